Context: an optimization exercise on an open-source flow, tuned for small area. The choices shown serve that exercise and are no tape-out recipe. At most, simulation tests tie the RTL to the original design; equivalence was not proved. The runs stand in the order in which they began. Some may have run side by side, so a run need not build on the results above it, and the first need not be the original design. Some runs may be left out. An edit can pass the tests and still lose a function that they never use. Only the layout flow was run in runs 13, 20, 25 and 26; the RTL was not checked for function there. The clock port is modelled as an ideal driver; clocking choices that lean on that would not hold on a real chip. Power figures rest on the tool's default switching activity, not on a simulated workload.

### design/flow/design.v
`timescale 1ns / 1ps
module meanfilter #(
    parameter           DATA_WITH    =  24,
    parameter    [7:0]  MEAN_Level   =  7
) 
(
    input       wire                        clk,
    input       wire                        rst,
    input       wire                        en,
    input       wire                        iValid,
    input       wire [DATA_WITH-1:0]     iData,
    output      wire  [DATA_WITH + MEAN_Level -1:0]     oData,
    output      wire                        oReady
);
reg     [DATA_WITH-1:0]  iDataReg;
reg     [DATA_WITH + MEAN_Level -1:0] data_mult;
reg     [DATA_WITH + MEAN_Level -1:0] data_sum;
reg     [DATA_WITH + MEAN_Level -1:0] data_div;
reg     [4:0]iValidReg;
reg     [1:0] StateReg;
wire  crossline =   ((iDataReg[DATA_WITH-1:DATA_WITH-2] ==2'b11) && (iData[DATA_WITH-1:DATA_WITH-2] == 2'b00))||
                    ((iDataReg[DATA_WITH-1:DATA_WITH-2] ==2'b00) && (iData[DATA_WITH-1:DATA_WITH-2] == 2'b11)) ;
always @(posedge clk) begin
    if (rst) begin
        StateReg    <=  2'd0;
        data_div    <=  0;
        data_mult   <=  0;
        data_sum    <=  0;
    end
    else if (en) begin
        case (StateReg)
            2'd0:begin
                if (crossline) begin
                    StateReg    <=  StateReg    +   1'b1;
                    data_div    <=  iData;
                end
                else if (~iValidReg[1] && iValidReg[0]) begin
                    StateReg    <=  StateReg    +   1'b1;
                    data_div    <=  iDataReg;
                end
            end 
            2'd1:begin
                if (crossline) begin
                    data_mult   <=  (iData   <<     MEAN_Level) -  iData;
                    StateReg    <=  StateReg    +   1'b1;
                end
                else if(~iValidReg[2] && iValidReg[1])    begin
                    data_mult   <=  (data_div    <<   MEAN_Level) - data_div;
                    StateReg    <=  StateReg    +   1'b1;
                end
            end
            2'd2:begin
                if (crossline) begin
                    data_sum    <=  iData << MEAN_Level;
                    StateReg    <=  StateReg    +   1'b1;
                end
                else if(~iValidReg[3] && iValidReg[2])    begin
                    data_sum    <=  data_mult   +   iData;
                    StateReg    <=  StateReg    +   1'b1;
                end
            end
            2'd3:begin
                if (crossline) begin
                    data_div    <=  iData ;
                    StateReg    <=  1;
                end
                else if (~iValidReg[4] && iValidReg[3]) begin
                    data_div        <=  data_sum    >>  MEAN_Level;
                    StateReg    <=  1;
                end
            end
            default: ;
        endcase 
    end
end
always @(posedge clk) begin
    if (rst) begin
        iDataReg    <=  iData;
    end
    else if (~iValidReg[0] && iValid) begin
        iDataReg    <=  iData;
    end
end
always @(posedge clk) begin
    if (rst) begin
        iValidReg   <=  5'd0;
    end
    else begin
        iValidReg   <=  {iValidReg[3:0],iValid};
    end
end
assign  oData   =   en  ?   data_sum    :   {iData,{(MEAN_Level){1'b0}}};
assign  oReady  =   iValidReg[4];
endmodule
### design/flow/run.sh
#!/bin/bash
# synth_recipe.tcl (not shown) runs the flow's synth.tcl, then flattens the netlist and writes it again
# the make line also repeats each setting of config.mk as NAME=value (left out here)
make -C /OpenROAD-flow-scripts/flow DESIGN_CONFIG=/design/flow/config.mk WORK_HOME=/design/flow/orfs CLKGATE_MAP_FILE= SYNTH_SCRIPT=/design/flow/synth_recipe.tcl finish
### design/flow/config.mk
export PLATFORM = sky130hd
export DESIGN_NAME = meanfilter
export DESIGN_NICKNAME = meanfilter
export VERILOG_FILES = /design/flow/design.v
export SDC_FILE = /design/flow/constraint.sdc
export NUM_CORES = 4
export LEC_CHECK = 0
export CAP_MARGIN = 20
export CORE_MARGIN = 2
export CORE_UTILIZATION = 40
export SLEW_MARGIN = 20
### design/flow/constraint.sdc
create_clock -name core_clock -period 5.0 [get_ports {clk}]
set_input_delay 1.0000 -clock core_clock [delete_from_list [all_inputs] [get_ports {clk}]]
set_output_delay 1.0000 -clock core_clock [all_outputs]
set_load 0.01 [all_outputs]
==> flow_summary.yaml, run 1 <==
run_status:
  status: "finished clean"
placement:
  io_buffers: 59
  hpwlAfterDp_um: 21600
  gp_congestion: 0.891
setup_path:
  critPathSlowestCell: "clkdlybuf4s50_1"
  cp_num_buf_inv: 1
  worstPathArrival_ps: 4460
  crit_required_ps: 5330
  crit_path_frequent_cell: "o21ai_0"
  slowest_delay_ps: 530
  startpoint_type: "primary input"
  cpLargestDelayFamily: "compound AO/OA/AOI/OAI gates"
  crit_path_max_fanout: 6
  end_kind: "flip-flop"
  worstSetupPathType: "primary input to flip-flop"
  crit_chain: "clkdlybuf4s50_1 -> ha_1 -> nand3_1 -> nor2_1 -> o211ai_1 -> a21bo_2 -> a211oi_1 -> o21ai_0 -> o21ai_0 -> mux2_2 -> a311oi_1"
global_route:
  overflow: 0
  grt.total_usage: 0.245
  grt_max_degree: 61
  first_global_vias: 8049
  antenna_found_initial: 0
  grt_pass1_wl_um: 45600
cells_and_area:
  fillers: 2267
  syn2layout_area_growth_pct: 14.6
  postLayoutCoreUtil: 0.464
  nets: 1284
  drive_above_1_share: 0.0881
  antenna_cells: 0
timing:
  slew_headroom: 0.440
  post-route-period-util: 0.825
  hold_viol_final: 0
  tns_ps: 0
  fin_worst_skew_ps: 8.91
  tightest_slew_ps: 838
  fmax_ghz: 0.243
  slew_viol_final: 0
  fin_crit_ps: 4120
  setup_viol: 0
  hold-worst-slack_ps: 452
  rsz0062_at_grt: "false"
power_and_ir_drop:
  power-per-cell-area_mw_per_mm2: 317
  vdd_ir_drop_max_uv: 208
  cellLeakagePower_nw: 4.07
drt:
  wl_um: 29100
  drc: 0
  wl_per_cell_um: 19.6
  vias_per_cell: 5.75
  drt_pre_antenna_iters: 5
  vias: 8552
  drt_iter0_drc: 799
  ant_nets: 0
synth:
  avgSynthCellArea_um2: 7.85
  postSynthCellCount: 1157
  synth.distinct_cells: 83
  yosysSeqAreaShare: 0.284
  synthArstFlopShare: 0
  netlist_area_mm2: 0.00909
  ys.warnings.count: 1
  synth_edf_count: 24
  synth-seq-cells: 117
  synth_ff_type: "dfxtp_1"
  syn_nets: 1251
flow_run:
  drv_cap: 0
cts:
  post_cts_buffers: 0
  path_clk_slew_ps: 60
  cts_resized: 0
  cts_tree: "done"
  cts_num_sinks: 117
  root_buffer: "clkbuf_16"
  htreeDepth: 4
  clock_path_buffers: 2
  cts_hold_repair.buffers: 0
  cts_buffers: 17
  worst_skew_pair.late_latency_ps: 430
floorplanning:
  fp.dieH_um: 155
  num_io_pins: 60
  die_width_um: 155
  dieArea_mm2: 0.0239
  core_mm2: 0.0224
  rows: 55
  initial_core_util: 0.405
worst_hold_path:
  hp-class: "flip-flop to flip-flop"
## metrics by stage
stage | cell area, µm² | instances | setup WS, ps | total power, mW
after floorplan | 9090 | 1157 | 1600 | 1.83
after global placement | 9850 | 1456 | 563 | 2.13
after detailed placement | 9850 | 1456 | 497 | 2.13
after CTS | 10400 | 1488 | 936 | 3.31
after global routing | 10400 | 1488 | 671 | 3.48
final | 10400 | 1488 | 877 | 3.30
## cell type report
class                   count  area, µm²  share of cell area
multi-input cells         913       5950               0.572
flip-flops and latches    117       2580               0.248
repair buffers             77        718              0.0690
clock buffers              19        464              0.0446
well taps                 285        357              0.0342
inverters                  64        240              0.0231
clock inverters            13       96.3             0.00925
## where the power goes
group          total [mW]  switching (mW)  internal [mW]
sequential           1.05          0.0410           1.01
clock                1.18           0.500          0.680
combinational        1.07           0.641          0.429
## path summary, 6_finish.rpt
kind | from | endpoint | slack, ps | cells past startpoint
worst max-delay path | iData[9] | data_sum[29]$_SDFFE_PP0P_ | 880 | 11
worst min register to register | iValidReg[0]$_SDFF_PP0_ | iValidReg[1]$_SDFF_PP0_ | 450 | 2
worst max register to register | data_mult[7]$_SDFFE_PP0P_ | data_sum[29]$_SDFFE_PP0P_ | 1700 | 10
worst min-delay path | iValidReg[0]$_SDFF_PP0_ | iValidReg[1]$_SDFF_PP0_ | 450 | 2
## flip-flops by register name (all words and copies together), names as in the netlist
register   cells
iDataReg      24
iValidReg      5
data_mult     31
data_div      24
data_sum      31
StateReg       2
## logic make-up (layout without fill, tap and decap cells)
| group | Yosys count | in the layout | synth area share |
|---|---|---|---|
| XOR/XNOR | 66 | 66 | 0.0636 |
| adder cells (fa/ha/maj) | 66 | 66 | 0.0917 |
| flip-flops | 117 | 117 | 0.284 |
| multiplexers | 32 | 32 | 0.0377 |
| buffers and inverters | 127 | 173 | 0.0622 |
| AND/OR/NAND/NOR | 398 | 398 | 0.201 |
| AO/OA/AOI/OAI | 351 | 351 | 0.260 |
## cell usage after synthesis (all sizes together) (5+ instances only)
| cell type | instances | share of area |
|---|---|---|
| nor2 | 135 | 0.056 |
| nand2 | 129 | 0.053 |
| a21oi | 108 | 0.060 |
| dfxtp | 93 | 0.20 |
| o21ai | 67 | 0.038 |
| ha | 65 | 0.090 |
| inv | 64 | 0.026 |
| clkbuf | 52 | 0.030 |
| xnor2 | 47 | 0.045 |
| nor3 | 35 | 0.019 |
| a211oi | 34 | 0.029 |
| a21o | 26 | 0.022 |
| nand3 | 26 | 0.014 |
| edfxtp | 24 | 0.079 |
| a311oi | 22 | 0.021 |
| xor2 | 19 | 0.018 |
| mux2 | 18 | 0.022 |
| a31oi | 14 | 0.010 |
| mux2i | 14 | 0.015 |
| buf | 11 | 0.0055 |
| o211ai | 11 | 0.0091 |
| and2 | 10 | 0.0070 |
| o21a | 10 | 0.0083 |
| and3 | 9 | 0.0070 |
| a211o | 8 | 0.0080 |
| nand2b | 8 | 0.0055 |
| nand4 | 8 | 0.0055 |
| or3 | 8 | 0.0055 |
| o21bai | 7 | 0.0058 |
| nor2b | 6 | 0.0041 |
| a2111oi | 5 | 0.0050 |
| nand3b | 5 | 0.0041 |
| nor4 | 5 | 0.0058 |
| o41ai | 5 | 0.0048 |
| or2 | 5 | 0.0034 |
## routing by layer
layer	part of all wire	vias up	GRT usage
met2	0.42	298	0.365
met5	0	-	0
li1	-	4251	-
met4	0.014	0	0.0604
met1	0.49	3966	0.362
met3	0.077	37	0.0465
## cells in the final DEF (no fill, tap or decap), types with 6 or more instances in the layout
master / count
a31oi_1: 13
nor3_1: 35
a21o_1: 25
clkinv_4: 6
nand3_1: 26
o21ai_0: 61
xor2_1: 19
nor2b_1: 6
mux2_2: 18
clkdlybuf4s50_1: 57
nand2b_1: 8
dfxtp_1: 93
inv_1: 64
xnor2_1: 47
mux2i_1: 14
o211ai_1: 11
buf_4: 19
ha_1: 65
edfxtp_1: 24
o21bai_1: 6
o21a_1: 10
clkbuf_16: 18
nand4_1: 8
nand2_1: 128
nor2_1: 135
or3_1: 8
a21oi_1: 106
a311oi_1: 22
a211oi_1: 33
and2_1: 8
a211o_1: 6
## worst reg2reg max path, cell delays in order (launching register included)
cell      delay, ps
dfxtp_1         340
ha_1            390
nand3_1         130
nor2_1          210
o211ai_1        170
a21bo_2         250
a211oi_1        520
o21ai_0         250
o21ai_0         350
mux2_2          380
a311oi_1        230
==> inputs of run 2 (changes only) <==
==> design/flow/design.v (replaced) <==
`timescale 1ns / 1ps
module meanfilter #(
    parameter           DATA_WITH    =  24,
    parameter    [7:0]  MEAN_Level   =  7
)
(
    input       wire                        clk,
    input       wire                        rst,
    input       wire                        en,
    input       wire                        iValid,
    input       wire [DATA_WITH-1:0]        iData,
    output      wire [DATA_WITH + MEAN_Level -1:0] oData,
    output      wire                        oReady
);
reg  [4:0]  v;       
reg  [1:0]  prev;    
reg         z;       
reg  [1:0]  cn;      
reg  [30:0] rn;      
reg  [3:0]  tn;      
wire st0 = iValid & ~v[0];
wire st1 = v[0] & ~v[1];
wire st2 = v[1] & ~v[2];
wire st3 = v[2] & ~v[3];
wire st4 = v[3] & ~v[4];
wire shift = en & (st0 | st1 | st2 | st3 | st4);
wire wrap = (prev == 2'b11 && iData[23:22] == 2'b00) ||
            (prev == 2'b00 && iData[23:22] == 2'b11);
wire m = z | (st0 & wrap);
wire g0 = m ? st1 : st0;
wire g1 = m ? st2 : st1;
wire g2 = m ? st3 : st2;
wire g3 = m ? st4 : st3;
wire [6:0] xdn = ~(({7{g0}} & iData[6:0]) | ({7{g1}} & iData[13:7]) |
                   ({7{g2}} & iData[20:14]) | ({7{g3}} & {4'b0, iData[23:21]}));
wire ga = m | st0;
wire gb = m | st4;
wire [6:0] an = {rn[6:3] | {4{ga | st4}}, rn[2:0] | {3{ga}}};
wire [6:0] bn = ~(rn[13:7] | {{4{gb | st3}}, {3{gb}}}) ;
wire [1:0] cin = st0 ? 2'b10 : cn;
wire [6:0] psn = an ^ bn ^ xdn;
wire [6:0] pcn = (an & bn) | (an & xdn) | (bn & xdn);
wire [7:0] rcn;
wire [6:0] dn;
assign dn[0]  = psn[0] ^ cin[0] ^ cin[1];
assign rcn[0] = (psn[0] & cin[0]) | (psn[0] & cin[1]) | (cin[0] & cin[1]);
genvar j;
generate for (j = 1; j < 7; j = j + 1) begin : g_rip
    assign dn[j]  = psn[j] ^ pcn[j-1] ^ rcn[j-1];
    assign rcn[j] = (psn[j] & pcn[j-1]) | (psn[j] & rcn[j-1]) | (pcn[j-1] & rcn[j-1]);
end endgenerate
always @(posedge clk) begin
    if (rst)
        v <= 5'd0;
    else
        v <= {v[3:0], iValid};
    prev <= iData[23:22];
    if (rst)
        z <= 1'b1;
    else if (en & st0 & wrap)
        z <= 1'b1;
    else if (en & st4)
        z <= 1'b0;
    cn <= {pcn[6], rcn[6]};
    tn <= dn[6:3];
    if (shift)
        rn <= {dn[2:0], tn, rn[30:7]};
end
assign oData  = en ? (z ? 31'd0 : ~rn) : {iData, 7'b0};
assign oReady = v[4];
endmodule
==> flow_summary.yaml, run 2 <==
synth:
  synth_edf_count: 31
  synth_commonest_cells: "inv_1 (34), edfxtp_1 (31), o22ai_1 (27)"
  synth-seq-cells: 45
  netlist_area_mm2: 0.00234
  ys.warnings.count: 1
  synth_top_area_cell: "edfxtp_1"
  syn_nets: 248
  synth_ff_type: "edfxtp_1"
  postSynthCellCount: 206
  netlist.area_leader.share: 0.397
  yosysSeqAreaShare: 0.517
  yosys.cell_count.top_type: "inv_1"
  avgSynthCellArea_um2: 11.4
  synth.distinct_cells: 35
  synthArstFlopShare: 0
  ys_top_cells_by_area: "edfxtp_1 (40%), dfxtp_1 (12%), fa_1 (12%)"
timing:
  post-route-period-util: 0.959
  setup_viol: 0
  slew_headroom: 0.596
  tns_ps: 0
  fmax_ghz: 0.209
  hold_viol_final: 0
  fin_worst_skew_ps: 9.39
  fin_ws_ps: 206
  fin_crit_ps: 4790
  rsz0062_at_grt: "false"
  slew_viol_final: 0
  tightest_slew_ps: 604
global_route:
  overflow: 0
  use_met1: 0.295
  grt_pass1_wl_um: 9660
  grt_busiest_layer: "met2"
  grt_max_degree: 32
  grt.total_usage: 0.198
  first_global_vias: 1881
  antenna_found_initial: 0
  grt.met2_usage: 0.300
  use_met3: 0.0360
placement:
  dp_slack_ps: -714
  gp_congestion: 0.828
  io_buffers: 59
  hpwlAfterDp_um: 4350
cells_and_area:
  antenna_cells: 0
  largest_reg_flops: 31
  ff_latch_area_mm2: 0.00121
  final_common_cell: "clkdlybuf4s50_1"
  nets: 334
  multi_input_area_mm2: 0.00103
  drive_above_1_share: 0.205
  top_regs: "rn (31), v (5), tn (4)"
  final_cell_mix: "clkdlybuf4s50_1 (56), inv_1 (32), edfxtp_1 (31), buf_4 (28), o22ai_1 (27)"
  syn2layout_area_growth_pct: 45.3
  fillers: 472
  top_register: "rn"
power_and_ir_drop:
  vdd_ir_drop_max_uv: 185
  cellLeakagePower_nw: 1.34
  power-per-cell-area_mw_per_mm2: 295
setup_path:
  worstPathArrival_ps: 4970
  crit_path_frequent_cell: "fa_2"
  end_kind: "flip-flop"
  r2r_cells: 15
  worstSetupPathType: "primary input to flip-flop"
  critPathSlowestCell: "fa_1"
  startpoint_type: "primary input"
  crit_chain: "clkdlybuf4s15_2 -> nor4bb_4 -> a31oi_4 -> buf_4 -> mux2i_1 -> a221o_1 -> a221o_1 -> fa_1 -> fa_2 -> fa_2 -> fa_2 -> inv_2 -> fa_2 -> fa_2 -> fa_1"
  crit_path_max_fanout: 6
  crit_required_ps: 5180
  slowest_delay_ps: 500
floorplanning:
  rows: 27
  dieArea_mm2: 0.00649
  num_io_pins: 60
  die_width_um: 80.5
  fp.dieH_um: 80.5
  initial_core_util: 0.420
  core_mm2: 0.00557
drt:
  drt_iter0_drc: 165
  vias_per_cell: 5.31
  wl_per_cell_um: 16.4
  vias: 1939
  drc: 0
  ant_nets: 0
  drt_pre_antenna_iters: 5
  wl_um: 5980
worst_hold_path:
  hp-class: "flip-flop to flip-flop"
  hold_depth: 0
cts:
  worst_skew_pair.late_latency_ps: 300
  path_clk_slew_ps: 80
  cts_tree: "done"
  cts_num_sinks: 45
  htreeDepth: 2
  cts_buffers: 5
  root_buffer: "clkbuf_8"
  clock_path_buffers: 2
flow_run:
  drv_cap: 0
run_status:
  status: "finished clean"
==> run 2: cells by family (layout without fill, tap and decap cells) <==
kind of cell	count (synthesis)	after routing	synth area share
AO/OA/AOI/OAI	54	54	0.178
multiplexers	3	3	0.0149
buffers and inverters	43	130	0.0689
adder cells (fa/ha/maj)	14	14	0.120
flip-flops	45	45	0.517
AND/OR/NAND/NOR	47	47	0.102
==> run 2: worst max-delay path, delay by kind of cell <==
kind / cells / cell delay [ps]
AO/OA/AOI/OAI: 3 / 700
adder cells (fa/ha/maj): 7 / 2380
buffers and inverters: 3 / 460
multiplexers: 1 / 120
AND/OR/NAND/NOR: 1 / 320
==> run 2: final timing paths <==
kind | startpoint | endpoint | slack, ps
worst max-delay path | iData[23] | tn[3]$_DFF_P_ | 210
worst min register to register | tn[0]$_DFF_P_ | rn[24]$_DFFE_PP_ | 420
worst max register to register | v[2]$_SDFF_PP0_ | tn[3]$_DFF_P_ | 530
worst min-delay path | tn[0]$_DFF_P_ | rn[24]$_DFFE_PP_ | 420
==> run 2: per-layer routing <==
metal	part of all wire	up-vias
li1	-	923
met1	0.49	945
met2	0.44	67
met3	0.063	4
met4	0.0067	0
met5	0	-
==> run 2: cell type report <==
class                      instances  share of cell area
clock inverter                     3              0.0202
inverter                          35              0.0386
clock buffer                       5              0.0202
tap                               72              0.0265
timing repair buffer              87               0.235
sequential                        45               0.356
multi-input combinational        118               0.304
==> run 2: timing repair <==
item | in CTS | in global routing
hold buffers | 0 | 0
setup buffers | 3 | 1
setup endpoints to repair | 3 | 3
resized for setup | 13 | 5
pin swaps | 6 | 11
==> run 2: metrics by stage <==
stage,hold slack [ps],power [mW],util,std cells,cell area (µm²)
3_3_place_gp,387,0.679,0.575,353,3200
2_1_floorplan,386,0.576,-,206,2370
6_report,424,1.00,0.611,365,3400
3_5_place_dp,407,0.681,0.575,353,3200
5_1_grt,433,1.05,0.611,365,3400
4_1_cts,428,1.01,0.606,364,3380
==> run 2: power by group <==
group | switching, mW | internal, mW | total (mW) | leakage [nW]
combinational | 0.0887 | 0.0998 | 0.189 | 0.857
clock | 0.125 | 0.201 | 0.326 | 0.0687
sequential | 0.0269 | 0.462 | 0.489 | 0.412
==> inputs of run 3 (changes only) <==
--- a/design/flow/config.mk
+++ b/design/flow/config.mk
@@ -5,6 +5,7 @@
 export SDC_FILE = /design/flow/constraint.sdc
 export NUM_CORES = 4
 export LEC_CHECK = 0
+export ABC_AREA = 1
 export CAP_MARGIN = 20
 export CORE_MARGIN = 2
 export CORE_UTILIZATION = 40
==> flow_summary.yaml, run 3 <==
floorplanning:
  core_mm2: 0.00557
  dieArea_mm2: 0.00646
  fp.dieH_um: 80.4
  die_width_um: 80.4
  rows: 27
  num_io_pins: 60
  initial_core_util: 0.419
power_and_ir_drop:
  p_int_mw: 0.665
  cellLeakagePower_nw: 1.37
  vdd_ir_drop_max_uv: 157
  seqPwrFrac: 0.539
  power-per-cell-area_mw_per_mm2: 271
  pwr-share-comb: 0.203
  swShare: 0.258
  power_switching_mw: 0.231
  clock_power_share: 0.257
drt:
  drc: 0
  wl_per_cell_um: 14.4
  wl_um: 5790
  ant_nets: 0
  drt_iter0_drc: 103
  vias_per_cell: 4.80
  drt_pre_antenna_iters: 4
  vias: 1925
setup_path:
  end_kind: "flip-flop"
  worstPathArrival_ps: 4980
  worstSetupPathType: "primary input to flip-flop"
  startpoint_type: "primary input"
  crit_path_max_fanout: 5
  crit_required_ps: 5180
placement:
  gp_congestion: 0.853
  hpwlAfterDp_um: 4350
  placed_cell_area_mm2: 0.00318
  io_buffers: 59
  placed_cells: 393
synth:
  synth_ff_type: "edfxtp_1"
  synth_commonest_cells: "nand2_1 (47), inv_1 (35), nor2_1 (33)"
  yosys.cell_count.top_type: "nand2_1"
  netlist.area_leader.share: 0.399
  avgSynthCellArea_um2: 9.53
  synth.distinct_cells: 22
  yosysSeqAreaShare: 0.519
  ys.warnings.count: 1
  synthArstFlopShare: 0
  synth_edf_count: 31
  netlist_area_mm2: 0.00233
  synth_top_area_cell: "edfxtp_1"
  postSynthCellCount: 245
  ys_top_cells_by_area: "edfxtp_1 (40%), dfxtp_1 (12%), fa_1 (12%)"
  syn_nets: 287
  synth-seq-cells: 45
cts:
  cts_buffers: 5
  root_buffer: "clkbuf_8"
  path_clk_slew_ps: 80
  cts_hold_repair.buffers: 0
  cts_tree: "done"
  cts_num_sinks: 45
  clock_path_buffers: 2
  worst_skew_pair.late_latency_ps: 300
  htreeDepth: 2
cells_and_area:
  final_cell_mix: "clkdlybuf4s50_1 (57), nand2_1 (46), inv_1 (34), nor2_1 (33), edfxtp_1 (31)"
  drive_above_1_share: 0.152
  final_cell_area_mm2: 0.00330
  largest_reg_flops: 31
  antenna_cells: 0
  postLayoutCoreUtil: 0.593
  nets: 370
  fillers: 501
  top_register: "rn"
  final_common_cell: "clkdlybuf4s50_1"
  stdcell_count: 401
  top_regs: "rn (31), v (5), tn (4)"
  syn2layout_area_growth_pct: 41.5
timing:
  rsz0062_at_grt: "false"
  fin_worst_skew_ps: 8.02
  fin_crit_ps: 4810
  fmax_ghz: 0.208
  slew_viol_final: 0
  post-route-period-util: 0.961
  hold_viol_final: 0
  tns_ps: 0
  slew_headroom: 0.467
  setup_viol: 0
  hold-worst-slack_ps: 410
  tightest_slew_ps: 798
global_route:
  grt_max_degree: 23
  grt.total_usage: 0.200
  first_global_vias: 1986
  grt_pass1_wl_um: 9690
  overflow: 0
  antenna_found_initial: 0
run_status:
  status: "finished clean"
flow_run:
  drv_cap: 0
worst_hold_path:
  hp-class: "flip-flop to flip-flop"
## run 3: cell count changes after synthesis, moves of 6 or more
cell,before,now
o22ai_1,27,5
a221o_1,6,0
or3_1,7,0
nand2_1,7,47
nand3_1,1,24
o21ai_0,1,20
nor2_1,18,33
nor2b_1,7,0
## run 3: worst max-delay path, stage by stage
cell	delay, ps
clkdlybuf4s50_1	450
inv_1	70
nor2_4	130
nand3_4	140
nand3_1	140
nand3_1	90
nand2_1	60
nor2_1	50
fa_1	520
inv_1	50
fa_2	330
fa_2	340
fa_2	350
fa_2	390
inv_2	70
fa_2	210
fa_2	210
fa_1	380
## run 3: repair_timing
action / CTS / global route
gates resized for setup: 8 / 4
gates cloned: 0 / 0
pin swaps: 1 / 4
endpoints found under the setup margin: 2 / 2
setup buffers: 0 / 0
## run 3: routing by layer
layer | global-route usage | wire, µm | up-vias
met4 | 0.0644 | 83 | 0
met2 | 0.309 | 2560 | 59
met5 | 0 | 0 | -
li1 | - | - | 953
met3 | 0.0449 | 345 | 7
met1 | 0.280 | 2810 | 906
## run 3: final timing paths
path	from	to	slack, ps	cells past startpoint
max reg2reg	v[0]$_SDFF_PP0_	tn[3]$_DFF_P_	1000	17
max	iValid	tn[3]$_DFF_P_	190	18
min	tn[2]$_DFF_P_	rn[26]$_DFFE_PP_	410	0
min reg2reg	tn[2]$_DFF_P_	rn[26]$_DFFE_PP_	410	0
## run 3: cell type report
cell class | count | area [µm²] | share of cell area
Inverter | 36 | 135 | 0.0409
Timing Repair Buffer | 82 | 768 | 0.232
Sequential cell | 45 | 1210 | 0.367
Tap cell | 72 | 90.1 | 0.0273
Clock buffer | 8 | 90.1 | 0.0273
Multi-Input combinational cell | 158 | 1010 | 0.306
## run 3: cell families after synthesis
| family | after synthesis | share of synthesized area |
|---|---|---|
| AOI/OAI and AO/OA | 26 | 0.0590 |
| DFF | 45 | 0.519 |
| buffers and inverters | 42 | 0.0686 |
| and+or+nand+nor | 118 | 0.234 |
| adders and majority gates | 14 | 0.120 |
## run 3: power by group through the flow
stage	registers, mW	clock network, mW	logic (mW)
final	0.483	0.231	0.182
after global placement	0.490	0	0.179
after global routing	0.490	0.248	0.205
after detailed placement	0.491	0	0.177
after floorplan	0.483	0	0.0873
after CTS	0.483	0.236	0.188
## run 3: stage by stage
stage / worst slack, ps / total power [mW]
after floorplan: 89.4 / 0.571
after global placement: -467 / 0.669
after detailed placement: -573 / 0.668
after CTS: 8.90 / 0.907
after global routing: 1.70 / 0.943
final: 195 / 0.896
==> inputs of run 4 (changes only) <==
==> design/flow/flow/run.sh (new file) <==
#!/bin/bash
set -e
cp standard.sh standard_sh_copy.log
export BUFFER_PORTS_ARGS="-buffer_cell sky130_fd_sc_hd__buf_1"
export RECOVER_POWER=100
bash standard.sh > standard.log 2>&1
==> design/flow/standard.sh (new file) <==
#!/bin/bash
# synth_recipe.tcl (not shown) runs the flow's synth.tcl, then flattens the netlist and writes it again
# the make line also repeats each setting of config.mk as NAME=value (left out here)
make -C /OpenROAD-flow-scripts/flow DESIGN_CONFIG=/design/flow/config.mk WORK_HOME=/design/flow/orfs CLKGATE_MAP_FILE= SYNTH_SCRIPT=/design/flow/synth_recipe.tcl "${@:-finish}"
removed: design/flow/run.sh
==> flow_summary.yaml, run 4 <==
cells_and_area:
  largest_reg_flops: 31
  nets: 364
  final_cell_mix: "buf_1 (58), nand2_1 (48), inv_1 (35), nor2_1 (33), edfxtp_1 (31)"
  drive_above_1_share: 0.102
  top_register: "rn"
  final_common_cell: "buf_1"
  antenna_cells: 0
  syn2layout_area_growth_pct: 20.9
  fillers: 576
  final_cell_area_mm2: 0.00282
  top_regs: "rn (31), v (5), tn (4)"
floorplanning:
  dieArea_mm2: 0.00646
  die_width_um: 80.4
  core_mm2: 0.00557
  initial_core_util: 0.419
  rows: 27
  num_io_pins: 60
  fp.dieH_um: 80.4
timing:
  fin_worst_skew_ps: 4.16
  post-route-period-util: 0.943
  rsz0062_at_grt: "false"
  setup_viol: 0
  fin_crit_ps: 4720
  tns_ps: 0
  fin_ws_ps: 283
  slew_viol_final: 16
  tightest_slew_ps: 1600
  hold_viol_final: 0
  fmax_ghz: 0.212
  hold-worst-slack_ps: 409
  slew_headroom: -0.0706
synth:
  synth_commonest_cells: "nand2_1 (47), inv_1 (35), nor2_1 (33)"
  synth.distinct_cells: 22
  syn_nets: 287
  synthArstFlopShare: 0
  avgSynthCellArea_um2: 9.53
  synth_top_area_cell: "edfxtp_1"
  yosys.cell_count.top_type: "nand2_1"
  synth-seq-cells: 45
  ys_top_cells_by_area: "edfxtp_1 (40%), dfxtp_1 (12%), fa_1 (12%)"
  postSynthCellCount: 245
  yosysSeqAreaShare: 0.519
  synth_edf_count: 31
  synth_ff_type: "edfxtp_1"
  netlist.area_leader.share: 0.399
  netlist_area_mm2: 0.00233
  ys.warnings.count: 1
setup_path:
  startpoint_type: "primary input"
  timing.rr.end: "tn[3]$_DFF_P_"
  crit_required_ps: 5170
  worstSetupPathType: "primary input to flip-flop"
  crit_path_max_fanout: 7
  r2r_cells: 17
  crit-reg2reg-launch: "v[0]$_SDFF_PP0_"
  worstPathArrival_ps: 4890
  end_kind: "flip-flop"
  rrSetupSlack_ps: 790
drt:
  drc: 0
  vias_per_cell: 4.90
  drt_iter0_drc: 89
  drt_pre_antenna_iters: 4
  vias: 1936
  wl_per_cell_um: 14.8
  wl_um: 5830
  ant_nets: 0
cts:
  path_clk_slew_ps: 80
  worst_skew_pair.late_latency_ps: 290
  htreeDepth: 2
  cts_tree: "done"
  cts_buffers: 5
  clock_path_buffers: 2
  root_buffer: "clkbuf_8"
  cts_num_sinks: 45
power_and_ir_drop:
  power_mw: 0.848
  power-per-cell-area_mw_per_mm2: 300
  vdd_ir_drop_max_uv: 165
  cellLeakagePower_nw: 1.16
global_route:
  grt.total_usage: 0.194
  overflow: 0
  antenna_found_initial: 0
  first_global_vias: 1937
  grt_pass1_wl_um: 9270
  grt_max_degree: 32
placement:
  hpwlAfterDp_um: 4320
  dp_slack_ps: -199
  io_buffers: 59
  gp_congestion: 0.846
  placed_cell_area_mm2: 0.00276
run_status:
  status: "complete, but fails checks"
  check-failures: "capacitance limit, slew limit"
worst_hold_path:
  hold_depth: 0
  hold_path_startpoint: "tn[0]$_DFF_P_"
  hold_end: "rn[24]$_DFFE_PP_"
  hp-class: "flip-flop to flip-flop"
flow_run:
  drv_cap: 1
[run 4: cell type report]
cell class | count | area, µm² | area share
multi-input cells | 158 | 968 | 0.343
repair buffers | 76 | 338 | 0.120
clock buffers | 7 | 76.3 | 0.0270
flip-flops and latches | 45 | 1210 | 0.429
clock inverters | 1 | 3.75 | 0.00133
well taps | 72 | 90.1 | 0.0319
inverters | 36 | 135 | 0.0479
[run 4: where the power goes]
group          internal [mW]  leakage, nW  switching (mW)  total (mW)
clock network         0.0975       0.0399           0.118       0.216
logic                 0.0583        0.710          0.0902       0.148
registers              0.463        0.410          0.0212       0.484
total                  0.619         1.16           0.230       0.848
[run 4: how the worst max path moves through the flow]
stage / cells after the start / slack (ps) / start / endpoint
floorplan: 16 / 90 / iValid / tn[3]$_DFF_P_
global placement: 20 / -80 / iData[22] / tn[3]$_DFF_P_
detailed placement: 20 / -200 / iData[23] / tn[3]$_DFF_P_
CTS: 20 / 100 / iData[23] / tn[3]$_DFF_P_
global route: 20 / 30 / iData[22] / tn[3]$_DFF_P_
finish: 20 / 280 / iData[23] / tn[3]$_DFF_P_
[run 4: cell families (layout without fill, tap and decap cells)]
group                      count (synthesis)  after routing  share of synthesized area
and+or+nand+nor                          118            118                      0.234
DFF                                       45             45                      0.519
buffers and inverters                     42            120                     0.0686
AOI/OAI and AO/OA                         26             26                     0.0590
adders and majority gates                 14             14                      0.120
[run 4: timing repair]
item,4_1_cts,5_1_grt
gates resized for setup,0,3
setup endpoints to repair,0,1
hold buffers,0,0
setup buffers,0,0
[run 4: layer usage]
layer / global-route usage / up-vias / wire [µm]
met5: 0 / - / 0
met4: 0.0542 / 0 / 69
met3: 0.0371 / 6 / 255
met2: 0.313 / 49 / 2700
met1: 0.267 / 939 / 2810
li1: - / 942 / -
[run 4: worst max-delay path: stages]
cell,delay [ps]
buf_1,130
inv_1,70
nand2_1,60
nand2_1,80
nand3_4,100
nand2_4,110
nand2_1,110
nand3_1,70
nand2_1,70
nor2_1,50
fa_1,530
inv_1,50
fa_2,340
fa_2,400
fa_2,400
fa_1,420
inv_1,90
fa_1,200
fa_1,210
fa_1,390
[run 4: stage by stage]
| step | utilization | std cells |
|---|---|---|
| 2_1_floorplan | - | 245 |
| 3_3_place_gp | 0.495 | 386 |
| 3_5_place_dp | 0.495 | 386 |
| 4_1_cts | 0.509 | 394 |
| 5_1_grt | 0.506 | 395 |
| 6_report | 0.506 | 395 |
==> inputs of run 5 (changes only) <==
==> design/flow/flow/run.sh (replaced) <==
#!/bin/bash
set -e
export BUFFER_PORTS_ARGS="-buffer_cell sky130_fd_sc_hd__buf_1"
bash standard.sh > standard.log 2>&1
--- a/design/flow/config.mk
+++ b/design/flow/config.mk
@@ -6,7 +6,9 @@
 export NUM_CORES = 4
 export LEC_CHECK = 0
 export ABC_AREA = 1
-export CAP_MARGIN = 20
+export CAP_MARGIN = 0
 export CORE_MARGIN = 2
 export CORE_UTILIZATION = 40
-export SLEW_MARGIN = 20
+export CTS_BUF_LIST = sky130_fd_sc_hd__clkbuf_8
+export GPL_TIMING_DRIVEN = 0
+export SLEW_MARGIN = 0
==> flow_summary.yaml, run 5 <==
timing:
  fin_crit_ps: 4800
  hold-worst-slack_ps: 412
  tns_ps: 0
  fmax_ghz: 0.209
  post-route-period-util: 0.959
  slew_viol_final: 0
  tightest_slew_ps: 671
  fin_worst_skew_ps: 5.01
  rsz0062_at_grt: "false"
  setup_viol: 0
  slew_headroom: 0.553
  hold_viol_final: 0
drt:
  wl_um: 6000
  vias_per_cell: 4.87
  drt_iter0_drc: 107
  wl_per_cell_um: 15.4
  drt_pre_antenna_iters: 4
  ant_nets: 0
  drc: 0
  vias: 1900
floorplanning:
  core_mm2: 0.00557
  initial_core_util: 0.419
  fp.dieH_um: 80.4
  die_width_um: 80.4
  num_io_pins: 60
  dieArea_mm2: 0.00646
  rows: 27
cells_and_area:
  largest_reg_flops: 31
  stdcell_count: 390
  final_cell_area_mm2: 0.00289
  fillers: 553
  antenna_cells: 0
  top_regs: "rn (31), v (5), tn (4)"
  final_common_cell: "buf_1"
  drive_above_1_share: 0.116
  top_register: "rn"
  final_cell_mix: "buf_1 (57), nand2_1 (46), inv_1 (36), nor2_1 (33), edfxtp_1 (31)"
  nets: 359
  syn2layout_area_growth_pct: 23.8
synth:
  synth_top_area_cell: "edfxtp_1"
  synthArstFlopShare: 0
  yosys.cell_count.top_type: "nand2_1"
  yosysSeqAreaShare: 0.519
  postSynthCellCount: 245
  avgSynthCellArea_um2: 9.53
  synth_top_family_by_area: "simple AND/OR/NAND/NOR gates"
  synth_edf_count: 31
  synthSimpleGateAreaFrac: 0.234
  synth_compound_area_frac: 0.0589
  netlist.area_leader.share: 0.399
  synth_mux_area_frac: 0
  synth_ff_type: "edfxtp_1"
  synthAdderAreaFrac: 0.120
  ys_top_cells_by_area: "edfxtp_1 (40%), dfxtp_1 (12%), fa_1 (12%)"
  netlist_area_mm2: 0.00233
  synth-seq-cells: 45
  ys.warnings.count: 1
  synth-xor-area-share: 0
  synth_commonest_cells: "nand2_1 (47), inv_1 (35), nor2_1 (33)"
  synth.distinct_cells: 22
  syn_nets: 287
setup_path:
  crit_path_max_fanout: 7
  worstPathArrival_ps: 4980
  startpoint_type: "primary input"
  crit_required_ps: 5180
  worstSetupPathType: "primary input to flip-flop"
  end_kind: "flip-flop"
worst_hold_path:
  hp-class: "flip-flop to flip-flop"
global_route:
  overflow: 0
  grt_max_degree: 20
  grt_pass1_wl_um: 9450
  first_global_vias: 1924
  grt.total_usage: 0.201
  antenna_found_initial: 0
cts:
  worst_skew_pair.late_latency_ps: 300
  cts_hold_repair.buffers: 0
  cts_buffers: 5
  htreeDepth: 2
  clock_path_buffers: 2
  cts_tree: "done"
  path_clk_slew_ps: 90
  cts_num_sinks: 45
  root_buffer: "clkbuf_8"
placement:
  hpwlAfterDp_um: 4400
  gp_congestion: 0.841
  io_buffers: 59
  placed_cells: 377
  placed_cell_area_mm2: 0.00269
power_and_ir_drop:
  power-per-cell-area_mw_per_mm2: 298
  clock_power_share: 0.260
  vdd_ir_drop_max_uv: 162
  pwr-share-comb: 0.180
  swShare: 0.279
  power_switching_mw: 0.241
  p_int_mw: 0.621
  cellLeakagePower_nw: 1.15
  seqPwrFrac: 0.560
run_status:
  status: "finished clean"
flow_run:
  drv_cap: 0
run 5: changes by cell type in the layout (fill, tap and decap cells not counted), moves of 2 or more:
cell / previous run / this run
buf_4: 13 / 5
nand2_8: 0 / 4
nand2_4: 4 / 1
clkbuf_1: 6 / 4
clkbuf_2: 0 / 2
clkinvlp_4: 0 / 2
fa_1: 11 / 9
fa_2: 3 / 5
nand2_1: 48 / 46
run 5: cell families (layout without fill, tap and decap cells):
| group | count (synthesis) | after routing |
|---|---|---|
| compound gates | 26 | 26 |
| simple gates | 118 | 118 |
| fa+ha+maj | 14 | 14 |
| flops | 45 | 45 |
| buf+inv | 42 | 115 |
run 5: area by class of cell:
| class | count | area, µm² | share of cell area |
|---|---|---|---|
| flip-flops and latches | 45 | 1210 | 0.419 |
| multi-input cells | 158 | 1050 | 0.362 |
| repair buffers | 65 | 289 | 0.100 |
| inverters | 36 | 135 | 0.0468 |
| well taps | 72 | 90.1 | 0.0312 |
| clock buffers | 5 | 68.8 | 0.0238 |
| plain buffers | 6 | 31.3 | 0.0108 |
| clock inverters | 3 | 18.8 | 0.00649 |
run 5: path summary, 6_finish.rpt:
kind | cells past startpoint | slack [ps] | to | start
worst min register to register | 0 | 410 | rn[24]$_DFFE_PP_ | tn[0]$_DFF_P_
worst max-delay path | 20 | 200 | tn[3]$_DFF_P_ | iData[22]
worst min-delay path | 0 | 410 | rn[24]$_DFFE_PP_ | tn[0]$_DFF_P_
worst max register to register | 17 | 510 | tn[3]$_DFF_P_ | v[3]$_SDFF_PP0_
run 5: per-layer routing:
layer	vias to the layer above	routed length [µm]	global-route usage
li1	935	-	-
met1	885	2610	0.273
met2	73	2860	0.324
met3	7	443	0.0315
met4	0	82	0.0797
met5	-	0	0
run 5: what timing repair did:
item                                    in CTS  in global routing
cloned                                       0                  0
pin swaps                                    0                  4
endpoints found under the setup margin       1                  1
resized for setup                            7                 11
hold endpoints to repair                     0                  0
buffers inserted                             0                  5
run 5: worst max-delay path: stages:
cell,delay [ps]
clkbuf_2,110
inv_1,60
nand2_1,70
nand2_2,60
nand3_4,130
nand2_8,130
nand2_8,120
nand3_1,70
nand2_1,70
nor2_1,60
fa_1,530
inv_1,50
fa_2,340
fa_2,400
fa_2,400
fa_1,420
inv_1,90
fa_2,220
fa_2,230
fa_1,400
run 5: power by group through the flow:
stage          logic [mW]  registers (mW)  clock network [mW]
2_1_floorplan      0.0873           0.483                   0
3_3_place_gp        0.137           0.491                   0
3_5_place_dp        0.146           0.490                   0
4_1_cts             0.152           0.482               0.232
5_1_grt             0.179           0.488               0.246
6_report            0.155           0.482               0.224
run 5: through the flow:
step | utilization | setup slack [ps] | power [mW]
floorplan | - | 89.4 | 0.571
global placement | 0.475 | -324 | 0.628
detailed placement | 0.482 | -372 | 0.636
CTS | 0.505 | 21.2 | 0.867
global route | 0.519 | 21.5 | 0.913
finish | 0.519 | 204 | 0.862
==> inputs of run 6 (changes only) <==
--- a/design/flow/design.v
+++ b/design/flow/design.v
@@ -26,7 +26,8 @@
 wire shift = en & (st0 | st1 | st2 | st3 | st4);
 wire wrap = (prev == 2'b11 && iData[23:22] == 2'b00) ||
             (prev == 2'b00 && iData[23:22] == 2'b11);
-wire m = z | (st0 & wrap);
+wire fw = st0 & wrap;
+wire m = z;
 wire g0 = m ? st1 : st0;
 wire g1 = m ? st2 : st1;
 wire g2 = m ? st3 : st2;
@@ -61,10 +62,10 @@
         z <= 1'b1;
     else if (en & st4)
         z <= 1'b0;
-    cn <= {pcn[6], rcn[6]};
-    tn <= dn[6:3];
+    cn <= {pcn[6] | fw, rcn[6] & ~fw};
+    tn <= dn[6:3] | {4{fw}};
     if (shift)
-        rn <= {dn[2:0], tn, rn[30:7]};
+        rn <= {dn[2:0] | {3{fw}}, tn, rn[30:7]};
 end
 assign oData  = en ? (z ? 31'd0 : ~rn) : {iData, 7'b0};
 assign oReady = v[4];
--- a/design/flow/config.mk
+++ b/design/flow/config.mk
@@ -9,6 +9,5 @@
 export CAP_MARGIN = 0
 export CORE_MARGIN = 2
 export CORE_UTILIZATION = 40
-export CTS_BUF_LIST = sky130_fd_sc_hd__clkbuf_8
 export GPL_TIMING_DRIVEN = 0
 export SLEW_MARGIN = 0
==> flow_summary.yaml, run 6 <==
global_route:
  grt_pass1_wl_um: 9460
  grt.total_usage: 0.202
  overflow: 0
  antenna_found_initial: 0
  grt_max_degree: 23
  first_global_vias: 1880
synth:
  synth-seq-cells: 45
  syn_nets: 298
  ys.warnings.count: 1
  synth_top_area_cell: "edfxtp_1"
  synth_commonest_cells: "nand2_1 (72), inv_1 (33), edfxtp_1 (31)"
  synth.distinct_cells: 19
  yosysSeqAreaShare: 0.520
  yosys.cell_count.top_type: "nand2_1"
  netlist_area_mm2: 0.00233
  netlist.area_leader.share: 0.400
  postSynthCellCount: 256
  synth_edf_count: 31
  synthArstFlopShare: 0
  synth_ff_type: "edfxtp_1"
  avgSynthCellArea_um2: 9.10
  ys_top_cells_by_area: "edfxtp_1 (40%), dfxtp_1 (12%), fa_1 (12%)"
drt:
  drt_iter0_drc: 138
  drt_pre_antenna_iters: 4
  ant_nets: 0
  wl_per_cell_um: 14.8
  vias_per_cell: 4.84
  drc: 0
  vias: 1917
  wl_um: 5870
cells_and_area:
  final_common_cell: "nand2_1"
  nets: 365
  stdcell_count: 396
  antenna_cells: 0
  largest_reg_flops: 31
  drive_above_1_share: 0.0926
  fillers: 561
  postLayoutCoreUtil: 0.505
  syn2layout_area_growth_pct: 20.9
  top_regs: "rn (31), v (5), tn (4)"
  top_register: "rn"
  final_cell_mix: "nand2_1 (71), buf_1 (58), inv_1 (33), edfxtp_1 (31), nor2_1 (29)"
floorplanning:
  die_width_um: 80.3
  fp.dieH_um: 80.3
  dieArea_mm2: 0.00645
  core_mm2: 0.00557
  rows: 27
  initial_core_util: 0.418
  num_io_pins: 60
cts:
  cts_num_sinks: 45
  htreeDepth: 2
  clock_path_buffers: 2
  worst_skew_pair.late_latency_ps: 300
  cts_buffers: 5
  cts_tree: "done"
  cts_hold_repair.buffers: 0
  path_clk_slew_ps: 90
  root_buffer: "clkbuf_8"
power_and_ir_drop:
  vdd_ir_drop_max_uv: 226
  power_mw: 0.911
  power-per-cell-area_mw_per_mm2: 323
  cellLeakagePower_nw: 1.16
timing:
  fmax_ghz: 0.209
  post-route-period-util: 0.958
  tightest_slew_ps: 467
  hold_viol_final: 0
  rsz0062_at_grt: "false"
  setup_viol: 0
  slew_headroom: 0.688
  fin_worst_skew_ps: 6.89
  slew_viol_final: 0
  fin_crit_ps: 4790
  tns_ps: 0
setup_path:
  rrSetupSlack_ps: 340
  crit_required_ps: 5190
  timing.rr.end: "tn[3]$_DFF_P_"
  worstSetupPathType: "primary input to flip-flop"
  end_kind: "flip-flop"
  worstPathArrival_ps: 4980
  startpoint_type: "primary input"
  startpoint: "iValid"
  endpoint: "tn[3]$_DFF_P_"
  crit_path_max_fanout: 10
  crit-reg2reg-launch: "z$_SDFFE_PP1P_"
  r2r_cells: 18
flow_run:
  drv_cap: 0
placement:
  hpwlAfterDp_um: 4380
  gp_congestion: 0.845
  placed_cells: 387
  io_buffers: 58
worst_hold_path:
  hp-class: "flip-flop to flip-flop"
run_status:
  status: "finished clean"
-- run 6: cells by family after synthesis --
family | after synthesis | share of synthesized area
AND/OR/NAND/NOR | 124 | 0.218
flip-flops | 45 | 0.520
adder cells (fa/ha/maj) | 14 | 0.120
buffers and inverters | 41 | 0.0693
AO/OA/AOI/OAI | 32 | 0.0725
-- run 6: layout make-up --
| class | instances | area [µm²] | area share |
|---|---|---|---|
| multi-input cells | 170 | 991 | 0.352 |
| flip-flops and latches | 45 | 1210 | 0.430 |
| clock buffers | 5 | 68.8 | 0.0244 |
| well taps | 72 | 90.1 | 0.0320 |
| plain buffers | 6 | 30.0 | 0.0107 |
| repair buffers | 60 | 253 | 0.0897 |
| inverters | 35 | 131 | 0.0466 |
| clock inverters | 3 | 41.3 | 0.0147 |
-- run 6: timing repair --
item / in CTS / in global routing
resized for setup: 2 / 1
gates cloned: 0 / 0
endpoints found under the setup margin: 2 / 2
endpoints found under the hold margin: 0 / 0
pin swaps: 0 / 2
setup buffers: 0 / 1
-- run 6: layer usage --
| metal | up-vias | global-route usage | share of wire |
|---|---|---|---|
| li1 | 951 | - | - |
| met1 | 888 | 0.277 | 0.44 |
| met4 | 0 | 0.0508 | 0.011 |
| met2 | 71 | 0.318 | 0.47 |
| met5 | - | 0 | 0 |
| met3 | 7 | 0.0573 | 0.083 |
-- run 6: worst max-delay path, cell delays in order --
cell and delay (ps):
buf_1 110, nand2_4 90, nand2_4 100, nand3_1 90, nand2_1 60, inv_1 50, nand2_1 60, fa_1 580
fa_1 170, inv_1 50, fa_1 430, fa_2 370, fa_2 400, fa_2 400, fa_2 400, fa_1 470
inv_1 60, nand2_1 60
-- run 6: power by group --
part,switching [mW],internal [mW]
logic,0.0956,0.0611
registers,0.0197,0.459
clock network,0.129,0.147
total,0.244,0.667
-- run 6: worst min path at each step --
stage | from | to | cells past startpoint
3_3_place_gp | tn[0]$_DFF_P_ | rn[24]$_DFFE_PP_ | 0
6_report | tn[2]$_DFF_P_ | rn[26]$_DFFE_PP_ | 0
3_5_place_dp | tn[1]$_DFF_P_ | rn[25]$_DFFE_PP_ | 0
2_1_floorplan | tn[0]$_DFF_P_ | rn[24]$_DFFE_PP_ | 0
5_1_grt | tn[3]$_DFF_P_ | rn[27]$_DFFE_PP_ | 0
4_1_cts | tn[2]$_DFF_P_ | rn[26]$_DFFE_PP_ | 0
-- run 6: per-stage QoR --
step	setup WS, ps	instance area, µm²	hold WS [ps]
2_1_floorplan	56.3	2340	386
3_3_place_gp	-370	2650	387
3_5_place_dp	-441	2690	390
4_1_cts	40.1	2800	416
5_1_grt	55.9	2820	431
6_report	208	2820	415
==> inputs of run 7 (changes only) <==
--- a/design/flow/config.mk
+++ b/design/flow/config.mk
@@ -9,5 +9,4 @@
 export CAP_MARGIN = 0
 export CORE_MARGIN = 2
 export CORE_UTILIZATION = 40
-export GPL_TIMING_DRIVEN = 0
 export SLEW_MARGIN = 0
==> flow_summary.yaml, run 7 <==
drt:
  drc: 0
  vias_per_cell: 4.80
  drt_pre_antenna_iters: 4
  drt_iter0_drc: 125
  vias: 1902
  wl_um: 5700
  wl_per_cell_um: 14.4
  ant_nets: 0
setup_path:
  worstPathArrival_ps: 4930
  end_kind: "flip-flop"
  startpoint_type: "primary input"
  r2r_cells: 18
  crit_required_ps: 5190
  crit_path_max_fanout: 2
  worstSetupPathType: "primary input to flip-flop"
synth:
  synthAdderAreaFrac: 0.120
  synth_mux_area_frac: 0
  netlist_area_mm2: 0.00233
  synth_top_area_cell: "edfxtp_1"
  synth-seq-cells: 45
  synth_ff_type: "edfxtp_1"
  synth_top_family_by_area: "simple AND/OR/NAND/NOR gates"
  synth_commonest_cells: "nand2_1 (72), inv_1 (33), edfxtp_1 (31)"
  synth_compound_area_frac: 0.0725
  synthArstFlopShare: 0
  netlist.area_leader.share: 0.400
  syn_nets: 298
  ys_top_cells_by_area: "edfxtp_1 (40%), dfxtp_1 (12%), fa_1 (12%)"
  ys.warnings.count: 1
  synthSimpleGateAreaFrac: 0.218
  synth_edf_count: 31
  yosysSeqAreaShare: 0.520
  postSynthCellCount: 256
  synth.distinct_cells: 19
  yosys.cell_count.top_type: "nand2_1"
  synth-xor-area-share: 0
  avgSynthCellArea_um2: 9.10
worst_hold_path:
  hp-class: "flip-flop to flip-flop"
  hold_depth: 0
timing:
  post-route-period-util: 0.948
  slew_viol_final: 0
  slew_headroom: 0.351
  setup_viol: 0
  fin_worst_skew_ps: 7.72
  fmax_ghz: 0.211
  tns_ps: 0
  rsz0062_at_grt: "false"
  fin_ws_ps: 261
  tightest_slew_ps: 973
  fin_crit_ps: 4740
  hold_viol_final: 0
cts:
  root_buffer: "clkbuf_8"
  worst_skew_pair.late_latency_ps: 300
  cts_tree: "done"
  cts_num_sinks: 45
  cts_buffers: 5
  path_clk_slew_ps: 80
  cts_hold_repair.buffers: 0
  htreeDepth: 2
  cts_resized: 0
  post_cts_buffers: 0
  clock_path_buffers: 2
power_and_ir_drop:
  power-per-cell-area_mw_per_mm2: 309
  vdd_ir_drop_max_uv: 209
  cellLeakagePower_nw: 1.14
cells_and_area:
  final_cell_mix: "nand2_1 (72), buf_1 (59), inv_1 (33), edfxtp_1 (31), nor2_1 (29)"
  largest_reg_flops: 31
  nets: 365
  final_common_cell: "nand2_1"
  antenna_cells: 0
  ff_latch_area_mm2: 0.00121
  top_register: "rn"
  stdcell_count: 396
  multi_input_area_um2: 971
  syn2layout_area_growth_pct: 18.4
  final_cell_area_mm2: 0.00276
  drive_above_1_share: 0.0802
  fillers: 585
  top_regs: "rn (31), v (5), tn (4)"
floorplanning:
  core_mm2: 0.00557
  dieArea_mm2: 0.00645
  die_width_um: 80.3
  rows: 27
  initial_core_util: 0.418
  num_io_pins: 60
  fp.dieH_um: 80.3
placement:
  gp_congestion: 0.866
  io_buffers: 59
  placed_cell_area_mm2: 0.00268
  dp_slack_ps: -61.5
  placed_cells: 388
  hpwlAfterDp_um: 4200
global_route:
  grt_max_degree: 32
  first_global_vias: 1886
  overflow: 0
  grt_pass1_wl_um: 9400
  grt.total_usage: 0.197
  antenna_found_initial: 0
flow_run:
  drv_cap: 0
run_status:
  status: "finished clean"
[run 7: cell types whose count changed in the layout (fill, tap and decap cells not counted), sizes merged]
cell,delta
clkbuf,+2
bufinv,-1
clkinvlp,-1
[run 7: metal layers]
| metal | global-route usage | share of wire | vias to the layer above |
|---|---|---|---|
| li1 | - | - | 948 |
| met1 | 0.274 | 0.48 | 894 |
| met2 | 0.311 | 0.46 | 54 |
| met3 | 0.0472 | 0.054 | 6 |
| met4 | 0.0492 | 0.0093 | 0 |
| met5 | 0 | 0 | - |
[run 7: critical path, stage by stage]
cell and delay [ps]:
buf_1 80, nand2_1 100, nand2_2 70, nand3_1 60, nand2_1 50, inv_1 50
nand2_1 70, fa_1 570, fa_1 170, inv_1 60, fa_1 460, fa_2 420
fa_2 400, fa_2 400, fa_2 400, fa_1 470, inv_1 60, nand2_1 40
[run 7: cell families (layout without fill, tap and decap cells)]
logic type | count (synthesis) | after routing
and+or+nand+nor | 124 | 124
DFF | 45 | 45
buffers and inverters | 41 | 109
AOI/OAI and AO/OA | 32 | 32
adders and majority gates | 14 | 14
[run 7: layout make-up]
class,instances,share of cell area
Sequential cell,45,0.439
Multi-Input combinational cell,170,0.352
Timing Repair Buffer,66,0.0994
Inverter,35,0.0476
Tap cell,72,0.0327
Clock buffer,7,0.0277
Clock inverter,1,0.00136
[run 7: power breakdown]
| group | total (mW) | internal, mW | switching, mW | leakage, nW |
|---|---|---|---|---|
| Sequential | 0.482 | 0.459 | 0.0233 | 0.409 |
| Clock | 0.217 | 0.0975 | 0.120 | 0.0399 |
| Combinational | 0.152 | 0.0597 | 0.0927 | 0.692 |
| Total | 0.852 | 0.616 | 0.236 | 1.14 |
[run 7: final timing paths]
check | startpoint | slack, ps | end
worst min-delay path | tn[2]$_DFF_P_ | 410 | rn[26]$_DFFE_PP_
worst max register to register | z$_SDFFE_PP1P_ | 420 | tn[3]$_DFF_P_
worst min register to register | tn[2]$_DFF_P_ | 410 | rn[26]$_DFFE_PP_
worst max-delay path | iValid | 260 | tn[3]$_DFF_P_
[run 7: through the flow]
stage                     total power [mW]  hold slack (ps)   util
after global placement               0.641              388  0.480
final                                0.852              413  0.495
after floorplan                      0.581              386      -
after CTS                            0.861              416  0.495
after global routing                 0.905              420  0.495
after detailed placement             0.643              389  0.480
==> inputs of run 8 (changes only) <==
==> design/flow/flow/run.sh (replaced) <==
#!/bin/bash
set -euo pipefail
rm -rf scripts_local
cp -r "$FLOW_HOME/scripts" scripts_local
cp flow/abc_area.script scripts_local/abc_area.script
export SCRIPTS_DIR="$PWD/scripts_local"
export BUFFER_PORTS_ARGS="-buffer_cell sky130_fd_sc_hd__buf_1"
bash standard.sh > standard.log 2>&1
==> design/flow/flow/abc_area.script (new file) <==
strash
dch -f
map -a
==> flow_summary.yaml, run 8 <==
power_and_ir_drop:
  p_int_mw: 0.619
  power_switching_mw: 0.224
  vdd_ir_drop_max_uv: 170
  seqPwrFrac: 0.568
  pwr-share-comb: 0.174
  clock_power_share: 0.258
  power_mw: 0.843
  cellLeakagePower_nw: 0.934
  swShare: 0.266
  power-per-cell-area_mw_per_mm2: 311
cells_and_area:
  postLayoutCoreUtil: 0.502
  final_common_cell: "buf_1"
  drive_above_1_share: 0.134
  stdcell_count: 362
  antenna_cells: 0
  nets: 331
  fillers: 520
  final_cell_mix: "buf_1 (59), clkinv_1 (45), nor2_1 (36), edfxtp_1 (31), o22ai_1 (26)"
  top_regs: "rn (31), v (5), tn (4)"
  syn2layout_area_growth_pct: 23.0
  top_register: "rn"
  largest_reg_flops: 31
floorplanning:
  die_width_um: 78.3
  num_io_pins: 60
  initial_core_util: 0.408
  dieArea_mm2: 0.00612
  rows: 27
  core_mm2: 0.00541
  fp.dieH_um: 78.3
drt:
  wl_per_cell_um: 14.2
  vias: 1740
  ant_nets: 0
  vias_per_cell: 4.81
  drt_pre_antenna_iters: 6
  drt_iter0_drc: 63
  wl_um: 5140
  drc: 0
synth:
  netlist_area_mm2: 0.00221
  synth-seq-cells: 45
  synth_commonest_cells: "clkinv_1 (45), nor2_1 (37), edfxtp_1 (31)"
  synthArstFlopShare: 0
  postSynthCellCount: 213
  netlist.area_leader.share: 0.422
  synth_edf_count: 31
  synth_ff_type: "edfxtp_1"
  yosysSeqAreaShare: 0.549
  ys_top_cells_by_area: "edfxtp_1 (42%), dfxtp_1 (13%), fa_1 (13%)"
  yosys.cell_count.top_type: "clkinv_1"
  ys.warnings.count: 1
  synth.distinct_cells: 15
  avgSynthCellArea_um2: 10.4
  syn_nets: 255
  synth_top_area_cell: "edfxtp_1"
cts:
  clock_path_buffers: 2
  cts_tree: "done"
  htreeDepth: 2
  worst_skew_pair.late_latency_ps: 300
  root_buffer: "clkbuf_8"
  post_cts_buffers: 0
  path_clk_slew_ps: 80
  cts_num_sinks: 45
  cts_buffers: 5
timing:
  fin_crit_ps: 4800
  slew_viol_final: 0
  fmax_ghz: 0.208
  fin_worst_skew_ps: 3.88
  slew_headroom: 0.323
  hold_viol_final: 0
  setup_viol: 0
  rsz0062_at_grt: "false"
  tightest_slew_ps: 1010
  post-route-period-util: 0.961
  hold-worst-slack_ps: 412
placement:
  io_buffers: 59
  hpwlAfterDp_um: 3920
  gp_congestion: 0.847
  placed_cells: 354
global_route:
  overflow: 0
  grt_max_degree: 32
  antenna_found_initial: 0
  grt.total_usage: 0.180
  first_global_vias: 1695
  grt_pass1_wl_um: 8310
setup_path:
  crit_required_ps: 5190
  worstPathArrival_ps: 4990
  crit_path_max_fanout: 4
  rrSetupSlack_ps: 310
  startpoint_type: "primary input"
  end_kind: "flip-flop"
  r2r_cells: 15
  crit-reg2reg-launch: "z$_SDFFE_PP1P_"
  worstSetupPathType: "primary input to flip-flop"
  timing.rr.end: "tn[3]$_DFF_P_"
flow_run:
  drv_cap: 0
worst_hold_path:
  hp-class: "flip-flop to flip-flop"
  hold_end: "rn[25]$_DFFE_PP_"
  hold_depth: 0
  hold_path_startpoint: "tn[1]$_DFF_P_"
run_status:
  status: "finished clean"
==> run 8: power by group through the flow <==
stage / Combinational (mW) / Sequential (mW) / Clock [mW]
floorplan: 0.0954 / 0.478 / 0
global placement: 0.143 / 0.486 / 0
detailed placement: 0.149 / 0.487 / 0
CTS: 0.150 / 0.479 / 0.226
global route: 0.170 / 0.484 / 0.238
finish: 0.147 / 0.479 / 0.217
==> run 8: cells by family after synthesis <==
family | after synthesis | synth area share
adder cells (fa/ha/maj) | 14 | 0.127
buffers and inverters | 45 | 0.0766
AND/OR/NAND/NOR | 64 | 0.123
flip-flops | 45 | 0.549
AO/OA/AOI/OAI | 45 | 0.124
==> run 8: cell type report <==
| type | instances | area, µm² | share of cell area |
|---|---|---|---|
| well taps | 72 | 90.1 | 0.0332 |
| clock inverters | 2 | 10.0 | 0.00369 |
| clock buffers | 6 | 72.6 | 0.0267 |
| multi-input cells | 123 | 865 | 0.319 |
| inverters | 45 | 169 | 0.0622 |
| flip-flops and latches | 45 | 1210 | 0.446 |
| repair buffers | 69 | 297 | 0.109 |
==> run 8: worst max-delay path, stage by stage <==
cell	delay, ps
buf_1	70
clkinv_1	60
nor2_1	50
nor2_2	140
a21oi_2	70
a21oi_2	160
o221ai_2	110
fa_1	540
fa_1	190
clkinv_1	80
fa_2	350
fa_2	360
fa_2	350
fa_2	350
fa_2	350
fa_1	460
or2_2	300
==> run 8: through the flow <==
stage | instance area [µm²] | setup TNS (ps) | worst slack, ps
3_5_place_dp | 2610 | -220 | -220
4_1_cts | 2700 | 0 | 98.1
2_1_floorplan | 2220 | 0 | 14.1
6_report | 2710 | 0 | 196
5_1_grt | 2710 | 0 | 8.63
3_3_place_gp | 2610 | -117 | -117
==> run 8: repair_timing <==
item,in CTS,in global routing
hold buffers,0,0
setup endpoints to repair,0,1
resized for setup,0,4
==> run 8: per-layer routing <==
layer  global-route usage  wire, µm  vias to the layer above
met5                    0         0                        -
li1                     -         -                      863
met3               0.0356       266                        6
met2                0.287      2360                       49
met4               0.0649        70                        0
met1                0.247      2440                      822
==> run 8: worst max-delay path by stage <==
stage	to	cells past startpoint	start
floorplan	tn[3]$_DFF_P_	16	iValid
global placement	tn[3]$_DFF_P_	17	iValid
detailed placement	tn[3]$_DFF_P_	17	iValid
CTS	tn[3]$_DFF_P_	17	iValid
global route	tn[3]$_DFF_P_	17	iValid
finish	tn[3]$_DFF_P_	17	iValid
==> inputs of run 9 (changes only) <==
--- a/design/flow/config.mk
+++ b/design/flow/config.mk
@@ -9,4 +9,7 @@
 export CAP_MARGIN = 0
 export CORE_MARGIN = 2
 export CORE_UTILIZATION = 40
+export CTS_BUF_LIST = sky130_fd_sc_hd__clkbuf_8
+export CTS_CLUSTER_DIAMETER = 200
+export CTS_CLUSTER_SIZE = 50
 export SLEW_MARGIN = 0
==> flow_summary.yaml, run 9 <==
floorplanning:
  fp.dieH_um: 78.3
  rows: 27
  dieArea_mm2: 0.00612
  core_mm2: 0.00541
  initial_core_util: 0.408
  num_io_pins: 60
  die_width_um: 78.3
global_route:
  grt_max_degree: 32
  grt.total_usage: 0.180
  antenna_found_initial: 0
  grt_pass1_wl_um: 8310
  first_global_vias: 1695
  overflow: 0
cells_and_area:
  multi_input_area_um2: 865
  final_cell_mix: "buf_1 (59), clkinv_1 (45), nor2_1 (36), edfxtp_1 (31), o22ai_1 (26)"
  top_register: "rn"
  largest_reg_flops: 31
  ff_latch_area_mm2: 0.00121
  postLayoutCoreUtil: 0.502
  stdcell_count: 362
  antenna_cells: 0
  nets: 331
  drive_above_1_share: 0.134
  top_regs: "rn (31), v (5), tn (4)"
  final_common_cell: "buf_1"
  syn2layout_area_growth_pct: 23.0
  fillers: 520
drt:
  vias: 1733
  wl_um: 5170
  drt_iter0_drc: 61
  wl_per_cell_um: 14.3
  drt_pre_antenna_iters: 6
  ant_nets: 0
  vias_per_cell: 4.79
  drc: 0
synth:
  synthArstFlopShare: 0
  yosysSeqAreaShare: 0.549
  netlist_area_mm2: 0.00221
  synth-seq-cells: 45
  postSynthCellCount: 213
  ys_top_cells_by_area: "edfxtp_1 (42%), dfxtp_1 (13%), fa_1 (13%)"
  netlist.area_leader.share: 0.422
  syn_nets: 255
  yosys.cell_count.top_type: "clkinv_1"
  ys.warnings.count: 1
  synth.distinct_cells: 15
  avgSynthCellArea_um2: 10.4
  synth_commonest_cells: "clkinv_1 (45), nor2_1 (37), edfxtp_1 (31)"
  synth_top_area_cell: "edfxtp_1"
  synth_edf_count: 31
  synth_ff_type: "edfxtp_1"
cts:
  root_buffer: "clkbuf_8"
  path_clk_slew_ps: 80
  post_cts_buffers: 0
  cts_hold_repair.buffers: 0
  cts_tree: "done"
  cts_buffers: 5
  cts_resized: 0
  worst_skew_pair.late_latency_ps: 300
  cts_num_sinks: 45
  htreeDepth: 2
  clock_path_buffers: 2
timing:
  hold_viol_final: 0
  hold-worst-slack_ps: 412
  fin_worst_skew_ps: 4.09
  post-route-period-util: 0.961
  fmax_ghz: 0.208
  rsz0062_at_grt: "false"
  slew_headroom: 0.323
  fin_ws_ps: 196
  tightest_slew_ps: 1010
  setup_viol: 0
  slew_viol_final: 0
  fin_crit_ps: 4800
power_and_ir_drop:
  cellLeakagePower_nw: 0.938
  power_switching_mw: 0.225
  pwr-share-comb: 0.175
  swShare: 0.267
  seqPwrFrac: 0.569
  clock_power_share: 0.256
  vdd_ir_drop_max_uv: 170
  power_mw: 0.842
  power-per-cell-area_mw_per_mm2: 310
  p_int_mw: 0.617
run_status:
  status: "finished clean"
setup_path:
  startpoint_type: "primary input"
  worstSetupPathType: "primary input to flip-flop"
  crit_required_ps: 5190
  worstPathArrival_ps: 4990
  crit_path_max_fanout: 4
  end_kind: "flip-flop"
placement:
  io_buffers: 59
  hpwlAfterDp_um: 3920
  placed_cells: 354
  dp_slack_ps: -220
  gp_congestion: 0.847
flow_run:
  drv_cap: 0
worst_hold_path:
  hp-class: "flip-flop to flip-flop"
-- run 9: cell counts after synthesis --
No cell type changed its count.
-- run 9: area by class of cell --
class / count / area share
inverters: 45 / 0.0622
multi-input cells: 123 / 0.319
flip-flops and latches: 45 / 0.446
clock inverters: 3 / 0.00507
clock buffers: 5 / 0.0254
repair buffers: 69 / 0.109
well taps: 72 / 0.0332
-- run 9: critical path, cell delays in order --
cell	delay [ps]
buf_1	70
clkinv_1	60
nor2_1	50
nor2_2	140
a21oi_2	70
a21oi_2	160
o221ai_2	110
fa_1	540
fa_1	190
clkinv_1	80
fa_2	350
fa_2	360
fa_2	350
fa_2	350
fa_2	350
fa_1	460
or2_2	300
-- run 9: layer usage --
| layer | vias up | share of wire | track usage |
|---|---|---|---|
| met5 | - | 0 | 0 |
| met2 | 47 | 0.46 | 0.287 |
| met1 | 818 | 0.48 | 0.247 |
| met3 | 6 | 0.049 | 0.0356 |
| met4 | 0 | 0.014 | 0.0649 |
| li1 | 862 | - | - |
-- run 9: kinds of logic after synthesis --
logic type	count (synthesis)	synth area share
compound gates	45	0.124
fa+ha+maj	14	0.127
buf+inv	45	0.0766
flops	45	0.549
simple gates	64	0.123
-- run 9: path summary, 6_finish.rpt --
check | from | end | slack [ps] | depth (start not counted)
worst min register to register | tn[1]$_DFF_P_ | rn[25]$_DFFE_PP_ | 410 | 0
worst min-delay path | tn[1]$_DFF_P_ | rn[25]$_DFFE_PP_ | 410 | 0
worst max register to register | z$_SDFFE_PP1P_ | tn[3]$_DFF_P_ | 300 | 15
worst max-delay path | iValid | tn[3]$_DFF_P_ | 200 | 17
-- run 9: through the flow --
stage               setup TNS [ps]  instance area [µm²]
global placement              -117                 2610
global route                     0                 2710
detailed placement            -220                 2610
floorplan                        0                 2220
CTS                              0                 2700
finish                           0                 2710
-- run 9: power groups by stage --
stage / Sequential [mW] / Combinational, mW / Clock, mW
5_1_grt: 0.484 / 0.170 / 0.237
4_1_cts: 0.479 / 0.150 / 0.224
3_5_place_dp: 0.487 / 0.149 / 0
3_3_place_gp: 0.486 / 0.143 / 0
2_1_floorplan: 0.478 / 0.0954 / 0
6_report: 0.479 / 0.147 / 0.216
==> inputs of run 10 (changes only) <==
--- a/design/flow/design.v
+++ b/design/flow/design.v
@@ -23,22 +23,22 @@
 wire st2 = v[1] & ~v[2];
 wire st3 = v[2] & ~v[3];
 wire st4 = v[3] & ~v[4];
+wire p0  = ~(st1 | st2 | st3 | st4);
 wire shift = en & (st0 | st1 | st2 | st3 | st4);
 wire wrap = (prev == 2'b11 && iData[23:22] == 2'b00) ||
             (prev == 2'b00 && iData[23:22] == 2'b11);
-wire fw = st0 & wrap;
-wire m = z;
-wire g0 = m ? st1 : st0;
-wire g1 = m ? st2 : st1;
-wire g2 = m ? st3 : st2;
-wire g3 = m ? st4 : st3;
+wire g0 = z ? st1 : p0;
+wire g1 = z ? st2 : st1;
+wire g2 = z ? st3 : st2;
+wire g3 = z ? st4 : st3;
 wire [6:0] xdn = ~(({7{g0}} & iData[6:0]) | ({7{g1}} & iData[13:7]) |
                    ({7{g2}} & iData[20:14]) | ({7{g3}} & {4'b0, iData[23:21]}));
-wire ga = m | st0;
-wire gb = m | st4;
+wire ga = z | p0;
+wire gb = z | st4;
 wire [6:0] an = {rn[6:3] | {4{ga | st4}}, rn[2:0] | {3{ga}}};
-wire [6:0] bn = ~(rn[13:7] | {{4{gb | st3}}, {3{gb}}}) ;
-wire [1:0] cin = st0 ? 2'b10 : cn;
+wire [6:0] bn = ~(rn[13:7] | {{4{gb | st3}}, {3{gb}}});
+wire       ci = p0 | (z & st1);      
+wire [1:0] cin = ci ? 2'b10 : cn;
 wire [6:0] psn = an ^ bn ^ xdn;
 wire [6:0] pcn = (an & bn) | (an & xdn) | (bn & xdn);
 wire [7:0] rcn;
@@ -62,10 +62,10 @@
         z <= 1'b1;
     else if (en & st4)
         z <= 1'b0;
-    cn <= {pcn[6] | fw, rcn[6] & ~fw};
-    tn <= dn[6:3] | {4{fw}};
+    cn <= {pcn[6], rcn[6]};
+    tn <= dn[6:3];
     if (shift)
-        rn <= {dn[2:0] | {3{fw}}, tn, rn[30:7]};
+        rn <= {dn[2:0], {tn, rn[30:28]} | {7{z & st1}}, rn[27:7]};
 end
 assign oData  = en ? (z ? 31'd0 : ~rn) : {iData, 7'b0};
 assign oReady = v[4];
--- a/design/flow/config.mk
+++ b/design/flow/config.mk
@@ -9,7 +9,4 @@
 export CAP_MARGIN = 0
 export CORE_MARGIN = 2
 export CORE_UTILIZATION = 40
-export CTS_BUF_LIST = sky130_fd_sc_hd__clkbuf_8
-export CTS_CLUSTER_DIAMETER = 200
-export CTS_CLUSTER_SIZE = 50
 export SLEW_MARGIN = 0
==> flow_summary.yaml, run 10 <==
floorplanning:
  die_width_um: 77.7
  initial_core_util: 0.420
  num_io_pins: 60
  fp.dieH_um: 77.7
  dieArea_mm2: 0.00604
  rows: 26
  core_mm2: 0.00517
timing:
  fmax_ghz: 0.209
  slew_viol_final: 0
  post-route-period-util: 0.958
  slew_headroom: 0.344
  fin_worst_skew_ps: 9.92
  fin_crit_ps: 4790
  tns_ps: 0
  hold_viol_final: 0
  rsz0062_at_grt: "false"
  tightest_slew_ps: 982
  fin_ws_ps: 212
  setup_viol: 0
synth:
  yosysSeqAreaShare: 0.557
  synth_edf_count: 31
  synth_top_area_cell: "edfxtp_1"
  avgSynthCellArea_um2: 10.7
  synth.distinct_cells: 16
  ys.warnings.count: 1
  synth_commonest_cells: "clkinv_1 (36), edfxtp_1 (31), nor2_1 (30)"
  postSynthCellCount: 204
  netlist_area_mm2: 0.00217
  synthArstFlopShare: 0
  synth_ff_type: "edfxtp_1"
  netlist.area_leader.share: 0.428
  synth-seq-cells: 45
  ys_top_cells_by_area: "edfxtp_1 (43%), dfxtp_1 (13%), fa_1 (13%)"
  yosys.cell_count.top_type: "clkinv_1"
  syn_nets: 246
cts:
  cts_tree: "done"
  root_buffer: "clkbuf_8"
  worst_skew_pair.late_latency_ps: 300
  path_clk_slew_ps: 80
  clock_path_buffers: 2
  htreeDepth: 2
  cts_buffers: 5
  cts_num_sinks: 45
  cts_hold_repair.buffers: 0
global_route:
  antenna_found_initial: 0
  grt_pass1_wl_um: 8600
  first_global_vias: 1754
  overflow: 0
  grt.total_usage: 0.185
  grt_max_degree: 32
drt:
  drt_pre_antenna_iters: 4
  vias_per_cell: 5.00
  drt_iter0_drc: 54
  ant_nets: 0
  vias: 1770
  drc: 0
  wl_per_cell_um: 14.8
  wl_um: 5220
placement:
  io_buffers: 59
  gp_congestion: 0.853
  hpwlAfterDp_um: 3860
  placed_cells: 346
  dp_slack_ps: -197
power_and_ir_drop:
  vdd_ir_drop_max_uv: 129
  cellLeakagePower_nw: 0.938
  power-per-cell-area_mw_per_mm2: 326
  power_mw: 0.888
setup_path:
  critPathSlowestCell: "fa_1"
  end_kind: "flip-flop"
  crit_path_max_fanout: 2
  startpoint_type: "flip-flop"
  cpLargestDelayFamily: "adder cells"
  worstSetupPathType: "flip-flop to flip-flop"
  crit_required_ps: 5170
  crit_chain: "clkinv_1 -> nor2_1 -> nor4_1 -> nor2_1 -> a21oi_1 -> a22oi_1 -> o221ai_2 -> fa_1 -> clkinv_1 -> fa_2 -> fa_2 -> fa_2 -> fa_2 -> fa_2 -> fa_2 -> fa_1"
  worstPathArrival_ps: 4960
  slowest_delay_ps: 550
  crit_path_frequent_cell: "fa_2"
  cp_num_buf_inv: 2
cells_and_area:
  nets: 325
  final_common_cell: "buf_1"
  drive_above_1_share: 0.148
  final_cell_mix: "buf_1 (59), clkinv_1 (36), edfxtp_1 (31), nor2_1 (27)"
  largest_reg_flops: 31
  top_register: "rn"
  syn2layout_area_growth_pct: 25.3
  antenna_cells: 0
  stdcell_count: 354
  top_regs: "rn (31), v (5), tn (4)"
run_status:
  status: "finished clean"
flow_run:
  drv_cap: 0
worst_hold_path:
  hp-class: "flip-flop to flip-flop"
run 10: changes by cell type in the layout (fill, tap and decap cells not counted), moves of 2 or more:
cell / change
a21oi_1: +4
buf_4: +3
nor2_1: -9
nand2_1: +7
o21ai_0: +2
clkinv_1: -9
a21oi_2: -2
a22oi_1: +2
o22ai_1: -6
nor3_1: -2
nor2_2: +2
run 10: power breakdown:
| group | switching (mW) | internal (mW) | total, mW |
|---|---|---|---|
| Combinational | 0.0811 | 0.0640 | 0.145 |
| Clock | 0.122 | 0.148 | 0.270 |
| Sequential | 0.0182 | 0.455 | 0.473 |
run 10: layout make-up:
cell class	count	area, µm²
timing repair buffer	72	319
clock inverter	2	35.0
multi-input combinational	123	865
inverter	36	135
fill	494	2450
tap	70	87.6
clock buffer	6	72.6
sequential	45	1210
run 10: kinds of logic after synthesis:
logic type / share of synthesized area
DFF: 0.557
buffers and inverters: 0.0621
and+or+nand+nor: 0.124
AOI/OAI and AO/OA: 0.128
adders and majority gates: 0.129
run 10: worst min-delay path, delay by kind of cell, from the launching register on:
family / cells / cell delay [ps]
buffers and inverters: 1 / 60
DFF: 1 / 330
and+or+nand+nor: 1 / 30
run 10: path summary, 6_finish.rpt:
check / from / to / slack, ps / cells after the start
min reg2reg: v[2]$_SDFF_PP0_ / v[3]$_SDFF_PP0_ / 450 / 2
max: v[2]$_SDFF_PP0_ / tn[3]$_DFF_P_ / 210 / 16
min: v[2]$_SDFF_PP0_ / v[3]$_SDFF_PP0_ / 450 / 2
max reg2reg: v[2]$_SDFF_PP0_ / tn[3]$_DFF_P_ / 210 / 16
run 10: what timing repair did:
action,in CTS,in global routing
resized for setup,0,6
setup endpoints to repair,0,2
setup buffers,0,0
run 10: layer usage:
metal	routed length, µm	vias up	share of wire	global-route usage
met5	0	-	0	0
met4	61	0	0.012	0.0482
met3	320	7	0.061	0.0442
met2	2420	62	0.46	0.290
met1	2420	847	0.46	0.259
li1	-	854	-	-
run 10: stage by stage:
stage	instance area, µm²	hold WS (ps)	utilization
floorplan	2190	413	-
global placement	2600	423	0.502
detailed placement	2600	430	0.502
CTS	2710	442	0.523
global route	2730	470	0.527
finish	2730	454	0.527
==> inputs of run 11 (changes only) <==
--- a/design/flow/flow/run.sh
+++ b/design/flow/flow/run.sh
@@ -5,4 +5,7 @@
 cp flow/abc_area.script scripts_local/abc_area.script
 export SCRIPTS_DIR="$PWD/scripts_local"
 export BUFFER_PORTS_ARGS="-buffer_cell sky130_fd_sc_hd__buf_1"
+RES="$PWD/orfs/results/sky130hd/meanfilter/base"
+bash standard.sh "$RES/1_2_yosys.v" > synth.log 2>&1
+python3 flow/fa_pins.py "$RES/1_2_yosys.v" > fa_pins.log 2>&1
 bash standard.sh > standard.log 2>&1
==> design/flow/flow/fa_pins.py (new file) <==
#!/usr/bin/env python3
"""Reorder the inputs of every full-adder cell in a Yosys netlist so that the
latest-arriving input uses the cell's fastest input pin (CIN), the next one B
and the earliest one A. A full adder is symmetric in its three inputs, so the
function of the netlist is unchanged. Arrival times are a rough estimate from
the netlist's structure: inputs at 1.1 ns, register outputs at 0.35 ns, 0.45 ns
per full adder and 0.15 ns per other gate.
usage: fa_pins.py netlist.v  (rewritten in place)"""
import re
import sys

path = sys.argv[1]
text = open(path).read()
inst_re = re.compile(r'(sky130_fd_sc_hd__(\w+))\s+(\S+)\s*\((.*?)\);', re.S)
pin_re = re.compile(r'\.(\w+)\(\s*([^()]*?)\s*\)')
insts = []
for m in inst_re.finditer(text):
    pins = {p: n.strip() for p, n in pin_re.findall(m.group(4))}
    insts.append((m, m.group(2), pins))

OUTPINS = {'X', 'Y', 'Q', 'Q_N', 'COUT', 'SUM', 'HI', 'LO'}
driver = {}
for idx, (m, cell, pins) in enumerate(insts):
    for p, n in pins.items():
        if p in OUTPINS:
            driver[n] = idx

sys.setrecursionlimit(10000)
memo = {}


def arrival(net):
    if net in memo:
        return memo[net]
    memo[net] = 0.0
    idx = driver.get(net)
    if idx is None:
        t = 1.1 if not re.match(r"^\d+'", net) else 0.0
    else:
        cell, pins = insts[idx][1], insts[idx][2]
        if cell.startswith(('dfxtp', 'edfxtp', 'dfrtp', 'sdf', 'dfx')):
            t = 0.35
        else:
            ins = [n for p, n in pins.items() if p not in OUTPINS]
            d = 0.45 if cell.startswith('fa_') else 0.15
            t = max([arrival(n) for n in ins] or [0.0]) + d
    memo[net] = t
    return t


out = []
last = 0
swapped = 0
for m, cell, pins in insts:
    if not cell.startswith('fa_'):
        continue
    nets = [pins['A'], pins['B'], pins['CIN']]
    order = sorted(nets, key=arrival)
    new = {'A': order[0], 'B': order[1], 'CIN': order[2]}
    if [new['A'], new['B'], new['CIN']] == nets:
        continue
    swapped += 1
    body = m.group(4)
    body = re.sub(r'\.A\(\s*[^()]*?\s*\)', '.A(@@A@@)', body, count=1)
    body = re.sub(r'\.B\(\s*[^()]*?\s*\)', '.B(@@B@@)', body, count=1)
    body = re.sub(r'\.CIN\(\s*[^()]*?\s*\)', '.CIN(@@CIN@@)', body, count=1)
    for p in ('A', 'B', 'CIN'):
        n = new[p]
        body = body.replace('@@%s@@' % p, n + (' ' if n.startswith('\\') else ''))
    out.append(text[last:m.start(4)])
    out.append(body)
    last = m.end(4)
out.append(text[last:])
open(path, 'w').write(''.join(out))
print('fa_pins: reordered inputs of %d full adders' % swapped)
==> flow_summary.yaml, run 11 <==
run_status:
  status: "finished clean"
placement:
  io_buffers: 59
  placed_cell_area_mm2: 0.00255
  gp_congestion: 0.847
  hpwlAfterDp_um: 3660
synth:
  synth_commonest_cells: "clkinv_1 (36), edfxtp_1 (31), nor2_1 (30)"
  synth_top_area_cell: "edfxtp_1"
  ys_top_cells_by_area: "edfxtp_1 (43%), dfxtp_1 (13%), fa_1 (13%)"
  synth-seq-cells: 45
  synth_mux_area_frac: 0
  synthAdderAreaFrac: 0.129
  synthArstFlopShare: 0
  netlist.area_leader.share: 0.428
  synth.distinct_cells: 16
  avgSynthCellArea_um2: 10.7
  netlist_area_mm2: 0.00217
  synth_compound_area_frac: 0.128
  syn_nets: 246
  yosysSeqAreaShare: 0.557
  ys.warnings.count: 1
  yosys.cell_count.top_type: "clkinv_1"
  synthSimpleGateAreaFrac: 0.124
  synth_ff_type: "edfxtp_1"
  synth_top_family_by_area: "adder cells"
  synth_edf_count: 31
  postSynthCellCount: 204
  synth-xor-area-share: 0
cells_and_area:
  antenna_cells: 0
  largest_reg_flops: 31
  final_cell_area_mm2: 0.00264
  top_register: "rn"
  nets: 320
  drive_above_1_share: 0.100
  postLayoutCoreUtil: 0.509
  final_common_cell: "buf_1"
  final_cell_mix: "buf_1 (59), clkinv_1 (36), edfxtp_1 (31), nor2_1 (28)"
  top_regs: "rn (31), v (5), tn (4)"
  syn2layout_area_growth_pct: 21.2
drt:
  drc: 0
  drt_iter0_drc: 52
  drt_pre_antenna_iters: 4
  wl_per_cell_um: 14.3
  vias: 1707
  wl_um: 5000
  ant_nets: 0
  vias_per_cell: 4.89
timing:
  tns_ps: 0
  slew_viol_final: 0
  post-route-period-util: 0.937
  fin_worst_skew_ps: 3.32
  hold_viol_final: 0
  fmax_ghz: 0.213
  tightest_slew_ps: 988
  rsz0062_at_grt: "false"
  slew_headroom: 0.340
  setup_viol: 0
  fin_crit_ps: 4690
cts:
  path_clk_slew_ps: 80
  worst_skew_pair.late_latency_ps: 290
  cts_buffers: 5
  post_cts_buffers: 0
  cts_tree: "done"
  clock_path_buffers: 2
  htreeDepth: 2
  root_buffer: "clkbuf_8"
  cts_num_sinks: 45
setup_path:
  cpLargestDelayFamily: "adder cells"
  end_kind: "flip-flop"
  crit_path_max_fanout: 6
  cp_num_buf_inv: 3
  crit_path_frequent_cell: "fa_1"
  crit_required_ps: 5170
  critPathSlowestCell: "fa_1"
  slowest_delay_ps: 510
  startpoint_type: "flip-flop"
  worstSetupPathType: "flip-flop to flip-flop"
  crit_chain: "clkinv_1 -> o21ai_1 -> clkinv_1 -> a22oi_1 -> o221ai_1 -> fa_1 -> clkinv_1 -> fa_1 -> fa_1 -> fa_1 -> fa_1 -> fa_1 -> fa_1 -> fa_1"
  worstPathArrival_ps: 4860
floorplanning:
  fp.dieH_um: 77.7
  dieArea_mm2: 0.00604
  die_width_um: 77.7
  initial_core_util: 0.420
  rows: 26
  num_io_pins: 60
  core_mm2: 0.00517
global_route:
  grt_max_degree: 32
  grt_pass1_wl_um: 8320
  grt.total_usage: 0.180
  first_global_vias: 1742
  antenna_found_initial: 0
  overflow: 0
worst_hold_path:
  hp-class: "flip-flop to flip-flop"
power_and_ir_drop:
  vdd_ir_drop_max_uv: 151
  clock_power_share: 0.260
  cellLeakagePower_nw: 0.909
  swShare: 0.257
  p_int_mw: 0.609
  seqPwrFrac: 0.575
  pwr-share-comb: 0.164
  power_switching_mw: 0.211
  power-per-cell-area_mw_per_mm2: 311
flow_run:
  drv_cap: 0
-- run 11: cell families (layout without fill, tap and decap cells) --
logic type | after synthesis | in the layout
AND/OR/NAND/NOR | 63 | 63
AO/OA/AOI/OAI | 46 | 46
adder cells (fa/ha/maj) | 14 | 14
flip-flops | 45 | 45
buffers and inverters | 36 | 111
-- run 11: per-layer routing --
layer | global-route usage | vias to the layer above | wire (µm)
met1 | 0.256 | 797 | 2390
met4 | 0.0536 | 0 | 56
met5 | 0 | - | 0
met2 | 0.281 | 61 | 2270
met3 | 0.0360 | 6 | 282
li1 | - | 843 | -
-- run 11: metrics by stage --
step,total power [mW],hold slack [ps],cells,setup slack (ps)
final,0.820,446,349,313
after global routing,0.869,469,349,4.03
after detailed placement,0.617,427,341,105
after CTS,0.833,441,349,191
after floorplan,0.557,413,204,148
after global placement,0.615,426,341,163
-- run 11: path summary, 6_finish.rpt --
check	startpoint	to	slack (ps)	cells after the start
setup / recovery	z$_SDFFE_PP1P_	tn[3]$_DFF_P_	310	14
hold / removal	v[2]$_SDFF_PP0_	v[3]$_SDFF_PP0_	450	2
setup reg to reg	z$_SDFFE_PP1P_	tn[3]$_DFF_P_	310	14
hold reg to reg	v[2]$_SDFF_PP0_	v[3]$_SDFF_PP0_	450	2
-- run 11: cell type report --
cell class / instances / area [µm²]
clock inverters: 2 / 10.0
inverters: 36 / 135
well taps: 70 / 87.6
repair buffers: 67 / 282
fillers: 533 / 2540
clock buffers: 6 / 72.6
multi-input cells: 123 / 837
flip-flops and latches: 45 / 1210
-- run 11: what timing repair did --
action	4_1_cts	5_1_grt
endpoints found under the setup margin	0	2
endpoints found under the hold margin	0	0
resized for setup	0	3
hold buffers	0	0
-- run 11: worst min-delay path, stage by stage (launching register included) --
cell and delay, ps:
dfxtp_1 320, clkinv_1 50, nor2_1 30
-- run 11: power by group through the flow --
stage          clock network [mW]  registers, mW  logic (mW)
2_1_floorplan                   0          0.475      0.0822
3_3_place_gp                    0          0.480       0.135
3_5_place_dp                    0          0.480       0.136
4_1_cts                     0.222          0.472       0.139
5_1_grt                     0.234          0.479       0.156
6_report                    0.213          0.472       0.135
==> inputs of run 12 (changes only) <==
--- a/design/flow/flow/run.sh
+++ b/design/flow/flow/run.sh
@@ -5,6 +5,7 @@
 cp flow/abc_area.script scripts_local/abc_area.script
 export SCRIPTS_DIR="$PWD/scripts_local"
 export BUFFER_PORTS_ARGS="-buffer_cell sky130_fd_sc_hd__buf_1"
+export CTS_ARGS="-sink_clustering_enable -repair_clock_nets -dont_use_dummy_load -root_buf sky130_fd_sc_hd__clkbuf_8 -buf_list sky130_fd_sc_hd__clkbuf_4"
 RES="$PWD/orfs/results/sky130hd/meanfilter/base"
 bash standard.sh "$RES/1_2_yosys.v" > synth.log 2>&1
 python3 flow/fa_pins.py "$RES/1_2_yosys.v" > fa_pins.log 2>&1
--- a/design/flow/config.mk
+++ b/design/flow/config.mk
@@ -8,5 +8,5 @@
 export ABC_AREA = 1
 export CAP_MARGIN = 0
 export CORE_MARGIN = 2
-export CORE_UTILIZATION = 40
+export CORE_UTILIZATION = 65
 export SLEW_MARGIN = 0
==> flow_summary.yaml, run 12 <==
run_status:
  status: "finished clean"
timing:
  hold_viol_final: 0
  tightest_slew_ps: 955
  fmax_ghz: 0.211
  slew_viol_final: 0
  setup_viol: 0
  slew_headroom: 0.362
  post-route-period-util: 0.948
  fin_crit_ps: 4740
  tns_ps: 0
  fin_worst_skew_ps: 20.2
  rsz0062_at_grt: "false"
global_route:
  grt_pass1_wl_um: 6960
  overflow: 0
  grt.total_usage: 0.267
  grt_max_degree: 32
  first_global_vias: 1431
  antenna_found_initial: 0
cts:
  post_cts_buffers: 0
  root_buffer: "clkbuf_8"
  clock_path_buffers: 2
  worst_skew_pair.late_latency_ps: 300
  cts_resized: 0
  htreeDepth: 2
  cts_hold_repair.buffers: 0
  cts_num_sinks: 45
  path_clk_slew_ps: 80
  cts_tree: "done"
  cts_buffers: 5
cells_and_area:
  nets: 320
  top_register: "rn"
  fillers: 216
  antenna_cells: 0
  top_regs: "rn (31), v (5), tn (4)"
  largest_reg_flops: 31
  syn2layout_area_growth_pct: 18.9
  final_cell_mix: "buf_1 (59), clkinv_1 (36), edfxtp_1 (31), nor2_1 (30)"
  final_common_cell: "buf_1"
  final_cell_area_mm2: 0.00259
  drive_above_1_share: 0.0870
synth:
  ys.warnings.count: 1
  netlist.area_leader.share: 0.428
  synth_edf_count: 31
  syn_nets: 246
  synth_ff_type: "edfxtp_1"
  synth_top_area_cell: "edfxtp_1"
  postSynthCellCount: 204
  ys_top_cells_by_area: "edfxtp_1 (43%), dfxtp_1 (13%), fa_1 (13%)"
  synth.distinct_cells: 16
  synth-seq-cells: 45
  avgSynthCellArea_um2: 10.7
  synth_commonest_cells: "clkinv_1 (36), edfxtp_1 (31), nor2_1 (30)"
  yosys.cell_count.top_type: "clkinv_1"
  synthArstFlopShare: 0
  netlist_area_mm2: 0.00217
  yosysSeqAreaShare: 0.557
setup_path:
  rrSetupSlack_ps: 260
  startpoint_type: "flip-flop"
  critPathSlowestCell: "fa_1"
  worstSetupPathType: "flip-flop to flip-flop"
  crit_chain: "clkinv_1 -> nor2_1 -> nor4_1 -> nor2_1 -> a21oi_1 -> a22oi_1 -> o221ai_1 -> fa_1 -> clkinv_1 -> fa_1 -> fa_1 -> fa_1 -> fa_1 -> fa_1 -> fa_1 -> fa_1"
  r2r_cells: 16
  end_kind: "flip-flop"
  cp_num_buf_inv: 2
  slowest_delay_ps: 510
  crit-reg2reg-launch: "v[3]$_SDFF_PP0_"
  timing.rr.end: "tn[3]$_DFF_P_"
  crit_path_frequent_cell: "fa_1"
  path_depth: 16
  cpLargestDelayFamily: "adder cells"
  crit_required_ps: 5180
  crit_path_max_fanout: 3
  worstPathArrival_ps: 4920
placement:
  hpwlAfterDp_um: 3540
  io_buffers: 59
  placed_cell_area_mm2: 0.00252
  gp_congestion: 0.866
power_and_ir_drop:
  power_switching_mw: 0.201
  seqPwrFrac: 0.587
  clock_power_share: 0.242
  vdd_ir_drop_max_uv: 238
  swShare: 0.250
  power-per-cell-area_mw_per_mm2: 312
  cellLeakagePower_nw: 0.901
  pwr-share-comb: 0.171
  p_int_mw: 0.605
worst_hold_path:
  hold_end: "v[3]$_SDFF_PP0_"
  hold_depth: 2
  hp-class: "flip-flop to flip-flop"
  hold_path_startpoint: "v[2]$_SDFF_PP0_"
floorplanning:
  fp.dieH_um: 61.8
  initial_core_util: 0.662
  die_width_um: 61.8
  rows: 21
  dieArea_mm2: 0.00382
  num_io_pins: 60
  core_mm2: 0.00328
drt:
  drt_iter0_drc: 137
  drc: 0
  vias_per_cell: 5.41
  ant_nets: 0
  wl_per_cell_um: 14.6
  drt_pre_antenna_iters: 4
  vias: 1742
  wl_um: 4710
flow_run:
  drv_cap: 0
-- run 12: cell counts after synthesis --
Identical to the previous run, type by type.
-- run 12: worst max-delay path by stage --
stage | startpoint | end | slack [ps]
2_1_floorplan | z$_SDFFE_PP1P_ | tn[3]$_DFF_P_ | 150
3_3_place_gp | iData[7] | tn[3]$_DFF_P_ | 190
3_5_place_dp | iData[7] | tn[3]$_DFF_P_ | 90
4_1_cts | z$_SDFFE_PP1P_ | tn[3]$_DFF_P_ | 270
5_1_grt | z$_SDFFE_PP1P_ | tn[3]$_DFF_P_ | 50
6_report | v[3]$_SDFF_PP0_ | tn[3]$_DFF_P_ | 260
-- run 12: per-layer routing --
layer | part of all wire | wire length, µm | GRT usage
met5 | 0 | 0 | 0
met4 | 0.0093 | 44 | 0.0942
met3 | 0.096 | 453 | 0.0766
met2 | 0.46 | 2190 | 0.374
met1 | 0.43 | 2030 | 0.403
-- run 12: cell type report --
| cell class | count | area (µm²) | area share |
|---|---|---|---|
| flip-flops and latches | 45 | 1210 | 0.468 |
| inverters | 36 | 135 | 0.0522 |
| repair buffers | 67 | 282 | 0.109 |
| well taps | 46 | 57.6 | 0.0223 |
| multi-input cells | 123 | 832 | 0.322 |
| clock buffers | 5 | 68.8 | 0.0266 |
-- run 12: per-stage QoR --
| step | utilization | worst slack [ps] | hold slack, ps | total power [mW] | cells |
|---|---|---|---|---|---|
| 2_1_floorplan | - | 148 | 413 | 0.557 | 204 |
| 3_3_place_gp | 0.766 | 191 | 423 | 0.612 | 317 |
| 3_5_place_dp | 0.766 | 89.1 | 426 | 0.616 | 317 |
| 4_1_cts | 0.787 | 274 | 420 | 0.812 | 322 |
| 5_1_grt | 0.787 | 53.7 | 438 | 0.844 | 322 |
| 6_report | 0.787 | 262 | 410 | 0.806 | 322 |
-- run 12: worst register-to-register path, stage by stage (launching register included) --
cell and delay [ps]:
dfxtp_1 340, clkinv_1 80, nor2_1 190, nor4_1 110, nor2_1 150, a21oi_1 90
a22oi_1 150, o221ai_1 150, fa_1 510, clkinv_1 80, fa_1 380, fa_1 390
fa_1 390, fa_1 390, fa_1 390, fa_1 390, fa_1 440
-- run 12: power groups by stage --
stage	sequential, mW	combinational (mW)	clock, mW
final	0.473	0.138	0.195
after global routing	0.477	0.155	0.212
after CTS	0.472	0.138	0.202
after detailed placement	0.480	0.137	0
after global placement	0.480	0.133	0
after floorplan	0.475	0.0822	0
-- run 12: logic make-up after synthesis --
| family | Yosys count | synth area share |
|---|---|---|
| compound gates | 46 | 0.128 |
| fa+ha+maj | 14 | 0.129 |
| buf+inv | 36 | 0.0621 |
| flops | 45 | 0.557 |
| simple gates | 63 | 0.124 |
==> inputs of run 13 (changes only) <==
--- a/design/flow/design.v
+++ b/design/flow/design.v
@@ -16,15 +16,14 @@
 reg  [1:0]  prev;    
 reg         z;       
 reg  [1:0]  cn;      
-reg  [30:0] rn;      
-reg  [3:0]  tn;      
+reg  [27:0] rn;      
+reg  [2:0]  tn;      
 wire st0 = iValid & ~v[0];
 wire st1 = v[0] & ~v[1];
 wire st2 = v[1] & ~v[2];
 wire st3 = v[2] & ~v[3];
 wire st4 = v[3] & ~v[4];
 wire p0  = ~(st1 | st2 | st3 | st4);
-wire shift = en & (st0 | st1 | st2 | st3 | st4);
 wire wrap = (prev == 2'b11 && iData[23:22] == 2'b00) ||
             (prev == 2'b00 && iData[23:22] == 2'b11);
 wire g0 = z ? st1 : p0;
@@ -35,8 +34,10 @@
                    ({7{g2}} & iData[20:14]) | ({7{g3}} & {4'b0, iData[23:21]}));
 wire ga = z | p0;
 wire gb = z | st4;
-wire [6:0] an = {rn[6:3] | {4{ga | st4}}, rn[2:0] | {3{ga}}};
-wire [6:0] bn = ~(rn[13:7] | {{4{gb | st3}}, {3{gb}}});
+wire [2:0] alo = st4 ? tn : rn[2:0];
+wire [2:0] blo = st3 ? tn : rn[9:7];
+wire [6:0] an = {rn[6:3] | {4{ga | st4}}, alo | {3{ga}}};
+wire [6:0] bn = ~({rn[13:10], blo} | {{4{gb | st3}}, {3{gb}}});
 wire       ci = p0 | (z & st1);      
 wire [1:0] cin = ci ? 2'b10 : cn;
 wire [6:0] psn = an ^ bn ^ xdn;
@@ -63,10 +64,11 @@
     else if (en & st4)
         z <= 1'b0;
     cn <= {pcn[6], rcn[6]};
-    tn <= dn[6:3];
-    if (shift)
-        rn <= {dn[2:0], {tn, rn[30:28]} | {7{z & st1}}, rn[27:7]};
+    if (en & (st0 | st1 | st2 | st3))
+        rn <= {dn, rn[27:21] | {7{z & st1}}, rn[20:7]};
+    if (en & st4)
+        tn <= dn[2:0];
 end
-assign oData  = en ? (z ? 31'd0 : ~rn) : {iData, 7'b0};
+assign oData  = en ? (z ? 31'd0 : ~{tn, rn}) : {iData, 7'b0};
 assign oReady = v[4];
 endmodule
==> flow_summary.yaml, run 13 <==
cells_and_area:
  drive_above_1_share: 0.131
  postLayoutCoreUtil: 0.860
  final_common_cell: "buf_1"
  stdcell_count: 342
  fillers: 186
  ff_latch_area_mm2: 0.00113
  syn2layout_area_growth_pct: 23.9
  largest_reg_flops: 28
  top_regs: "rn (28), v (5), tn (3)"
  antenna_cells: 0
  nets: 342
  top_register: "rn"
  multi_input_area_um2: 902
  final_cell_mix: "buf_1 (59), clkinv_1 (39), nand2_1 (33), edfxtp_1 (31), nor2_1 (24)"
power_and_ir_drop:
  vdd_ir_drop_max_uv: 206
  power_mw: 0.768
  power-per-cell-area_mw_per_mm2: 288
  cellLeakagePower_nw: 0.945
cts:
  root_buffer: "clkbuf_8"
  cts_tree: "done"
  path_clk_slew_ps: 80
  cts_hold_repair.buffers: 0
  cts_buffers: 5
  htreeDepth: 2
  cts_num_sinks: 41
  worst_skew_pair.late_latency_ps: 290
  clock_path_buffers: 2
global_route:
  grt_max_degree: 32
  antenna_found_initial: 0
  grt.total_usage: 0.347
  first_global_vias: 1900
  overflow: 0
  grt_pass1_wl_um: 8870
floorplanning:
  die_width_um: 61.6
  core_mm2: 0.00310
  rows: 20
  num_io_pins: 60
  dieArea_mm2: 0.00379
  initial_core_util: 0.694
  fp.dieH_um: 61.6
setup_path:
  slowest_delay_ps: 510
  cpLargestDelayFamily: "adder cells"
  worstSetupPathType: "flip-flop to flip-flop"
  crit-reg2reg-launch: "z$_SDFFE_PP1P_"
  crit_path_max_fanout: 7
  crit_chain: "clkinvlp_4 -> o21ai_2 -> clkinv_1 -> a22oi_2 -> o211ai_1 -> fa_1 -> clkinv_1 -> fa_2 -> fa_2 -> fa_2 -> fa_1 -> fa_1 -> fa_1 -> fa_1"
  startpoint_type: "flip-flop"
  end_kind: "flip-flop"
  crit_path_frequent_cell: "fa_1"
  startpoint: "z$_SDFFE_PP1P_"
  critPathSlowestCell: "fa_1"
  r2r_cells: 14
  worstPathArrival_ps: 4870
  path_depth: 14
  crit_required_ps: 5040
  cp_num_buf_inv: 3
synth:
  postSynthCellCount: 218
  yosysSeqAreaShare: 0.525
  synth_ff_type: "edfxtp_1"
  yosys.cell_count.top_type: "clkinv_1"
  avgSynthCellArea_um2: 9.88
  synth_edf_count: 31
  synth.distinct_cells: 17
  synthArstFlopShare: 0
  netlist.area_leader.share: 0.432
  synth_top_area_cell: "edfxtp_1"
  synth_commonest_cells: "clkinv_1 (44), nand2_1 (33), edfxtp_1 (31)"
  syn_nets: 260
  ys_top_cells_by_area: "edfxtp_1 (43%), fa_1 (13%), dfxtp_1 (9.3%)"
  netlist_area_mm2: 0.00215
  synth-seq-cells: 41
  ys.warnings.count: 1
timing:
  fmax_ghz: 0.207
  fin_crit_ps: 4830
  tightest_slew_ps: 959
  post-route-period-util: 0.966
  slew_viol_final: 0
  fin_worst_skew_ps: 20.0
  tns_ps: 0
  setup_viol: 0
  hold_viol_final: 0
  hold-worst-slack_ps: 452
  slew_headroom: 0.359
  rsz0062_at_grt: "false"
worst_hold_path:
  hold_depth: 0
  hold_path_startpoint: "rn[15]$_DFFE_PP_"
  hp-class: "flip-flop to flip-flop"
drt:
  vias: 1978
  ant_nets: 0
  wl_um: 5840
  drt_pre_antenna_iters: 6
  drt_iter0_drc: 182
  wl_per_cell_um: 17.1
  drc: 0
  vias_per_cell: 5.78
run_status:
  status: "finished clean"
placement:
  io_buffers: 59
  placed_cells: 336
  hpwlAfterDp_um: 3970
  gp_congestion: 0.926
flow_run:
  drv_cap: 0
run 13: cell types whose count changed in the layout (fill, tap and decap cells not counted), sizes merged, moves of 4 or more:
cell	previous run	this run
o211ai	0	4
or2	10	0
buf	67	75
o21ai	12	16
nand2	20	33
clkinv	36	40
dfxtp	14	10
run 13: kinds of logic (layout without fill, tap and decap cells):
logic type / after synthesis / after routing / synth area share
buf+inv: 44 / 124 / 0.0767
flops: 41 / 41 / 0.525
fa+ha+maj: 14 / 14 / 0.130
compound gates: 55 / 55 / 0.153
simple gates: 64 / 64 / 0.116
run 13: power breakdown:
part / internal (mW) / switching [mW] / total [mW]
Sequential: 0.411 / 0.0172 / 0.428
Clock: 0.0899 / 0.0988 / 0.189
Combinational: 0.0614 / 0.0897 / 0.151
run 13: worst reg2reg max path, cell delays in order, from the launching register on:
cell and delay, ps:
dfxtp_1 390, clkinvlp_4 200, o21ai_2 260, clkinv_1 140, a22oi_2 220, o211ai_1 130, fa_1 510, clkinv_1 80
fa_2 350, fa_2 360, fa_2 360, fa_1 390, fa_1 390, fa_1 390, fa_1 440
run 13: timing repair:
item / CTS / global route
gates resized for setup: 11 / 8
setup endpoints to repair: 2 / 2
pin swaps: 1 / 0
buffers inserted: 1 / 0
run 13: path summary, 6_finish.rpt:
kind / end / slack, ps
min: rn[8]$_DFFE_PP_ / 450
min reg2reg: rn[8]$_DFFE_PP_ / 450
max reg2reg: rn[27]$_DFFE_PP_ / 170
max: rn[27]$_DFFE_PP_ / 170
run 13: layout make-up:
cell class	count	area share
Sequential cell	41	0.424
Multi-Input combinational cell	133	0.338
Timing Repair Buffer	75	0.128
Inverter	44	0.0637
Clock buffer	5	0.0258
Tap cell	44	0.0206
run 13: metrics by stage:
step                worst slack, ps  area, µm²
floorplan                      13.7       2160
global placement               29.8       2550
detailed placement             -121       2550
CTS                            35.5       2660
global route                   21.5       2670
finish                          171       2670
run 13: per-layer routing:
layer | up-vias | share of wire | wire, µm | global-route usage
met2 | 120 | 0.50 | 2910 | 0.565
met4 | 0 | 0.035 | 206 | 0.167
li1 | 898 | - | - | -
met3 | 29 | 0.082 | 479 | 0.0840
met1 | 931 | 0.38 | 2240 | 0.438
met5 | - | 0 | 0 | 0
==> inputs of run 14 (changes only) <==
--- a/design/flow/design.v
+++ b/design/flow/design.v
@@ -16,14 +16,15 @@
 reg  [1:0]  prev;    
 reg         z;       
 reg  [1:0]  cn;      
-reg  [27:0] rn;      
-reg  [2:0]  tn;      
+reg  [30:0] rn;      
+reg  [3:0]  tn;      
 wire st0 = iValid & ~v[0];
 wire st1 = v[0] & ~v[1];
 wire st2 = v[1] & ~v[2];
 wire st3 = v[2] & ~v[3];
 wire st4 = v[3] & ~v[4];
 wire p0  = ~(st1 | st2 | st3 | st4);
+wire shift = en & (st0 | st1 | st2 | st3 | st4);
 wire wrap = (prev == 2'b11 && iData[23:22] == 2'b00) ||
             (prev == 2'b00 && iData[23:22] == 2'b11);
 wire g0 = z ? st1 : p0;
@@ -34,10 +35,8 @@
                    ({7{g2}} & iData[20:14]) | ({7{g3}} & {4'b0, iData[23:21]}));
 wire ga = z | p0;
 wire gb = z | st4;
-wire [2:0] alo = st4 ? tn : rn[2:0];
-wire [2:0] blo = st3 ? tn : rn[9:7];
-wire [6:0] an = {rn[6:3] | {4{ga | st4}}, alo | {3{ga}}};
-wire [6:0] bn = ~({rn[13:10], blo} | {{4{gb | st3}}, {3{gb}}});
+wire [6:0] an = {rn[6:3] | {4{ga | st4}}, rn[2:0] | {3{ga}}};
+wire [6:0] bn = ~(rn[13:7] | {{4{gb | st3}}, {3{gb}}});
 wire       ci = p0 | (z & st1);      
 wire [1:0] cin = ci ? 2'b10 : cn;
 wire [6:0] psn = an ^ bn ^ xdn;
@@ -64,11 +63,10 @@
     else if (en & st4)
         z <= 1'b0;
     cn <= {pcn[6], rcn[6]};
-    if (en & (st0 | st1 | st2 | st3))
-        rn <= {dn, rn[27:21] | {7{z & st1}}, rn[20:7]};
-    if (en & st4)
-        tn <= dn[2:0];
+    tn <= dn[6:3];
+    if (shift)
+        rn <= {dn[2:0], {tn, rn[30:28]} | {7{z & st1}}, rn[27:7]};
 end
-assign oData  = en ? (z ? 31'd0 : ~{tn, rn}) : {iData, 7'b0};
+assign oData  = en ? (z ? 31'd0 : ~rn) : {iData, 7'b0};
 assign oReady = v[4];
 endmodule
--- a/design/flow/flow/run.sh
+++ b/design/flow/flow/run.sh
@@ -6,6 +6,7 @@
 export SCRIPTS_DIR="$PWD/scripts_local"
 export BUFFER_PORTS_ARGS="-buffer_cell sky130_fd_sc_hd__buf_1"
 export CTS_ARGS="-sink_clustering_enable -repair_clock_nets -dont_use_dummy_load -root_buf sky130_fd_sc_hd__clkbuf_8 -buf_list sky130_fd_sc_hd__clkbuf_4"
+export GPL_KEEP_OVERFLOW=0
 RES="$PWD/orfs/results/sky130hd/meanfilter/base"
 bash standard.sh "$RES/1_2_yosys.v" > synth.log 2>&1
 python3 flow/fa_pins.py "$RES/1_2_yosys.v" > fa_pins.log 2>&1
==> flow_summary.yaml, run 14 <==
cells_and_area:
  multi_input_area_um2: 928
  largest_reg_flops: 31
  final_common_cell: "buf_1"
  antenna_cells: 0
  final_cell_mix: "buf_1 (59), clkinv_1 (31), edfxtp_1 (31), nor2_1 (24)"
  stdcell_count: 316
  top_regs: "rn (31), v (5), tn (4)"
  syn2layout_area_growth_pct: 22.4
  nets: 314
  fillers: 206
  top_register: "rn"
  ff_latch_area_mm2: 0.00121
  drive_above_1_share: 0.133
drt:
  wl_um: 5220
  ant_nets: 0
  vias: 1807
  drc: 0
  drt_iter0_drc: 49
  wl_per_cell_um: 16.5
  drt_pre_antenna_iters: 4
  vias_per_cell: 5.72
setup_path:
  startpoint_type: "flip-flop"
  end_kind: "flip-flop"
  worstPathArrival_ps: 5080
  worstSetupPathType: "flip-flop to flip-flop"
  crit_chain: "inv_2 -> nor2_4 -> nor4_4 -> nor2_2 -> a21oi_4 -> a22oi_2 -> o221ai_2 -> fa_1 -> clkinv_1 -> fa_1 -> fa_1 -> fa_1 -> fa_1 -> fa_1 -> fa_1 -> fa_1"
  crit_path_frequent_cell: "fa_1"
  critPathSlowestCell: "fa_1"
  crit_path_max_fanout: 7
  crit_required_ps: 5170
  slowest_delay_ps: 590
  rrSetupSlack_ps: 80
timing:
  tightest_slew_ps: 950
  fin_ws_ps: 82.7
  setup_viol: 0
  slew_headroom: 0.365
  hold_viol_final: 0
  post-route-period-util: 0.983
  fmax_ghz: 0.203
  fin_crit_ps: 4920
  hold-worst-slack_ps: 451
  fin_worst_skew_ps: 9.60
  slew_viol_final: 0
  tns_ps: 0
floorplanning:
  fp.dieH_um: 61.8
  rows: 21
  dieArea_mm2: 0.00382
  die_width_um: 61.8
  num_io_pins: 60
  core_mm2: 0.00328
  initial_core_util: 0.662
global_route:
  first_global_vias: 1594
  antenna_found_initial: 0
  grt.total_usage: 0.284
  grt_pass1_wl_um: 7390
  overflow: 0
  grt_max_degree: 32
run_status:
  status: "finished clean"
synth:
  yosysSeqAreaShare: 0.557
  synthArstFlopShare: 0
  synth_commonest_cells: "clkinv_1 (36), edfxtp_1 (31), nor2_1 (30)"
  synth.distinct_cells: 16
  ys.warnings.count: 1
  ys_top_cells_by_area: "edfxtp_1 (43%), dfxtp_1 (13%), fa_1 (13%)"
  netlist.area_leader.share: 0.428
  netlist_area_mm2: 0.00217
  synth-seq-cells: 45
  syn_nets: 246
  synth_top_area_cell: "edfxtp_1"
  postSynthCellCount: 204
  synth_ff_type: "edfxtp_1"
  yosys.cell_count.top_type: "clkinv_1"
  avgSynthCellArea_um2: 10.7
  synth_edf_count: 31
cts:
  path_clk_slew_ps: 80
  worst_skew_pair.late_latency_ps: 290
  cts_num_sinks: 45
  clock_path_buffers: 2
  root_buffer: "clkbuf_8"
  cts_buffers: 5
  cts_tree: "done"
  htreeDepth: 2
  cts_hold_repair.buffers: 0
power_and_ir_drop:
  vdd_ir_drop_max_uv: 283
  cellLeakagePower_nw: 0.897
  power-per-cell-area_mw_per_mm2: 308
placement:
  io_buffers: 59
  placed_cells: 310
  hpwlAfterDp_um: 3570
  gp_congestion: 0.830
  dp_slack_ps: -761
worst_hold_path:
  hp-class: "flip-flop to flip-flop"
flow_run:
  drv_cap: 0
## run 14: cell types whose count changed after synthesis, sizes merged, moves of 2 or more
cell / before / now
nor2: 28 / 30
o221ai: 0 / 3
a211oi: 3 / 0
clkinv: 44 / 36
o21ai: 16 / 12
or2: 0 / 10
dfxtp: 10 / 14
o211ai: 4 / 0
nand2: 33 / 20
## run 14: final timing paths
kind                          from                to  cells after the start
hold reg to reg   rn[22]$_DFFE_PP_  rn[15]$_DFFE_PP_                      0
hold / removal    rn[22]$_DFFE_PP_  rn[15]$_DFFE_PP_                      0
setup reg to reg   v[1]$_SDFF_PP0_     tn[3]$_DFF_P_                     16
setup / recovery   v[1]$_SDFF_PP0_     tn[3]$_DFF_P_                     16
## run 14: stage by stage
stage / cell area (µm²) / power, mW / util
finish: 2660 / 0.818 / 0.810
global route: 2660 / 0.856 / 0.810
CTS: 2610 / 0.811 / 0.794
detailed placement: 2490 / 0.617 / 0.759
global placement: 2450 / 0.605 / 0.747
floorplan: 2170 / 0.557 / -
## run 14: worst max-delay path, delay by kind of cell, from the launching register on
family          cells  cell delay, ps
flops               1             360
buf+inv             2             140
fa+ha+maj           8            3410
compound gates      3             400
simple gates        3             500
## run 14: repair_timing
action / in CTS / in global routing
resized for setup: 11 / 17
setup buffers: 1 / 0
cloned: 0 / 0
pin swaps: 1 / 3
setup endpoints to repair: 3 / 2
## run 14: kinds of logic (layout without fill, tap and decap cells)
family / count (synthesis) / count (layout) / share of synthesized area
and+or+nand+nor: 63 / 63 / 0.124
AOI/OAI and AO/OA: 46 / 46 / 0.128
DFF: 45 / 45 / 0.557
buffers and inverters: 36 / 102 / 0.0621
adders and majority gates: 14 / 14 / 0.129
## run 14: routing by layer
layer | vias to the layer above | routed length [µm] | global-route usage
li1 | 832 | - | -
met1 | 880 | 2160 | 0.368
met2 | 84 | 2640 | 0.466
met3 | 11 | 322 | 0.0870
met4 | 0 | 95 | 0.0851
met5 | - | 0 | 0
## run 14: cell type report
class,count,share of cell area
Sequential cell,45,0.456
Inverter,36,0.0512
Clock buffer,5,0.0259
Tap cell,46,0.0216
Timing Repair Buffer,61,0.0964
Multi-Input combinational cell,123,0.349
## run 14: power by group
| part | internal, mW | switching (mW) |
|---|---|---|
| Sequential | 0.455 | 0.0195 |
| Clock | 0.0901 | 0.105 |
| Combinational | 0.0630 | 0.0853 |
| Total | 0.608 | 0.210 |
==> inputs of run 15 (changes only) <==
==> design/flow/flow/run.sh (replaced) <==
#!/bin/bash
set -euo pipefail
rm -rf scripts_local
cp -r "$FLOW_HOME/scripts" scripts_local
cp flow/abc_area.script scripts_local/abc_area.script
export SCRIPTS_DIR="$PWD/scripts_local"
export BUFFER_PORTS_ARGS="-buffer_cell sky130_fd_sc_hd__buf_1"
export PRE_CTS_TCL="$PWD/flow/manual_cts.tcl"
export CTS_ARGS="-clk_nets clk -dont_use_dummy_load"
export MCTS_N=3 MCTS_CELL=sky130_fd_sc_hd__clkbuf_8 MCTS_ROOT=sky130_fd_sc_hd__clkbuf_1
RES="$PWD/orfs/results/sky130hd/meanfilter/base"
bash standard.sh "$RES/1_2_yosys.v" > synth.log 2>&1
python3 flow/fa_pins.py "$RES/1_2_yosys.v" > fa_pins.log 2>&1
bash standard.sh > standard.log 2>&1
==> design/flow/flow/manual_cts.tcl (new file) <==
# Clock buffering done by hand, in place of TritonCTS's H-tree: the clock port
# drives one root buffer (MCTS_ROOT) and the root drives MCTS_N leaf buffers
# (MCTS_CELL), each driving the clock pins of one group of registers, the
# groups split by x position into equal sizes. Each buffer sits at the centroid
# of what it drives; detailed placement legalizes them afterwards.
set nbuf [expr {[info exists ::env(MCTS_N)] ? $::env(MCTS_N) : 3}]
set cell [expr {[info exists ::env(MCTS_CELL)] ? $::env(MCTS_CELL) : "sky130_fd_sc_hd__clkbuf_8"}]
set rootcell [expr {[info exists ::env(MCTS_ROOT)] ? $::env(MCTS_ROOT) : "sky130_fd_sc_hd__clkbuf_2"}]
set block [ord::get_db_block]
set clknet [$block findNet clk]
set master [[ord::get_db] findMaster $cell]
set sinks {}
foreach it [$clknet getITerms] {
  set loc [[$it getInst] getLocation]
  lappend sinks [list [lindex $loc 0] [lindex $loc 1] $it]
}
set sinks [lsort -integer -index 0 $sinks]
set n [llength $sinks]
set rootnet [odb::dbNet_create $block "clk_root"]
$rootnet setSigType CLOCK
set rx 0; set ry 0
for {set b 0} {$b < $nbuf} {incr b} {
  set lo [expr {$b * $n / $nbuf}]
  set hi [expr {($b + 1) * $n / $nbuf - 1}]
  set grp [lsort -integer -index 1 [lrange $sinks $lo $hi]]
  set net [odb::dbNet_create $block "clk_leaf_$b"]
  $net setSigType CLOCK
  set inst [odb::dbInst_create $block $master "clk_leaf_buf_$b"]
  set sx 0; set sy 0
  foreach s $grp {
    set it [lindex $s 2]
    $it disconnect
    $it connect $net
    incr sx [lindex $s 0]; incr sy [lindex $s 1]
  }
  [$inst findITerm A] connect $rootnet
  [$inst findITerm X] connect $net
  set x [expr {$sx / [llength $grp]}]; set y [expr {$sy / [llength $grp]}]
  $inst setLocation $x $y
  $inst setPlacementStatus PLACED
  incr rx $x; incr ry $y
}
set root [odb::dbInst_create $block [[ord::get_db] findMaster $rootcell] "clk_root_buf"]
[$root findITerm A] connect $clknet
[$root findITerm X] connect $rootnet
$root setLocation [expr {$rx / $nbuf}] [expr {$ry / $nbuf}]
$root setPlacementStatus PLACED
==> flow_summary.yaml, run 15 <==
run_status:
  status: "finished clean"
worst_hold_path:
  hold_end: "v[3]$_SDFF_PP0_"
  hp-class: "flip-flop to flip-flop"
  hold_depth: 2
  hold_path_startpoint: "v[2]$_SDFF_PP0_"
timing:
  slew_viol_final: 0
  setup_viol: 0
  tightest_slew_ps: 958
  slew_headroom: 0.360
  hold_viol_final: 0
  fin_worst_skew_ps: 14.3
  tns_ps: 0
  rsz0062_at_grt: "false"
  fmax_ghz: 0.210
  post-route-period-util: 0.955
  fin_crit_ps: 4770
synth:
  yosys.cell_count.top_type: "clkinv_1"
  synth_top_area_cell: "edfxtp_1"
  synthArstFlopShare: 0
  ys.warnings.count: 1
  synth_commonest_cells: "clkinv_1 (36), edfxtp_1 (31), nor2_1 (30)"
  synth.distinct_cells: 16
  ys_top_cells_by_area: "edfxtp_1 (43%), dfxtp_1 (13%), fa_1 (13%)"
  postSynthCellCount: 204
  netlist.area_leader.share: 0.428
  synth-seq-cells: 45
  syn_nets: 246
  yosysSeqAreaShare: 0.557
  synth_ff_type: "edfxtp_1"
  avgSynthCellArea_um2: 10.7
  netlist_area_mm2: 0.00217
  synth_edf_count: 31
cells_and_area:
  nets: 319
  largest_reg_flops: 31
  stdcell_count: 321
  final_cell_mix: "buf_1 (59), clkinv_1 (36), edfxtp_1 (31), nor2_1 (30)"
  fillers: 226
  final_common_cell: "buf_1"
  top_regs: "rn (31), v (5), tn (4)"
  ff_latch_area_mm2: 0.00121
  syn2layout_area_growth_pct: 17.8
  drive_above_1_share: 0.0800
  multi_input_area_um2: 832
  top_register: "rn"
  antenna_cells: 0
  postLayoutCoreUtil: 0.780
setup_path:
  timing.rr.end: "tn[3]$_DFF_P_"
  r2r_cells: 14
  worstPathArrival_ps: 5120
  slowest_delay_ps: 510
  rrSetupSlack_ps: 230
  crit-reg2reg-launch: "z$_SDFFE_PP1P_"
  crit_path_max_fanout: 6
  crit_required_ps: 5350
  startpoint_type: "flip-flop"
  cp_num_buf_inv: 3
  path_depth: 14
  crit_chain: "clkinv_1 -> o21ai_0 -> clkinv_1 -> a22oi_1 -> o221ai_1 -> fa_1 -> clkinv_1 -> fa_1 -> fa_1 -> fa_1 -> fa_1 -> fa_1 -> fa_1 -> fa_1"
  worstSetupPathType: "flip-flop to flip-flop"
  cpLargestDelayFamily: "adder cells"
  startpoint: "z$_SDFFE_PP1P_"
  critPathSlowestCell: "fa_1"
  end_kind: "flip-flop"
  crit_path_frequent_cell: "fa_1"
global_route:
  grt_pass1_wl_um: 6960
  antenna_found_initial: 0
  grt_max_degree: 32
  first_global_vias: 1453
  grt.total_usage: 0.249
  overflow: 0
floorplanning:
  initial_core_util: 0.662
  fp.dieH_um: 61.8
  num_io_pins: 60
  dieArea_mm2: 0.00382
  core_mm2: 0.00328
  rows: 21
  die_width_um: 61.8
drt:
  wl_um: 4700
  drt_iter0_drc: 130
  wl_per_cell_um: 14.6
  drt_pre_antenna_iters: 4
  drc: 0
  vias_per_cell: 5.37
  ant_nets: 0
  vias: 1723
power_and_ir_drop:
  cellLeakagePower_nw: 0.888
  power_mw: 0.765
  vdd_ir_drop_max_uv: 318
  power-per-cell-area_mw_per_mm2: 299
cts:
  worst_skew_pair.late_latency_ps: 460
  cts_hold_repair.buffers: 0
  post_cts_buffers: 0
  path_clk_slew_ps: 100
  cts_resized: 0
placement:
  gp_congestion: 0.866
  io_buffers: 59
  hpwlAfterDp_um: 3540
  placed_cells: 317
flow_run:
  drv_cap: 0
## run 15: cell counts after synthesis
Identical to the previous run, type by type.
## run 15: kinds of logic after synthesis
logic type / after synthesis / synth area share
buffers and inverters: 36 / 0.0621
adders and majority gates: 14 / 0.129
and+or+nand+nor: 63 / 0.124
AOI/OAI and AO/OA: 46 / 0.128
DFF: 45 / 0.557
## run 15: layout make-up
cell class / instances / share of cell area
inverter: 36 / 0.0527
sequential: 45 / 0.473
tap: 46 / 0.0225
buffer: 4 / 0.0176
multi-input combinational: 123 / 0.325
timing repair buffer: 67 / 0.110
## run 15: worst max-delay path by stage
stage | end
after CTS | tn[3]$_DFF_P_
final | tn[3]$_DFF_P_
after detailed placement | tn[3]$_DFF_P_
after floorplan | tn[3]$_DFF_P_
after global placement | tn[3]$_DFF_P_
after global routing | tn[3]$_DFF_P_
## run 15: worst reg2reg max path, cell delays in order, from the launching register on
cell	delay (ps)
dfxtp_1	420
clkinv_1	100
o21ai_0	260
clkinv_1	160
a22oi_1	200
o221ai_1	150
fa_1	510
clkinv_1	80
fa_1	380
fa_1	390
fa_1	390
fa_1	390
fa_1	390
fa_1	390
fa_1	440
## run 15: through the flow
step,area [µm²],setup WS (ps),hold WS (ps)
after global routing,2560,19.9,460
after global placement,2520,191,423
final,2560,227,439
after CTS,2560,109,430
after floorplan,2170,148,413
after detailed placement,2520,89.1,426
## run 15: power breakdown
group	leakage, nW	total, mW	internal, mW	switching (mW)
Sequential	0.406	0.472	0.455	0.0171
Combinational	0.459	0.137	0.0593	0.0781
Clock	0.0228	0.156	0.0564	0.0998
Total	0.888	0.765	0.570	0.195
## run 15: layer usage
layer,up-vias,share of wire,track usage
met3,2,0.072,0.0311
met4,0,0.0043,0.0274
met5,-,0,0
met2,73,0.48,0.389
li1,838,-,-
met1,810,0.44,0.393
==> inputs of run 16 (changes only) <==
--- a/design/flow/flow/manual_cts.tcl
+++ b/design/flow/flow/manual_cts.tcl
@@ -14,15 +14,30 @@
   set loc [[$it getInst] getLocation]
   lappend sinks [list [lindex $loc 0] [lindex $loc 1] $it]
 }
-set sinks [lsort -integer -index 0 $sinks]
-set n [llength $sinks]
+# groups: split by x into MCTS_N strips, or with MCTS_QUAD=1 into four
+# quadrants (halves by x, then each half by y)
+set groups {}
+if {[info exists ::env(MCTS_QUAD)] && $::env(MCTS_QUAD)} {
+  set sinks [lsort -integer -index 0 $sinks]
+  set n [llength $sinks]
+  foreach half [list [lrange $sinks 0 [expr {$n / 2 - 1}]] [lrange $sinks [expr {$n / 2}] end]] {
+    set half [lsort -integer -index 1 $half]
+    set m [llength $half]
+    lappend groups [lrange $half 0 [expr {$m / 2 - 1}]] [lrange $half [expr {$m / 2}] end]
+  }
+} else {
+  set sinks [lsort -integer -index 0 $sinks]
+  set n [llength $sinks]
+  for {set b 0} {$b < $nbuf} {incr b} {
+    lappend groups [lrange $sinks [expr {$b * $n / $nbuf}] [expr {($b + 1) * $n / $nbuf - 1}]]
+  }
+}
+set nbuf [llength $groups]
 set rootnet [odb::dbNet_create $block "clk_root"]
 $rootnet setSigType CLOCK
 set rx 0; set ry 0
 for {set b 0} {$b < $nbuf} {incr b} {
-  set lo [expr {$b * $n / $nbuf}]
-  set hi [expr {($b + 1) * $n / $nbuf - 1}]
-  set grp [lsort -integer -index 1 [lrange $sinks $lo $hi]]
+  set grp [lindex $groups $b]
   set net [odb::dbNet_create $block "clk_leaf_$b"]
   $net setSigType CLOCK
   set inst [odb::dbInst_create $block $master "clk_leaf_buf_$b"]
==> flow_summary.yaml, run 16 <==
cells_and_area:
  antenna_cells: 0
  syn2layout_area_growth_pct: 17.8
  top_register: "rn"
  final_common_cell: "buf_1"
  largest_reg_flops: 31
  nets: 319
  stdcell_count: 321
  top_regs: "rn (31), v (5), tn (4)"
  fillers: 226
  final_cell_mix: "buf_1 (59), clkinv_1 (36), edfxtp_1 (31), nor2_1 (30)"
  drive_above_1_share: 0.0800
synth:
  ys_top_cells_by_area: "edfxtp_1 (43%), dfxtp_1 (13%), fa_1 (13%)"
  synth_ff_type: "edfxtp_1"
  synthArstFlopShare: 0
  yosysSeqAreaShare: 0.557
  ys.warnings.count: 1
  synth-seq-cells: 45
  synth_commonest_cells: "clkinv_1 (36), edfxtp_1 (31), nor2_1 (30)"
  netlist.area_leader.share: 0.428
  netlist_area_mm2: 0.00217
  syn_nets: 246
  postSynthCellCount: 204
  synth_edf_count: 31
  synth_top_area_cell: "edfxtp_1"
  synth.distinct_cells: 16
  yosys.cell_count.top_type: "clkinv_1"
  avgSynthCellArea_um2: 10.7
timing:
  hold-worst-slack_ps: 438
  fin_worst_skew_ps: 14.9
  tns_ps: 0
  slew_viol_final: 0
  rsz0062_at_grt: "false"
  post-route-period-util: 0.954
  slew_headroom: 0.353
  fmax_ghz: 0.210
  fin_crit_ps: 4770
  tightest_slew_ps: 969
  hold_viol_final: 0
  setup_viol: 0
setup_path:
  crit_path_max_fanout: 6
  endpoint: "tn[3]$_DFF_P_"
  end_kind: "flip-flop"
  r2r_cells: 14
  startpoint_type: "flip-flop"
  startpoint: "z$_SDFFE_PP1P_"
  worstSetupPathType: "flip-flop to flip-flop"
  crit_required_ps: 5350
  crit-reg2reg-launch: "z$_SDFFE_PP1P_"
  timing.rr.end: "tn[3]$_DFF_P_"
  rrSetupSlack_ps: 230
  worstPathArrival_ps: 5120
worst_hold_path:
  hp-class: "flip-flop to flip-flop"
placement:
  hpwlAfterDp_um: 3540
  io_buffers: 59
  placed_cells: 317
  gp_congestion: 0.866
drt:
  wl_um: 4710
  drt_pre_antenna_iters: 4
  vias: 1718
  ant_nets: 0
  vias_per_cell: 5.35
  wl_per_cell_um: 14.7
  drt_iter0_drc: 129
  drc: 0
floorplanning:
  core_mm2: 0.00328
  fp.dieH_um: 61.8
  initial_core_util: 0.662
  die_width_um: 61.8
  num_io_pins: 60
  dieArea_mm2: 0.00382
  rows: 21
global_route:
  first_global_vias: 1450
  grt_max_degree: 32
  overflow: 0
  antenna_found_initial: 0
  grt_pass1_wl_um: 6950
  grt.total_usage: 0.249
flow_run:
  drv_cap: 0
cts:
  path_clk_slew_ps: 100
  worst_skew_pair.late_latency_ps: 460
  cts_resized: 0
  post_cts_buffers: 0
  cts_hold_repair.buffers: 0
run_status:
  status: "finished clean"
power_and_ir_drop:
  power_mw: 0.765
  vdd_ir_drop_max_uv: 318
  power-per-cell-area_mw_per_mm2: 299
  cellLeakagePower_nw: 0.888
-- run 16: cell counts in the layout (fill, tap and decap cells not counted) --
Identical to the previous run, type by type.
-- run 16: power by group --
group	internal (mW)	leakage, nW	switching [mW]
combinational	0.0593	0.459	0.0782
clock	0.0564	0.0228	0.0994
sequential	0.455	0.406	0.0172
-- run 16: how the worst min path moves through the flow --
stage                    startpoint               to  slack (ps)  cells after the start
finish              v[2]$_SDFF_PP0_  v[3]$_SDFF_PP0_         440                      2
global route        v[2]$_SDFF_PP0_  v[3]$_SDFF_PP0_         460                      2
CTS                 v[2]$_SDFF_PP0_  v[3]$_SDFF_PP0_         430                      2
detailed placement  v[2]$_SDFF_PP0_  v[3]$_SDFF_PP0_         430                      2
global placement    v[2]$_SDFF_PP0_  v[3]$_SDFF_PP0_         420                      2
floorplan           v[1]$_SDFF_PP0_  v[2]$_SDFF_PP0_         410                      2
-- run 16: cell type report --
| cell class | instances | area [µm²] | area share |
|---|---|---|---|
| repair buffers | 67 | 282 | 0.110 |
| well taps | 46 | 57.6 | 0.0225 |
| flip-flops and latches | 45 | 1210 | 0.473 |
| plain buffers | 4 | 45.0 | 0.0176 |
| multi-input cells | 123 | 832 | 0.325 |
| inverters | 36 | 135 | 0.0527 |
-- run 16: cells by family (layout without fill, tap and decap cells) --
family | after synthesis | count (layout) | share of synthesized area
AO/OA/AOI/OAI | 46 | 46 | 0.128
buffers and inverters | 36 | 107 | 0.0621
AND/OR/NAND/NOR | 63 | 63 | 0.124
adder cells (fa/ha/maj) | 14 | 14 | 0.129
flip-flops | 45 | 45 | 0.557
-- run 16: critical path, stage by stage, from the launching register on --
cell and delay, ps:
dfxtp_1 420, clkinv_1 100, o21ai_0 270, clkinv_1 160, a22oi_1 200, o221ai_1 150, fa_1 510, clkinv_1 80
fa_1 380, fa_1 390, fa_1 390, fa_1 390, fa_1 390, fa_1 390, fa_1 440
-- run 16: per-layer routing --
metal	part of all wire	track usage
met1	0.45	0.389
met2	0.48	0.392
met3	0.071	0.0311
met4	0.0042	0.0274
met5	0	0
-- run 16: metrics by stage --
stage / cell area [µm²] / setup slack (ps) / util
after floorplan: 2170 / 148 / -
after global placement: 2520 / 191 / 0.766
after detailed placement: 2520 / 89.1 / 0.766
after CTS: 2560 / 109 / 0.780
after global routing: 2560 / 20.2 / 0.780
final: 2560 / 229 / 0.780
==> inputs of run 17 (changes only) <==
--- a/design/flow/config.mk
+++ b/design/flow/config.mk
@@ -8,5 +8,5 @@
 export ABC_AREA = 1
 export CAP_MARGIN = 0
 export CORE_MARGIN = 2
-export CORE_UTILIZATION = 65
+export CORE_UTILIZATION = 80
 export SLEW_MARGIN = 0
==> flow_summary.yaml, run 17 <==
run_status:
  status: "aborted with a tool error"
  haltStage: "3_3_place_gp"
  error: "[ERROR GPL-0301] Utilization 100.115 % exceeds 100%."
synth:
  netlist.area_leader.share: 0.428
  yosysSeqAreaShare: 0.557
  synth-seq-cells: 45
  synth_commonest_cells: "clkinv_1 (36), edfxtp_1 (31), nor2_1 (30)"
  ys_top_cells_by_area: "edfxtp_1 (43%), dfxtp_1 (13%), fa_1 (13%)"
  synthAdderAreaFrac: 0.129
  ys.warnings.count: 1
  synthSimpleGateAreaFrac: 0.124
  netlist_area_mm2: 0.00217
  synth_edf_count: 31
  yosys.cell_count.top_type: "clkinv_1"
  synth.distinct_cells: 16
  synth-xor-area-share: 0
  synth_top_area_cell: "edfxtp_1"
  synth_top_family_by_area: "adder cells"
  avgSynthCellArea_um2: 10.7
  synth_mux_area_frac: 0
  synthArstFlopShare: 0
  postSynthCellCount: 204
  synth_compound_area_frac: 0.128
  synth_ff_type: "edfxtp_1"
  syn_nets: 246
floorplanning:
  fp.dieH_um: 56.1
  num_io_pins: 60
  rows: 18
  initial_core_util: 0.862
  die_width_um: 56.1
placement:
  io_buffers: 59
## run 17: cell counts after synthesis
No cell type changed its count.
## run 17: logic make-up after synthesis
family | after synthesis
AND/OR/NAND/NOR | 63
AO/OA/AOI/OAI | 46
flip-flops | 45
buffers and inverters | 36
adder cells (fa/ha/maj) | 14
==> inputs of run 18 (changes only) <==
--- a/design/flow/flow/run.sh
+++ b/design/flow/flow/run.sh
@@ -5,6 +5,7 @@
 cp flow/abc_area.script scripts_local/abc_area.script
 export SCRIPTS_DIR="$PWD/scripts_local"
 export BUFFER_PORTS_ARGS="-buffer_cell sky130_fd_sc_hd__buf_1"
+export DONT_USE_CELLS="sky130_fd_sc_hd__buf_4 sky130_fd_sc_hd__buf_6 sky130_fd_sc_hd__buf_8 sky130_fd_sc_hd__buf_12 sky130_fd_sc_hd__buf_16"
 export PRE_CTS_TCL="$PWD/flow/manual_cts.tcl"
 export CTS_ARGS="-clk_nets clk -dont_use_dummy_load"
 export MCTS_N=3 MCTS_CELL=sky130_fd_sc_hd__clkbuf_8 MCTS_ROOT=sky130_fd_sc_hd__clkbuf_1
--- a/design/flow/config.mk
+++ b/design/flow/config.mk
@@ -8,5 +8,5 @@
 export ABC_AREA = 1
 export CAP_MARGIN = 0
 export CORE_MARGIN = 2
-export CORE_UTILIZATION = 80
+export CORE_UTILIZATION = 65
 export SLEW_MARGIN = 0
==> flow_summary.yaml, run 18 <==
floorplanning:
  dieArea_mm2: 0.00382
  rows: 21
  core_mm2: 0.00328
  initial_core_util: 0.662
  num_io_pins: 60
  fp.dieH_um: 61.8
  die_width_um: 61.8
power_and_ir_drop:
  power-per-cell-area_mw_per_mm2: 299
  cellLeakagePower_nw: 0.888
  vdd_ir_drop_max_uv: 318
  power_mw: 0.765
cells_and_area:
  nets: 319
  final_cell_mix: "buf_1 (59), clkinv_1 (36), edfxtp_1 (31), nor2_1 (30)"
  syn2layout_area_growth_pct: 17.8
  top_regs: "rn (31), v (5), tn (4)"
  largest_reg_flops: 31
  stdcell_count: 321
  top_register: "rn"
  antenna_cells: 0
  drive_above_1_share: 0.0800
  final_common_cell: "buf_1"
synth:
  synth_top_area_cell: "edfxtp_1"
  ys_top_cells_by_area: "edfxtp_1 (43%), dfxtp_1 (13%), fa_1 (13%)"
  yosysSeqAreaShare: 0.557
  synthArstFlopShare: 0
  synth_commonest_cells: "clkinv_1 (36), edfxtp_1 (31), nor2_1 (30)"
  synth_edf_count: 31
  syn_nets: 246
  avgSynthCellArea_um2: 10.7
  synth-seq-cells: 45
  netlist.area_leader.share: 0.428
  yosys.cell_count.top_type: "clkinv_1"
  synth.distinct_cells: 16
  ys.warnings.count: 1
  postSynthCellCount: 204
  netlist_area_mm2: 0.00217
  synth_ff_type: "edfxtp_1"
setup_path:
  timing.rr.end: "tn[3]$_DFF_P_"
  crit_path_frequent_cell: "fa_1"
  crit_chain: "clkinv_1 -> o21ai_0 -> clkinv_1 -> a22oi_1 -> o221ai_1 -> fa_1 -> clkinv_1 -> fa_1 -> fa_1 -> fa_1 -> fa_1 -> fa_1 -> fa_1 -> fa_1"
  crit_path_max_fanout: 6
  worstPathArrival_ps: 5120
  worstSetupPathType: "flip-flop to flip-flop"
  rrSetupSlack_ps: 230
  r2r_cells: 14
  startpoint_type: "flip-flop"
  critPathSlowestCell: "fa_1"
  end_kind: "flip-flop"
  crit_required_ps: 5350
  slowest_delay_ps: 510
  crit-reg2reg-launch: "z$_SDFFE_PP1P_"
global_route:
  grt_pass1_wl_um: 6950
  grt.total_usage: 0.249
  overflow: 0
  antenna_found_initial: 0
  first_global_vias: 1450
  grt_max_degree: 32
flow_run:
  drv_cap: 0
timing:
  fin_worst_skew_ps: 14.9
  tightest_slew_ps: 969
  setup_viol: 0
  tns_ps: 0
  hold_viol_final: 0
  fin_crit_ps: 4770
  fmax_ghz: 0.210
  slew_viol_final: 0
  post-route-period-util: 0.954
  rsz0062_at_grt: "false"
  slew_headroom: 0.353
  hold-worst-slack_ps: 438
placement:
  hpwlAfterDp_um: 3540
  placed_cells: 317
  io_buffers: 59
  gp_congestion: 0.866
run_status:
  status: "finished clean"
cts:
  cts_resized: 0
  worst_skew_pair.late_latency_ps: 460
  path_clk_slew_ps: 100
  post_cts_buffers: 0
  cts_hold_repair.buffers: 0
drt:
  drt_iter0_drc: 129
  drt_pre_antenna_iters: 4
  drc: 0
  vias: 1718
  vias_per_cell: 5.35
  wl_um: 4710
  wl_per_cell_um: 14.7
  ant_nets: 0
worst_hold_path:
  hold_depth: 2
  hp-class: "flip-flop to flip-flop"
  hold_path_startpoint: "v[2]$_SDFF_PP0_"
  hold_end: "v[3]$_SDFF_PP0_"
[run 18: cell counts after synthesis]
Identical to the previous run, type by type.
[run 18: critical path: cells and delay by family, from the launching register on]
family                     cells  cell delay [ps]
buffers and inverters          3              340
adders and majority gates      8             3280
AOI/OAI and AO/OA              3              620
DFF                            1              420
[run 18: kinds of logic (layout without fill, tap and decap cells)]
group | count (synthesis) | after routing | share of synthesized area
and+or+nand+nor | 63 | 63 | 0.124
AOI/OAI and AO/OA | 46 | 46 | 0.128
DFF | 45 | 45 | 0.557
buffers and inverters | 36 | 107 | 0.0621
adders and majority gates | 14 | 14 | 0.129
[run 18: stage by stage]
stage | utilization | area (µm²) | setup slack [ps]
global placement | 0.766 | 2520 | 191
floorplan | - | 2170 | 148
global route | 0.780 | 2560 | 20.2
finish | 0.780 | 2560 | 229
detailed placement | 0.766 | 2520 | 89.1
CTS | 0.780 | 2560 | 109
[run 18: final cells by class]
class | count | area [µm²]
plain buffers | 4 | 45.0
fillers | 226 | 722
inverters | 36 | 135
multi-input cells | 123 | 832
flip-flops and latches | 45 | 1210
well taps | 46 | 57.6
repair buffers | 67 | 282
[run 18: worst max path at each step]
| stage | cells past startpoint | slack [ps] | end | startpoint |
|---|---|---|---|---|
| floorplan | 14 | 150 | tn[3]$_DFF_P_ | z$_SDFFE_PP1P_ |
| CTS | 12 | 110 | tn[3]$_DFF_P_ | iData[7] |
| finish | 14 | 230 | tn[3]$_DFF_P_ | z$_SDFFE_PP1P_ |
| global route | 14 | 20 | tn[3]$_DFF_P_ | z$_SDFFE_PP1P_ |
| detailed placement | 12 | 90 | tn[3]$_DFF_P_ | iData[7] |
| global placement | 12 | 190 | tn[3]$_DFF_P_ | iData[7] |
[run 18: per-layer routing]
metal	vias to the layer above	wire (µm)	track usage	share of wire
met3	2	336	0.0311	0.071
met5	-	0	0	0
met4	0	20	0.0274	0.0042
met2	70	2250	0.392	0.48
li1	838	-	-	-
met1	808	2110	0.389	0.45
[run 18: power breakdown]
part	internal, mW	switching, mW
clock network	0.0564	0.0994
logic	0.0593	0.0782
registers	0.455	0.0172
==> inputs of run 19 (changes only) <==
==> design/flow/flow/run.sh (replaced) <==
#!/bin/bash
set -euo pipefail
rm -rf scripts_local
cp -r "$FLOW_HOME/scripts" scripts_local
cp flow/abc_area.script scripts_local/abc_area.script
export SCRIPTS_DIR="$PWD/scripts_local"
export BUFFER_PORTS_ARGS="-buffer_cell sky130_fd_sc_hd__buf_1"
export PRE_CTS_TCL="$PWD/flow/manual_cts.tcl"
export CTS_ARGS="-clk_nets clk -dont_use_dummy_load"
export MCTS_N=3 MCTS_CELL=sky130_fd_sc_hd__clkbuf_8 MCTS_ROOT=sky130_fd_sc_hd__clkbuf_1
RES="$PWD/orfs/results/sky130hd/meanfilter/base"
bash standard.sh "$RES/1_2_yosys.v" > synth.log 2>&1
python3 flow/fa_pins.py "$RES/1_2_yosys.v" > fa_pins.log 2>&1
# the platform's don't-use cells, plus the larger plain buffers, so that repair
# buffers high-fanout nets with buf_1/buf_2
DONT_USE="sky130_fd_sc_hd__probe_p_8 sky130_fd_sc_hd__probec_p_8 sky130_fd_sc_hd__lpflow_bleeder_1 sky130_fd_sc_hd__lpflow_clkbufkapwr_1 sky130_fd_sc_hd__lpflow_clkbufkapwr_16 sky130_fd_sc_hd__lpflow_clkbufkapwr_2 sky130_fd_sc_hd__lpflow_clkbufkapwr_4 sky130_fd_sc_hd__lpflow_clkbufkapwr_8 sky130_fd_sc_hd__lpflow_clkinvkapwr_1 sky130_fd_sc_hd__lpflow_clkinvkapwr_16 sky130_fd_sc_hd__lpflow_clkinvkapwr_2 sky130_fd_sc_hd__lpflow_clkinvkapwr_4 sky130_fd_sc_hd__lpflow_clkinvkapwr_8 sky130_fd_sc_hd__lpflow_decapkapwr_12 sky130_fd_sc_hd__lpflow_decapkapwr_3 sky130_fd_sc_hd__lpflow_decapkapwr_4 sky130_fd_sc_hd__lpflow_decapkapwr_6 sky130_fd_sc_hd__lpflow_decapkapwr_8 sky130_fd_sc_hd__lpflow_inputiso0n_1 sky130_fd_sc_hd__lpflow_inputiso0p_1 sky130_fd_sc_hd__lpflow_inputiso1n_1 sky130_fd_sc_hd__lpflow_inputiso1p_1 sky130_fd_sc_hd__lpflow_inputisolatch_1 sky130_fd_sc_hd__lpflow_isobufsrc_1 sky130_fd_sc_hd__lpflow_isobufsrc_16 sky130_fd_sc_hd__lpflow_isobufsrc_2 sky130_fd_sc_hd__lpflow_isobufsrc_4 sky130_fd_sc_hd__lpflow_isobufsrc_8 sky130_fd_sc_hd__lpflow_isobufsrckapwr_16 sky130_fd_sc_hd__lpflow_lsbuf_lh_hl_isowell_tap_1 sky130_fd_sc_hd__lpflow_lsbuf_lh_hl_isowell_tap_2 sky130_fd_sc_hd__lpflow_lsbuf_lh_hl_isowell_tap_4 sky130_fd_sc_hd__lpflow_lsbuf_lh_isowell_4 sky130_fd_sc_hd__lpflow_lsbuf_lh_isowell_tap_1 sky130_fd_sc_hd__lpflow_lsbuf_lh_isowell_tap_2 sky130_fd_sc_hd__lpflow_lsbuf_lh_isowell_tap_4 sky130_fd_sc_hd__buf_4 sky130_fd_sc_hd__buf_6 sky130_fd_sc_hd__buf_8 sky130_fd_sc_hd__buf_12 sky130_fd_sc_hd__buf_16"
bash standard.sh DONT_USE_CELLS="$DONT_USE" finish > standard.log 2>&1
==> flow_summary.yaml, run 19 <==
cells_and_area:
  nets: 319
  top_register: "rn"
  final_common_cell: "buf_1"
  final_cell_mix: "buf_1 (59), clkinv_1 (36), edfxtp_1 (31), nor2_1 (30)"
  final_cell_area_mm2: 0.00258
  largest_reg_flops: 31
  drive_above_1_share: 0.0618
  top_regs: "rn (31), v (5), tn (4)"
  fillers: 238
  stdcell_count: 321
  postLayoutCoreUtil: 0.786
  syn2layout_area_growth_pct: 18.7
  antenna_cells: 0
drt:
  ant_nets: 0
  vias: 1757
  wl_um: 4810
  drc: 0
  drt_pre_antenna_iters: 4
  wl_per_cell_um: 15.0
  drt_iter0_drc: 96
  vias_per_cell: 5.47
synth:
  synthArstFlopShare: 0
  ys_top_cells_by_area: "edfxtp_1 (43%), dfxtp_1 (13%), fa_1 (13%)"
  netlist.area_leader.share: 0.428
  postSynthCellCount: 204
  yosys.cell_count.top_type: "clkinv_1"
  synth_top_area_cell: "edfxtp_1"
  synth.distinct_cells: 16
  yosysSeqAreaShare: 0.557
  avgSynthCellArea_um2: 10.7
  syn_nets: 246
  netlist_area_mm2: 0.00217
  synth_commonest_cells: "clkinv_1 (36), edfxtp_1 (31), nor2_1 (30)"
  ys.warnings.count: 1
  synth_ff_type: "edfxtp_1"
  synth-seq-cells: 45
  synth_edf_count: 31
setup_path:
  crit_required_ps: 5320
  cpLargestDelayFamily: "adder cells"
  crit_path_frequent_cell: "fa_1"
  startpoint_type: "flip-flop"
  slowest_delay_ps: 510
  crit_path_max_fanout: 4
  cp_num_buf_inv: 3
  worstSetupPathType: "flip-flop to flip-flop"
  worstPathArrival_ps: 5110
  critPathSlowestCell: "fa_1"
  crit_chain: "clkinv_1 -> nor2_1 -> nor4_2 -> nor2_1 -> a21oi_1 -> dlygate4sd1_1 -> a22oi_1 -> o221ai_1 -> fa_1 -> clkinv_1 -> fa_1 -> fa_1 -> fa_1 -> fa_1 -> fa_1 -> fa_1"
  end_kind: "flip-flop"
global_route:
  grt_pass1_wl_um: 7050
  antenna_found_initial: 0
  first_global_vias: 1486
  overflow: 0
  grt.total_usage: 0.255
  grt_max_degree: 32
placement:
  io_buffers: 59
  placed_cells: 317
  placed_cell_area_mm2: 0.00253
  gp_congestion: 0.831
  hpwlAfterDp_um: 3640
  dp_slack_ps: 98.8
floorplanning:
  core_mm2: 0.00328
  initial_core_util: 0.662
  num_io_pins: 60
  dieArea_mm2: 0.00382
  rows: 21
  fp.dieH_um: 61.8
  die_width_um: 61.8
cts:
  worst_skew_pair.late_latency_ps: 440
  path_clk_slew_ps: 100
timing:
  fmax_ghz: 0.209
  fin_worst_skew_ps: 13.0
  fin_ws_ps: 216
  fin_crit_ps: 4780
  setup_viol: 0
  tightest_slew_ps: 1000
  slew_viol_final: 0
  slew_headroom: 0.329
  hold_viol_final: 0
  post-route-period-util: 0.957
run_status:
  status: "finished clean"
flow_run:
  drv_cap: 0
power_and_ir_drop:
  vdd_ir_drop_max_uv: 287
  cellLeakagePower_nw: 0.898
  power-per-cell-area_mw_per_mm2: 295
worst_hold_path:
  hp-class: "flip-flop to flip-flop"
[run 19: worst register-to-register path, delay by kind of cell (launching register included)]
kind                     cells  cell delay, ps
buffers and inverters        3             490
AND/OR/NAND/NOR              3             530
AO/OA/AOI/OAI                3             420
flip-flops                   1             340
adder cells (fa/ha/maj)      7            2900
[run 19: metrics by stage]
stage                     hold slack, ps  TNS (ps)  power, mW
after floorplan                      413         0      0.557
final                                436         0      0.761
after CTS                            428         0      0.738
after global routing                 467     -9.78      0.802
after detailed placement             427         0      0.615
after global placement               424         0      0.612
[run 19: what timing repair did]
action                     4_1_cts  5_1_grt
setup endpoints to repair        0        1
hold buffers                     0        0
buffers inserted                 0        0
gates resized for setup          0        2
[run 19: cell type report]
class | count | area (µm²) | area share
tap | 46 | 57.6 | 0.0223
buffer | 4 | 45.0 | 0.0175
inverter | 36 | 135 | 0.0524
sequential | 45 | 1210 | 0.469
timing repair buffer | 67 | 294 | 0.114
multi-input combinational | 123 | 838 | 0.325
[run 19: where the power goes]
group          switching, mW  internal (mW)  total, mW
combinational         0.0782         0.0575      0.136
sequential            0.0181          0.455      0.473
clock                 0.0959         0.0565      0.152
total                  0.192          0.569      0.761
[run 19: cells by family (layout without fill, tap and decap cells)]
family	Yosys count	in the layout	share of synthesized area
adders and majority gates	14	14	0.129
and+or+nand+nor	63	63	0.124
DFF	45	45	0.557
AOI/OAI and AO/OA	46	46	0.128
buffers and inverters	36	107	0.0621
[run 19: per-layer routing]
layer	global-route usage	part of all wire
met4	0.0456	0.013
met2	0.423	0.49
met1	0.381	0.45
met5	0	0
met3	0.0207	0.055
[run 19: final timing paths]
| check | end | start | slack (ps) | cells past startpoint |
|---|---|---|---|---|
| min | v[2]$_SDFF_PP0_ | v[1]$_SDFF_PP0_ | 440 | 2 |
| min reg2reg | v[2]$_SDFF_PP0_ | v[1]$_SDFF_PP0_ | 440 | 2 |
| max reg2reg | tn[3]$_DFF_P_ | v[3]$_SDFF_PP0_ | 220 | 16 |
| max | tn[3]$_DFF_P_ | v[3]$_SDFF_PP0_ | 220 | 16 |
==> inputs of run 20 (changes only) <==
--- a/design/flow/design.v
+++ b/design/flow/design.v
@@ -18,6 +18,7 @@
 reg  [1:0]  cn;      
 reg  [30:0] rn;      
 reg  [3:0]  tn;      
+reg         l0;      
 wire st0 = iValid & ~v[0];
 wire st1 = v[0] & ~v[1];
 wire st2 = v[1] & ~v[2];
@@ -65,8 +66,10 @@
     cn <= {pcn[6], rcn[6]};
     tn <= dn[6:3];
     if (shift)
-        rn <= {dn[2:0], {tn, rn[30:28]} | {7{z & st1}}, rn[27:7]};
+        rn <= {dn[2:0], tn, rn[30:7]};
+    if (en & st4)
+        l0 <= z;
 end
-assign oData  = en ? (z ? 31'd0 : ~rn) : {iData, 7'b0};
+assign oData  = en ? (z ? 31'd0 : ~rn & {24'hffffff, {7{~l0}}}) : {iData, 7'b0};
 assign oReady = v[4];
 endmodule
==> design/flow/flow/run.sh (replaced) <==
#!/bin/bash
set -euo pipefail
rm -rf scripts_local
cp -r "$FLOW_HOME/scripts" scripts_local
cp flow/abc_area.script scripts_local/abc_area.script
export SCRIPTS_DIR="$PWD/scripts_local"
export BUFFER_PORTS_ARGS="-buffer_cell sky130_fd_sc_hd__buf_1"
export PRE_CTS_TCL="$PWD/flow/manual_cts.tcl"
export CTS_ARGS="-clk_nets clk -dont_use_dummy_load"
export MCTS_N=3 MCTS_CELL=sky130_fd_sc_hd__clkbuf_8 MCTS_ROOT=sky130_fd_sc_hd__clkbuf_1
RES="$PWD/orfs/results/sky130hd/meanfilter/base"
bash standard.sh "$RES/1_2_yosys.v" > synth.log 2>&1
python3 flow/fa_pins.py "$RES/1_2_yosys.v" > fa_pins.log 2>&1
bash standard.sh > standard.log 2>&1
==> flow_summary.yaml, run 20 <==
cells_and_area:
  stdcell_count: 315
  fillers: 200
  final_cell_mix: "buf_1 (59), clkinv_1 (34), edfxtp_1 (32), o22ai_1 (20), nor2_1 (19)"
  nets: 315
  largest_reg_flops: 31
  top_regs: "rn (31), v (5), tn (4)"
  antenna_cells: 0
  final_common_cell: "buf_1"
  syn2layout_area_growth_pct: 19.9
  top_register: "rn"
  drive_above_1_share: 0.122
global_route:
  grt_max_degree: 32
  first_global_vias: 1622
  grt_pass1_wl_um: 7750
  antenna_found_initial: 0
  grt.total_usage: 0.285
  overflow: 0
drt:
  drc: 0
  vias: 1776
  wl_per_cell_um: 16.6
  drt_iter0_drc: 205
  wl_um: 5230
  ant_nets: 0
  vias_per_cell: 5.64
  drt_pre_antenna_iters: 5
placement:
  dp_slack_ps: -60.9
  io_buffers: 59
  hpwlAfterDp_um: 3750
  placed_cells: 309
  gp_congestion: 0.905
synth:
  yosys.cell_count.top_type: "clkinv_1"
  synth.distinct_cells: 18
  avgSynthCellArea_um2: 10.9
  synth_edf_count: 32
  synth_top_area_cell: "edfxtp_1"
  netlist_area_mm2: 0.00217
  yosysSeqAreaShare: 0.571
  synth_ff_type: "edfxtp_1"
  synthArstFlopShare: 0
  synthAdderAreaFrac: 0.129
  synth_top_family_by_area: "compound AO/OA/AOI/OAI gates"
  synth_compound_area_frac: 0.130
  postSynthCellCount: 199
  ys_top_cells_by_area: "edfxtp_1 (44%), dfxtp_1 (13%), fa_1 (13%)"
  synth-xor-area-share: 0
  synth_commonest_cells: "clkinv_1 (37), edfxtp_1 (32), nor2_1 (23)"
  syn_nets: 241
  synthSimpleGateAreaFrac: 0.105
  synth_mux_area_frac: 0
  netlist.area_leader.share: 0.442
  synth-seq-cells: 46
  ys.warnings.count: 1
floorplanning:
  fp.dieH_um: 61.8
  core_mm2: 0.00313
  die_width_um: 61.8
  dieArea_mm2: 0.00382
  initial_core_util: 0.694
  num_io_pins: 60
  rows: 20
power_and_ir_drop:
  vdd_ir_drop_max_uv: 309
  power-per-cell-area_mw_per_mm2: 306
  cellLeakagePower_nw: 0.873
worst_hold_path:
  hp-class: "flip-flop to flip-flop"
timing:
  hold_viol_final: 0
  rsz0062_at_grt: "false"
  fin_ws_ps: 186
  fin_worst_skew_ps: 16.8
  setup_viol: 0
  post-route-period-util: 0.963
  slew_viol_final: 0
  fin_crit_ps: 4810
  tightest_slew_ps: 1050
  fmax_ghz: 0.208
  slew_headroom: 0.299
cts:
  path_clk_slew_ps: 100
  cts_hold_repair.buffers: 0
  worst_skew_pair.late_latency_ps: 470
setup_path:
  crit_path_max_fanout: 3
  startpoint_type: "flip-flop"
  end_kind: "flip-flop"
  worstSetupPathType: "flip-flop to flip-flop"
  crit_required_ps: 5350
  worstPathArrival_ps: 5160
flow_run:
  drv_cap: 0
run_status:
  status: "finished clean"
[run 20: cell count changes after synthesis, moves of 4 or more]
| cell | before | now |
|---|---|---|
| nor2_1 | 30 | 23 |
| nand2_1 | 20 | 16 |
| nor3_1 | 0 | 9 |
| o21ai_0 | 12 | 16 |
| or2_2 | 10 | 3 |
[run 20: final timing paths]
path | startpoint | end | slack, ps | cells after the start
worst max register to register | v[3]$_SDFF_PP0_ | tn[3]$_DFF_P_ | 190 | 18
worst min-delay path | tn[0]$_DFF_P_ | rn[24]$_DFFE_PP_ | 420 | 0
worst min register to register | tn[0]$_DFF_P_ | rn[24]$_DFFE_PP_ | 420 | 0
worst max-delay path | v[3]$_SDFF_PP0_ | tn[3]$_DFF_P_ | 190 | 18
[run 20: report_power, final]
group          internal, mW  leakage, nW  switching (mW)
clock network        0.0564       0.0228           0.103
registers             0.476        0.420          0.0258
logic                0.0558        0.430          0.0813
[run 20: per-layer routing]
metal  wire length (µm)  up-vias  track usage
met1               2040      866        0.375
met4                 30        0       0.0334
met2               2840       75        0.531
li1                   -      830            -
met5                  0        -            0
met3                318        5       0.0269
[run 20: logic make-up after synthesis]
| kind of cell | after synthesis |
|---|---|
| fa+ha+maj | 14 |
| flops | 46 |
| buf+inv | 37 |
| simple gates | 54 |
| compound gates | 48 |
[run 20: area by class of cell]
cell class              count  area, µm²  area share
plain buffers               4       45.0      0.0173
flip-flops and latches     46       1250       0.478
inverters                  37        140      0.0538
repair buffers             68        289       0.111
well taps                  44       55.1      0.0211
multi-input cells         116        830       0.318
[run 20: stage by stage]
step	total power [mW]	instance area (µm²)	utilization	setup TNS, ps	hold slack (ps)
6_report	0.798	2610	0.833	0	416
3_5_place_dp	0.635	2500	0.801	-90.1	391
5_1_grt	0.832	2610	0.833	0	430
3_3_place_gp	0.630	2500	0.801	0	389
4_1_cts	0.767	2580	0.826	0	398
2_1_floorplan	0.572	2170	-	0	386
[run 20: timing repair]
item,in CTS,in global routing
endpoints found under the setup margin,2,2
gates resized for setup,9,9
buffers inserted,1,1
pin swaps,3,2
[run 20: critical path, cell delays in order, from the launching register on]
cell,delay (ps)
dfxtp_2,350
clkinv_1,90
nor2_2,140
nor4_1,100
nor2_1,160
clkinv_2,80
o21ai_0,100
inv_2,80
a22oi_2,170
o221ai_2,130
fa_1,520
clkinv_1,80
fa_1,390
fa_2,360
fa_2,360
fa_1,390
fa_1,400
fa_2,360
fa_1,440
==> inputs of run 21 (changes only) <==
--- a/design/flow/design.v
+++ b/design/flow/design.v
@@ -18,7 +18,6 @@
 reg  [1:0]  cn;      
 reg  [30:0] rn;      
 reg  [3:0]  tn;      
-reg         l0;      
 wire st0 = iValid & ~v[0];
 wire st1 = v[0] & ~v[1];
 wire st2 = v[1] & ~v[2];
@@ -66,10 +65,8 @@
     cn <= {pcn[6], rcn[6]};
     tn <= dn[6:3];
     if (shift)
-        rn <= {dn[2:0], tn, rn[30:7]};
-    if (en & st4)
-        l0 <= z;
+        rn <= {dn[2:0], {tn, rn[30:28]} | {7{z & st1}}, rn[27:7]};
 end
-assign oData  = en ? (z ? 31'd0 : ~rn & {24'hffffff, {7{~l0}}}) : {iData, 7'b0};
+assign oData  = en ? (z ? 31'd0 : ~rn) : {iData, 7'b0};
 assign oReady = v[4];
 endmodule
==> design/flow/flow/abc_area.script (replaced) <==
strash
&get -n
&dch -f
&nf -a -F 50 -A 50 -R 1000
&put
==> flow_summary.yaml, run 21 <==
run_status:
  status: "finished clean"
floorplanning:
  num_io_pins: 60
  dieArea_mm2: 0.00382
  rows: 20
  die_width_um: 61.8
  initial_core_util: 0.699
  core_mm2: 0.00310
  fp.dieH_um: 61.8
cells_and_area:
  final_common_cell: "buf_1"
  top_register: "rn"
  final_cell_mix: "buf_1 (59), edfxtp_1 (31), clkinv_1 (28), o22ai_1 (24), nor2_1 (16)"
  antenna_cells: 0
  ff_latch_area_mm2: 0.00121
  nets: 299
  stdcell_count: 299
  postLayoutCoreUtil: 0.825
  top_regs: "rn (31), v (5), tn (4)"
  syn2layout_area_growth_pct: 18.1
  largest_reg_flops: 31
  drive_above_1_share: 0.0510
  fillers: 197
  multi_input_area_um2: 856
drt:
  drt_iter0_drc: 145
  vias_per_cell: 5.78
  wl_um: 5070
  drt-met1-wl_um: 1930
  drt_pre_antenna_iters: 4
  maxUsedRoutingLayer: "met4"
  wl_per_cell_um: 16.9
  met2_length_um: 2650
  ant_nets: 0
  drc: 0
  vias: 1728
  route.met3.wl_um: 416
synth:
  syn_nets: 225
  synth-seq-cells: 45
  postSynthCellCount: 183
  synth.distinct_cells: 21
  ys_top_cells_by_area: "edfxtp_1 (43%), dfxtp_1 (13%), fa_1 (13%)"
  synth_ff_type: "edfxtp_1"
  yosys.cell_count.top_type: "edfxtp_1"
  synth_edf_count: 31
  synth_top_area_cell: "edfxtp_1"
  synthArstFlopShare: 0
  netlist_area_mm2: 0.00217
  ys.warnings.count: 1
  avgSynthCellArea_um2: 11.9
  netlist.area_leader.share: 0.429
  synth_commonest_cells: "edfxtp_1 (31), clkinv_1 (28), o22ai_1 (24)"
  yosysSeqAreaShare: 0.558
placement:
  dp_slack_ps: -27.7
  gp_congestion: 0.903
  hpwlAfterDp_um: 3810
  placed_cells: 295
  io_buffers: 59
timing:
  fin_worst_skew_ps: 14.9
  fin_ws_ps: 272
  rsz0062_at_grt: "false"
  tightest_slew_ps: 1150
  slew_viol_final: 0
  fin_crit_ps: 4730
  fmax_ghz: 0.212
  hold_viol_final: 0
  post-route-period-util: 0.946
  setup_viol: 0
  slew_headroom: 0.237
setup_path:
  end_kind: "flip-flop"
  worstSetupPathType: "flip-flop to flip-flop"
  slowest_delay_ps: 490
  startpoint_type: "flip-flop"
  cp_num_buf_inv: 1
  crit_path_frequent_cell: "fa_1"
  crit_path_max_fanout: 7
  critPathSlowestCell: "fa_1"
  crit_chain: "mux2_1 -> a222oi_1 -> nand2_1 -> fa_1 -> clkinv_1 -> fa_1 -> fa_1 -> fa_1 -> fa_1 -> fa_2 -> fa_1 -> fa_1"
  crit_required_ps: 5340
  cpLargestDelayFamily: "adder cells"
  worstPathArrival_ps: 5070
global_route:
  grt_pass1_wl_um: 7900
  antenna_found_initial: 0
  first_global_vias: 1700
  grt.total_usage: 0.286
  overflow: 0
  grt_max_degree: 32
power_and_ir_drop:
  power-per-cell-area_mw_per_mm2: 306
  cellLeakagePower_nw: 0.883
  vdd_ir_drop_max_uv: 245
flow_run:
  drv_cap: 0
cts:
  worst_skew_pair.late_latency_ps: 450
  path_clk_slew_ps: 100
worst_hold_path:
  hp-class: "flip-flop to flip-flop"
-- run 21: routing by layer --
metal	track usage	vias to the layer above
li1	-	804
met1	0.377	824
met2	0.502	92
met3	0.0538	8
met4	0.0547	0
met5	0	-
-- run 21: kinds of logic after synthesis --
kind of cell | count (synthesis) | share of synthesized area
muxes | 1 | 0.00519
buffers and inverters | 28 | 0.0484
and+or+nand+nor | 57 | 0.136
DFF | 45 | 0.558
AOI/OAI and AO/OA | 38 | 0.123
adders and majority gates | 14 | 0.129
-- run 21: power by group --
group | switching, mW | internal, mW | total, mW
sequential | 0.0237 | 0.462 | 0.486
combinational | 0.0795 | 0.0603 | 0.140
clock | 0.102 | 0.0565 | 0.158
-- run 21: repair_timing --
action                     4_1_cts  5_1_grt
gates resized for setup          1        0
hold buffers                     0        0
buffers inserted                 0        0
setup endpoints to repair        1        0
-- run 21: area by class of cell --
type,count,share of cell area
plain buffers,4,0.0176
inverters,28,0.0410
flip-flops and latches,45,0.473
repair buffers,68,0.113
well taps,44,0.0215
multi-input cells,110,0.334
-- run 21: per-stage QoR --
stage | hold slack [ps] | TNS [ps] | area (µm²) | power, mW
2_1_floorplan | 428 | 0 | 2170 | 0.564
3_3_place_gp | 430 | 0 | 2510 | 0.618
3_5_place_dp | 442 | -27.7 | 2510 | 0.631
4_1_cts | 445 | 0 | 2560 | 0.756
5_1_grt | 462 | 0 | 2560 | 0.825
6_report | 464 | 0 | 2560 | 0.784
-- run 21: path summary, 6_finish.rpt --
kind,from,end,slack [ps],cells past startpoint
setup / recovery,z$_SDFFE_PP1P_,tn[3]$_DFF_P_,270,12
setup reg to reg,z$_SDFFE_PP1P_,tn[3]$_DFF_P_,270,12
hold / removal,rn[25]$_DFFE_PP_,rn[18]$_DFFE_PP_,460,0
hold reg to reg,rn[25]$_DFFE_PP_,rn[18]$_DFFE_PP_,460,0
==> inputs of run 22 (changes only) <==
--- a/design/flow/flow/run.sh
+++ b/design/flow/flow/run.sh
@@ -11,4 +11,7 @@
 RES="$PWD/orfs/results/sky130hd/meanfilter/base"
 bash standard.sh "$RES/1_2_yosys.v" > synth.log 2>&1
 python3 flow/fa_pins.py "$RES/1_2_yosys.v" > fa_pins.log 2>&1
-bash standard.sh > standard.log 2>&1
+# the platform's don't-use cells, plus the larger plain buffers, so that repair
+# buffers high-fanout nets with buf_1/buf_2
+DONT_USE="sky130_fd_sc_hd__probe_p_8 sky130_fd_sc_hd__probec_p_8 sky130_fd_sc_hd__lpflow_bleeder_1 sky130_fd_sc_hd__lpflow_clkbufkapwr_1 sky130_fd_sc_hd__lpflow_clkbufkapwr_16 sky130_fd_sc_hd__lpflow_clkbufkapwr_2 sky130_fd_sc_hd__lpflow_clkbufkapwr_4 sky130_fd_sc_hd__lpflow_clkbufkapwr_8 sky130_fd_sc_hd__lpflow_clkinvkapwr_1 sky130_fd_sc_hd__lpflow_clkinvkapwr_16 sky130_fd_sc_hd__lpflow_clkinvkapwr_2 sky130_fd_sc_hd__lpflow_clkinvkapwr_4 sky130_fd_sc_hd__lpflow_clkinvkapwr_8 sky130_fd_sc_hd__lpflow_decapkapwr_12 sky130_fd_sc_hd__lpflow_decapkapwr_3 sky130_fd_sc_hd__lpflow_decapkapwr_4 sky130_fd_sc_hd__lpflow_decapkapwr_6 sky130_fd_sc_hd__lpflow_decapkapwr_8 sky130_fd_sc_hd__lpflow_inputiso0n_1 sky130_fd_sc_hd__lpflow_inputiso0p_1 sky130_fd_sc_hd__lpflow_inputiso1n_1 sky130_fd_sc_hd__lpflow_inputiso1p_1 sky130_fd_sc_hd__lpflow_inputisolatch_1 sky130_fd_sc_hd__lpflow_isobufsrc_1 sky130_fd_sc_hd__lpflow_isobufsrc_16 sky130_fd_sc_hd__lpflow_isobufsrc_2 sky130_fd_sc_hd__lpflow_isobufsrc_4 sky130_fd_sc_hd__lpflow_isobufsrc_8 sky130_fd_sc_hd__lpflow_isobufsrckapwr_16 sky130_fd_sc_hd__lpflow_lsbuf_lh_hl_isowell_tap_1 sky130_fd_sc_hd__lpflow_lsbuf_lh_hl_isowell_tap_2 sky130_fd_sc_hd__lpflow_lsbuf_lh_hl_isowell_tap_4 sky130_fd_sc_hd__lpflow_lsbuf_lh_isowell_4 sky130_fd_sc_hd__lpflow_lsbuf_lh_isowell_tap_1 sky130_fd_sc_hd__lpflow_lsbuf_lh_isowell_tap_2 sky130_fd_sc_hd__lpflow_lsbuf_lh_isowell_tap_4 sky130_fd_sc_hd__buf_4 sky130_fd_sc_hd__buf_6 sky130_fd_sc_hd__buf_8 sky130_fd_sc_hd__buf_12 sky130_fd_sc_hd__buf_16 sky130_fd_sc_hd__clkbuf_4 sky130_fd_sc_hd__clkbuf_16 sky130_fd_sc_hd__dlygate4sd1_1 sky130_fd_sc_hd__dlygate4sd2_1 sky130_fd_sc_hd__dlygate4sd3_1 sky130_fd_sc_hd__clkdlybuf4s15_1 sky130_fd_sc_hd__clkdlybuf4s15_2 sky130_fd_sc_hd__clkdlybuf4s18_1 sky130_fd_sc_hd__clkdlybuf4s18_2 sky130_fd_sc_hd__clkdlybuf4s25_1 sky130_fd_sc_hd__clkdlybuf4s25_2 sky130_fd_sc_hd__clkdlybuf4s50_1 sky130_fd_sc_hd__clkdlybuf4s50_2 sky130_fd_sc_hd__dlymetal6s2s_1 sky130_fd_sc_hd__dlymetal6s4s_1 sky130_fd_sc_hd__dlymetal6s6s_1"
+bash standard.sh DONT_USE_CELLS="$DONT_USE" finish > standard.log 2>&1
==> design/flow/flow/abc_area.script (replaced) <==
strash
dch -f
map -a
--- a/design/flow/config.mk
+++ b/design/flow/config.mk
@@ -8,5 +8,5 @@
 export ABC_AREA = 1
 export CAP_MARGIN = 0
 export CORE_MARGIN = 2
-export CORE_UTILIZATION = 65
+export CORE_UTILIZATION = 72
 export SLEW_MARGIN = 0
==> flow_summary.yaml, run 22 <==
timing:
  setup_viol: 0
  fin_crit_ps: 4860
  fmax_ghz: 0.206
  slew_viol_final: 0
  fin_worst_skew_ps: 22.3
  slew_headroom: 0.371
  tightest_slew_ps: 941
  post-route-period-util: 0.972
  hold_viol_final: 0
  tns_ps: 0
run_status:
  status: "finished clean"
floorplanning:
  initial_core_util: 0.775
  num_io_pins: 60
  die_width_um: 59.0
  core_mm2: 0.00281
  dieArea_mm2: 0.00348
  fp.dieH_um: 59.0
  rows: 19
global_route:
  first_global_vias: 1742
  grt_max_degree: 32
  grt.total_usage: 0.322
  overflow: 0
  antenna_found_initial: 0
  grt_pass1_wl_um: 8220
synth:
  synth_top_area_cell: "edfxtp_1"
  synth_commonest_cells: "clkinv_1 (36), edfxtp_1 (31), nor2_1 (30)"
  synth-seq-cells: 45
  postSynthCellCount: 204
  yosys.cell_count.top_type: "clkinv_1"
  netlist.area_leader.share: 0.428
  synth_ff_type: "edfxtp_1"
  synth_edf_count: 31
  yosysSeqAreaShare: 0.557
  synthArstFlopShare: 0
  netlist_area_mm2: 0.00217
  synth.distinct_cells: 16
  syn_nets: 246
  ys_top_cells_by_area: "edfxtp_1 (43%), dfxtp_1 (13%), fa_1 (13%)"
  ys.warnings.count: 1
  avgSynthCellArea_um2: 10.7
power_and_ir_drop:
  power-per-cell-area_mw_per_mm2: 305
  cellLeakagePower_nw: 0.871
  power_mw: 0.778
  vdd_ir_drop_max_uv: 332
setup_path:
  end_kind: "flip-flop"
  cp_num_buf_inv: 3
  cpLargestDelayFamily: "adder cells"
  rrSetupSlack_ps: 140
  worstSetupPathType: "flip-flop to flip-flop"
  slowest_delay_ps: 510
  worstPathArrival_ps: 5230
  startpoint_type: "flip-flop"
  crit_chain: "clkinv_1 -> o21ai_0 -> clkinv_1 -> a22oi_1 -> o221ai_2 -> fa_1 -> clkinv_1 -> fa_1 -> fa_1 -> fa_1 -> fa_1 -> fa_1 -> fa_1 -> fa_1"
  critPathSlowestCell: "fa_1"
  crit_path_max_fanout: 6
  crit_path_frequent_cell: "fa_1"
  crit_required_ps: 5370
flow_run:
  drv_cap: 0
worst_hold_path:
  hp-class: "flip-flop to flip-flop"
drt:
  drt_iter0_drc: 111
  ant_nets: 0
  wl_um: 5270
  drc: 0
  wl_per_cell_um: 17.2
  vias_per_cell: 6.04
  drt_pre_antenna_iters: 15
  vias: 1854
cells_and_area:
  ff_latch_area_mm2: 0.00121
  stdcell_count: 307
  fillers: 121
  top_register: "rn"
  syn2layout_area_growth_pct: 17.3
  drive_above_1_share: 0.0870
  final_cell_mix: "buf_1 (65), clkinv_1 (36), edfxtp_1 (31), nor2_1 (26)"
  largest_reg_flops: 31
  final_common_cell: "buf_1"
  top_regs: "rn (31), v (5), tn (4)"
  nets: 320
  multi_input_area_um2: 860
  antenna_cells: 0
cts:
  path_clk_slew_ps: 110
  worst_skew_pair.late_latency_ps: 480
  cts_hold_repair.buffers: 0
placement:
  placed_cells: 303
  io_buffers: 59
  gp_congestion: 0.898
  hpwlAfterDp_um: 3900
==> run 22: cell type report <==
class | instances | area share
tap | 31 | 0.0152
timing repair buffer | 68 | 0.102
inverter | 36 | 0.0530
buffer | 4 | 0.0177
multi-input combinational | 123 | 0.337
sequential | 45 | 0.475
==> run 22: per-layer routing <==
layer	global-route usage	share of wire	vias up
met5	0	0	-
met4	0.0584	0.017	0
met3	0.0571	0.10	11
met2	0.557	0.52	112
met1	0.438	0.36	892
li1	-	-	839
==> run 22: worst paths after layout <==
path	from	endpoint	cells past startpoint
max	z$_SDFFE_PP1P_	tn[3]$_DFF_P_	14
min	rn[16]$_DFFE_PP_	rn[9]$_DFFE_PP_	0
max reg2reg	z$_SDFFE_PP1P_	tn[3]$_DFF_P_	14
min reg2reg	rn[16]$_DFFE_PP_	rn[9]$_DFFE_PP_	0
==> run 22: logic make-up after synthesis <==
| group | share of synthesized area |
|---|---|
| fa+ha+maj | 0.129 |
| flops | 0.557 |
| buf+inv | 0.0621 |
| simple gates | 0.124 |
| compound gates | 0.128 |
==> run 22: metrics by stage <==
step | instance area, µm² | setup slack, ps | hold WS, ps | utilization
after detailed placement | 2470 | 86.4 | 430 | 0.882
after global placement | 2470 | 171 | 420 | 0.882
final | 2550 | 141 | 433 | 0.909
after CTS | 2520 | 75.9 | 431 | 0.898
after floorplan | 2170 | 148 | 413 | -
after global routing | 2550 | -57.6 | 457 | 0.909
==> run 22: where the power goes <==
| group | total (mW) | internal (mW) | switching [mW] |
|---|---|---|---|
| registers | 0.474 | 0.455 | 0.0193 |
| logic | 0.143 | 0.0593 | 0.0837 |
| clock network | 0.160 | 0.0564 | 0.104 |
==> run 22: repair_timing <==
action,in CTS,in global routing
endpoints found under the setup margin,0,2
resized for setup,0,8
setup buffers,0,1
==> inputs of run 23 (changes only) <==
--- a/design/flow/config.mk
+++ b/design/flow/config.mk
@@ -8,5 +8,6 @@
 export ABC_AREA = 1
 export CAP_MARGIN = 0
 export CORE_MARGIN = 2
-export CORE_UTILIZATION = 72
+export CORE_UTILIZATION = 65
+export PLACE_DENSITY = 0.8
 export SLEW_MARGIN = 0
==> flow_summary.yaml, run 23 <==
setup_path:
  cp_num_buf_inv: 3
  crit_path_frequent_cell: "fa_1"
  endpoint: "tn[3]$_DFF_P_"
  crit_chain: "clkinv_1 -> o21ai_1 -> clkinv_1 -> a22oi_1 -> o221ai_1 -> fa_1 -> clkinv_1 -> fa_1 -> fa_1 -> fa_1 -> fa_1 -> fa_1 -> fa_1 -> fa_1"
  crit-reg2reg-launch: "z$_SDFFE_PP1P_"
  critPathSlowestCell: "fa_1"
  timing.rr.end: "tn[3]$_DFF_P_"
  path_depth: 14
  crit_required_ps: 5360
  rrSetupSlack_ps: 210
  slowest_delay_ps: 510
  r2r_cells: 14
  worstPathArrival_ps: 5150
  worstSetupPathType: "flip-flop to flip-flop"
  startpoint_type: "flip-flop"
  startpoint: "z$_SDFFE_PP1P_"
  end_kind: "flip-flop"
  crit_path_max_fanout: 6
  cpLargestDelayFamily: "adder cells"
cells_and_area:
  top_regs: "rn (31), v (5), tn (4)"
  largest_reg_flops: 31
  antenna_cells: 0
  final_common_cell: "buf_1"
  drive_above_1_share: 0.0657
  final_cell_mix: "buf_1 (64), clkinv_1 (36), edfxtp_1 (31), nor2_1 (29)"
  syn2layout_area_growth_pct: 16.8
  nets: 318
  top_register: "rn"
floorplanning:
  fp.dieH_um: 61.8
  dieArea_mm2: 0.00382
  rows: 21
  num_io_pins: 60
  initial_core_util: 0.662
  core_mm2: 0.00328
  die_width_um: 61.8
timing:
  fin_worst_skew_ps: 10.5
  rsz0062_at_grt: "false"
  slew_viol_final: 0
  slew_headroom: 0.334
  setup_viol: 0
  fmax_ghz: 0.209
  tightest_slew_ps: 996
  post-route-period-util: 0.959
  tns_ps: 0
  fin_crit_ps: 4790
  hold-worst-slack_ps: 433
  hold_viol_final: 0
synth:
  synth_ff_type: "edfxtp_1"
  yosys.cell_count.top_type: "clkinv_1"
  synth_edf_count: 31
  synth_commonest_cells: "clkinv_1 (36), edfxtp_1 (31), nor2_1 (30)"
  synth-seq-cells: 45
  postSynthCellCount: 204
  ys.warnings.count: 1
  netlist_area_mm2: 0.00217
  synthArstFlopShare: 0
  netlist.area_leader.share: 0.428
  synth_top_area_cell: "edfxtp_1"
  ys_top_cells_by_area: "edfxtp_1 (43%), dfxtp_1 (13%), fa_1 (13%)"
  synth.distinct_cells: 16
  syn_nets: 246
  yosysSeqAreaShare: 0.557
  avgSynthCellArea_um2: 10.7
global_route:
  grt.total_usage: 0.252
  grt_max_degree: 32
  grt_pass1_wl_um: 7020
  overflow: 0
  first_global_vias: 1530
  antenna_found_initial: 0
drt:
  ant_nets: 0
  vias: 1764
  drc: 0
  wl_um: 4840
  drt_iter0_drc: 97
  wl_per_cell_um: 15.1
  drt_pre_antenna_iters: 4
  vias_per_cell: 5.51
placement:
  gp_congestion: 0.881
  io_buffers: 59
  hpwlAfterDp_um: 3580
power_and_ir_drop:
  cellLeakagePower_nw: 0.865
  clock_power_share: 0.205
  p_int_mw: 0.568
  seqPwrFrac: 0.620
  swShare: 0.258
  power_switching_mw: 0.197
  pwr-share-comb: 0.175
  vdd_ir_drop_max_uv: 315
  power-per-cell-area_mw_per_mm2: 301
cts:
  path_clk_slew_ps: 100
  cts_hold_repair.buffers: 0
  worst_skew_pair.late_latency_ps: 470
  post_cts_buffers: 0
worst_hold_path:
  hp-class: "flip-flop to flip-flop"
run_status:
  status: "finished clean"
flow_run:
  drv_cap: 0
## run 23: repair_timing
| item | in CTS | in global routing |
|---|---|---|
| endpoints found under the setup margin | 0 | 2 |
| endpoints found under the hold margin | 0 | 0 |
| gates resized for setup | 0 | 3 |
## run 23: worst min-delay path by stage
stage | endpoint | cells after the start | from
detailed placement | v[3]$_SDFF_PP0_ | 2 | v[2]$_SDFF_PP0_
global placement | v[2]$_SDFF_PP0_ | 2 | v[1]$_SDFF_PP0_
finish | v[2]$_SDFF_PP0_ | 2 | v[1]$_SDFF_PP0_
global route | v[3]$_SDFF_PP0_ | 2 | v[2]$_SDFF_PP0_
floorplan | v[2]$_SDFF_PP0_ | 2 | v[1]$_SDFF_PP0_
CTS | v[3]$_SDFF_PP0_ | 2 | v[2]$_SDFF_PP0_
## run 23: worst min-delay path: stages (launching register included)
cell	delay [ps]
dfxtp_1	320
clkinv_1	50
nor2_1	30
## run 23: layout make-up
class / instances / area, µm²
timing repair buffer: 66 / 250
inverter: 36 / 135
fill: 239 / 744
sequential: 45 / 1210
multi-input combinational: 123 / 841
tap: 46 / 57.6
buffer: 4 / 45.0
## run 23: kinds of logic (layout without fill, tap and decap cells)
| kind of cell | Yosys count | in the layout | synth area share |
|---|---|---|---|
| AND/OR/NAND/NOR | 63 | 63 | 0.124 |
| buffers and inverters | 36 | 106 | 0.0621 |
| flip-flops | 45 | 45 | 0.557 |
| adder cells (fa/ha/maj) | 14 | 14 | 0.129 |
| AO/OA/AOI/OAI | 46 | 46 | 0.128 |
## run 23: power groups by stage
stage	registers, mW	clock network, mW	logic [mW]
finish	0.474	0.157	0.134
global route	0.478	0.170	0.151
CTS	0.482	0.120	0.134
detailed placement	0.481	0	0.132
global placement	0.481	0	0.127
floorplan	0.475	0	0.0822
## run 23: per-layer routing
metal / up-vias / GRT usage / share of wire
met5: - / 0 / 0
met4: 0 / 0.0729 / 0.018
met3: 12 / 0.0248 / 0.072
met2: 87 / 0.445 / 0.50
met1: 830 / 0.333 / 0.41
li1: 835 / - / -
## run 23: stage by stage
step | total power [mW] | std cells | setup WS, ps | util | instance area [µm²]
after floorplan | 0.557 | 204 | 148 | - | 2170
after global placement | 0.609 | 316 | 195 | 0.757 | 2490
after detailed placement | 0.613 | 316 | 55.1 | 0.757 | 2490
after CTS | 0.736 | 320 | 52.2 | 0.771 | 2530
after global routing | 0.800 | 320 | 2.22 | 0.773 | 2540
final | 0.765 | 320 | 207 | 0.773 | 2540
==> inputs of run 24 (changes only) <==
--- a/design/flow/config.mk
+++ b/design/flow/config.mk
@@ -9,5 +9,4 @@
 export CAP_MARGIN = 0
 export CORE_MARGIN = 2
 export CORE_UTILIZATION = 65
-export PLACE_DENSITY = 0.8
 export SLEW_MARGIN = 0
==> flow_summary.yaml, run 24 <==
synth:
  syn_nets: 246
  ys.warnings.count: 1
  synth_edf_count: 31
  avgSynthCellArea_um2: 10.7
  synth.distinct_cells: 16
  synth_commonest_cells: "clkinv_1 (36), edfxtp_1 (31), nor2_1 (30)"
  synthArstFlopShare: 0
  ys_top_cells_by_area: "edfxtp_1 (43%), dfxtp_1 (13%), fa_1 (13%)"
  synth_top_area_cell: "edfxtp_1"
  synth-seq-cells: 45
  postSynthCellCount: 204
  yosys.cell_count.top_type: "clkinv_1"
  netlist.area_leader.share: 0.428
  netlist_area_mm2: 0.00217
  synth_ff_type: "edfxtp_1"
  yosysSeqAreaShare: 0.557
floorplanning:
  fp.dieH_um: 61.8
  num_io_pins: 60
  die_width_um: 61.8
  core_mm2: 0.00328
  rows: 21
  initial_core_util: 0.662
  dieArea_mm2: 0.00382
power_and_ir_drop:
  swShare: 0.257
  cellLeakagePower_nw: 0.866
  vdd_ir_drop_max_uv: 345
  pwr-share-comb: 0.174
  seqPwrFrac: 0.621
  clock_power_share: 0.205
  power-per-cell-area_mw_per_mm2: 300
  power_switching_mw: 0.196
  p_int_mw: 0.567
global_route:
  grt.total_usage: 0.255
  overflow: 0
  grt_max_degree: 32
  antenna_found_initial: 0
  first_global_vias: 1548
  grt_pass1_wl_um: 7150
run_status:
  status: "finished clean"
cts:
  path_clk_slew_ps: 100
  cts_hold_repair.buffers: 0
  worst_skew_pair.late_latency_ps: 470
  cts_resized: 0
  post_cts_buffers: 0
cells_and_area:
  drive_above_1_share: 0.0691
  syn2layout_area_growth_pct: 16.8
  top_regs: "rn (31), v (5), tn (4)"
  stdcell_count: 321
  top_register: "rn"
  antenna_cells: 0
  fillers: 241
  nets: 319
  largest_reg_flops: 31
  final_common_cell: "buf_1"
  final_cell_mix: "buf_1 (64), clkinv_1 (36), edfxtp_1 (31), nor2_1 (29)"
drt:
  drt_iter0_drc: 102
  drt_pre_antenna_iters: 4
  wl_um: 4780
  wl_per_cell_um: 14.9
  vias_per_cell: 5.37
  vias: 1725
  ant_nets: 0
  drc: 0
timing:
  fin_worst_skew_ps: 12.2
  slew_headroom: 0.380
  slew_viol_final: 0
  tightest_slew_ps: 928
  fmax_ghz: 0.210
  fin_crit_ps: 4750
  hold_viol_final: 0
  post-route-period-util: 0.951
  tns_ps: 0
  setup_viol: 0
  rsz0062_at_grt: "false"
setup_path:
  timing.rr.end: "tn[3]$_DFF_P_"
  crit-reg2reg-launch: "v[3]$_SDFF_PP0_"
  worstSetupPathType: "flip-flop to flip-flop"
  startpoint_type: "flip-flop"
  rrSetupSlack_ps: 250
  crit_path_max_fanout: 4
  r2r_cells: 16
  end_kind: "flip-flop"
  crit_required_ps: 5360
  worstPathArrival_ps: 5110
placement:
  placed_cells: 317
  gp_congestion: 0.920
  hpwlAfterDp_um: 3570
  io_buffers: 59
worst_hold_path:
  hold_end: "v[3]$_SDFF_PP0_"
  hp-class: "flip-flop to flip-flop"
  hold_path_startpoint: "v[2]$_SDFF_PP0_"
  hold_depth: 2
flow_run:
  drv_cap: 0
==> run 24: cell count changes in the layout (fill, tap and decap cells not counted), sizes merged <==
cell and change:
buf +1
==> run 24: critical path, stage by stage, from the launching register on <==
cell and delay, ps:
dfxtp_1 330, clkinv_1 70, nor2_2 50, nor4_1 370, buf_1 250, nor2_1 70
clkinv_1 70, nor2_1 50, fa_1 510, clkinv_1 80, fa_1 420, fa_1 410
fa_1 390, fa_1 380, fa_1 380, fa_1 380, fa_1 420
==> run 24: how the worst max path moves through the flow <==
stage / start / to / slack, ps / cells after the start
CTS: iData[7] / tn[3]$_DFF_P_ / 50 / 12
finish: v[3]$_SDFF_PP0_ / tn[3]$_DFF_P_ / 250 / 16
global route: v[0]$_SDFF_PP0_ / tn[3]$_DFF_P_ / 10 / 16
detailed placement: iData[7] / tn[3]$_DFF_P_ / 50 / 12
global placement: iData[7] / tn[3]$_DFF_P_ / 190 / 12
floorplan: z$_SDFFE_PP1P_ / tn[3]$_DFF_P_ / 150 / 14
==> run 24: logic make-up (layout without fill, tap and decap cells) <==
logic type               count (synthesis)  count (layout)  synth area share
AND/OR/NAND/NOR                         63              63             0.124
AO/OA/AOI/OAI                           46              46             0.128
flip-flops                              45              45             0.557
buffers and inverters                   36             107            0.0621
adder cells (fa/ha/maj)                 14              14             0.129
==> run 24: cell type report <==
class	instances	area [µm²]	area share
Inverter	36	135	0.0532
Tap cell	46	57.6	0.0227
Timing Repair Buffer	67	255	0.100
Sequential cell	45	1210	0.477
Multi-Input combinational cell	123	835	0.329
Buffer	4	45.0	0.0177
==> run 24: power by group through the flow <==
stage	clock network, mW	logic [mW]	registers (mW)
after CTS	0.120	0.133	0.482
after floorplan	0	0.0822	0.475
after detailed placement	0	0.131	0.480
after global placement	0	0.129	0.480
after global routing	0.175	0.150	0.478
final	0.156	0.133	0.474
==> run 24: metrics by stage <==
stage	instance area [µm²]	total power, mW	hold slack (ps)	util	setup slack, ps
6_report	2540	0.763	427	0.773	247
5_1_grt	2540	0.803	457	0.773	9.54
4_1_cts	2540	0.735	427	0.772	52.0
3_5_place_dp	2490	0.611	426	0.758	45.7
3_3_place_gp	2490	0.609	419	0.758	189
2_1_floorplan	2170	0.557	413	-	148
==> run 24: per-layer routing <==
metal,part of all wire,wire [µm],GRT usage
met1,0.44,2100,0.371
met5,0,0,0
met3,0.076,365,0.0207
met2,0.47,2270,0.435
met4,0.011,52,0.0426
==> inputs of run 25 (changes only) <==
--- a/design/flow/design.v
+++ b/design/flow/design.v
@@ -15,6 +15,7 @@
 reg  [4:0]  v;       
 reg  [1:0]  prev;    
 reg         z;       
+reg         l0;      
 reg  [1:0]  cn;      
 reg  [30:0] rn;      
 reg  [3:0]  tn;      
@@ -24,21 +25,16 @@
 wire st3 = v[2] & ~v[3];
 wire st4 = v[3] & ~v[4];
 wire p0  = ~(st1 | st2 | st3 | st4);
-wire shift = en & (st0 | st1 | st2 | st3 | st4);
+wire shift = en & (st0 | st1 | st2 | st3 | (st4 & ~z));
 wire wrap = (prev == 2'b11 && iData[23:22] == 2'b00) ||
             (prev == 2'b00 && iData[23:22] == 2'b11);
-wire g0 = z ? st1 : p0;
-wire g1 = z ? st2 : st1;
-wire g2 = z ? st3 : st2;
-wire g3 = z ? st4 : st3;
-wire [6:0] xdn = ~(({7{g0}} & iData[6:0]) | ({7{g1}} & iData[13:7]) |
-                   ({7{g2}} & iData[20:14]) | ({7{g3}} & {4'b0, iData[23:21]}));
+wire [6:0] xdn = ~(({7{p0}}  & iData[6:0]) | ({7{st1}} & iData[13:7]) |
+                   ({7{st2}} & iData[20:14]) | ({7{st3}} & {4'b0, iData[23:21]}));
 wire ga = z | p0;
-wire gb = z | st4;
+wire gb = z | st4 | (p0 & wrap);
 wire [6:0] an = {rn[6:3] | {4{ga | st4}}, rn[2:0] | {3{ga}}};
 wire [6:0] bn = ~(rn[13:7] | {{4{gb | st3}}, {3{gb}}});
-wire       ci = p0 | (z & st1);      
-wire [1:0] cin = ci ? 2'b10 : cn;
+wire [1:0] cin = p0 ? 2'b10 : cn;
 wire [6:0] psn = an ^ bn ^ xdn;
 wire [6:0] pcn = (an & bn) | (an & xdn) | (bn & xdn);
 wire [7:0] rcn;
@@ -62,11 +58,13 @@
         z <= 1'b1;
     else if (en & st4)
         z <= 1'b0;
+    if (en & st4)
+        l0 <= z;
     cn <= {pcn[6], rcn[6]};
     tn <= dn[6:3];
     if (shift)
-        rn <= {dn[2:0], {tn, rn[30:28]} | {7{z & st1}}, rn[27:7]};
+        rn <= {dn[2:0], tn, rn[30:7]};
 end
-assign oData  = en ? (z ? 31'd0 : ~rn) : {iData, 7'b0};
+assign oData  = en ? (z ? 31'd0 : ~rn & {24'hffffff, {7{~l0}}}) : {iData, 7'b0};
 assign oReady = v[4];
 endmodule
==> flow_summary.yaml, run 25 <==
floorplanning:
  core_mm2: 0.00310
  num_io_pins: 60
  initial_core_util: 0.692
  die_width_um: 61.5
  dieArea_mm2: 0.00378
  rows: 20
  fp.dieH_um: 61.5
power_and_ir_drop:
  vdd_ir_drop_max_uv: 412
  pwr-share-comb: 0.169
  seqPwrFrac: 0.630
  cellLeakagePower_nw: 0.855
  power-per-cell-area_mw_per_mm2: 307
  p_int_mw: 0.580
  swShare: 0.259
  clock_power_share: 0.201
  power_switching_mw: 0.203
timing:
  hold-worst-slack_ps: 420
  tightest_slew_ps: 1010
  slew_headroom: 0.323
  fmax_ghz: 0.217
  post-route-period-util: 0.923
  fin_crit_ps: 4620
  rsz0062_at_grt: "false"
  hold_viol_final: 0
  slew_viol_final: 0
  fin_worst_skew_ps: 13.8
  setup_viol: 0
global_route:
  first_global_vias: 1532
  grt.total_usage: 0.255
  overflow: 0
  grt_pass1_wl_um: 7020
  antenna_found_initial: 0
  grt_max_degree: 32
drt:
  drc: 0
  vias_per_cell: 5.46
  drt_iter0_drc: 155
  ant_nets: 0
  vias: 1716
  wl_per_cell_um: 15.1
  wl_um: 4750
  drt_pre_antenna_iters: 4
synth:
  syn_nets: 235
  ys_top_cells_by_area: "edfxtp_1 (45%), dfxtp_1 (13%), fa_1 (13%)"
  postSynthCellCount: 193
  synth_commonest_cells: "clkinv_1 (37), edfxtp_1 (32), nor2_1 (23)"
  netlist_area_mm2: 0.00215
  synth_edf_count: 32
  avgSynthCellArea_um2: 11.1
  synth-seq-cells: 46
  ys.warnings.count: 1
  synthArstFlopShare: 0
  synth_ff_type: "edfxtp_1"
  yosysSeqAreaShare: 0.578
  synth.distinct_cells: 16
  synth_top_area_cell: "edfxtp_1"
  netlist.area_leader.share: 0.448
  yosys.cell_count.top_type: "clkinv_1"
cells_and_area:
  final_cell_mix: "buf_1 (65), clkinv_1 (36), edfxtp_1 (32), nor2_1 (23), o22ai_1 (20)"
  final_common_cell: "buf_1"
  syn2layout_area_growth_pct: 18.9
  drive_above_1_share: 0.0889
  top_regs: "rn (31), v (5), tn (4)"
  nets: 314
  antenna_cells: 0
  top_register: "rn"
  largest_reg_flops: 31
  final_cell_area_mm2: 0.00255
setup_path:
  worstSetupPathType: "flip-flop to flip-flop"
  end_kind: "flip-flop"
  startpoint_type: "flip-flop"
  critPathSlowestCell: "fa_1"
  crit_path_max_fanout: 3
  slowest_delay_ps: 590
  worstPathArrival_ps: 4930
  crit_path_frequent_cell: "fa_2"
  crit_chain: "clkinv_1 -> nor2_1 -> nor3_1 -> nand2_1 -> clkinv_1 -> a22oi_1 -> o221ai_1 -> fa_1 -> clkinv_2 -> fa_2 -> fa_2 -> fa_2 -> fa_2 -> fa_2 -> fa_2 -> fa_1"
  crit_required_ps: 5320
placement:
  placed_cell_area_mm2: 0.00248
  hpwlAfterDp_um: 3380
  gp_congestion: 0.868
  io_buffers: 59
flow_run:
  drv_cap: 0
cts:
  path_clk_slew_ps: 100
  worst_skew_pair.late_latency_ps: 430
  cts_hold_repair.buffers: 0
run_status:
  status: "finished clean"
worst_hold_path:
  hp-class: "flip-flop to flip-flop"
run 25: changes by cell type after synthesis, sizes merged, moves of 2 or more:
cell,previous run,this run
nand2,20,15
nor2,30,23
a21oi,7,5
nor3,0,8
or2,10,5
run 25: layout make-up:
class | count | area (µm²)
buffer | 4 | 45.0
fill | 196 | 549
inverter | 37 | 140
multi-input combinational | 110 | 788
sequential | 46 | 1240
tap | 44 | 55.1
timing repair buffer | 73 | 284
run 25: cells by family after synthesis:
group,count (synthesis),share of synthesized area
buffers and inverters,37,0.0647
AND/OR/NAND/NOR,53,0.105
AO/OA/AOI/OAI,43,0.121
flip-flops,46,0.578
adder cells (fa/ha/maj),14,0.131
run 25: final timing paths:
kind              startpoint               end  slack (ps)  depth (start not counted)
max          v[1]$_SDFF_PP0_     tn[3]$_DFF_P_         380                         16
min            tn[1]$_DFF_P_  rn[25]$_DFFE_PP_         420                          0
min reg2reg    tn[1]$_DFF_P_  rn[25]$_DFFE_PP_         420                          0
max reg2reg  v[1]$_SDFF_PP0_     tn[3]$_DFF_P_         380                         16
run 25: metal layers:
metal | track usage | share of wire | up-vias | wire length, µm
li1 | - | - | 823 | -
met1 | 0.348 | 0.41 | 807 | 1950
met2 | 0.448 | 0.50 | 77 | 2370
met3 | 0.0294 | 0.071 | 9 | 338
met4 | 0.0517 | 0.019 | 0 | 89
met5 | 0 | 0 | - | 0
run 25: metrics by stage:
step | power, mW | setup TNS, ps | cells | utilization | setup slack, ps
global placement | 0.624 | -238 | 308 | 0.799 | -155
global route | 0.818 | 0 | 314 | 0.823 | 211
CTS | 0.756 | 0 | 314 | 0.823 | 38.5
finish | 0.783 | 0 | 314 | 0.823 | 383
floorplan | 0.567 | 0 | 193 | - | 3.70
detailed placement | 0.623 | -502 | 308 | 0.799 | -285
run 25: what timing repair did:
action                                  in CTS  in global routing
endpoints found under the setup margin       2                  0
gates resized for setup                      8                  0
buffers inserted                             2                  0
run 25: worst max-delay path, delay by kind of cell, from the launching register on:
family	cells	cell delay, ps
flops	1	350
buf+inv	3	230
fa+ha+maj	8	3150
compound gates	2	340
simple gates	3	440
run 25: power groups by stage:
stage	sequential [mW]	combinational, mW	clock, mW
finish	0.493	0.132	0.158
global route	0.497	0.149	0.171
CTS	0.501	0.134	0.121
detailed placement	0.499	0.124	0
global placement	0.499	0.125	0
floorplan	0.491	0.0763	0
==> inputs of run 26 (changes only) <==
--- a/design/flow/design.v
+++ b/design/flow/design.v
@@ -47,10 +47,11 @@
     assign rcn[j] = (psn[j] & pcn[j-1]) | (psn[j] & rcn[j-1]) | (pcn[j-1] & rcn[j-1]);
 end endgenerate
 always @(posedge clk) begin
+    v[0] <= iValid;
     if (rst)
-        v <= 5'd0;
+        v[4:1] <= 4'd0;
     else
-        v <= {v[3:0], iValid};
+        v[4:1] <= v[3:0];
     prev <= iData[23:22];
     if (rst)
         z <= 1'b1;
==> flow_summary.yaml, run 26 <==
cells_and_area:
  top_regs: "rn (31), v (5), tn (4)"
  largest_reg_flops: 31
  final_common_cell: "buf_1"
  antenna_cells: 0
  final_cell_mix: "buf_1 (62), buf_2 (42), clkinv_1 (34), edfxtp_1 (32), nor2_1 (21)"
  syn2layout_area_growth_pct: 27.4
  final_cell_area_mm2: 0.00273
  drive_above_1_share: 0.207
  fillers: 157
  nets: 344
  top_register: "rn"
timing:
  slew_headroom: 0.344
  setup_viol: 0
  hold_viol_final: 0
  fmax_ghz: 0.204
  fin_crit_ps: 4900
  post-route-period-util: 0.979
  tightest_slew_ps: 982
  fin_worst_skew_ps: 16.3
  slew_viol_final: 0
placement:
  gp_congestion: 0.800
  io_buffers: 59
  hpwlAfterDp_um: 3510
  placed_cell_area_mm2: 0.00247
global_route:
  grt_max_degree: 32
  grt.total_usage: 0.341
  grt.met2_usage: 0.559
  grt_busiest_layer: "met2"
  overflow: 0
  use_met1: 0.455
  grt_pass1_wl_um: 9210
  use_met3: 0.0483
  first_global_vias: 1930
  antenna_found_initial: 0
synth:
  postSynthCellCount: 192
  avgSynthCellArea_um2: 11.2
  synth_edf_count: 32
  synth_top_area_cell: "edfxtp_1"
  yosys.cell_count.top_type: "clkinv_1"
  synth-seq-cells: 46
  netlist_area_mm2: 0.00214
  syn_nets: 234
  synth_commonest_cells: "clkinv_1 (36), edfxtp_1 (32), nor2_1 (23)"
  ys.warnings.count: 1
  synth_ff_type: "edfxtp_1"
  synth.distinct_cells: 17
  synthArstFlopShare: 0
  yosysSeqAreaShare: 0.579
  netlist.area_leader.share: 0.449
  ys_top_cells_by_area: "edfxtp_1 (45%), dfxtp_1 (13%), fa_1 (13%)"
setup_path:
  worstPathArrival_ps: 5310
  critPathSlowestCell: "nor4_4"
  crit_required_ps: 5420
  startpoint_type: "primary input"
  end_kind: "flip-flop"
  startpoint: "iData[23]"
  crit-reg2reg-launch: "v[1]$_SDFF_PP0_"
  crit_path_max_fanout: 3
  slowest_delay_ps: 270
  worstSetupPathType: "primary input to flip-flop"
  crit_path_frequent_cell: "buf_2"
cts:
  worst_skew_pair.late_latency_ps: 480
  cts_hold_repair.buffers: 0
  path_clk_slew_ps: 100
drt:
  drc: 0
  drt_pre_antenna_iters: 5
  vias: 2004
  drt_iter0_drc: 233
  ant_nets: 0
  vias_per_cell: 5.83
  wl_um: 5980
  wl_per_cell_um: 17.4
worst_hold_path:
  hold_path_startpoint: "tn[3]$_DFF_P_"
  hp-class: "flip-flop to flip-flop"
power_and_ir_drop:
  power_mw: 0.837
  vdd_ir_drop_max_uv: 341
  power-per-cell-area_mw_per_mm2: 307
  cellLeakagePower_nw: 0.949
floorplanning:
  core_mm2: 0.00310
  dieArea_mm2: 0.00377
  fp.dieH_um: 61.4
  rows: 20
  initial_core_util: 0.690
  num_io_pins: 60
  die_width_um: 61.4
run_status:
  status: "finished clean"
flow_run:
  drv_cap: 0
==> run 26: final timing paths <==
path,to,slack (ps),cells past startpoint
hold reg to reg,rn[27]$_DFFE_PP_,420,0
setup reg to reg,tn[3]$_DFF_P_,290,18
hold / removal,rn[27]$_DFFE_PP_,420,0
setup / recovery,z$_SDFFE_PP1P_,100,38
==> run 26: layout make-up <==
class,count,area [µm²],share of cell area
tap,44,55.1,0.0202
sequential,46,1240,0.455
buffer,4,45.0,0.0165
inverter,36,136,0.0500
multi-input combinational,110,808,0.296
timing repair buffer,104,443,0.162
==> run 26: cell families after synthesis <==
logic type / Yosys count / share of synthesized area
compound gates: 43 / 0.121
fa+ha+maj: 14 / 0.131
buf+inv: 36 / 0.0631
flops: 46 / 0.579
simple gates: 53 / 0.105
==> run 26: report_power, final <==
part	internal (mW)	switching, mW	total, mW	leakage [nW]
Sequential	0.479	0.0279	0.507	0.420
Combinational	0.0701	0.0988	0.169	0.506
Clock	0.0564	0.104	0.161	0.0228
Total	0.606	0.231	0.837	0.949
==> run 26: critical path: cells and delay by family <==
kind,cells,cell delay [ps]
compound gates,2,210
buf+inv,35,3840
simple gates,1,270
==> run 26: through the flow <==
step | hold slack, ps | util | setup TNS (ps) | std cells | setup WS, ps
after CTS | 389 | 0.873 | 0 | 344 | 2.73
after global routing | 426 | 0.879 | -2.76 | 344 | -2.76
after floorplan | 386 | - | 0 | 192 | 5.07
final | 417 | 0.879 | 0 | 344 | 104
after global placement | 389 | 0.796 | -236 | 306 | -154
after detailed placement | 389 | 0.796 | -491 | 306 | -273
==> run 26: per-layer routing <==
layer	vias to the layer above	share of wire
met5	-	0
met4	0	0.042
met3	35	0.097
met2	160	0.48
met1	928	0.38
li1	881	-
==> run 26: what timing repair did <==
item	in CTS	in global routing
cloned	0	0
setup buffers	35	0
setup endpoints to repair	2	3
pin swaps	4	1
resized for setup	10	5
==> inputs of run 27 (changes only) <==
--- a/design/flow/design.v
+++ b/design/flow/design.v
@@ -13,7 +13,8 @@
     output      wire                        oReady
 );
 reg  [4:0]  v;       
-reg  [1:0]  prev;    
+reg         p11;     
+reg         p00;     
 reg         z;       
 reg         l0;      
 reg  [1:0]  cn;      
@@ -26,8 +27,7 @@
 wire st4 = v[3] & ~v[4];
 wire p0  = ~(st1 | st2 | st3 | st4);
 wire shift = en & (st0 | st1 | st2 | st3 | (st4 & ~z));
-wire wrap = (prev == 2'b11 && iData[23:22] == 2'b00) ||
-            (prev == 2'b00 && iData[23:22] == 2'b11);
+wire wrap = (p11 & ~iData[23] & ~iData[22]) | (p00 & iData[23] & iData[22]);
 wire [6:0] xdn = ~(({7{p0}}  & iData[6:0]) | ({7{st1}} & iData[13:7]) |
                    ({7{st2}} & iData[20:14]) | ({7{st3}} & {4'b0, iData[23:21]}));
 wire ga = z | p0;
@@ -52,7 +52,8 @@
         v[4:1] <= 4'd0;
     else
         v[4:1] <= v[3:0];
-    prev <= iData[23:22];
+    p11 <= iData[23] & iData[22];
+    p00 <= ~(iData[23] | iData[22]);
     if (rst)
         z <= 1'b1;
     else if (en & st0 & wrap)
==> flow_summary.yaml, run 27 <==
synth:
  synth_edf_count: 32
  syn_nets: 234
  synthArstFlopShare: 0
  ys_top_cells_by_area: "edfxtp_1 (45%), dfxtp_1 (13%), fa_1 (13%)"
  synth-seq-cells: 46
  yosys.cell_count.top_type: "clkinv_1"
  synth_ff_type: "edfxtp_1"
  ys.warnings.count: 1
  synth_commonest_cells: "clkinv_1 (36), edfxtp_1 (32), nor2_1 (24)"
  postSynthCellCount: 192
  netlist.area_leader.share: 0.449
  synth_top_area_cell: "edfxtp_1"
  avgSynthCellArea_um2: 11.2
  netlist_area_mm2: 0.00214
  synth.distinct_cells: 15
  yosysSeqAreaShare: 0.580
cells_and_area:
  final_cell_area_mm2: 0.00255
  nets: 313
  final_cell_mix: "buf_1 (64), clkinv_1 (36), edfxtp_1 (32), nor2_1 (24), o22ai_1 (20)"
  syn2layout_area_growth_pct: 19.0
  top_regs: "rn (31), v (5), tn (4)"
  stdcell_count: 313
  largest_reg_flops: 31
  final_common_cell: "buf_1"
  antenna_cells: 0
  top_register: "rn"
  postLayoutCoreUtil: 0.821
  drive_above_1_share: 0.0892
floorplanning:
  rows: 20
  num_io_pins: 60
  die_width_um: 61.4
  core_mm2: 0.00310
  initial_core_util: 0.690
  fp.dieH_um: 61.4
  dieArea_mm2: 0.00377
timing:
  rsz0062_at_grt: "false"
  setup_viol: 0
  slew_headroom: 0.300
  hold_viol_final: 0
  post-route-period-util: 0.928
  fin_crit_ps: 4640
  fmax_ghz: 0.216
  fin_worst_skew_ps: 13.4
  tightest_slew_ps: 1050
  slew_viol_final: 0
setup_path:
  worstPathArrival_ps: 5010
  end_kind: "flip-flop"
  worstSetupPathType: "flip-flop to flip-flop"
  crit_path_frequent_cell: "fa_2"
  slowest_delay_ps: 510
  crit_path_max_fanout: 8
  cpLargestDelayFamily: "adder cells"
  startpoint_type: "flip-flop"
  cp_num_buf_inv: 5
  critPathSlowestCell: "fa_1"
  crit_required_ps: 5370
  crit_chain: "clkinv_1 -> nor2_1 -> nor3_1 -> nand2_1 -> clkinv_1 -> buf_2 -> nor2_1 -> clkinv_1 -> nor2_1 -> fa_1 -> clkinv_1 -> fa_1 -> fa_2 -> fa_2 -> fa_2 -> fa_2 -> fa_2 -> fa_1"
drt:
  drt_iter0_drc: 163
  ant_nets: 0
  wl_um: 4960
  vias: 1725
  wl_per_cell_um: 15.8
  drc: 0
  vias_per_cell: 5.51
  drt_pre_antenna_iters: 4
flow_run:
  drv_cap: 0
power_and_ir_drop:
  power-per-cell-area_mw_per_mm2: 319
  cellLeakagePower_nw: 0.858
  vdd_ir_drop_max_uv: 235
global_route:
  antenna_found_initial: 0
  overflow: 0
  grt_pass1_wl_um: 7500
  grt.total_usage: 0.276
  grt_max_degree: 32
  first_global_vias: 1575
run_status:
  status: "finished clean"
cts:
  cts_hold_repair.buffers: 0
  worst_skew_pair.late_latency_ps: 490
  path_clk_slew_ps: 100
placement:
  hpwlAfterDp_um: 3490
  io_buffers: 59
  placed_cell_area_mm2: 0.00248
  gp_congestion: 0.872
  placed_cells: 308
worst_hold_path:
  hp-class: "flip-flop to flip-flop"
[run 27: timing repair]
item                                    CTS  global route
gates resized for setup                   7             0
endpoints found under the setup margin    2             0
buffers inserted                          1             0
[run 27: per-stage QoR]
stage,setup TNS (ps),power [mW],worst slack (ps),hold WS [ps]
2_1_floorplan,0,0.586,1.90,386
3_3_place_gp,-286,0.648,-179,389
3_5_place_dp,-643,0.653,-356,402
4_1_cts,0,0.783,21.8,398
5_1_grt,0,0.852,150,428
6_report,0,0.813,360,415
[run 27: worst paths after layout]
check	startpoint	endpoint	slack, ps	cells after the start
hold reg to reg	tn[0]$_DFF_P_	rn[24]$_DFFE_PP_	420	0
setup reg to reg	v[1]$_SDFF_PP0_	tn[3]$_DFF_P_	360	18
setup / recovery	v[1]$_SDFF_PP0_	tn[3]$_DFF_P_	360	18
hold / removal	tn[0]$_DFF_P_	rn[24]$_DFFE_PP_	420	0
[run 27: worst reg2reg max path, cell delays in order, from the launching register on]
cell and delay (ps):
dfxtp_1 330, clkinv_1 50, nor2_1 60, nor3_1 290, nand2_1 180, clkinv_1 100
buf_2 220, nor2_1 70, clkinv_1 60, nor2_1 50, fa_1 510, clkinv_1 70
fa_1 380, fa_2 350, fa_2 350, fa_2 350, fa_2 360, fa_2 340
fa_1 420
[run 27: layout make-up]
cell class | instances | area [µm²]
Buffer | 4 | 45.0
Fill cell | 199 | 556
Inverter | 36 | 135
Multi-Input combinational cell | 110 | 786
Sequential cell | 46 | 1240
Tap cell | 44 | 55.1
Timing Repair Buffer | 73 | 285
[run 27: power by group]
| group | internal, mW | switching [mW] | total, mW |
|---|---|---|---|
| Combinational | 0.0603 | 0.0885 | 0.149 |
| Sequential | 0.479 | 0.0267 | 0.506 |
| Clock | 0.0563 | 0.103 | 0.159 |
[run 27: cells by family (layout without fill, tap and decap cells)]
group | count (synthesis) | count (layout) | share of synthesized area
flip-flops | 46 | 46 | 0.580
adder cells (fa/ha/maj) | 14 | 14 | 0.131
buffers and inverters | 36 | 113 | 0.0631
AO/OA/AOI/OAI | 43 | 43 | 0.122
AND/OR/NAND/NOR | 53 | 53 | 0.104
[run 27: per-layer routing]
layer	wire length, µm	track usage	up-vias	part of all wire
met5	0	0	-	0
met4	80	0.0699	0	0.016
met3	317	0.0273	10	0.064
met2	2450	0.467	80	0.49
met1	2110	0.391	818	0.43
li1	-	-	817	-
==> inputs of run 28 (changes only) <==
--- a/design/flow/design.v
+++ b/design/flow/design.v
@@ -13,10 +13,8 @@
     output      wire                        oReady
 );
 reg  [4:0]  v;       
-reg         p11;     
-reg         p00;     
+reg  [1:0]  prev;    
 reg         z;       
-reg         l0;      
 reg  [1:0]  cn;      
 reg  [30:0] rn;      
 reg  [3:0]  tn;      
@@ -26,15 +24,21 @@
 wire st3 = v[2] & ~v[3];
 wire st4 = v[3] & ~v[4];
 wire p0  = ~(st1 | st2 | st3 | st4);
-wire shift = en & (st0 | st1 | st2 | st3 | (st4 & ~z));
-wire wrap = (p11 & ~iData[23] & ~iData[22]) | (p00 & iData[23] & iData[22]);
-wire [6:0] xdn = ~(({7{p0}}  & iData[6:0]) | ({7{st1}} & iData[13:7]) |
-                   ({7{st2}} & iData[20:14]) | ({7{st3}} & {4'b0, iData[23:21]}));
+wire shift = en & (st0 | st1 | st2 | st3 | st4);
+wire wrap = (prev == 2'b11 && iData[23:22] == 2'b00) ||
+            (prev == 2'b00 && iData[23:22] == 2'b11);
+wire g0 = z ? st1 : p0;
+wire g1 = z ? st2 : st1;
+wire g2 = z ? st3 : st2;
+wire g3 = z ? st4 : st3;
+wire [6:0] xdn = ~(({7{g0}} & iData[6:0]) | ({7{g1}} & iData[13:7]) |
+                   ({7{g2}} & iData[20:14]) | ({7{g3}} & {4'b0, iData[23:21]}));
 wire ga = z | p0;
-wire gb = z | st4 | (p0 & wrap);
+wire gb = z | st4;
 wire [6:0] an = {rn[6:3] | {4{ga | st4}}, rn[2:0] | {3{ga}}};
 wire [6:0] bn = ~(rn[13:7] | {{4{gb | st3}}, {3{gb}}});
-wire [1:0] cin = p0 ? 2'b10 : cn;
+wire       ci = p0 | (z & st1);      
+wire [1:0] cin = ci ? 2'b10 : cn;
 wire [6:0] psn = an ^ bn ^ xdn;
 wire [6:0] pcn = (an & bn) | (an & xdn) | (bn & xdn);
 wire [7:0] rcn;
@@ -52,21 +56,18 @@
         v[4:1] <= 4'd0;
     else
         v[4:1] <= v[3:0];
-    p11 <= iData[23] & iData[22];
-    p00 <= ~(iData[23] | iData[22]);
+    prev <= iData[23:22];
     if (rst)
         z <= 1'b1;
     else if (en & st0 & wrap)
         z <= 1'b1;
     else if (en & st4)
         z <= 1'b0;
-    if (en & st4)
-        l0 <= z;
     cn <= {pcn[6], rcn[6]};
     tn <= dn[6:3];
     if (shift)
-        rn <= {dn[2:0], tn, rn[30:7]};
+        rn <= {dn[2:0], {tn, rn[30:28]} | {7{z & st1}}, rn[27:7]};
 end
-assign oData  = en ? (z ? 31'd0 : ~rn & {24'hffffff, {7{~l0}}}) : {iData, 7'b0};
+assign oData  = en ? (z ? 31'd0 : ~rn) : {iData, 7'b0};
 assign oReady = v[4];
 endmodule
==> flow_summary.yaml, run 28 <==
global_route:
  overflow: 0
  use_met3: 0.0311
  antenna_found_initial: 0
  grt.total_usage: 0.260
  first_global_vias: 1495
  grt_max_degree: 32
  grt.met2_usage: 0.453
  grt_pass1_wl_um: 7160
  grt_busiest_layer: "met2"
  use_met1: 0.361
cells_and_area:
  postLayoutCoreUtil: 0.815
  ff_latch_area_mm2: 0.00121
  multi_input_area_um2: 835
  top_regs: "rn (31), v (5), tn (4)"
  largest_reg_flops: 31
  nets: 316
  fillers: 217
  final_cell_mix: "buf_1 (64), clkinv_1 (35), edfxtp_1 (31), nor2_1 (29)"
  antenna_cells: 0
  final_common_cell: "buf_1"
  drive_above_1_share: 0.0625
  syn2layout_area_growth_pct: 16.6
  final_cell_area_mm2: 0.00253
  top_register: "rn"
  stdcell_count: 316
drt:
  drc: 0
  ant_nets: 0
  vias_per_cell: 5.47
  drt_pre_antenna_iters: 4
  wl_um: 4840
  wl_per_cell_um: 15.3
  drt_iter0_drc: 115
  vias: 1728
synth:
  yosysSeqAreaShare: 0.559
  netlist_area_mm2: 0.00217
  netlist.area_leader.share: 0.430
  synth_ff_type: "edfxtp_1"
  synthArstFlopShare: 0
  yosys.cell_count.top_type: "clkinv_1"
  synth_top_area_cell: "edfxtp_1"
  synth_edf_count: 31
  synth_commonest_cells: "clkinv_1 (35), edfxtp_1 (31), nor2_1 (29)"
  syn_nets: 244
  postSynthCellCount: 202
  ys_top_cells_by_area: "edfxtp_1 (43%), dfxtp_1 (13%), fa_1 (13%)"
  avgSynthCellArea_um2: 10.7
  ys.warnings.count: 1
  synth.distinct_cells: 16
  synth-seq-cells: 45
timing:
  hold-worst-slack_ps: 441
  slew_viol_final: 0
  fin_ws_ps: 208
  fin_worst_skew_ps: 8.97
  setup_viol: 0
  tns_ps: 0
  rsz0062_at_grt: "false"
  tightest_slew_ps: 1000
  fmax_ghz: 0.209
  hold_viol_final: 0
  slew_headroom: 0.329
  fin_crit_ps: 4790
  post-route-period-util: 0.958
floorplanning:
  core_mm2: 0.00310
  rows: 20
  die_width_um: 61.7
  num_io_pins: 60
  initial_core_util: 0.698
  fp.dieH_um: 61.7
  dieArea_mm2: 0.00381
run_status:
  status: "finished clean"
cts:
  worst_skew_pair.late_latency_ps: 450
  post_cts_buffers: 0
  path_clk_slew_ps: 90
  cts_hold_repair.buffers: 0
  cts_resized: 0
placement:
  placed_cells: 312
  dp_slack_ps: 113
  placed_cell_area_mm2: 0.00248
  io_buffers: 59
  gp_congestion: 0.807
  hpwlAfterDp_um: 3580
power_and_ir_drop:
  power_mw: 0.787
  power-per-cell-area_mw_per_mm2: 311
  power_switching_mw: 0.206
  clock_power_share: 0.195
  vdd_ir_drop_max_uv: 318
  p_int_mw: 0.581
  pwr-share-comb: 0.191
  seqPwrFrac: 0.614
  swShare: 0.262
  cellLeakagePower_nw: 0.859
setup_path:
  crit_required_ps: 5340
  end_kind: "flip-flop"
  crit_path_max_fanout: 5
  worstSetupPathType: "flip-flop to flip-flop"
  startpoint_type: "flip-flop"
  worstPathArrival_ps: 5130
flow_run:
  drv_cap: 0
worst_hold_path:
  hp-class: "flip-flop to flip-flop"
==> run 28: final timing paths <==
path	from	endpoint	slack [ps]	depth (start not counted)
setup / recovery	v[1]$_SDFF_PP0_	tn[3]$_DFF_P_	210	16
setup reg to reg	v[1]$_SDFF_PP0_	tn[3]$_DFF_P_	210	16
hold reg to reg	v[3]$_SDFF_PP0_	v[4]$_SDFF_PP0_	440	2
hold / removal	v[3]$_SDFF_PP0_	v[4]$_SDFF_PP0_	440	2
==> run 28: logic make-up (layout without fill, tap and decap cells) <==
| family | Yosys count | count (layout) | synth area share |
|---|---|---|---|
| and+or+nand+nor | 62 | 62 | 0.123 |
| adders and majority gates | 14 | 14 | 0.129 |
| buffers and inverters | 35 | 105 | 0.0606 |
| AOI/OAI and AO/OA | 46 | 46 | 0.128 |
| DFF | 45 | 45 | 0.559 |
==> run 28: worst max-delay path, stage by stage (launching register included) <==
cell and delay (ps):
dfxtp_1 350, clkinv_1 80, nor2_1 210, nor4_2 130, nor2_1 160, a21oi_1 80
a22oi_1 140, o221ai_1 150, fa_1 510, clkinv_1 70, fa_1 380, fa_1 390
fa_1 390, fa_1 400, fa_1 410, fa_1 400, fa_1 430
==> run 28: power groups by stage <==
stage / Combinational [mW] / Sequential [mW] / Clock, mW
after floorplan: 0.0941 / 0.483 / 0
after global placement: 0.143 / 0.489 / 0
after detailed placement: 0.145 / 0.491 / 0
after CTS: 0.151 / 0.492 / 0.120
after global routing: 0.169 / 0.488 / 0.172
final: 0.150 / 0.483 / 0.153
==> run 28: layout make-up <==
class / instances / area share
inverters: 35 / 0.0520
flip-flops and latches: 45 / 0.479
plain buffers: 4 / 0.0178
multi-input cells: 122 / 0.330
well taps: 44 / 0.0218
repair buffers: 66 / 0.0990
==> run 28: routing by layer <==
metal  vias to the layer above  share of wire
li1                        832              -
met5                         -              0
met1                       821           0.42
met2                        71           0.51
met3                         4          0.065
met4                         0         0.0089
==> inputs of run 29 (changes only) <==
==> design/flow/flow/abc_area.script (replaced) <==
strash
dch -f
map -a
strash
dch -f
amap
==> flow_summary.yaml, run 29 <==
run_status:
  status: "finished clean"
synth:
  avgSynthCellArea_um2: 11.7
  postSynthCellCount: 182
  syn_nets: 224
  netlist_area_mm2: 0.00212
  synth.distinct_cells: 22
  ys.warnings.count: 1
  synth_commonest_cells: "edfxtp_1 (31), nor2_1 (22), o21ai_0 (19)"
  netlist.area_leader.share: 0.438
  synth_edf_count: 31
  synth-seq-cells: 45
  yosysSeqAreaShare: 0.570
  ys_top_cells_by_area: "edfxtp_1 (44%), dfxtp_1 (13%), fa_1 (13%)"
  synth_ff_type: "edfxtp_1"
  synth_top_area_cell: "edfxtp_1"
  yosys.cell_count.top_type: "edfxtp_1"
  synthArstFlopShare: 0
setup_path:
  crit_path_frequent_cell: "fa_1"
  end_kind: "flip-flop"
  timing.rr.end: "tn[3]$_DFF_P_"
  critPathSlowestCell: "fa_1"
  crit-reg2reg-launch: "v[1]$_SDFF_PP0_"
  r2r_cells: 15
  crit_chain: "clkinv_1 -> nor2_4 -> nor4_1 -> a21oi_1 -> clkinv_1 -> a221o_1 -> fa_1 -> clkinv_1 -> fa_1 -> fa_1 -> fa_1 -> fa_2 -> fa_1 -> fa_1 -> fa_1"
  crit_path_max_fanout: 3
  cp_num_buf_inv: 3
  cpLargestDelayFamily: "adder cells"
  worstSetupPathType: "flip-flop to flip-flop"
  crit_required_ps: 5360
  worstPathArrival_ps: 5210
  startpoint_type: "flip-flop"
  slowest_delay_ps: 500
  rrSetupSlack_ps: 140
timing:
  setup_viol: 0
  post-route-period-util: 0.971
  fin_worst_skew_ps: 4.93
  slew_headroom: 0.337
  fin_crit_ps: 4860
  slew_viol_final: 0
  hold_viol_final: 0
  tightest_slew_ps: 992
  fmax_ghz: 0.206
  hold-worst-slack_ps: 456
placement:
  hpwlAfterDp_um: 3850
  placed_cell_area_mm2: 0.00244
  placed_cells: 295
  gp_congestion: 0.889
  io_buffers: 59
cells_and_area:
  largest_reg_flops: 31
  final_cell_mix: "buf_1 (68), edfxtp_1 (31), o21ai_0 (18), nor2_1 (18), nand2_1 (18)"
  top_regs: "rn (31), v (5), tn (4)"
  drive_above_1_share: 0.0623
  syn2layout_area_growth_pct: 18.8
  fillers: 207
  ff_latch_area_mm2: 0.00121
  multi_input_area_um2: 871
  final_common_cell: "buf_1"
  top_register: "rn"
  antenna_cells: 0
  nets: 301
  stdcell_count: 301
  final_cell_area_mm2: 0.00252
worst_hold_path:
  hold_path_startpoint: "rn[24]$_DFFE_PP_"
  hold_depth: 0
  hold_end: "rn[17]$_DFFE_PP_"
  hp-class: "flip-flop to flip-flop"
global_route:
  grt_max_degree: 32
  grt.total_usage: 0.296
  first_global_vias: 1664
  overflow: 0
  antenna_found_initial: 0
  grt_pass1_wl_um: 8010
drt:
  wl_um: 5330
  ant_nets: 0
  wl_per_cell_um: 17.7
  drc: 0
  vias: 1787
  drt_pre_antenna_iters: 5
  vias_per_cell: 5.94
  drt_iter0_drc: 190
power_and_ir_drop:
  vdd_ir_drop_max_uv: 260
  power_mw: 0.798
  cellLeakagePower_nw: 0.833
  power-per-cell-area_mw_per_mm2: 316
cts:
  worst_skew_pair.late_latency_ps: 470
  path_clk_slew_ps: 90
floorplanning:
  die_width_um: 61.2
  dieArea_mm2: 0.00374
  num_io_pins: 60
  rows: 20
  initial_core_util: 0.690
  fp.dieH_um: 61.2
  core_mm2: 0.00308
flow_run:
  drv_cap: 0
## run 29: report_power, final
part | internal (mW) | switching [mW] | total, mW
Clock | 0.0564 | 0.104 | 0.160
Sequential | 0.466 | 0.0237 | 0.490
Combinational | 0.0586 | 0.0896 | 0.148
Total | 0.581 | 0.217 | 0.798
## run 29: cells by family after synthesis
group	count (synthesis)	share of synthesized area
DFF	45	0.570
buffers and inverters	18	0.0318
and+or+nand+nor	62	0.135
AOI/OAI and AO/OA	43	0.131
adders and majority gates	14	0.132
## run 29: how the worst max path moves through the flow
stage,startpoint,end,slack [ps],depth (start not counted)
4_1_cts,iData[14],tn[3]$_DFF_P_,20,13
2_1_floorplan,v[3]$_SDFF_PP0_,tn[3]$_DFF_P_,130,15
3_3_place_gp,iData[21],tn[3]$_DFF_P_,120,13
6_report,v[1]$_SDFF_PP0_,tn[3]$_DFF_P_,140,15
3_5_place_dp,iData[14],tn[3]$_DFF_P_,-20,13
5_1_grt,v[1]$_SDFF_PP0_,tn[3]$_DFF_P_,-50,15
## run 29: repair_timing
item | 4_1_cts | 5_1_grt
gates resized for setup | 1 | 10
hold buffers | 0 | 0
buffers inserted | 0 | 2
pin swaps | 0 | 2
endpoints found under the setup margin | 1 | 2
## run 29: final cells by class
class,instances,share of cell area
sequential,45,0.481
multi-input combinational,119,0.345
timing repair buffer,71,0.107
tap,44,0.0218
inverter,18,0.0268
buffer,4,0.0179
## run 29: per-stage QoR
step	util	worst slack [ps]	setup TNS, ps
5_1_grt	0.820	-52.2	-52.2
6_report	0.820	145	0
3_3_place_gp	0.794	120	0
4_1_cts	0.809	20.3	0
2_1_floorplan	-	132	0
3_5_place_dp	0.794	-24.9	-24.9
## run 29: worst reg2reg max path, stage by stage (launching register included)
cell	delay (ps)
dfxtp_2	360
clkinv_1	120
nor2_4	130
nor4_1	70
a21oi_1	230
clkinv_1	120
a221o_1	370
fa_1	500
clkinv_1	80
fa_1	390
fa_1	390
fa_1	400
fa_2	360
fa_1	380
fa_1	400
fa_1	430
## run 29: per-layer routing
| layer | global-route usage | routed length, µm | vias up |
|---|---|---|---|
| li1 | - | - | 808 |
| met1 | 0.405 | 2050 | 864 |
| met2 | 0.523 | 2780 | 102 |
| met3 | 0.0273 | 423 | 13 |
| met4 | 0.0590 | 70 | 0 |
| met5 | 0 | 0 | - |
==> inputs of run 30 (changes only) <==
--- a/design/flow/design.v
+++ b/design/flow/design.v
@@ -13,8 +13,10 @@
     output      wire                        oReady
 );
 reg  [4:0]  v;       
-reg  [1:0]  prev;    
+reg         p11;     
+reg         p00;     
 reg         z;       
+reg         l0;      
 reg  [1:0]  cn;      
 reg  [30:0] rn;      
 reg  [3:0]  tn;      
@@ -24,21 +26,15 @@
 wire st3 = v[2] & ~v[3];
 wire st4 = v[3] & ~v[4];
 wire p0  = ~(st1 | st2 | st3 | st4);
-wire shift = en & (st0 | st1 | st2 | st3 | st4);
-wire wrap = (prev == 2'b11 && iData[23:22] == 2'b00) ||
-            (prev == 2'b00 && iData[23:22] == 2'b11);
-wire g0 = z ? st1 : p0;
-wire g1 = z ? st2 : st1;
-wire g2 = z ? st3 : st2;
-wire g3 = z ? st4 : st3;
-wire [6:0] xdn = ~(({7{g0}} & iData[6:0]) | ({7{g1}} & iData[13:7]) |
-                   ({7{g2}} & iData[20:14]) | ({7{g3}} & {4'b0, iData[23:21]}));
+wire shift = en & (st0 | st1 | st2 | st3 | (st4 & ~z));
+wire wrap = (p11 & ~iData[23] & ~iData[22]) | (p00 & iData[23] & iData[22]);
+wire [6:0] xdn = ~(({7{p0}}  & iData[6:0]) | ({7{st1}} & iData[13:7]) |
+                   ({7{st2}} & iData[20:14]) | ({7{st3}} & {4'b0, iData[23:21]}));
 wire ga = z | p0;
-wire gb = z | st4;
+wire gb = z | st4 | (p0 & wrap);
 wire [6:0] an = {rn[6:3] | {4{ga | st4}}, rn[2:0] | {3{ga}}};
 wire [6:0] bn = ~(rn[13:7] | {{4{gb | st3}}, {3{gb}}});
-wire       ci = p0 | (z & st1);      
-wire [1:0] cin = ci ? 2'b10 : cn;
+wire [1:0] cin = p0 ? 2'b10 : cn;
 wire [6:0] psn = an ^ bn ^ xdn;
 wire [6:0] pcn = (an & bn) | (an & xdn) | (bn & xdn);
 wire [7:0] rcn;
@@ -56,18 +52,21 @@
         v[4:1] <= 4'd0;
     else
         v[4:1] <= v[3:0];
-    prev <= iData[23:22];
+    p11 <= iData[23] & iData[22];
+    p00 <= ~(iData[23] | iData[22]);
     if (rst)
         z <= 1'b1;
     else if (en & st0 & wrap)
         z <= 1'b1;
     else if (en & st4)
         z <= 1'b0;
+    if (en & st4)
+        l0 <= z;
     cn <= {pcn[6], rcn[6]};
     tn <= dn[6:3];
     if (shift)
-        rn <= {dn[2:0], {tn, rn[30:28]} | {7{z & st1}}, rn[27:7]};
+        rn <= {dn[2:0], tn, rn[30:7]};
 end
-assign oData  = en ? (z ? 31'd0 : ~rn) : {iData, 7'b0};
+assign oData  = en ? (z ? 31'd0 : ~rn & {24'hffffff, {7{~l0}}}) : {iData, 7'b0};
 assign oReady = v[4];
 endmodule
==> flow_summary.yaml, run 30 <==
run_status:
  status: "finished clean"
synth:
  ys_top_cells_by_area: "edfxtp_1 (46%), dfxtp_1 (13%), fa_1 (13%)"
  ys.warnings.count: 1
  synth_commonest_cells: "edfxtp_1 (32), nor2_1 (22), nand2_1 (21), o21ai_0 (21), clkinv_1 (19)"
  synth_top_area_cell: "edfxtp_1"
  synth_mux_area_frac: 0
  synth_top_family_by_area: "adder cells"
  postSynthCellCount: 179
  synth-xor-area-share: 0
  synth_compound_area_frac: 0.115
  yosysSeqAreaShare: 0.590
  synth-seq-cells: 46
  synth.distinct_cells: 18
  netlist.area_leader.share: 0.457
  syn_nets: 221
  synthArstFlopShare: 0
  synth_ff_type: "edfxtp_1"
  avgSynthCellArea_um2: 11.8
  synthSimpleGateAreaFrac: 0.128
  netlist_area_mm2: 0.00210
  synth_edf_count: 32
  synthAdderAreaFrac: 0.133
  yosys.cell_count.top_type: "edfxtp_1"
drt:
  drc: 0
  drt_pre_antenna_iters: 5
  drt_iter0_drc: 161
  wl_per_cell_um: 16.5
  vias_per_cell: 5.69
  ant_nets: 0
  wl_um: 4960
  vias: 1706
timing:
  fin_ws_ps: 283
  tightest_slew_ps: 946
  rsz0062_at_grt: "false"
  slew_viol_final: 0
  slew_headroom: 0.368
  post-route-period-util: 0.943
  fin_worst_skew_ps: 16.8
  fmax_ghz: 0.212
  setup_viol: 0
  hold_viol_final: 0
  fin_crit_ps: 4720
floorplanning:
  initial_core_util: 0.684
  dieArea_mm2: 0.00371
  num_io_pins: 60
  rows: 20
  die_width_um: 60.9
  fp.dieH_um: 60.9
  core_mm2: 0.00308
setup_path:
  r2r_cells: 15
  crit_path_frequent_cell: "fa_2"
  rrSetupSlack_ps: 280
  cpLargestDelayFamily: "adder cells"
  crit_path_max_fanout: 4
  path_depth: 15
  cp_num_buf_inv: 2
  slowest_delay_ps: 590
  critPathSlowestCell: "fa_1"
  endpoint: "tn[3]$_DFF_P_"
  worstSetupPathType: "flip-flop to flip-flop"
  end_kind: "flip-flop"
  startpoint_type: "flip-flop"
  worstPathArrival_ps: 5080
  crit_required_ps: 5360
  startpoint: "v[0]$_DFF_P_"
  timing.rr.end: "tn[3]$_DFF_P_"
  crit-reg2reg-launch: "v[0]$_DFF_P_"
  crit_chain: "clkinv_1 -> nor2_1 -> or3_1 -> nor2_1 -> a222oi_1 -> o21ai_0 -> fa_1 -> clkinv_2 -> fa_2 -> fa_2 -> fa_2 -> fa_2 -> fa_2 -> fa_2 -> fa_1"
power_and_ir_drop:
  vdd_ir_drop_max_uv: 305
  cellLeakagePower_nw: 0.830
  power-per-cell-area_mw_per_mm2: 323
global_route:
  overflow: 0
  grt.total_usage: 0.277
  grt_max_degree: 32
  grt_pass1_wl_um: 7450
  first_global_vias: 1585
  antenna_found_initial: 0
cells_and_area:
  largest_reg_flops: 31
  antenna_cells: 0
  syn2layout_area_growth_pct: 19.4
  final_common_cell: "buf_1"
  drive_above_1_share: 0.0742
  fillers: 193
  top_register: "rn"
  final_cell_mix: "buf_1 (67), edfxtp_1 (32), nand2_1 (21), o21ai_0 (21), nor2_1 (20)"
  nets: 300
  top_regs: "rn (31), v (5), tn (4)"
  final_cell_area_mm2: 0.00251
flow_run:
  drv_cap: 0
cts:
  path_clk_slew_ps: 100
  worst_skew_pair.late_latency_ps: 480
  cts_hold_repair.buffers: 0
worst_hold_path:
  hp-class: "flip-flop to flip-flop"
placement:
  dp_slack_ps: -275
  gp_congestion: 0.805
  placed_cell_area_mm2: 0.00244
  io_buffers: 59
  hpwlAfterDp_um: 3680
==> run 30: how the worst min path moves through the flow <==
stage / from / end / slack (ps) / depth (start not counted)
6_report: tn[0]$_DFF_P_ / rn[24]$_DFFE_PP_ / 420 / 0
4_1_cts: tn[0]$_DFF_P_ / rn[24]$_DFFE_PP_ / 400 / 0
3_5_place_dp: tn[0]$_DFF_P_ / rn[24]$_DFFE_PP_ / 400 / 0
5_1_grt: tn[0]$_DFF_P_ / rn[24]$_DFFE_PP_ / 440 / 0
2_1_floorplan: tn[0]$_DFF_P_ / rn[24]$_DFFE_PP_ / 390 / 0
3_3_place_gp: tn[0]$_DFF_P_ / rn[24]$_DFFE_PP_ / 400 / 0
==> run 30: layout make-up <==
class | instances | area [µm²] | share of cell area
Timing Repair Buffer | 73 | 282 | 0.112
Buffer | 4 | 45.0 | 0.0179
Multi-Input combinational cell | 114 | 817 | 0.325
Tap cell | 44 | 55.1 | 0.0219
Inverter | 19 | 72.6 | 0.0289
Sequential cell | 46 | 1240 | 0.494
==> run 30: metrics by stage <==
step / std cells / utilization / setup TNS [ps] / power, mW / hold WS, ps
after CTS: 300 / 0.816 / 0 / 0.780 / 402
after global placement: 295 / 0.794 / -73.9 / 0.640 / 399
after global routing: 300 / 0.816 / 0 / 0.848 / 440
after floorplan: 179 / - / 0 / 0.581 / 386
final: 300 / 0.816 / 0 / 0.811 / 422
after detailed placement: 295 / 0.794 / -487 / 0.647 / 397
==> run 30: where the power goes <==
part / switching, mW / internal [mW]
combinational: 0.0856 / 0.0587
sequential: 0.0272 / 0.479
clock: 0.104 / 0.0564
==> run 30: cells by family after synthesis <==
kind of cell / after synthesis
AND/OR/NAND/NOR: 62
flip-flops: 46
adder cells (fa/ha/maj): 14
AO/OA/AOI/OAI: 38
buffers and inverters: 19
==> run 30: timing repair <==
action,4_1_cts,5_1_grt
setup buffers,1,0
gates resized for setup,7,0
setup endpoints to repair,2,0
==> run 30: per-layer routing <==
| metal | global-route usage | share of wire | wire, µm | up-vias |
|---|---|---|---|---|
| li1 | - | - | - | 798 |
| met1 | 0.355 | 0.39 | 1920 | 793 |
| met2 | 0.487 | 0.51 | 2510 | 100 |
| met3 | 0.0469 | 0.085 | 424 | 15 |
| met4 | 0.0807 | 0.021 | 104 | 0 |
| met5 | 0 | 0 | 0 | - |
==> inputs of run 31 (changes only) <==
--- a/design/flow/design.v
+++ b/design/flow/design.v
@@ -31,10 +31,11 @@
 wire [6:0] xdn = ~(({7{p0}}  & iData[6:0]) | ({7{st1}} & iData[13:7]) |
                    ({7{st2}} & iData[20:14]) | ({7{st3}} & {4'b0, iData[23:21]}));
 wire ga = z | p0;
-wire gb = z | st4 | (p0 & wrap);
+wire gb = z | st4;
+wire gw = gb | (p0 & wrap);
 wire [6:0] an = {rn[6:3] | {4{ga | st4}}, rn[2:0] | {3{ga}}};
-wire [6:0] bn = ~(rn[13:7] | {{4{gb | st3}}, {3{gb}}});
-wire [1:0] cin = p0 ? 2'b10 : cn;
+wire [6:0] bn = ~(rn[13:7] | {{4{gw | st3}}, {2{gw}}, gb});
+wire [1:0] cin = p0 ? {~wrap | z | rn[7], 1'b0} : cn;
 wire [6:0] psn = an ^ bn ^ xdn;
 wire [6:0] pcn = (an & bn) | (an & xdn) | (bn & xdn);
 wire [7:0] rcn;
==> flow_summary.yaml, run 31 <==
drt:
  ant_nets: 0
  drt_iter0_drc: 166
  drt_pre_antenna_iters: 7
  vias_per_cell: 5.89
  vias: 1748
  drc: 0
  wl_um: 5110
  wl_per_cell_um: 17.2
setup_path:
  end_kind: "flip-flop"
  worstPathArrival_ps: 5160
  crit_required_ps: 5380
  crit_path_max_fanout: 4
  startpoint_type: "flip-flop"
  worstSetupPathType: "flip-flop to flip-flop"
run_status:
  status: "finished clean"
worst_hold_path:
  hp-class: "flip-flop to flip-flop"
cells_and_area:
  antenna_cells: 0
  largest_reg_flops: 31
  top_register: "rn"
  nets: 297
  postLayoutCoreUtil: 0.812
  drive_above_1_share: 0.0593
  top_regs: "rn (31), v (5), tn (4)"
  final_cell_mix: "buf_1 (64), edfxtp_1 (32), nor2_1 (23), clkinv_1 (19)"
  final_cell_area_mm2: 0.00250
  syn2layout_area_growth_pct: 18.4
  final_common_cell: "buf_1"
synth:
  synth.distinct_cells: 20
  yosys.cell_count.top_type: "edfxtp_1"
  ys_top_cells_by_area: "edfxtp_1 (45%), dfxtp_1 (13%), fa_1 (13%)"
  synth_top_area_cell: "edfxtp_1"
  synth_commonest_cells: "edfxtp_1 (32), nor2_1 (24), clkinv_1 (19)"
  synth_ff_type: "edfxtp_1"
  synth-xor-area-share: 0
  ys.warnings.count: 1
  netlist.area_leader.share: 0.455
  netlist_area_mm2: 0.00211
  postSynthCellCount: 179
  synth_edf_count: 32
  synth_mux_area_frac: 0
  synth_top_family_by_area: "adder cells"
  synthAdderAreaFrac: 0.133
  yosysSeqAreaShare: 0.588
  avgSynthCellArea_um2: 11.8
  synth_compound_area_frac: 0.120
  synth-seq-cells: 46
  synthSimpleGateAreaFrac: 0.126
  syn_nets: 221
  synthArstFlopShare: 0
floorplanning:
  fp.dieH_um: 61
  num_io_pins: 60
  core_mm2: 0.00308
  die_width_um: 61
  initial_core_util: 0.686
  dieArea_mm2: 0.00372
  rows: 20
global_route:
  first_global_vias: 1709
  antenna_found_initial: 0
  grt_pass1_wl_um: 7900
  grt.total_usage: 0.292
  grt_max_degree: 31
  overflow: 0
power_and_ir_drop:
  vdd_ir_drop_max_uv: 330
  cellLeakagePower_nw: 0.834
  power-per-cell-area_mw_per_mm2: 326
  power_mw: 0.814
timing:
  fin_worst_skew_ps: 14.2
  slew_headroom: 0.390
  slew_viol_final: 0
  fmax_ghz: 0.209
  hold_viol_final: 0
  rsz0062_at_grt: "false"
  post-route-period-util: 0.955
  setup_viol: 0
  fin_crit_ps: 4780
  tightest_slew_ps: 913
placement:
  gp_congestion: 0.880
  io_buffers: 59
  placed_cell_area_mm2: 0.00244
  hpwlAfterDp_um: 3690
flow_run:
  drv_cap: 0
cts:
  cts_hold_repair.buffers: 0
  worst_skew_pair.late_latency_ps: 490
  path_clk_slew_ps: 100
  post_cts_buffers: 0
==> run 31: cell count changes after synthesis, moves of 2 or more <==
cell | before | now
o21ai_0 | 21 | 18
nor2_1 | 22 | 24
o22ai_1 | 7 | 9
or2_0 | 4 | 2
nand2_1 | 21 | 18
==> run 31: kinds of logic after synthesis <==
logic type | Yosys count
AND/OR/NAND/NOR | 61
buffers and inverters | 19
AO/OA/AOI/OAI | 39
adder cells (fa/ha/maj) | 14
flip-flops | 46
==> run 31: through the flow <==
step           cells  hold WS, ps  setup TNS (ps)  setup slack [ps]
2_1_floorplan    179          386               0              64.4
3_3_place_gp     293          399           -60.8             -60.8
3_5_place_dp     293          391            -461              -256
4_1_cts          297          399               0              23.5
5_1_grt          297          426               0               122
6_report         297          424               0               224
==> run 31: what timing repair did <==
action,CTS,global route
endpoints found under the hold margin,0,0
setup endpoints to repair,2,0
gates resized for setup,6,0
==> run 31: metal layers <==
layer,GRT usage,vias to the layer above,part of all wire
met5,0,-,0
met4,0.0932,0,0.022
met2,0.525,114,0.53
met1,0.362,829,0.37
met3,0.0448,14,0.085
li1,-,791,-
==> run 31: worst max-delay path, stage by stage, from the launching register on <==
cell and delay (ps):
dfxtp_1 340, clkinv_1 80, nor2_1 280, or3_1 250, nor2_1 110, a221o_1 380, fa_1 490, clkinv_1 70
fa_1 380, fa_2 360, fa_2 350, fa_1 410, fa_2 380, fa_2 350, fa_1 430
==> run 31: layout make-up <==
class | instances | area, µm²
inverters | 19 | 71.3
well taps | 44 | 55.1
plain buffers | 4 | 45.0
flip-flops and latches | 46 | 1240
fillers | 204 | 578
repair buffers | 70 | 270
multi-input cells | 114 | 817
==> run 31: final timing paths <==
path / from / endpoint / slack (ps) / depth (start not counted)
min reg2reg: tn[2]$_DFF_P_ / rn[26]$_DFFE_PP_ / 420 / 0
min: tn[2]$_DFF_P_ / rn[26]$_DFFE_PP_ / 420 / 0
max reg2reg: v[2]$_SDFF_PP0_ / tn[3]$_DFF_P_ / 220 / 14
max: v[2]$_SDFF_PP0_ / tn[3]$_DFF_P_ / 220 / 14
==> run 31: where the power goes <==
group	switching, mW	internal (mW)
clock network	0.108	0.0564
logic	0.0862	0.0578
registers	0.0268	0.479
total	0.221	0.593
==> inputs of run 32 (changes only) <==
==> design/flow/flow/abc_area.script (replaced) <==
strash
dch -f
amap
strash
dch -f
amap
strash
dch -f
amap
==> flow_summary.yaml, run 32 <==
cells_and_area:
  drive_above_1_share: 0.0551
  top_regs: "rn (31), v (5), tn (4)"
  largest_reg_flops: 31
  fillers: 207
  final_cell_mix: "buf_1 (67), edfxtp_1 (32), nand2_1 (28), nor2_1 (27), o21ai_0 (22)"
  final_common_cell: "buf_1"
  stdcell_count: 298
  antenna_cells: 0
  final_cell_area_mm2: 0.00249
  nets: 298
  syn2layout_area_growth_pct: 18.7
  top_register: "rn"
  postLayoutCoreUtil: 0.816
setup_path:
  end_kind: "flip-flop"
  crit_chain: "clkinv_1 -> nor2_2 -> clkinv_1 -> nand2_1 -> inv_2 -> a222oi_1 -> o21ai_1 -> fa_1 -> clkinv_1 -> fa_2 -> fa_2 -> fa_2 -> fa_2 -> fa_1 -> fa_1 -> fa_1"
  crit_required_ps: 5390
  slowest_delay_ps: 510
  crit-reg2reg-launch: "v[3]$_SDFF_PP0_"
  worstPathArrival_ps: 5190
  timing.rr.end: "tn[3]$_DFF_P_"
  startpoint_type: "flip-flop"
  critPathSlowestCell: "fa_1"
  r2r_cells: 16
  rrSetupSlack_ps: 200
  worstSetupPathType: "flip-flop to flip-flop"
  crit_path_max_fanout: 3
drt:
  drc: 0
  vias_per_cell: 5.94
  wl_um: 5260
  vias: 1770
  drt_iter0_drc: 176
  ant_nets: 0
  drt_pre_antenna_iters: 5
  wl_per_cell_um: 17.6
placement:
  placed_cell_area_mm2: 0.00243
  hpwlAfterDp_um: 3770
  io_buffers: 59
  dp_slack_ps: -162
  gp_congestion: 1.01
  placed_cells: 294
timing:
  fmax_ghz: 0.208
  slew_viol_final: 0
  fin_crit_ps: 4800
  post-route-period-util: 0.960
  fin_ws_ps: 202
  hold-worst-slack_ps: 421
  fin_worst_skew_ps: 9.17
  hold_viol_final: 0
  tightest_slew_ps: 1080
  setup_viol: 0
  slew_headroom: 0.280
  rsz0062_at_grt: "false"
  tns_ps: 0
synth:
  yosys.cell_count.top_type: "edfxtp_1"
  synth_edf_count: 32
  netlist.area_leader.share: 0.458
  ys_top_cells_by_area: "edfxtp_1 (46%), dfxtp_1 (13%), fa_1 (13%)"
  synth_top_area_cell: "edfxtp_1"
  synth_ff_type: "edfxtp_1"
  avgSynthCellArea_um2: 11.5
  synthArstFlopShare: 0
  netlist_area_mm2: 0.00210
  syn_nets: 224
  synth.distinct_cells: 18
  yosysSeqAreaShare: 0.591
  ys.warnings.count: 1
  synth-seq-cells: 46
  postSynthCellCount: 182
  synth_commonest_cells: "edfxtp_1 (32), nor2_1 (29), nand2_1 (28)"
worst_hold_path:
  hold_end: "rn[25]$_DFFE_PP_"
  hp-class: "flip-flop to flip-flop"
  hold_depth: 0
  hold_path_startpoint: "tn[1]$_DFF_P_"
cts:
  post_cts_buffers: 0
  cts_hold_repair.buffers: 0
  worst_skew_pair.late_latency_ps: 510
  path_clk_slew_ps: 100
global_route:
  first_global_vias: 1702
  grt_pass1_wl_um: 7850
  grt.total_usage: 0.298
  overflow: 0
  antenna_found_initial: 0
  grt_max_degree: 32
run_status:
  status: "finished clean"
floorplanning:
  dieArea_mm2: 0.00370
  fp.dieH_um: 60.8
  rows: 20
  num_io_pins: 60
  initial_core_util: 0.688
  die_width_um: 60.8
  core_mm2: 0.00305
power_and_ir_drop:
  vdd_ir_drop_max_uv: 335
  power_mw: 0.815
  power-per-cell-area_mw_per_mm2: 327
  cellLeakagePower_nw: 0.835
flow_run:
  drv_cap: 0
==> run 32: changes by cell type in the layout (fill, tap and decap cells not counted), moves of 3 or more <==
cell | before | now
buf_1 | 64 | 67
buf_2 | 6 | 1
clkinv_1 | 19 | 14
nand2_1 | 18 | 28
nor2_1 | 23 | 27
nor3_1 | 8 | 2
o21ai_0 | 18 | 22
o22ai_1 | 9 | 3
==> run 32: kinds of logic (layout without fill, tap and decap cells) <==
logic type      count (synthesis)  in the layout  share of synthesized area
compound gates                 38             38                      0.113
simple gates                   68             68                      0.133
flops                          46             46                      0.591
buf+inv                        16             88                     0.0286
fa+ha+maj                      14             14                      0.133
==> run 32: layout make-up <==
| class | count | area (µm²) | area share |
|---|---|---|---|
| Buffer | 4 | 45.0 | 0.0181 |
| Inverter | 16 | 60.1 | 0.0241 |
| Tap cell | 44 | 55.1 | 0.0221 |
| Multi-Input combinational cell | 120 | 833 | 0.334 |
| Timing Repair Buffer | 68 | 256 | 0.103 |
| Sequential cell | 46 | 1240 | 0.498 |
==> run 32: power by group <==
group | leakage [nW] | internal (mW) | total [mW] | switching (mW)
Clock | 0.0228 | 0.0563 | 0.161 | 0.105
Combinational | 0.392 | 0.0590 | 0.151 | 0.0919
Sequential | 0.421 | 0.479 | 0.504 | 0.0245
Total | 0.835 | 0.594 | 0.815 | 0.221
==> run 32: worst max path at each step <==
stage / endpoint / from / depth (start not counted)
after floorplan: tn[3]$_DFF_P_ / v[1]$_SDFF_PP0_ / 16
after global placement: tn[3]$_DFF_P_ / iData[0] / 12
after detailed placement: tn[3]$_DFF_P_ / iData[0] / 12
after CTS: tn[3]$_DFF_P_ / iData[0] / 12
after global routing: tn[3]$_DFF_P_ / v[0]$_DFF_P_ / 16
final: tn[3]$_DFF_P_ / v[3]$_SDFF_PP0_ / 16
==> run 32: timing repair <==
action | 4_1_cts | 5_1_grt
pin swaps | 1 | 1
endpoints found under the setup margin | 2 | 2
gates resized for setup | 6 | 5
==> run 32: worst max-delay path: cells and delay by family (launching register included) <==
kind / cells / cell delay, ps
buffers and inverters: 4 / 360
adders and majority gates: 8 / 3190
AOI/OAI and AO/OA: 2 / 510
and+or+nand+nor: 2 / 270
DFF: 1 / 370
==> run 32: per-layer routing <==
layer / track usage / part of all wire / vias to the layer above
li1: - / - / 788
met1: 0.387 / 0.37 / 849
met2: 0.515 / 0.50 / 119
met3: 0.0405 / 0.10 / 14
met4: 0.112 / 0.021 / 0
met5: 0 / 0 / -
==> inputs of run 33 (changes only) <==
--- a/design/flow/flow/run.sh
+++ b/design/flow/flow/run.sh
@@ -11,7 +11,8 @@
 RES="$PWD/orfs/results/sky130hd/meanfilter/base"
 bash standard.sh "$RES/1_2_yosys.v" > synth.log 2>&1
 python3 flow/fa_pins.py "$RES/1_2_yosys.v" > fa_pins.log 2>&1
-# the platform's don't-use cells, plus the larger plain buffers, so that repair
-# buffers high-fanout nets with buf_1/buf_2
+# the platform's don't-use cells, plus the larger buffers and the delay cells,
+# so that repair buffers high-fanout nets with buf_1/buf_2 (clkbuf_8 is kept
+# for the clock tree)
 DONT_USE="sky130_fd_sc_hd__probe_p_8 sky130_fd_sc_hd__probec_p_8 sky130_fd_sc_hd__lpflow_bleeder_1 sky130_fd_sc_hd__lpflow_clkbufkapwr_1 sky130_fd_sc_hd__lpflow_clkbufkapwr_16 sky130_fd_sc_hd__lpflow_clkbufkapwr_2 sky130_fd_sc_hd__lpflow_clkbufkapwr_4 sky130_fd_sc_hd__lpflow_clkbufkapwr_8 sky130_fd_sc_hd__lpflow_clkinvkapwr_1 sky130_fd_sc_hd__lpflow_clkinvkapwr_16 sky130_fd_sc_hd__lpflow_clkinvkapwr_2 sky130_fd_sc_hd__lpflow_clkinvkapwr_4 sky130_fd_sc_hd__lpflow_clkinvkapwr_8 sky130_fd_sc_hd__lpflow_decapkapwr_12 sky130_fd_sc_hd__lpflow_decapkapwr_3 sky130_fd_sc_hd__lpflow_decapkapwr_4 sky130_fd_sc_hd__lpflow_decapkapwr_6 sky130_fd_sc_hd__lpflow_decapkapwr_8 sky130_fd_sc_hd__lpflow_inputiso0n_1 sky130_fd_sc_hd__lpflow_inputiso0p_1 sky130_fd_sc_hd__lpflow_inputiso1n_1 sky130_fd_sc_hd__lpflow_inputiso1p_1 sky130_fd_sc_hd__lpflow_inputisolatch_1 sky130_fd_sc_hd__lpflow_isobufsrc_1 sky130_fd_sc_hd__lpflow_isobufsrc_16 sky130_fd_sc_hd__lpflow_isobufsrc_2 sky130_fd_sc_hd__lpflow_isobufsrc_4 sky130_fd_sc_hd__lpflow_isobufsrc_8 sky130_fd_sc_hd__lpflow_isobufsrckapwr_16 sky130_fd_sc_hd__lpflow_lsbuf_lh_hl_isowell_tap_1 sky130_fd_sc_hd__lpflow_lsbuf_lh_hl_isowell_tap_2 sky130_fd_sc_hd__lpflow_lsbuf_lh_hl_isowell_tap_4 sky130_fd_sc_hd__lpflow_lsbuf_lh_isowell_4 sky130_fd_sc_hd__lpflow_lsbuf_lh_isowell_tap_1 sky130_fd_sc_hd__lpflow_lsbuf_lh_isowell_tap_2 sky130_fd_sc_hd__lpflow_lsbuf_lh_isowell_tap_4 sky130_fd_sc_hd__buf_4 sky130_fd_sc_hd__buf_6 sky130_fd_sc_hd__buf_8 sky130_fd_sc_hd__buf_12 sky130_fd_sc_hd__buf_16 sky130_fd_sc_hd__clkbuf_4 sky130_fd_sc_hd__clkbuf_16 sky130_fd_sc_hd__dlygate4sd1_1 sky130_fd_sc_hd__dlygate4sd2_1 sky130_fd_sc_hd__dlygate4sd3_1 sky130_fd_sc_hd__clkdlybuf4s15_1 sky130_fd_sc_hd__clkdlybuf4s15_2 sky130_fd_sc_hd__clkdlybuf4s18_1 sky130_fd_sc_hd__clkdlybuf4s18_2 sky130_fd_sc_hd__clkdlybuf4s25_1 sky130_fd_sc_hd__clkdlybuf4s25_2 sky130_fd_sc_hd__clkdlybuf4s50_1 sky130_fd_sc_hd__clkdlybuf4s50_2 sky130_fd_sc_hd__dlymetal6s2s_1 sky130_fd_sc_hd__dlymetal6s4s_1 sky130_fd_sc_hd__dlymetal6s6s_1"
 bash standard.sh DONT_USE_CELLS="$DONT_USE" finish > standard.log 2>&1
==> flow_summary.yaml, run 33 <==
timing:
  fin_worst_skew_ps: 9.17
  setup_viol: 0
  rsz0062_at_grt: "false"
  slew_viol_final: 0
  tightest_slew_ps: 1080
  fmax_ghz: 0.208
  slew_headroom: 0.280
  tns_ps: 0
  hold_viol_final: 0
  fin_crit_ps: 4800
  post-route-period-util: 0.960
power_and_ir_drop:
  clock_power_share: 0.197
  vdd_ir_drop_max_uv: 335
  power_switching_mw: 0.221
  pwr-share-comb: 0.185
  power-per-cell-area_mw_per_mm2: 327
  cellLeakagePower_nw: 0.835
  p_int_mw: 0.594
  seqPwrFrac: 0.618
  swShare: 0.271
placement:
  placed_cells: 294
  placed_cell_area_mm2: 0.00243
  gp_congestion: 1.01
  io_buffers: 59
  hpwlAfterDp_um: 3770
synth:
  synth.distinct_cells: 18
  synth_edf_count: 32
  synth_ff_type: "edfxtp_1"
  synthArstFlopShare: 0
  synth-seq-cells: 46
  synth_top_area_cell: "edfxtp_1"
  avgSynthCellArea_um2: 11.5
  synth_commonest_cells: "edfxtp_1 (32), nor2_1 (29), nand2_1 (28)"
  netlist_area_mm2: 0.00210
  yosys.cell_count.top_type: "edfxtp_1"
  yosysSeqAreaShare: 0.591
  syn_nets: 224
  ys.warnings.count: 1
  netlist.area_leader.share: 0.458
  postSynthCellCount: 182
  ys_top_cells_by_area: "edfxtp_1 (46%), dfxtp_1 (13%), fa_1 (13%)"
worst_hold_path:
  hp-class: "flip-flop to flip-flop"
setup_path:
  slowest_delay_ps: 510
  worstPathArrival_ps: 5190
  critPathSlowestCell: "fa_1"
  crit_path_max_fanout: 3
  crit_chain: "clkinv_1 -> nor2_2 -> clkinv_1 -> nand2_1 -> inv_2 -> a222oi_1 -> o21ai_1 -> fa_1 -> clkinv_1 -> fa_2 -> fa_2 -> fa_2 -> fa_2 -> fa_1 -> fa_1 -> fa_1"
  cp_num_buf_inv: 4
  end_kind: "flip-flop"
  startpoint_type: "flip-flop"
  worstSetupPathType: "flip-flop to flip-flop"
  crit_required_ps: 5390
  cpLargestDelayFamily: "adder cells"
drt:
  vias: 1770
  drc: 0
  ant_nets: 0
  wl_per_cell_um: 17.6
  wl_um: 5260
  vias_per_cell: 5.94
  drt_pre_antenna_iters: 5
  drt_iter0_drc: 176
global_route:
  first_global_vias: 1702
  grt_pass1_wl_um: 7850
  antenna_found_initial: 0
  grt_max_degree: 32
  overflow: 0
  grt.total_usage: 0.298
cells_and_area:
  nets: 298
  stdcell_count: 298
  top_register: "rn"
  postLayoutCoreUtil: 0.816
  final_cell_area_mm2: 0.00249
  final_common_cell: "buf_1"
  syn2layout_area_growth_pct: 18.7
  fillers: 207
  final_cell_mix: "buf_1 (67), edfxtp_1 (32), nand2_1 (28), nor2_1 (27), o21ai_0 (22)"
  top_regs: "rn (31), v (5), tn (4)"
  largest_reg_flops: 31
  drive_above_1_share: 0.0551
  antenna_cells: 0
floorplanning:
  fp.dieH_um: 60.8
  core_mm2: 0.00305
  dieArea_mm2: 0.00370
  num_io_pins: 60
  rows: 20
  initial_core_util: 0.688
  die_width_um: 60.8
run_status:
  status: "finished clean"
cts:
  post_cts_buffers: 0
  cts_hold_repair.buffers: 0
  worst_skew_pair.late_latency_ps: 510
  path_clk_slew_ps: 100
flow_run:
  drv_cap: 0
==> run 33: cell counts after synthesis <==
No cell type changed its count.
==> run 33: path summary, 6_finish.rpt <==
path                   start  depth (start not counted)  slack [ps]                to
max          v[3]$_SDFF_PP0_                         16         200     tn[3]$_DFF_P_
min            tn[1]$_DFF_P_                          0         420  rn[25]$_DFFE_PP_
max reg2reg  v[3]$_SDFF_PP0_                         16         200     tn[3]$_DFF_P_
min reg2reg    tn[1]$_DFF_P_                          0         420  rn[25]$_DFFE_PP_
==> run 33: stage by stage <==
| stage | total power, mW | setup WS (ps) | hold slack [ps] |
|---|---|---|---|
| final | 0.815 | 202 | 421 |
| after global routing | 0.844 | 3.70 | 427 |
| after CTS | 0.779 | 41.3 | 401 |
| after detailed placement | 0.648 | -162 | 391 |
| after global placement | 0.641 | 1.11 | 399 |
| after floorplan | 0.581 | 18.8 | 386 |
==> run 33: timing repair <==
action,CTS,global route
setup endpoints to repair,2,2
pin swaps,1,1
resized for setup,6,5
==> run 33: layer usage <==
layer	track usage	vias to the layer above	part of all wire
met1	0.387	849	0.37
met5	0	-	0
met2	0.515	119	0.50
met4	0.112	0	0.021
li1	-	788	-
met3	0.0405	14	0.10
==> run 33: logic make-up (layout without fill, tap and decap cells) <==
kind of cell	count (synthesis)	after routing	synth area share
adders and majority gates	14	14	0.133
buffers and inverters	16	88	0.0286
DFF	46	46	0.591
and+or+nand+nor	68	68	0.133
AOI/OAI and AO/OA	38	38	0.113
==> run 33: power groups by stage <==
stage / clock, mW / sequential, mW / combinational, mW
CTS: 0.121 / 0.512 / 0.146
floorplan: 0 / 0.501 / 0.0801
finish: 0.161 / 0.504 / 0.151
global route: 0.172 / 0.507 / 0.165
global placement: 0 / 0.507 / 0.134
detailed placement: 0 / 0.510 / 0.138
==> run 33: layout make-up <==
type,instances,area (µm²),area share
sequential,46,1240,0.498
multi-input combinational,120,833,0.334
timing repair buffer,68,256,0.103
inverter,16,60.1,0.0241
tap,44,55.1,0.0221
buffer,4,45.0,0.0181

-- static timing again, ports no longer ideal --
In the flow no input, the clock included, has a driving cell. The finished layouts below were timed again as built, in two steps. Step 1 assumes that a clkbuf_16 drives the clock port and a buf_2 every other input. Step 2 times the ports against the registers' clock, not the clock port: input delays grow and output delays shrink by t, the midpoint of the rising clock arrivals with the driver on. Three values: ideal ports, drivers, drivers and shift; two values: the first two.
run	t (ns)	setup slack, ns	cell pins on the clock port's net
run 1	0.467	0.877 / 0.878 / 0.411	1
run 2	0.321	0.206 / 0.212 / -0.108	1
run 3	0.322	0.195 / 0.201 / -0.121	1
run 4	0.322	0.283 / 0.291 / -0.030	1
run 5	0.325	0.204 / 0.210 / -0.114	1
run 6	0.325	0.208 / 0.211 / -0.113	1
run 7	0.322	0.261 / 0.264 / -0.057	1
run 8	0.323	0.196 / 0.202 / -0.121	1
run 9	0.324	0.196 / 0.201 / -0.123	1
run 10	0.321	0.212 / 0.212 / 0.012	1
run 11	0.316	0.313 / 0.313 / 0.121	1
run 12	0.315	0.262 / 0.262 / 0.121	1
run 13	0.305	0.171 / 0.171 / 0.052	1
run 14	0.311	0.083 / 0.083 / -0.040	1
run 15	0.477	0.227 / 0.227 / 0.115	1
run 16	0.476	0.229 / 0.229 / 0.118	1
run 18	0.476	0.229 / 0.229 / 0.118	1
run 19	0.452	0.216 / 0.216 / 0.137	1
run 20	0.480	0.186 / 0.186 / 0.165	1
run 21	0.466	0.272 / 0.272 / 0.058	1
run 22	0.492	0.141 / 0.141 / 0.059	1
run 23	0.488	0.207 / 0.207 / 0.085	1
run 24	0.487	0.247 / 0.247 / 0.083	1
run 25	0.450	0.383 / 0.383 / 0.036	1
run 26	0.495	0.104 / 0.097 / -0.398	1
run 27	0.500	0.360 / 0.360 / -0.002	1
run 28	0.469	0.208 / 0.208 / 0.095	1
run 29	0.494	0.145 / 0.145 / 0.038	1
run 30	0.493	0.283 / 0.283 / -0.036	1
run 31	0.507	0.224 / 0.224 / -0.032	1
run 32	0.530	0.202 / 0.202 / 0.020	1
run 33	0.530	0.202 / 0.202 / 0.020	1
The setup slack of run 26, which loses most, moves by -0.007 ns with the drivers and by -0.502 ns with both steps.
